Context: an optimization exercise on an open-source flow, tuned for small area. The choices shown serve that exercise and are no tape-out recipe. The RTL was checked by simulation tests, not by an equivalence proof against the original design. The runs stand in the order in which they began. Some may have run side by side, so a run need not build on the results above it, and the first need not be the original design. Not every run is shown, and edits may drop behaviour that the tests do not exercise. In runs 9 to 15 and 17 to 23 the design's own scripts or RTL, not TritonCTS, make the clock network. The flow treats the clock pin as an ideal source. Dropping or thinning the clock tree relies on that and would not hold on a real chip. Power is estimated from default activity; no workload was simulated.

## design/flow/run.sh

```bash
#!/bin/bash
# synth_recipe.tcl (not shown) runs the flow's synth.tcl, then flattens the netlist and writes it again
# the make line also repeats each setting of config.mk as NAME=value (left out here)
make -C /OpenROAD-flow-scripts/flow DESIGN_CONFIG=/design/flow/config.mk WORK_HOME=/design/flow/orfs CLKGATE_MAP_FILE= SYNTH_SCRIPT=/design/flow/synth_recipe.tcl finish
```

## design/flow/config.mk

```make
export PLATFORM = sky130hd
export DESIGN_NAME = baseline_c5gx
export DESIGN_NICKNAME = baseline_c5gx
export VERILOG_FILES = /design/flow/design.v
export SDC_FILE = /design/flow/constraint.sdc
export NUM_CORES = 4
export LEC_CHECK = 0
export CAP_MARGIN = 20
export CORE_MARGIN = 2
export CORE_UTILIZATION = 40
export SLEW_MARGIN = 20
```

## design/flow/constraint.sdc

```tcl
create_clock -name core_clock -period 20.0 [get_ports {CLOCK_50_B7A}]
set_input_delay 4.0000 -clock core_clock [delete_from_list [all_inputs] [get_ports {CLOCK_50_B7A}]]
set_output_delay 4.0000 -clock core_clock [all_outputs]
set_load 0.01 [all_outputs]
```

## design/flow/design.v

```verilog
module falling_edge_detect (
  input  wire clk,
  input  wire in,
  output wire pulse
);
	reg a; 
	assign pulse = !a&&!in;	
	always @(posedge clk)
	begin
		if(!in)
			a<=1;
		else
			a<=0;
	end
endmodule
module toggle (
  input  wire clk,
  input  wire in,
  input  wire reset,
  output reg enable
);
	always @(posedge clk)
	begin
		if(reset)begin
			enable <= 0;
		end else if(in) begin
			enable <= ~enable;
		end
	end
endmodule
module counter_modulo #(
  parameter N = 10
) (
  input wire clk,
  input wire reset,
  input wire ce,
  input wire enable,
  output reg  [31:0] cnt,
  output reg         tick,
  output wire        wrap
);
	assign wrap = ce && enable && !(N-1>cnt);
	always @(posedge clk, posedge reset) begin
		if(reset) begin
			cnt <= 32'h00000000;
			tick <= 0;		
		end else if (ce) begin
			if (enable && N-1>cnt) begin
				tick <= 0;			
				cnt <= cnt + 1;
			end else if(enable) begin
				cnt <= 0;
				tick <= 1;
			end else
				tick <=0;		
		end
	end
endmodule
module clockDivider #(
	parameter [24:0] RELOAD = 25'b0011111010111100001000000
) (
	input wire clk,
	input wire reset,
	output reg second,
	output wire secondRise
);
	reg [24:0] counter;
	reg [24:0] nextCounter;
	assign secondRise = (counter == 25'h1ffffff) && !second;
	always @(posedge clk, posedge reset)
		begin : clockDivider
			if (reset) begin
				counter <= RELOAD;
				second <= 0;
			end else begin
				nextCounter = counter + 1;
				if (nextCounter == 0) begin
					counter <= RELOAD;
					second <= ~second;
				end	
				else
					counter <= nextCounter;
			end
		end
endmodule
module uiLedBehavior(
	input wire [5:0] sec,  
	input wire [3:0] button,
	input wire [9:0] sw,
	output wire on,  
	output wire set,  
	output wire minOrSec,  
	output wire [1:0] sourceSelect, 
	output wire enableDisplay,
	output wire [1:0] sethms,  
	output wire [1:0] upDown,  
	output wire [9:0] ledr,
	output wire [7:0] ledg
);
	assign ledr = sw;
	assign ledg[7:6] = 0;
	assign ledg[5:0] = sec;
	assign on = sw[8];
	assign enableDisplay = sw[9];
	assign set = sw[2];
	assign minOrSec = sw[7];
	assign sourceSelect[1:0] = sw[4:3];
	assign sethms[1:0] = sw[1:0];
	assign upDown[1:0] = button[1:0];
endmodule
module clock(
	input wire clk,
	input wire reset,
	input wire oneSecTick,
	input wire on,
	input wire set,
	input wire [1:0] sethms,
	input wire [1:0] upDown,
	output reg [4:0] hour,
	output reg [5:0] min,
	output reg [5:0] sec
);
	reg [5:0] nextSec;
	reg [5:0] nextMin;
	reg [4:0] nextHour;
	always @(posedge clk, posedge reset)
		begin : CLOCK
		if (reset) begin
			hour <= 0;
			min <= 0;
			sec <= 0;
		end
		else if (!oneSecTick) begin
		end
		else if(set) 
		begin
 			case (sethms)
				2'b00: begin 
					if(upDown == 2'b01) begin
						if(hour >= 23)
							hour <= 5'b00000;
						else
							hour <= hour + 1;
					end		
					else if(upDown == 2'b10) begin
						if(hour == 0)
							hour <= 5'b10111;
						else
						hour <= hour - 1;
					end
				end 
				2'b01: begin 
					if(upDown == 2'b01) begin 
						if(min >= 59)
							min <= 6'b000000;
						else
							min <= min + 1;
					end		
					else if(upDown == 2'b10) begin
						if(min == 0)
							min <= 6'b111011;
						else
						min <= min - 1;
					end	
				end  
				2'b10: begin 
					if(upDown == 2'b01) 
						sec <= 6'b000000;
					else if(upDown == 2'b10)
						sec <= 6'b000000;
				end
			endcase
		end
		else if (on) begin
				nextSec = sec + 1;
				nextMin = min;
				nextHour = hour;
				if(nextSec == 60) begin
					nextSec = 0;
					nextMin = min + 1;
					if(nextMin == 60) begin
						nextMin = 0;
						nextHour = hour + 1;
						if(nextHour == 24) begin
							nextHour = 0;
						end
					end
				end
				sec <= nextSec;
				min <= nextMin;
				hour <= nextHour;
			end
		end
endmodule
module timeToNumber(
	input wire [4:0] hour,
	input wire [5:0] min,
	input wire [5:0] sec,
	input wire minOrSec,
	output reg [3:0] hhour,
	output reg [3:0] lhour,
	output reg [3:0] hminsec,
	output reg [3:0] lminsec
);
	always @(*)
		begin : CONVERT
			if(minOrSec) begin
				hhour = 0;
				lhour = 0;
				hminsec = sec/10;
				lminsec = sec%10;
			end
			else begin
				hhour = hour/10;
				lhour = hour%10;
				hminsec = min/10;
				lminsec = min%10;
			end
		end
endmodule	
module source_selector(
	input wire clk,
	input wire enable,
	input wire [3:0] stopwatchsech,
	input wire [3:0] stopwatchsecl,
	input wire [3:0] stopwatchmsech,
	input wire [3:0] stopwatchmsecl,
	input wire [3:0] hourh,
	input wire [3:0] hourl,
	input wire [3:0] minh,
	input wire [3:0] minl,
	input wire [3:0] sech,
	input wire [3:0] secl,
	input wire [1:0] select,
	output reg [3:0] hex,
	output reg [3:0] hex3,	
	output reg [3:0] hex2,
	output reg [3:0] hex1,
	output reg [3:0] hex0
);
	always @(posedge clk)
	begin : selector
		if(enable) begin
			case (select)
				2'b00: begin 
					hex <= 4'hf;
					hex3 <= hourh;
					hex2 <= hourl;
					hex1 <= minh;
					hex0 <= minl;
				end 
				2'b01: begin 
					hex <= 4'h3;
					hex3 <= 4'h0;
					hex2 <= 4'h0;
					hex1 <= sech;
					hex0 <= secl;
				end  
				2'b10: begin 
					hex <= 4'hf;
					hex3 <= stopwatchsech;
					hex2 <= stopwatchsecl;
					hex1 <= stopwatchmsech;
					hex0 <= stopwatchmsecl;				
				end
				2'b11: begin
					hex <=4'h0;
					hex3 <= 4'h0;
					hex2 <= 4'h0;
					hex1 <= 4'h0;
					hex0 <= 4'h0;
				end
			endcase
		end else begin
			hex <=4'h0;
		end
	end
endmodule
module sevenSegDisplay(
	input wire enable,
	input wire [3:0] number,
	output reg [6:0] pattern
);
	always @(*)
		begin : DISPLAY
			if (enable) begin
				case(number)
				0: pattern = 	7'b1000000;
				1: pattern = 	7'b1111001;  
				2: pattern = 	7'b0100100;  
				3: pattern = 	7'b0110000;  
				4: pattern = 	7'b0011001;  
				5: pattern = 	7'b0010010;  
				6: pattern = 	7'b0000010;  
				7: pattern = 	7'b1111000;  
				8: pattern = 	7'b0000000;
				9: pattern = 	7'b0010000;  
				10: pattern =	7'b0100000;  
				11: pattern =	7'b0000011;  
				12: pattern =	7'b1000110;  
				13: pattern =	7'b0100001;  
				14: pattern =	7'b0000110;  
				15: pattern =	7'b0001110;  
				default:
					pattern = 7'b1111111;
				endcase
			end
			else begin
				pattern = 7'b1111111;
			end
		end
endmodule
module baseline_c5gx(
      input              CLOCK_50_B7A,
      input              CPU_RESET_n,
      output      [6:0]  HEX0,
      output      [6:0]  HEX1,
      output      [6:0]  HEX2,
      output      [6:0]  HEX3,
      input       [3:0]  KEY,
      output      [7:0]  LEDG,
      output      [9:0]  LEDR,
      input       [9:0]  SW
);
		wire clk; 
		wire on;  
		wire enableDisplay;  
		wire set;  
		wire minOrSec;  
		wire toggleEnable;
		wire pulse_from_key3;
		wire tick10ms;
		wire tick0;
		wire tick1;
		wire tick2;
		wire tick3;
		wire wrap10ms;
		wire wrap0;
		wire wrap1;
		wire wrap2;
		wire wrap3;
		wire [31:0] stopwatch0;  
		wire [31:0] stopwatch1;  
		wire [31:0] stopwatch2;  
		wire [31:0] stopwatch3;  
		wire [1:0] sethms;
		wire [1:0] upDown;
		wire [5:0] sec;
		wire [5:0] min;
		wire [4:0] hour;
		wire [3:0] hhour;
		wire [3:0] lhour;
		wire [3:0] hminsec;
		wire [3:0] lminsec;
		wire [1:0] sourceSelect;
		wire [3:0] toHex;
		wire [3:0] toHex3;  
		wire [3:0] toHex2;  
		wire [3:0] toHex1;  
		wire [3:0] toHex0;  
		wire secondRise;
		falling_edge_detect falling_edge_detect_inst3(
				.clk (CLOCK_50_B7A),
				.in (KEY[3]),
				.pulse (pulse_from_key3)
		);
		toggle toggle_inst(
				.clk (CLOCK_50_B7A),
				.in (pulse_from_key3),
				.reset (!CPU_RESET_n),
				.enable (toggleEnable)				
		);
		counter_modulo #(.N(8)) counter_modulo10ms(
				 .clk (CLOCK_50_B7A),
				 .reset (!CPU_RESET_n),
				 .ce (1'b1),
				 .enable (toggleEnable),
				 .cnt (),
				 .tick (tick10ms),
				 .wrap (wrap10ms)
		);
		counter_modulo counter_modulo0(
				 .clk (CLOCK_50_B7A),
				 .reset (!CPU_RESET_n),
				 .ce (wrap10ms),
				 .enable (toggleEnable),
				 .cnt (stopwatch0),
				 .tick (tick0),
				 .wrap (wrap0)
		);
		counter_modulo counter_modulo1(
				 .clk (CLOCK_50_B7A),
				 .reset (!CPU_RESET_n),
				 .ce (wrap0),
				 .enable (toggleEnable),
				 .cnt (stopwatch1),
				 .tick (tick1),
				 .wrap (wrap1)
		);
		counter_modulo counter_modulo2(
				 .clk (CLOCK_50_B7A),
				 .reset (!CPU_RESET_n),
				 .ce (wrap1),
				 .enable (toggleEnable),
				 .cnt (stopwatch2),
				 .tick (tick2),
				 .wrap (wrap2)
		);
		counter_modulo counter_modulo3(
				 .clk (CLOCK_50_B7A),
				 .reset (!CPU_RESET_n),
				 .ce (wrap2),
				 .enable (toggleEnable),
				 .cnt (stopwatch3),
				 .tick (tick3),
				 .wrap (wrap3)
		);
		clockDivider #(.RELOAD(25'h1fffff8)) clockDivider_inst(
				.clk (CLOCK_50_B7A),
				.reset (!CPU_RESET_n),
				.second (clk),
				.secondRise (secondRise)
		);
		uiLedBehavior uiLedBehavior_instance (
				.sec (sec),  
				.button (KEY),
				.sw (SW),
				.on (on),  
				.enableDisplay (enableDisplay),
				.set (set),  
				.minOrSec (minOrSec),  
				.sourceSelect (sourceSelect),  
				.sethms (sethms),  
				.upDown (upDown),  
				.ledr (LEDR),
				.ledg (LEDG)
		);
		clock clock_inst (
				.clk (CLOCK_50_B7A),
				.reset (!CPU_RESET_n),
				.oneSecTick (secondRise),
				.on (on),
				.set (set),
				.sethms (sethms),
				.upDown (upDown),
				.hour (hour),
				.min (min),
				.sec (sec)
		);
		timeToNumber timeToNumber_instance (
				.hour (hour),
				.min (min),
				.sec (sec),
				.minOrSec (minOrSec),
				.hhour (hhour),
				.lhour (lhour),
				.hminsec (hminsec),
				.lminsec (lminsec)
		);
		source_selector source_selector_insance(
				.clk (CLOCK_50_B7A),
				.enable (enableDisplay),
				.stopwatchsech (stopwatch3[3:0]),
				.stopwatchsecl (stopwatch2[3:0]),
				.stopwatchmsech (stopwatch1[3:0]),
				.stopwatchmsecl (stopwatch0[3:0]),
				.hourh (hhour),
				.hourl (lhour),
				.minh (hminsec),  
				.minl (lminsec),
				.sech (hminsec),
				.secl (lminsec),
				.select (sourceSelect),
				.hex (toHex),
				.hex3 (toHex3),	
				.hex2 (toHex2),
				.hex1 (toHex1),
				.hex0 (toHex0)
		);
		sevenSegDisplay sevenSegDisplay_inst0 (
				.enable (toHex[3]),
				.number (toHex3),
				.pattern (HEX3)
		);
		sevenSegDisplay sevenSegDisplay_inst1 (
				.enable (toHex[2]),
				.number (toHex2),
				.pattern (HEX2)
		);
		sevenSegDisplay sevenSegDisplay_inst2 (
				.enable (toHex[1]),
				.number (toHex1),
				.pattern (HEX1)
		);
		sevenSegDisplay sevenSegDisplay_inst3 (
				.enable (toHex[0]),
				.number (toHex0),
				.pattern (HEX0)
		);
endmodule
```

==> impl_metrics.yaml, run 1 <==
placed_design:
  numPortBuffers: 54
  place_congestion: 0.783
  place_inst: 1785
  pre_cts_slack_ns: 10.43
  hpwl_mm: 17.6
timing:
  fin_crit_ns: 9.57
  fmax_mhz: 104
  hold-worst-slack_ns: 0.463
  fin_crit_sh_pct: 47.9
  setup_viol: 0
  clock_skew_ns: 0.0221
  worst_slack_ns: 10.43
  tightest_slew_ns: 1.01
  tns_ns: 0
  rsz0062_at_grt: "no"
  slew_viol_final: 0
  final-hold-violation-count: 0
  slew-limit-headroom_pct: 32.9
clocking:
  cts_buffer_depth: 3
  cts_resized: 0
  insertion_delay_ns: 0.54
  cts_sinks: 251
  htreeDepth: 1
  cts_tree: "yes"
  clk_pin_slew_ns: 0.06
  ctsHoldBuffers: 0
  cts_root_buf: "clkbuf_16"
  numCtsBuffers: 29
  post-cts-setup-buffer-count: 0
grt:
  antenna_found_initial: 0
  grt_pass1_vias: 9454
  grt_use_total_pct: 15.8
  overflow: 0
  grt_first_pass_wirelength_mm: 45.5
  grt_max_degree: 77
power:
  p_clk_share_pct: 45.0
  leakagePower_nw: 6.80
  ir_drop_v: 0.0000551
  powerDensity_nw_per_um2: 75.2
  intPower_uw: 848
  power_mw: 1.10
  p_sw_uw: 254
  swShare_pct: 23.0
  power.share.combinational_pct: 6.7
  seqPwrFrac_pct: 48.4
worst_setup_path:
  crit_path_top_delay_cell: "clkdlybuf4s50_1"
  cp_cell_sequence: "clkdlybuf4s50_1, clkdlybuf4s50_1"
  worstSetupPathType: "in -> out"
  critPathTopFamily: "buffers and inverters"
  cp-end-kind: "output pin"
  reg2regPathDepth: 15
  cp.required_ns: 16.00
  cp_common_cell: "clkdlybuf4s50_1"
  crit_fanout: 20
  startpoint_type: "input port"
  reg2reg_slack_ns: 16.31
  timing.rr.start: "clock_inst.min[3]$_DFFE_PN0P_"
  arrival_ns: 5.57
  cp_num_buf_inv: 2
  critPathMaxStageDelay_ns: 0.90
synthesis:
  synth_top_area_cell: "dfrtp_1"
  yosysSeqAreaShare_pct: 48.1
  synthFlopType: "dfrtp_1"
  ys_ff_latch: 251
  ys_warn_count: 9
  post-synth-top-count-cell: "nor2_1"
  async_flop_share_pct: 80.9
  synthTopCellsByCount: "206 x nor2_1, 181 x dfrtp_1, 120 x nand2_1"
  syn-instance-count: 1386
  syn_area_per_cell_sq_um: 9.34
  synth_edf_count: 16
  synth.top_cell.area_share_pct: 35.0
  synthTopCellsByArea: "dfrtp_1 35%, nor2_1 6.0%, dfxtp_1 4.9%"
  netlist_area_sq_um: 12900
  ys_types: 78
finish:
  drive_gt1_share_pct: 7.53
  nNetsFinal: 1472
  diodes: 0
  area_growth_pct: 13.2
  fin_cells: 1837
floorplanning:
  fp.dieW_um: 184
  core_area_sq_um: 31700
  io_pins: 62
  row_count: 65
  die_area_sq_um: 33800
  initial_utilization_pct: 40.8
  dieHeight_um: 184
hold_path:
  worstHoldEndpoint: "clockDivider_inst.second$_DFFE_PN0P_"
  worstHoldPathCells: 1
  hold_path.class: "reg -> reg"
  min_from: "clockDivider_inst.second$_DFFE_PN0P_"
outcome:
  status: "timing/DRC/antenna clean"
routing:
  wl_per_cell_um: 14.4
  drt_iter0_drc: 673
  dr.pass1.iters: 5
  routed_wl_mm: 26.4
  antenna_left: 0
  drc: 0
  num_vias: 10061
  avgViaCountPerCell: 5.48
flow_run:
  drv_cap: 0
layer usage:
layer,vias up,wire [um],track usage [%]
met1,4817,13100,22.6
met4,0,509,4.10
met5,-,0,0
li1,5036,-,-
met3,44,944,2.18
met2,164,11800,25.1
how the worst max path moves through the flow:
stage / to / startpoint / cells past startpoint / slack, ns
finish: LEDR[2] / SW[2] / 2 / 10.43
global route: LEDR[2] / SW[2] / 2 / 10.35
CTS: LEDR[2] / SW[2] / 2 / 10.43
detailed placement: LEDR[2] / SW[2] / 2 / 10.43
global placement: LEDR[2] / SW[2] / 2 / 10.42
floorplan: LEDR[0] / SW[0] / 1 / 11.88
metrics by stage:
stage          util (%)  instance area, sq um
2_1_floorplan         -                 13000
3_3_place_gp       43.4                 13800
3_5_place_dp       43.4                 13800
6_report           46.2                 14700
5_1_grt            46.2                 14700
4_1_cts            46.2                 14600
logic make-up (layout without fill, tap and decap cells):
| kind of cell | after synthesis | count (layout) | synth area share, % |
|---|---|---|---|
| AOI/OAI and AO/OA | 298 | 298 | 14.9 |
| buffers and inverters | 98 | 146 | 3.41 |
| xor gates and xnor gates | 37 | 37 | 2.50 |
| muxes | 36 | 36 | 3.12 |
| and+or+nand+nor | 623 | 623 | 23.9 |
| DFF | 251 | 251 | 48.1 |
| other | 1 | 2 | 0.0290 |
| adders and majority gates | 42 | 42 | 4.06 |
power by group through the flow:
| stage | Combinational [mW] | Sequential (mW) | Clock, mW |
|---|---|---|---|
| 2_1_floorplan | 0.0469 | 0.539 | 0 |
| 3_3_place_gp | 0.0729 | 0.542 | 0 |
| 3_5_place_dp | 0.0746 | 0.542 | 0 |
| 4_1_cts | 0.0746 | 0.533 | 0.513 |
| 5_1_grt | 0.0837 | 0.534 | 0.531 |
| 6_report | 0.0734 | 0.533 | 0.495 |
cell usage in the layout, fill, tap and decap left out, types with 29 or more instances in the layout:
cell,count
and3_1,42
o21ai_0,61
nand2b_1,41
inv_1,29
nand3_1,44
dfxtp_1,32
a21oi_1,72
clkbuf_16,29
nor2_1,205
a31oi_1,58
nand2_1,120
clkdlybuf4s50_1,52
nor4_1,40
ha_1,42
dfrtp_1,181
cell type report:
type / instances / area, sq um
Tap cell: 402 / 503
Multi-Input combinational cell: 1038 / 6300
Sequential cell: 251 / 6230
Clock inverter: 9 / 48.8
Timing Repair Buffer: 63 / 607
Clock buffer: 43 / 848
Inverter: 31 / 124
Fill cell: 3040 / 17100
==> inputs of run 2 (changes only) <==
==> design/flow/design.v (replaced) <==
module baseline_c5gx(
      input              CLOCK_50_B7A,
      input              CPU_RESET_n,
      output      [6:0]  HEX0,
      output      [6:0]  HEX1,
      output      [6:0]  HEX2,
      output      [6:0]  HEX3,
      input       [3:0]  KEY,
      output      [7:0]  LEDG,
      output      [9:0]  LEDR,
      input       [9:0]  SW
);
	wire clk = CLOCK_50_B7A;
	wire rst = !CPU_RESET_n;
	localparam [2:0] OP_CLR  = 3'd0,
	                 OP_NONE = 3'd1,
	                 OP_HUP  = 3'd4,
	                 OP_HDN  = 3'd5,
	                 OP_MUP  = 3'd6,
	                 OP_MDN  = 3'd7,
	                 OP_SCLR = 3'd3,
	                 OP_ADV  = 3'd2;
	reg key3_low;
	always @(posedge clk) key3_low <= !KEY[3];
	wire pulse = !key3_low && !KEY[3];
	reg run;
	always @(posedge clk) run <= !rst && (run ^ pulse);
	reg [2:0] step;
	always @(posedge clk, posedge rst)
		if (rst) step <= 3'd0;
		else if (run) step <= step + 3'd1;
	reg [3:0] div;
	always @(posedge clk, posedge rst)
		if (rst) div <= 4'd0;
		else div <= div + 4'd1;
	wire tick = (div == 4'd7);
	reg [2:0] op;
	reg       sw_inc;
	reg [2:0] op_next;
	always @(*) begin
		op_next = OP_NONE;
		if (tick) begin
			if (SW[2]) begin
				case (SW[1:0])
					2'b00: if (KEY[1:0] == 2'b01) op_next = OP_HUP;
					       else if (KEY[1:0] == 2'b10) op_next = OP_HDN;
					2'b01: if (KEY[1:0] == 2'b01) op_next = OP_MUP;
					       else if (KEY[1:0] == 2'b10) op_next = OP_MDN;
					2'b10: if (KEY[1] != KEY[0]) op_next = OP_SCLR;
					default: ;
				endcase
			end else if (SW[8])
				op_next = OP_ADV;
		end
	end
	always @(posedge clk, posedge rst)
		if (rst) op <= OP_CLR;
		else op <= op_next;
	always @(posedge clk) sw_inc <= run && (step == 3'd7);
	wire clr = (op == OP_CLR);
	wire adv = (op == OP_ADV);
	reg [4:0] t_h;
	reg [5:0] t_m;
	reg [5:0] t_s;
	wire s_last = t_s[5] & t_s[4] & t_s[3] & t_s[1] & t_s[0];
	wire m_last = t_m[5] & t_m[4] & t_m[3] & t_m[1] & t_m[0];
	wire h_last = t_h[4] & t_h[2] & t_h[1] & t_h[0];
	wire m_zero = (t_m == 6'd0);
	wire h_zero = (t_h == 5'd0);
	wire s_clr = clr | (op == OP_SCLR);
	wire m_up = (op == OP_MUP) | adv & s_last;
	wire m_dn = (op == OP_MDN);
	wire h_up = (op == OP_HUP) | adv & s_last & m_last;
	wire h_dn = (op == OP_HDN);
	wire [5:0] s_t;
	assign s_t[0] = adv;
	assign s_t[1] = adv & t_s[0];
	assign s_t[2] = adv & t_s[0] & t_s[1] & !s_last;
	assign s_t[3] = adv & (t_s[0] & t_s[1] & t_s[2] | s_last);
	assign s_t[4] = adv & (t_s[0] & t_s[1] & t_s[2] & t_s[3] | s_last);
	assign s_t[5] = adv & (t_s[0] & t_s[1] & t_s[2] & t_s[3] & t_s[4] | s_last);
	wire [5:0] c_s = s_clr ? 6'd0 : t_s ^ s_t;
	wire [5:0] md = t_m ^ {6{m_dn}};
	wire m_en = m_up | m_dn;
	wire m_wrap = m_up & m_last | m_dn & m_zero;
	wire [5:0] m_t;
	assign m_t[0] = m_en;
	assign m_t[1] = m_en & md[0];
	assign m_t[2] = m_en & md[0] & md[1] & !m_wrap;
	assign m_t[3] = m_en & md[0] & md[1] & md[2] | m_up & m_last;
	assign m_t[4] = m_en & md[0] & md[1] & md[2] & md[3] | m_up & m_last;
	assign m_t[5] = m_en & md[0] & md[1] & md[2] & md[3] & md[4] | m_up & m_last;
	wire [5:0] c_m = clr ? 6'd0 : t_m ^ m_t;
	wire [4:0] hd = t_h ^ {5{h_dn}};
	wire h_en = h_up | h_dn;
	wire [4:0] h_t;
	assign h_t[0] = h_en;
	assign h_t[1] = h_en & hd[0];
	assign h_t[2] = h_en & hd[0] & hd[1];
	assign h_t[3] = h_en & hd[0] & hd[1] & hd[2] & !(h_up & h_last | h_dn & h_zero);
	assign h_t[4] = h_en & hd[0] & hd[1] & hd[2] & hd[3] | h_up & h_last;
	wire [4:0] c_h = clr ? 5'd0 : t_h ^ h_t;
	always @(posedge clk) begin
		t_h <= c_h;
		t_m <= c_m;
		t_s <= c_s;
	end
	reg [3:0] d0, d1, d2, d3;
	function [3:0] dnext(input [3:0] d, input inc, input clr);
	begin
		dnext[0] = !clr & (d[0] ^ inc);
		dnext[1] = !clr & (d[1] ^ (inc & d[0] & !d[3]));
		dnext[2] = !clr & (d[2] ^ (inc & d[0] & d[1]));
		dnext[3] = !clr & (d[3] ^ (inc & d[0] & (d[3] | d[1] & d[2])));
	end
	endfunction
	wire i1 = sw_inc & d0[0] & d0[3];
	wire i2 = i1 & d1[0] & d1[3];
	wire i3 = i2 & d2[0] & d2[3];
	always @(posedge clk) begin
		d0 <= dnext(d0, sw_inc, clr);
		d1 <= dnext(d1, i1, clr);
		d2 <= dnext(d2, i2, clr);
		d3 <= dnext(d3, i3, clr);
	end
	reg [1:0] dsp_mode;
	reg       dsp_sec;
	always @(posedge clk) begin
		dsp_mode <= SW[9] ? SW[4:3] : 2'b11;
		dsp_sec  <= SW[7];
	end
	function [6:0] seg(input [3:0] n);
	begin
		seg[0] = (n[0] & !n[1] & !n[2] & !n[3]) | (n[2] & n[3]) | (!n[0] & !n[1] & n[2]);
		seg[1] = !((!n[0] & !n[1]) | (n[0] & n[1] & !n[3]) | (!n[2]));
		seg[2] = (n[1] & n[3]) | (!n[0] & n[1] & !n[2]);
		seg[3] = (!n[0] & !n[1] & n[2]) | (n[0] & !n[1] & !n[2] & !n[3]) | (n[0] & n[1] & n[2]);
		seg[4] = (!n[1] & n[2]) | (n[0]);
		seg[5] = (n[1] & !n[2]) | (n[0] & !n[2] & !n[3]) | (n[0] & n[1]);
		seg[6] = (!n[1] & !n[2] & !n[3]) | (n[0] & n[1] & n[2]);
	end
	endfunction
	function [6:0] bcd60(input [5:0] v);
	begin
		bcd60[0] = (v[0]);
		bcd60[1] = !((v[1] & v[3] & !v[4] & !v[5]) | (v[1] & !v[2] & !v[3] & v[4]) | (!v[1] & !v[2] & v[3] & !v[5]) | (v[2] & v[3] & v[4]) | (!v[1] & !v[2] & !v[4] & !v[5]) | (v[1] & v[4] & v[5]) | (!v[1] & v[3] & !v[4] & v[5]) | (v[1] & !v[3] & v[5]) | (!v[2] & !v[3] & v[4] & v[5]) | (!v[1] & v[2] & !v[3] & !v[5]));
		bcd60[2] = !((v[1] & v[2] & !v[3] & !v[4] & v[5]) | (!v[1] & !v[3] & v[4] & v[5]) | (v[1] & !v[2] & !v[3] & v[4]) | (!v[1] & v[2] & v[3] & !v[5]) | (v[2] & v[4] & !v[5]) | (!v[1] & !v[2] & !v[4]) | (v[1] & !v[2] & v[3] & v[5]) | (!v[2] & !v[4] & !v[5]));
		bcd60[3] = (v[1] & v[2] & !v[3] & !v[4] & v[5]) | (!v[1] & v[2] & v[3] & v[4]) | (v[1] & v[3] & v[4] & v[5]) | (v[1] & !v[2] & !v[3] & v[4] & !v[5]) | (!v[1] & !v[2] & !v[3] & v[4] & v[5]) | (!v[1] & !v[2] & v[3] & !v[4] & !v[5]);
		bcd60[4] = !((!v[1] & v[2] & v[3] & v[4]) | (!v[3] & !v[4] & !v[5]) | (!v[1] & !v[2] & !v[3] & v[4] & v[5]) | (!v[1] & !v[2] & v[3] & !v[4]) | (v[3] & !v[4] & v[5]) | (v[2] & !v[3] & !v[5]) | (!v[2] & v[3] & v[4] & !v[5]));
		bcd60[5] = (v[2] & v[4] & !v[5]) | (!v[3] & !v[4] & v[5]) | (v[3] & v[4] & !v[5]);
		bcd60[6] = !((!v[5]) | (!v[3] & !v[4]));
	end
	endfunction
	function [5:0] bcd24(input [4:0] v);
	begin
		bcd24[0] = (v[0]);
		bcd24[1] = !((v[1] & !v[2] & v[4]) | (v[1] & v[3]) | (!v[1] & v[2] & !v[3]) | (!v[1] & !v[2] & !v[4]));
		bcd24[2] = !((v[2] & v[4]) | (v[1] & !v[2]) | (!v[1] & v[3]) | (!v[2] & !v[4]));
		bcd24[3] = !((!v[1] & !v[3]) | (v[2]) | (v[1] & !v[4]));
		bcd24[4] = (v[1] & v[3]) | (!v[2] & v[4]) | (v[2] & v[3]);
		bcd24[5] = (v[2] & v[4]);
	end
	endfunction
	wire [5:0] x  = dsp_sec ? t_s : t_m;
	wire [6:0] xb = bcd60(x);
	wire [5:0] hb = bcd24(t_h);
	wire [3:0] n3 = dsp_mode == 2'b00 ? (dsp_sec ? 4'd0 : {2'b00, hb[5:4]}) :
	                dsp_mode == 2'b10 ? d3 : 4'hf;
	wire [3:0] n2 = dsp_mode == 2'b00 ? (dsp_sec ? 4'd0 : hb[3:0]) :
	                dsp_mode == 2'b10 ? d2 : 4'hf;
	wire [3:0] n1 = !dsp_mode[1] ? {1'b0, xb[6:4]} : dsp_mode[0] ? 4'hf : d1;
	wire [3:0] n0 = !dsp_mode[1] ? xb[3:0] : dsp_mode[0] ? 4'hf : d0;
	assign HEX3 = seg(n3);
	assign HEX2 = seg(n2);
	assign HEX1 = seg(n1);
	assign HEX0 = seg(n0);
	assign LEDR = SW;
	assign LEDG = {2'b00, c_s};
endmodule
==> impl_metrics.yaml, run 2 <==
synthesis:
  synthMuxAreaShare_pct: 7.08
  yosys.area_share.simple_pct: 24.6
  ys_ff_latch: 49
  post-synth-top-count-cell: "nor2_1"
  synthTopCellsByArea: "dfxtp_1 23%, dfrtp_1 7.3%, nor2_1 5.8%"
  syn-instance-count: 425
  synth_edf_count: 0
  ys_warn_count: 1
  netlist_area_sq_um: 3450
  synth_xor_area_share_pct: 5.59
  synthFlopType: "dfxtp_1"
  synth_top_area_cell: "dfxtp_1"
  async_flop_share_pct: 20.4
  yosysSeqAreaShare_pct: 29.9
  syn_area_per_cell_sq_um: 8.11
  synth.top_cell.area_share_pct: 22.6
  ys_types: 66
  synth_top_family_by_area: "simple AND/OR/NAND/NOR gates"
  synth-compound-area-share_pct: 22.8
  synthTopCellsByCount: "53 x nor2_1, 39 x dfxtp_1, 31 x o21ai_0"
  synthAdderAreaFrac_pct: 3.63
floorplanning:
  dieHeight_um: 96.8
  fp.dieW_um: 96.8
  row_count: 33
  die_area_sq_um: 9380
  initial_utilization_pct: 41.5
  core_area_sq_um: 8300
  io_pins: 62
timing:
  clock_skew_ns: 0.00857
  tns_ns: 0
  rsz0062_at_grt: "no"
  slew-limit-headroom_pct: 33.3
  tightest_slew_ns: 1.00
  fmax_mhz: 110
  fin_crit_sh_pct: 45.5
  slew_viol_final: 0
  final-hold-violation-count: 0
  hold-worst-slack_ns: 0.473
  setup_viol: 0
  fin_crit_ns: 9.11
clocking:
  numCtsBuffers: 5
  cts_root_buf: "clkbuf_8"
  cts_buffer_depth: 2
  post-cts-setup-buffer-count: 0
  cts_sinks: 49
  ctsHoldBuffers: 0
  cts_tree: "yes"
  cts_resized: 0
  htreeDepth: 2
  clk_pin_slew_ns: 0.10
  insertion_delay_ns: 0.31
worst_setup_path:
  cp-end-kind: "output pin"
  cp_cell_sequence: "clkdlybuf4s50_1, clkdlybuf4s50_1"
  critPathMaxStageDelay_ns: 0.57
  crit_cells: 2
  worstSetupPathType: "in -> out"
  cp_num_buf_inv: 2
  arrival_ns: 5.11
  startpoint_type: "input port"
  cp.required_ns: 16.00
  reg2regPathDepth: 6
  crit_fanout: 5
  critPathTopFamily: "buffers and inverters"
  crit_path_top_delay_cell: "clkdlybuf4s50_1"
  cp_common_cell: "clkdlybuf4s50_1"
power:
  ir_drop_v: 0.0000338
  powerDensity_nw_per_um2: 63.1
  leakagePower_nw: 1.56
routing:
  avgViaCountPerCell: 5.53
  antenna_left: 0
  drt_iter0_drc: 161
  routed_wl_mm: 7.46
  num_vias: 3111
  dr.pass1.iters: 4
  wl_per_cell_um: 13.3
  drc: 0
finish:
  nNetsFinal: 483
  drive_gt1_share_pct: 7.86
  fin_util_pct: 48.7
  final_common_cell: "clkdlybuf4s50_1"
  diodes: 0
  area_growth_pct: 17.2
  largestRegisters: "t_m x6, t_s x6, t_h x5"
  mostFrequentLayoutCells: "54 x clkdlybuf4s50_1, 52 x nor2_1, 39 x dfxtp_1"
placed_design:
  place_congestion: 0.840
  hpwl_mm: 5.54
  numPortBuffers: 54
hold_path:
  worstHoldPathCells: 1
  hold_path.class: "reg -> reg"
grt:
  grt_use_total_pct: 15.9
  grt_pass1_vias: 2849
  grt_max_degree: 26
  grt_first_pass_wirelength_mm: 13.0
  overflow: 0
  antenna_found_initial: 0
flow_run:
  drv_cap: 0
outcome:
  status: "timing/DRC/antenna clean"
-- run 2: changes by cell type after synthesis, sizes merged, moves of 39 or more --
cell   change
dfrtp    -171
nor2     -153
a21oi     -57
and3      -40
a31oi     -51
nor4      -39
nand2     -92
-- run 2: per-stage QoR --
step                      total power, mW  cell area, sq um  setup WS, ns  cells
after floorplan                     0.168              3450         11.88    426
after global placement              0.194              3950         10.91    555
after detailed placement            0.196              3950         10.89    555
after CTS                           0.258              4040         10.88    563
after global routing                0.272              4040         10.86    563
final                               0.255              4040         10.89    563
-- run 2: logic make-up after synthesis --
kind of cell               count (synthesis)
AOI/OAI and AO/OA                        113
xor gates and xnor gates                  22
adders and majority gates                 10
buffers and inverters                     40
DFF                                       49
muxes                                     21
other                                      1
and+or+nand+nor                          169
-- run 2: final timing paths --
path                                  endpoint  slack, ns        startpoint
max                                    LEDR[2]      10.89             SW[2]
min                           div[0]$_DFF_PN0_       0.47  div[0]$_DFF_PN0_
max reg2reg                  t_h[3]$_SDFF_PN0_      17.62   op[1]$_DFF_PN0_
min reg2reg                   div[0]$_DFF_PN0_       0.47  div[0]$_DFF_PN0_
max in group asynchronous      op[2]$_DFF_PN0_      15.66       CPU_RESET_n
min in group asynchronous  step[1]$_DFFE_PN0P_       4.01       CPU_RESET_n
-- run 2: layer usage --
layer | global-route usage, % | wire length, um | vias up
li1 | - | - | 1586
met2 | 26.5 | 3440 | 71
met3 | 2.38 | 248 | 6
met5 | 0 | 0 | -
met4 | 4.12 | 67 | 0
met1 | 21.5 | 3710 | 1448
-- run 2: worst reg2reg max path: stages, from the launching register on --
cell and delay [ns]:
dfrtp_1 0.74, nor3b_1 0.45, nand2_1 0.09, nor3_1 0.22, nor2_1 0.18, or4_1 0.49
a21oi_1 0.14
-- run 2: power breakdown --
part	switching (mW)	internal (mW)	leakage (nW)
Sequential	0.0147	0.110	0.446
Combinational	0.0287	0.0395	1.07
Clock	0.0365	0.0256	0.0452
-- run 2: cell type report --
type	count	area [sq um]
Clock inverter	3	25.0
Clock buffer	5	68.8
Fill cell	816	4260
Multi-Input combinational cell	337	2210
Sequential cell	49	1030
Timing Repair Buffer	54	541
Tap cell	105	131
Inverter	10	37.5
==> inputs of run 3 (changes only) <==
==> design/flow/flow/run.sh (new file) <==
#!/bin/bash
# Standard synthesis, then the combinational gates re-optimised with a stronger
# ABC script (flip-flops untouched), then the standard layout from floorplan on.
set -euo pipefail
W=$PWD
F=$W/flow
R=$W/orfs/results/$FLOW_PLATFORM/baseline_c5gx/base
YOSYS=$(command -v yosys || echo /OpenROAD-flow-scripts/tools/install/yosys/bin/yosys)

bash standard.sh synth > $W/std_synth.log 2>&1

cp $R/1_2_yosys.v $W/std_netlist.v
printf 'set_driving_cell sky130_fd_sc_hd__buf_1\nset_load 5\n' > $W/abc.constr
PERIOD_PS=$(python3 -c "print(int(float('$FLOW_PERIOD_NS')*1000))")
RS_LIB=$FLOW_HOME/platforms/$FLOW_PLATFORM/lib/sky130_fd_sc_hd__tt_025C_1v80.lib \
RS_TOP=$FLOW_TOP RS_IN=$W/std_netlist.v RS_OUT=$W/resynth_netlist.v \
RS_SCRIPT=$F/abc.script RS_CONSTR=$W/abc.constr RS_PERIOD_PS=$PERIOD_PS \
  $YOSYS -c $F/resynth.tcl > $W/resynth.log 2>&1

cp $W/resynth_netlist.v $R/1_2_yosys.v
rm -f $R/1_synth.odb $R/1_synth.sdc
bash standard.sh > $W/std_layout.log 2>&1
==> design/flow/flow/abc.script (new file) <==
strash
&get -n
&deepsyn -T 10
&nf -R 1000
&put
topo
stime -c
upsize -c
dnsize -c
==> design/flow/flow/resynth.tcl (new file) <==
# Re-optimises the combinational logic of the standard synthesis netlist with a
# stronger ABC script. Every flip-flop (and tie cell) stays the same instance,
# with the same name and cell type; only the gates between them change.
yosys -import
set lib $::env(RS_LIB)
set top $::env(RS_TOP)
read_liberty -overwrite -ignore_miss_func -ignore_miss_dir $lib
read_verilog -overwrite $::env(RS_IN)
hierarchy -top $top
setattr -mod -set keep_hierarchy 1 {sky130_fd_sc_hd__df*} {sky130_fd_sc_hd__edf*} {sky130_fd_sc_hd__conb*}
flatten
opt_clean -purge
techmap
opt -fast
abc -script $::env(RS_SCRIPT) -liberty $lib -dont_use *lpflow* -dont_use *probe* -constr $::env(RS_CONSTR) -D $::env(RS_PERIOD_PS)
opt_clean -purge
hilomap -singleton -hicell sky130_fd_sc_hd__conb_1 HI -locell sky130_fd_sc_hd__conb_1 LO
splitnets
opt_clean -purge
select -module $top
tee -o $::env(RS_OUT).stat stat -liberty $lib
write_verilog -noattr -nohex -nodec -selected $::env(RS_OUT)
==> design/flow/standard.sh (new file) <==
#!/bin/bash
# synth_recipe.tcl (not shown) runs the flow's synth.tcl, then flattens the netlist and writes it again
# the make line also repeats each setting of config.mk as NAME=value (left out here)
make -C /OpenROAD-flow-scripts/flow DESIGN_CONFIG=/design/flow/config.mk WORK_HOME=/design/flow/orfs CLKGATE_MAP_FILE= SYNTH_SCRIPT=/design/flow/synth_recipe.tcl "${@:-finish}"
removed: design/flow/run.sh
==> impl_metrics.yaml, run 3 <==
outcome:
  status: "timing/DRC/antenna clean"
finish:
  fin_cells: 490
  fin_area_sq_um: 3460
  nNetsFinal: 425
  drive_gt1_share_pct: 5.12
  diodes: 0
  fin_util_pct: 51.8
  final_common_cell: "clkdlybuf4s50_1"
  mostFrequentLayoutCells: "54 x clkdlybuf4s50_1, 41 x nor2_1, 39 x dfxtp_1"
  area_growth_pct: 27.0
  largestRegisters: "t_m x6, t_s x6, t_h x5"
floorplanning:
  io_pins: 62
  row_count: 30
  die_area_sq_um: 7500
  fp.dieW_um: 86.6
  core_area_sq_um: 6680
  initial_utilization_pct: 40.8
  dieHeight_um: 86.6
worst_setup_path:
  cp.required_ns: 16.00
  crit_fanout: 3
  cp_num_buf_inv: 2
  startpoint_type: "input port"
  crit_cells: 2
  critPathLaunch: "SW[1]"
  reg2regPathDepth: 16
  timing.rr.start: "op[0]$_DFF_PN0_"
  cp_cell_sequence: "clkdlybuf4s50_1, clkdlybuf4s50_1"
  arrival_ns: 5.07
  cp_common_cell: "clkdlybuf4s50_1"
  worstSetupPathType: "in -> out"
  cp-end-kind: "output pin"
  crit_path_top_delay_cell: "clkdlybuf4s50_1"
  critPathMaxStageDelay_ns: 0.55
  critPathTopFamily: "buffers and inverters"
placed_design:
  placed_area_sq_um: 3380
  place_inst: 482
  hpwl_mm: 4.59
  numPortBuffers: 54
  place_congestion: 0.803
clocking:
  cts_tree: "yes"
  cts_resized: 0
  clk_pin_slew_ns: 0.08
  cts_buffer_depth: 2
  insertion_delay_ns: 0.30
  ctsHoldBuffers: 0
  cts_root_buf: "clkbuf_8"
  cts_sinks: 49
  htreeDepth: 2
  post-cts-setup-buffer-count: 0
  numCtsBuffers: 5
grt:
  grt_max_degree: 31
  antenna_found_initial: 0
  grt_first_pass_wirelength_mm: 10.4
  grt_use_total_pct: 17.1
  grt_pass1_vias: 2430
  overflow: 0
synthesis:
  syn-instance-count: 346
  syn_area_per_cell_sq_um: 7.88
  ys_warn_count: 1
  netlist_area_sq_um: 2730
power:
  powerDensity_nw_per_um2: 82.3
  leakagePower_nw: 1.35
  ir_drop_v: 0.0000450
timing:
  fmax_mhz: 110
  setup_viol: 0
  slew_viol_final: 0
  fin_crit_sh_pct: 45.3
  slew-limit-headroom_pct: 34.5
  rsz0062_at_grt: "no"
  fin_crit_ns: 9.07
  tightest_slew_ns: 0.982
  tns_ns: 0
  final-hold-violation-count: 0
  clock_skew_ns: 0.00258
hold_path:
  min_from: "div[3]$_DFF_PN0_"
  worstHoldPathCells: 1
  hold_path.class: "reg -> reg"
flow_run:
  drv_cap: 0
routing:
  wl_met2_mm: 2.83
  drt_iter0_drc: 104
  wl_met1_mm: 3.00
  antenna_left: 0
  dr_wl_met3_um: 226
  routed_wl_mm: 6.10
  routed.top_layer: "met4"
  wl_per_cell_um: 12.5
  dr.pass1.iters: 4
  drc: 0
  num_vias: 2709
  avgViaCountPerCell: 5.53
## run 3: per-stage QoR
step | hold WS (ns) | setup slack (ns) | power (mW)
2_1_floorplan | 0.445 | 12.00 | 0.190
3_3_place_gp | 0.461 | 10.93 | 0.230
3_5_place_dp | 0.464 | 10.94 | 0.232
4_1_cts | 0.480 | 10.93 | 0.288
5_1_grt | 0.505 | 10.91 | 0.308
6_report | 0.476 | 10.93 | 0.285
## run 3: worst paths after layout
check / to / slack [ns]
worst min-delay path: div[3]$_DFF_PN0_ / 0.48
worst max-delay path: LEDR[1] / 10.93
min in group asynchronous: step[2]$_DFFE_PN0P_ / 4.03
worst min register to register: div[3]$_DFF_PN0_ / 0.48
max in group asynchronous: op[1]$_DFF_PN0_ / 15.64
worst max register to register: t_h[4]$_SDFF_PN0_ / 16.83
## run 3: cell type report
type                            instances  area, sq um
Clock buffer                            7         76.3
Tap cell                               80          100
Timing Repair Buffer                   55          548
Fill cell                             683         3220
Inverter                               11         41.3
Sequential cell                        49         1030
Clock inverter                          1         7.51
Multi-Input combinational cell        287         1660
## run 3: metal layers
layer	GRT usage, %	vias up
met4	6.82	0
met5	0	-
met3	3.33	4
met1	21.8	1254
met2	28.5	56
li1	-	1395
## run 3: power breakdown
| part | internal (mW) | switching, mW | total, mW |
|---|---|---|---|
| combinational | 0.0472 | 0.0395 | 0.0867 |
| sequential | 0.118 | 0.0250 | 0.143 |
| clock | 0.0248 | 0.0310 | 0.0557 |
| total | 0.190 | 0.0954 | 0.285 |
==> inputs of run 4 (changes only) <==
--- a/design/flow/flow/run.sh
+++ b/design/flow/flow/run.sh
@@ -7,4 +7,6 @@
 R=$W/orfs/results/$FLOW_PLATFORM/baseline_c5gx/base
 YOSYS=$(command -v yosys || echo /OpenROAD-flow-scripts/tools/install/yosys/bin/yosys)
+
+export BUFFER_PORTS_ARGS="-buffer_cell sky130_fd_sc_hd__buf_1"
 
 bash standard.sh synth > $W/std_synth.log 2>&1
==> design/flow/flow/abc.script (replaced) <==
strash
&get -n
&deepsyn -I 4 -J 200
&nf -R 1000 -p -F 10 -A 5 -a
&put
topo
stime -c
upsize -c
dnsize -c
--- a/design/flow/config.mk
+++ b/design/flow/config.mk
@@ -8,4 +8,4 @@
 export CAP_MARGIN = 20
 export CORE_MARGIN = 2
-export CORE_UTILIZATION = 40
+export CORE_UTILIZATION = 70
 export SLEW_MARGIN = 20
==> impl_metrics.yaml, run 4 <==
outcome:
  status: "timing/DRC/antenna clean"
finish:
  drive_gt1_share_pct: 4.57
  fin_cells: 442
  fin_area_sq_um: 3030
  mostFrequentLayoutCells: "54 x buf_1, 39 x dfxtp_1, 36 x a21oi_1"
  fillers: 247
  largestRegisters: "t_m x6, t_s x6, t_h x5"
  nNetsFinal: 409
  area_growth_pct: 13.9
  diodes: 0
  fin_util_pct: 82.7
  final_common_cell: "buf_1"
power:
  powerDensity_nw_per_um2: 89.5
  power_uw: 271
  leakagePower_nw: 1.19
  ir_drop_v: 0.0000599
placed_design:
  hpwl_mm: 4.37
  pre_cts_slack_ns: 11.70
  numPortBuffers: 54
  place_congestion: 0.833
  place_inst: 434
  placed_area_sq_um: 2930
grt:
  grt_pass1_vias: 2417
  overflow: 0
  grt_max_degree: 29
  antenna_found_initial: 0
  grt_use_total_pct: 30.3
  grt_first_pass_wirelength_mm: 10.2
routing:
  routed_wl_mm: 6.01
  num_vias: 2679
  drt_iter0_drc: 170
  wl_per_cell_um: 13.6
  avgViaCountPerCell: 6.06
  antenna_left: 0
  dr.pass1.iters: 4
  drc: 0
timing:
  fin_crit_sh_pct: 41.5
  rsz0062_at_grt: "no"
  slew_viol_final: 0
  clock_skew_ns: 0.0130
  fmax_mhz: 120
  tns_ns: 0
  tightest_slew_ns: 0.949
  hold-worst-slack_ns: 0.477
  slew-limit-headroom_pct: 36.7
  fin_crit_ns: 8.30
  worst_slack_ns: 11.70
  final-hold-violation-count: 0
  setup_viol: 0
clocking:
  htreeDepth: 2
  numCtsBuffers: 5
  cts_resized: 0
  clk_pin_slew_ns: 0.09
  cts_sinks: 49
  post-cts-setup-buffer-count: 0
  cts_tree: "yes"
  ctsHoldBuffers: 0
  cts_buffer_depth: 2
  insertion_delay_ns: 0.31
  cts_root_buf: "clkbuf_8"
floorplanning:
  die_area_sq_um: 4310
  initial_utilization_pct: 72.6
  io_pins: 62
  core_area_sq_um: 3660
  row_count: 22
  dieHeight_um: 65.6
  fp.dieW_um: 65.6
hold_path:
  hold_path.class: "reg -> reg"
synthesis:
  syn-instance-count: 330
  ys_warn_count: 1
  netlist_area_sq_um: 2660
  syn_area_per_cell_sq_um: 8.05
worst_setup_path:
  worstSetupPathType: "in -> out"
  cp_num_buf_inv: 2
  cp.required_ns: 16.00
  cp_cell_sequence: "buf_1, buf_1"
  cp-end-kind: "output pin"
  arrival_ns: 4.30
  critPathTopFamily: "buffers and inverters"
  crit_path_top_delay_cell: "buf_1"
  startpoint_type: "input port"
  cp_common_cell: "buf_1"
  critPathMaxStageDelay_ns: 0.17
  crit_fanout: 3
flow_run:
  drv_cap: 0
-- run 4: metal layers --
layer / GRT usage [%] / wire [um] / vias to the layer above
li1: - / - / 1327
met1: 35.3 / 2610 / 1247
met2: 54.8 / 2960 / 94
met3: 6.34 / 345 / 11
met4: 10.4 / 93 / 0
met5: 0 / 0 / -
-- run 4: report_power, final --
part / internal (mW) / switching [mW]
Clock: 0.0281 / 0.0342
Sequential: 0.117 / 0.0233
Combinational: 0.0297 / 0.0392
-- run 4: area by class of cell --
type	instances	area [sq um]	share of cell area [%]
Timing Repair Buffer	55	210	6.94
Multi-Input combinational cell	270	1590	52.4
Clock inverter	2	13.8	0.455
Sequential cell	49	1030	34.0
Inverter	12	45.0	1.49
Tap cell	48	60.1	1.98
Clock buffer	6	82.6	2.73
-- run 4: path summary, 6_finish.rpt --
path / cells past startpoint / end / startpoint / slack (ns)
worst max-delay path: 2 / LEDR[1] / SW[1] / 11.70
worst min-delay path: 1 / step[2]$_DFFE_PN0P_ / step[2]$_DFFE_PN0P_ / 0.48
worst max register to register: 11 / t_h[4]$_SDFF_PN0_ / op[1]$_DFF_PN0_ / 17.22
worst min register to register: 1 / step[2]$_DFFE_PN0P_ / step[2]$_DFFE_PN0P_ / 0.48
max in group asynchronous: 1 / step[1]$_DFFE_PN0P_ / CPU_RESET_n / 16.00
min in group asynchronous: 1 / step[0]$_DFFE_PN0P_ / CPU_RESET_n / 3.64
==> inputs of run 5 (changes only) <==
==> design/flow/flow/abc.script (replaced) <==
strash
&get -n
&deepsyn -I 4 -J 200
&nf -R 1000 -p -F 10 -A 5 -a
&put
topo
dnsize -c
--- a/design/flow/config.mk
+++ b/design/flow/config.mk
@@ -9,3 +9,6 @@
 export CORE_MARGIN = 2
 export CORE_UTILIZATION = 70
+export CTS_BUF_LIST = sky130_fd_sc_hd__clkbuf_16
+export CTS_CLUSTER_DIAMETER = 200
+export CTS_CLUSTER_SIZE = 64
 export SLEW_MARGIN = 20
==> impl_metrics.yaml, run 5 <==
timing:
  fmax_mhz: 120
  rsz0062_at_grt: "no"
  fin_crit_sh_pct: 41.6
  worst_slack_ns: 11.69
  setup_viol: 0
  slew-limit-headroom_pct: 41.8
  slew_viol_final: 0
  fin_crit_ns: 8.31
  tns_ns: 0
  tightest_slew_ns: 0.872
  clock_skew_ns: 0.00552
  final-hold-violation-count: 0
worst_setup_path:
  cp_num_buf_inv: 2
  arrival_ns: 4.31
  worstSetupPathType: "in -> out"
  critPathTopFamily: "buffers and inverters"
  cp_common_cell: "buf_1"
  cp_cell_sequence: "buf_1, buf_1"
  crit_fanout: 3
  critPathMaxStageDelay_ns: 0.17
  startpoint_type: "input port"
  crit_path_top_delay_cell: "buf_1"
  cp.required_ns: 16.00
  cp-end-kind: "output pin"
  reg2reg_slack_ns: 17.34
hold_path:
  hold_path.class: "reg -> reg"
clocking:
  cts_resized: 0
  cts_tree: "yes"
  cts_root_buf: "clkbuf_16"
  ctsHoldBuffers: 0
  cts_sinks: 49
  cts_buffer_depth: 2
  clk_pin_slew_ns: 0.07
  insertion_delay_ns: 0.30
  post-cts-setup-buffer-count: 0
  htreeDepth: 2
  numCtsBuffers: 5
floorplanning:
  row_count: 22
  initial_utilization_pct: 71.7
  die_area_sq_um: 4230
  dieHeight_um: 65.0
  fp.dieW_um: 65.0
  core_area_sq_um: 3630
  io_pins: 62
finish:
  diodes: 0
  mostFrequentLayoutCells: "54 x buf_1, 39 x dfxtp_1, 37 x a21oi_1"
  area_growth_pct: 16.3
  fin_cells: 442
  final_common_cell: "buf_1"
  drive_gt1_share_pct: 2.28
  largestRegisters: "t_m x6, t_s x6, t_h x5"
  nNetsFinal: 409
  fillers: 224
  fin_area_sq_um: 3030
grt:
  grt_pass1_vias: 2330
  overflow: 0
  grt_max_degree: 29
  grt_first_pass_wirelength_mm: 10.0
  antenna_found_initial: 0
  grt_use_total_pct: 30.0
routing:
  drt_iter0_drc: 206
  antenna_left: 0
  dr.pass1.iters: 4
  drc: 0
  avgViaCountPerCell: 6.04
  wl_per_cell_um: 13.4
  num_vias: 2670
  routed_wl_mm: 5.92
synthesis:
  ys_warn_count: 1
  netlist_area_sq_um: 2610
  syn_area_per_cell_sq_um: 7.90
  syn-instance-count: 330
power:
  power.share.combinational_pct: 22.7
  leakagePower_nw: 1.18
  swShare_pct: 34.3
  ir_drop_v: 0.0000659
  intPower_uw: 193
  powerDensity_nw_per_um2: 96.7
  seqPwrFrac_pct: 47.7
  p_sw_uw: 101
  p_clk_share_pct: 29.6
flow_run:
  drv_cap: 0
placed_design:
  placed_area_sq_um: 2880
  place_congestion: 0.806
  place_inst: 434
  pre_cts_slack_ns: 11.69
  numPortBuffers: 54
  hpwl_mm: 4.08
outcome:
  status: "timing/DRC/antenna clean"
[run 5: metrics by stage]
stage / hold WS [ns] / util (%) / total power [mW]
floorplan: 0.439 / - / 0.184
global placement: 0.454 / 79.3 / 0.203
detailed placement: 0.473 / 79.3 / 0.206
CTS: 0.486 / 83.4 / 0.292
global route: 0.511 / 83.4 / 0.308
finish: 0.478 / 83.4 / 0.293
[run 5: worst paths after layout]
kind	start	endpoint	cells past startpoint
min reg2reg	div[3]$_DFF_PN0_	div[3]$_DFF_PN0_	1
max reg2reg	op[1]$_DFF_PN0_	t_h[4]$_SDFF_PN0_	11
min	div[3]$_DFF_PN0_	div[3]$_DFF_PN0_	1
max	SW[1]	LEDR[1]	2
max in group asynchronous	CPU_RESET_n	step[2]$_DFFE_PN0P_	1
min in group asynchronous	CPU_RESET_n	step[1]$_DFFE_PN0P_	1
[run 5: area by class of cell]
class / instances / area, sq um / area share, %
Inverter: 12 / 45.0 / 1.49
Timing Repair Buffer: 55 / 210 / 6.93
Multi-Input combinational cell: 270 / 1530 / 50.6
Clock inverter: 3 / 26.3 / 0.867
Clock buffer: 5 / 125 / 4.13
Sequential cell: 49 / 1030 / 34.0
Tap cell: 48 / 60.1 / 1.98
[run 5: layer usage]
metal / part of all wire (%) / vias to the layer above / track usage [%]
li1: - / 1330 / -
met1: 44 / 1219 / 36.2
met2: 48 / 106 / 53.7
met3: 6.3 / 15 / 6.25
met4: 2.1 / 0 / 8.59
met5: 0 / - / 0
[run 5: power groups by stage]
| stage | Sequential [mW] | Combinational, mW | Clock (mW) |
|---|---|---|---|
| 6_report | 0.140 | 0.0667 | 0.0867 |
| 5_1_grt | 0.143 | 0.0754 | 0.0896 |
| 4_1_cts | 0.139 | 0.0666 | 0.0865 |
| 3_5_place_dp | 0.140 | 0.0660 | 0 |
| 3_3_place_gp | 0.140 | 0.0634 | 0 |
| 2_1_floorplan | 0.135 | 0.0492 | 0 |
==> inputs of run 6 (changes only) <==
--- a/design/flow/config.mk
+++ b/design/flow/config.mk
@@ -9,6 +9,3 @@
 export CORE_MARGIN = 2
 export CORE_UTILIZATION = 70
-export CTS_BUF_LIST = sky130_fd_sc_hd__clkbuf_16
-export CTS_CLUSTER_DIAMETER = 200
-export CTS_CLUSTER_SIZE = 64
 export SLEW_MARGIN = 20
==> impl_metrics.yaml, run 6 <==
placed_design:
  place_congestion: 0.806
  hpwl_mm: 4.08
  numPortBuffers: 54
  placed_area_sq_um: 2880
clocking:
  cts_buffer_depth: 2
  cts_tree: "yes"
  post-cts-setup-buffer-count: 0
  cts_resized: 0
  cts_root_buf: "clkbuf_8"
  htreeDepth: 2
  cts_sinks: 49
  insertion_delay_ns: 0.31
  clk_pin_slew_ns: 0.10
  numCtsBuffers: 5
  ctsHoldBuffers: 0
synthesis:
  netlist_area_sq_um: 2610
  ys_warn_count: 1
  syn-instance-count: 330
  syn_area_per_cell_sq_um: 7.90
worst_setup_path:
  crit_path_top_delay_cell: "buf_1"
  worstSetupPathType: "in -> out"
  critPathMaxStageDelay_ns: 0.17
  cp_common_cell: "buf_1"
  startpoint_type: "input port"
  cp_num_buf_inv: 2
  crit_fanout: 3
  arrival_ns: 4.34
  cp-end-kind: "output pin"
  critPathTopFamily: "buffers and inverters"
  cp.required_ns: 16.00
  cp_cell_sequence: "buf_1, buf_1"
finish:
  diodes: 0
  fin_area_sq_um: 2980
  fin_util_pct: 81.9
  mostFrequentLayoutCells: "54 x buf_1, 39 x dfxtp_1, 37 x a21oi_1"
  nNetsFinal: 409
  drive_gt1_share_pct: 2.28
  final_common_cell: "buf_1"
  area_growth_pct: 14.2
  largestRegisters: "t_m x6, t_s x6, t_h x5"
grt:
  grt_use_total_pct: 29.3
  met3_usage_pct: 4.86
  grt_busiest_layer: "met2"
  grt_pass1_vias: 2288
  antenna_found_initial: 0
  overflow: 0
  grt_max_degree: 29
  gr-usage-met2_pct: 52.2
  grt_first_pass_wirelength_mm: 9.91
  grtUsageMet1_pct: 36.2
timing:
  setup_viol: 0
  clock_skew_ns: 0.00910
  slew_viol_final: 0
  fin_crit_sh_pct: 41.7
  fin_crit_ns: 8.34
  final-hold-violation-count: 0
  slew-limit-headroom_pct: 41.9
  tightest_slew_ns: 0.871
  fmax_mhz: 120
  rsz0062_at_grt: "no"
  tns_ns: 0
floorplanning:
  fp.dieW_um: 65.0
  core_area_sq_um: 3630
  row_count: 22
  io_pins: 62
  initial_utilization_pct: 71.7
  die_area_sq_um: 4230
  dieHeight_um: 65.0
power:
  ir_drop_v: 0.0000707
  leakagePower_nw: 1.16
  power_uw: 268
  powerDensity_nw_per_um2: 90.1
routing:
  wl_per_cell_um: 13.3
  drt_iter0_drc: 211
  antenna_left: 0
  routed_wl_mm: 5.86
  dr.pass1.iters: 5
  num_vias: 2661
  avgViaCountPerCell: 6.02
  drc: 0
flow_run:
  drv_cap: 0
outcome:
  status: "timing/DRC/antenna clean"
hold_path:
  hold_path.class: "reg -> reg"
## run 6: worst paths after layout
| kind | start | to | slack [ns] | cells past startpoint |
|---|---|---|---|---|
| worst max-delay path | SW[1] | LEDR[1] | 11.66 | 2 |
| worst min-delay path | div[3]$_DFF_PN0_ | div[3]$_DFF_PN0_ | 0.48 | 1 |
| worst max register to register | op[1]$_DFF_PN0_ | t_h[4]$_SDFF_PN0_ | 17.26 | 11 |
| worst min register to register | div[3]$_DFF_PN0_ | div[3]$_DFF_PN0_ | 0.48 | 1 |
| max in group asynchronous | CPU_RESET_n | step[1]$_DFFE_PN0P_ | 16.03 | 1 |
| min in group asynchronous | CPU_RESET_n | div[1]$_DFF_PN0_ | 3.62 | 1 |
## run 6: metal layers
layer	up-vias	part of all wire, %
li1	1332	-
met1	1207	44
met2	108	48
met3	14	6.9
met4	0	1.8
met5	-	0
## run 6: metrics by stage
step	cells	setup WS, ns	hold WS, ns
after global placement	434	11.71	0.454
after CTS	442	11.66	0.490
after floorplan	331	12.00	0.439
after global routing	442	11.64	0.516
final	442	11.66	0.482
after detailed placement	434	11.69	0.473
## run 6: final cells by class
cell class	count	area [sq um]
clock buffer	5	68.8
clock inverter	3	26.3
fill	241	658
inverter	12	45.0
multi-input combinational	270	1530
sequential	49	1030
tap	48	60.1
timing repair buffer	55	210
## run 6: report_power, final
group / switching, mW / internal [mW]
clock: 0.0365 / 0.0255
sequential: 0.0231 / 0.117
combinational: 0.0377 / 0.0287
total: 0.0973 / 0.171
==> inputs of run 7 (changes only) <==
--- a/design/flow/flow/run.sh
+++ b/design/flow/flow/run.sh
@@ -9,4 +9,6 @@
 
 export BUFFER_PORTS_ARGS="-buffer_cell sky130_fd_sc_hd__buf_1"
+export PRE_CTS_TCL=$F/prects.tcl
+export ROOT_CLKBUF=sky130_fd_sc_hd__clkbuf_8
 
 bash standard.sh synth > $W/std_synth.log 2>&1
==> design/flow/flow/prects.tcl (new file) <==
# Clock distribution: one clock buffer, placed at the centre of the
# flip-flops it drives, between the clock port and every clock pin (no skew
# between registers). ORFS's clock_tree_synthesis is then skipped; the rest
# of its CTS step (placement legalisation, timing repair) runs as usual.
set clk_port [get_name [lindex [get_property [lindex [all_clocks] 0] sources] 0]]
set block [ord::get_db_block]
set net [$block findNet $clk_port]
set n 0
set sx 0
set sy 0
foreach it [$net getITerms] {
  set inst [$it getInst]
  set box [$inst getBBox]
  set sx [expr {$sx + ([$box xMin] + [$box xMax]) / 2.0}]
  set sy [expr {$sy + ([$box yMin] + [$box yMax]) / 2.0}]
  incr n
}
set dbu [$block getDbUnitsPerMicron]
set x [expr {$sx / $n / $dbu}]
set y [expr {$sy / $n / $dbu}]
puts "clock root buffer $::env(ROOT_CLKBUF) for $n clock pins at ($x, $y)"
insert_buffer -buffer_cell $::env(ROOT_CLKBUF) -net $clk_port -location [list $x $y] \
  -buffer_name clkroot_buf -net_name clknet_root
foreach name [list $clk_port clknet_root] {
  [$block findNet $name] setSigType CLOCK
}
set_propagated_clock [all_clocks]
rename clock_tree_synthesis __orfs_clock_tree_synthesis
proc clock_tree_synthesis { args } {
  puts "clock_tree_synthesis skipped: the clock has its root buffer"
}
==> impl_metrics.yaml, run 7 <==
outcome:
  status: "stopped before the end"
  firstError: "Error: cts.tcl, 6 invalid command name \"NULL\""
  failed_stage: "4_1_cts"
floorplanning:
  fp.dieW_um: 65.0
  io_pins: 62
  initial_utilization_pct: 71.7
  row_count: 22
  dieHeight_um: 65.0
placed_design:
  place_inst: 434
  numPortBuffers: 54
  place_congestion: 0.806
  hpwl_mm: 4.08
  placed_area_sq_um: 2880
synthesis:
  syn-instance-count: 330
  syn_area_per_cell_sq_um: 7.90
  netlist_area_sq_um: 2610
  ys_warn_count: 1
[run 7: power groups by stage]
stage	registers (mW)	clock network (mW)	logic, mW
after floorplan	0.135	0	0.0492
after global placement	0.140	0	0.0634
after detailed placement	0.140	0	0.0660
[run 7: how the worst max path moves through the flow]
stage	depth (start not counted)	start	slack, ns	end
after floorplan	0	SW[0]	12.00	LEDR[0]
after global placement	2	SW[1]	11.71	LEDR[1]
after detailed placement	2	SW[1]	11.69	LEDR[1]
[run 7: through the flow]
step,hold slack (ns),setup slack [ns],power (mW),utilization [%]
after global placement,0.454,11.71,0.203,79.3
after detailed placement,0.473,11.69,0.206,79.3
after floorplan,0.439,12.00,0.184,-
==> inputs of run 8 (changes only) <==
--- a/design/flow/flow/run.sh
+++ b/design/flow/flow/run.sh
@@ -10,5 +10,5 @@
 export BUFFER_PORTS_ARGS="-buffer_cell sky130_fd_sc_hd__buf_1"
 export PRE_CTS_TCL=$F/prects.tcl
-export ROOT_CLKBUF=sky130_fd_sc_hd__clkbuf_8
+export ROOT_CLKBUF=sky130_fd_sc_hd__clkbuf_16
 
 bash standard.sh synth > $W/std_synth.log 2>&1
==> impl_metrics.yaml, run 8 <==
outcome:
  status: "stopped before the end"
  failed_stage: "4_1_cts"
  firstError: "Error: cts.tcl, 6 invalid command name \"NULL\""
placed_design:
  numPortBuffers: 54
  placed_area_sq_um: 2880
  pre_cts_slack_ns: 11.69
  place_congestion: 0.806
  place_inst: 434
  hpwl_mm: 4.08
floorplanning:
  row_count: 22
  io_pins: 62
  dieHeight_um: 65.0
  fp.dieW_um: 65.0
  initial_utilization_pct: 71.7
synthesis:
  netlist_area_sq_um: 2610
  ys_warn_count: 1
  syn_area_per_cell_sq_um: 7.90
  syn-instance-count: 330
==> run 8: worst max-delay path by stage <==
stage / end / slack, ns / cells past startpoint
after detailed placement: LEDR[1] / 11.69 / 2
after floorplan: LEDR[0] / 12.00 / 0
after global placement: LEDR[1] / 11.71 / 2
==> run 8: power by group through the flow <==
stage / clock network, mW / logic (mW) / registers (mW)
floorplan: 0 / 0.0492 / 0.135
detailed placement: 0 / 0.0660 / 0.140
global placement: 0 / 0.0634 / 0.140
==> inputs of run 9 (changes only) <==
--- a/design/flow/flow/run.sh
+++ b/design/flow/flow/run.sh
@@ -10,5 +10,6 @@
 export BUFFER_PORTS_ARGS="-buffer_cell sky130_fd_sc_hd__buf_1"
 export PRE_CTS_TCL=$F/prects.tcl
-export ROOT_CLKBUF=sky130_fd_sc_hd__clkbuf_16
+export ROOT_CLKBUF=sky130_fd_sc_hd__clkbuf_2
+export LEAF_CLKBUF=sky130_fd_sc_hd__clkbuf_8
 
 bash standard.sh synth > $W/std_synth.log 2>&1
==> design/flow/flow/prects.tcl (replaced) <==
# Clock distribution made here instead of by clock_tree_synthesis: the clock
# pins are split into four groups by position (halves in x, then in y), each
# group is driven by a leaf clock buffer at its centre, and one root buffer
# drives the four leaves, so every register's clock passes the same two
# buffers. ORFS's clock_tree_synthesis is then skipped; the rest of its CTS
# step (placement legalisation, timing repair) runs as usual.
set clk_port [get_name [lindex [get_property [lindex [all_clocks] 0] sources] 0]]
set block [ord::get_db_block]
set dbu [$block getDbUnitsPerMicron]
set net [$block findNet $clk_port]
set sinks {}
foreach it [$net getITerms] {
  set box [[$it getInst] getBBox]
  lappend sinks [list [expr {([$box xMin] + [$box xMax]) / 2.0 / $dbu}] \
                      [expr {([$box yMin] + [$box yMax]) / 2.0 / $dbu}] \
                      "[[$it getInst] getName]/[[$it getMTerm] getName]"]
}
proc halves { items idx } {
  set s [lsort -real -index $idx $items]
  set h [expr {[llength $s] / 2}]
  return [list [lrange $s 0 [expr {$h - 1}]] [lrange $s $h end]]
}
proc centre { items } {
  set sx 0.0
  set sy 0.0
  foreach i $items {
    set sx [expr {$sx + [lindex $i 0]}]
    set sy [expr {$sy + [lindex $i 1]}]
  }
  set n [llength $items]
  return [list [expr {$sx / $n}] [expr {$sy / $n}]]
}
set groups {}
foreach half [halves $sinks 0] {
  foreach q [halves $half 1] { lappend groups $q }
}
set k 0
set leaves {}
foreach g $groups {
  set pins {}
  foreach i $g { lappend pins [get_pins [lindex $i 2]] }
  set c [centre $g]
  puts "clock leaf buffer $k: [llength $g] clock pins at $c"
  insert_buffer -buffer_cell $::env(LEAF_CLKBUF) -net $clk_port -load_pins $pins \
    -location $c -buffer_name clkleaf_$k -net_name clknet_leaf_$k
  lappend leaves [list {*}$c x]
  incr k
}
set c [centre $leaves]
puts "clock root buffer at $c"
insert_buffer -buffer_cell $::env(ROOT_CLKBUF) -net $clk_port -location $c \
  -buffer_name clkroot_buf -net_name clknet_root
foreach n [$block getNets] {
  foreach it [$n getITerms] {
    if { [$it isClocked] } { $n setSigType CLOCK; break }
  }
}
$net setSigType CLOCK
foreach it [$net getITerms] {
  set o [[$it getInst] findITerm X]
  if { $o ne "NULL" && [$o getNet] ne "NULL" } { [$o getNet] setSigType CLOCK }
}
set_propagated_clock [all_clocks]
rename clock_tree_synthesis __orfs_clock_tree_synthesis
proc clock_tree_synthesis { args } {
  puts "clock_tree_synthesis skipped: the clock has its buffers"
}
==> impl_metrics.yaml, run 9 <==
outcome:
  status: "timing/DRC/antenna clean"
timing:
  slew_viol_final: 0
  setup_viol: 0
  hold-worst-slack_ns: 0.480
  fin_crit_ns: 8.31
  final-hold-violation-count: 0
  tightest_slew_ns: 0.866
  tns_ns: 0
  fmax_mhz: 120
  clock_skew_ns: 0.0155
  rsz0062_at_grt: "no"
  slew-limit-headroom_pct: 42.2
  fin_crit_sh_pct: 41.6
grt:
  overflow: 0
  grt_use_total_pct: 27.6
  grt_pass1_vias: 2223
  antenna_found_initial: 0
  grt_max_degree: 29
  grt_first_pass_wirelength_mm: 9.71
worst_setup_path:
  critPathMaxStageDelay_ns: 0.17
  startpoint_type: "input port"
  arrival_ns: 4.31
  crit_cells: 2
  cp_common_cell: "buf_1"
  cp.required_ns: 16.00
  critPathTopFamily: "buffers and inverters"
  crit_path_top_delay_cell: "buf_1"
  cp-end-kind: "output pin"
  crit_fanout: 3
  cp_cell_sequence: "buf_1, buf_1"
  reg2regPathDepth: 11
  cp_num_buf_inv: 2
  worstSetupPathType: "in -> out"
routing:
  avgViaCountPerCell: 5.98
  wl_per_cell_um: 13.0
  drc: 0
  routed_wl_mm: 5.70
  num_vias: 2625
  antenna_left: 0
  drt_iter0_drc: 182
  dr.pass1.iters: 4
synthesis:
  netlist_area_sq_um: 2610
  syn-instance-count: 330
  ys_warn_count: 1
  syn_area_per_cell_sq_um: 7.90
placed_design:
  place_congestion: 0.806
  hpwl_mm: 4.08
  placed_area_sq_um: 2880
  numPortBuffers: 54
power:
  ir_drop_v: 0.0000678
  powerDensity_nw_per_um2: 86.8
  leakagePower_nw: 1.15
finish:
  largestRegisters: "t_m x6, t_s x6, t_h x5"
  final_common_cell: "buf_1"
  diodes: 0
  area_growth_pct: 12.8
  drive_gt1_share_pct: 1.53
  mostFrequentLayoutCells: "54 x buf_1, 39 x dfxtp_1, 37 x a21oi_1"
  fillers: 248
  nNetsFinal: 409
  fin_area_sq_um: 2940
floorplanning:
  core_area_sq_um: 3630
  row_count: 22
  io_pins: 62
  dieHeight_um: 65.0
  fp.dieW_um: 65.0
  die_area_sq_um: 4230
  initial_utilization_pct: 71.7
clocking:
  insertion_delay_ns: 0.39
  ctsHoldBuffers: 0
  cts_resized: 0
  clk_pin_slew_ns: 0.07
  post-cts-setup-buffer-count: 0
hold_path:
  hold_path.class: "reg -> reg"
  worstHoldPathCells: 1
flow_run:
  drv_cap: 0
==> run 9: path summary, 6_finish.rpt <==
| path | start | end | slack [ns] |
|---|---|---|---|
| min in group asynchronous | CPU_RESET_n | op[2]$_DFF_PN0_ | 3.56 |
| min | div[3]$_DFF_PN0_ | div[3]$_DFF_PN0_ | 0.48 |
| max in group asynchronous | CPU_RESET_n | step[2]$_DFFE_PN0P_ | 16.07 |
| max | SW[1] | LEDR[1] | 11.69 |
| min reg2reg | div[3]$_DFF_PN0_ | div[3]$_DFF_PN0_ | 0.48 |
| max reg2reg | op[1]$_DFF_PN0_ | t_h[4]$_SDFF_PN0_ | 17.33 |
==> run 9: metal layers <==
metal	vias up	wire (um)	GRT usage, %
li1	1332	-	-
met1	1192	2560	36.7
met2	95	2730	51.0
met3	6	361	1.91
met4	0	48	2.34
met5	-	0	0
==> run 9: layout make-up, clock buffers not listed <==
| class | instances | area [sq um] | share of cell area, % |
|---|---|---|---|
| Timing Repair Buffer | 55 | 210 | 7.15 |
| Multi-Input combinational cell | 270 | 1530 | 52.2 |
| Tap cell | 48 | 60.1 | 2.04 |
| Sequential cell | 49 | 1030 | 35.1 |
| Inverter | 12 | 45.0 | 1.53 |
==> run 9: metrics by stage <==
step / power [mW] / utilization (%) / setup WS [ns] / instances
3_5_place_dp: 0.206 / 79.3 / 11.69 / 434
3_3_place_gp: 0.203 / 79.3 / 11.71 / 434
4_1_cts: 0.255 / 80.9 / 11.69 / 439
2_1_floorplan: 0.184 / - / 12.00 / 331
6_report: 0.255 / 80.9 / 11.69 / 439
5_1_grt: 0.271 / 80.9 / 11.69 / 439
==> run 9: power breakdown <==
| part | internal (mW) | switching (mW) |
|---|---|---|
| Combinational | 0.0287 | 0.0379 |
| Sequential | 0.117 | 0.0228 |
| Clock | 0.0191 | 0.0302 |
==> inputs of run 10 (changes only) <==
--- a/design/flow/flow/run.sh
+++ b/design/flow/flow/run.sh
@@ -10,5 +10,5 @@
 export BUFFER_PORTS_ARGS="-buffer_cell sky130_fd_sc_hd__buf_1"
 export PRE_CTS_TCL=$F/prects.tcl
-export ROOT_CLKBUF=sky130_fd_sc_hd__clkbuf_2
+export ROOT_CLKBUF=sky130_fd_sc_hd__clkbuf_4
 export LEAF_CLKBUF=sky130_fd_sc_hd__clkbuf_8
 
==> impl_metrics.yaml, run 10 <==
routing:
  routed_wl_mm: 5.69
  dr.pass1.iters: 5
  wl_per_cell_um: 13.0
  num_vias: 2626
  drc: 0
  antenna_left: 0
  drt_iter0_drc: 203
  avgViaCountPerCell: 5.98
worst_setup_path:
  cp_num_buf_inv: 2
  crit_fanout: 3
  startpoint_type: "input port"
  critPathMaxStageDelay_ns: 0.17
  arrival_ns: 4.32
  crit_path_top_delay_cell: "buf_1"
  critPathTopFamily: "buffers and inverters"
  worstSetupPathType: "in -> out"
  cp.required_ns: 16.00
  cp-end-kind: "output pin"
  cp_cell_sequence: "buf_1, buf_1"
  reg2reg_slack_ns: 17.33
  cp_common_cell: "buf_1"
clocking:
  ctsHoldBuffers: 0
  clk_pin_slew_ns: 0.09
  insertion_delay_ns: 0.35
  post-cts-setup-buffer-count: 0
  cts_resized: 0
flow_run:
  drv_cap: 0
grt:
  antenna_found_initial: 0
  grt_pass1_vias: 2224
  grt_max_degree: 29
  overflow: 0
  grt_first_pass_wirelength_mm: 9.71
  grt_use_total_pct: 27.6
synthesis:
  netlist_area_sq_um: 2610
  syn_area_per_cell_sq_um: 7.90
  ys_warn_count: 1
  syn-instance-count: 330
finish:
  fillers: 249
  final_common_cell: "buf_1"
  mostFrequentLayoutCells: "54 x buf_1, 39 x dfxtp_1, 37 x a21oi_1"
  largestRegisters: "t_m x6, t_s x6, t_h x5"
  drive_gt1_share_pct: 1.53
  diodes: 0
  area_growth_pct: 12.9
  nNetsFinal: 409
power:
  leakagePower_nw: 1.15
  ir_drop_v: 0.0000678
  powerDensity_nw_per_um2: 87.2
timing:
  slew_viol_final: 0
  final-hold-violation-count: 0
  fin_crit_sh_pct: 41.6
  worst_slack_ns: 11.68
  setup_viol: 0
  tns_ns: 0
  clock_skew_ns: 0.0156
  tightest_slew_ns: 0.864
  rsz0062_at_grt: "no"
  fin_crit_ns: 8.32
  slew-limit-headroom_pct: 42.3
  fmax_mhz: 120
floorplanning:
  initial_utilization_pct: 71.7
  core_area_sq_um: 3630
  fp.dieW_um: 65.0
  io_pins: 62
  dieHeight_um: 65.0
  die_area_sq_um: 4230
  row_count: 22
placed_design:
  hpwl_mm: 4.08
  place_congestion: 0.806
  pre_cts_slack_ns: 11.69
  numPortBuffers: 54
hold_path:
  hold_path.class: "reg -> reg"
outcome:
  status: "timing/DRC/antenna clean"
## run 10: cell types whose count changed in the layout (fill, tap and decap cells not counted)
cell,before,now
clkbuf_2,1,0
clkbuf_4,0,1
## run 10: cell type report, clock buffers not listed
type	instances	area [sq um]	share of cell area (%)
Timing Repair Buffer	55	210	7.14
Sequential cell	49	1030	35.0
Inverter	12	45.0	1.53
Tap cell	48	60.1	2.04
Multi-Input combinational cell	270	1530	52.1
## run 10: path summary, 6_finish.rpt
kind | startpoint | end | depth (start not counted)
max in group asynchronous | CPU_RESET_n | div[1]$_DFF_PN0_ | 1
min in group asynchronous | CPU_RESET_n | op[2]$_DFF_PN0_ | 1
setup / recovery | SW[1] | LEDR[1] | 2
hold reg to reg | sw_inc$_DFF_P_ | d0[0]$_DFF_P_ | 2
setup reg to reg | op[1]$_DFF_PN0_ | t_h[4]$_SDFF_PN0_ | 11
hold / removal | sw_inc$_DFF_P_ | d0[0]$_DFF_P_ | 2
## run 10: power breakdown
group          internal, mW  leakage [nW]  switching [mW]  total (mW)
registers             0.117         0.446          0.0229       0.139
clock network        0.0203        0.0334          0.0302      0.0506
logic                0.0287         0.669          0.0379      0.0666
total                 0.166          1.15          0.0910       0.257
## run 10: routing by layer
layer	GRT usage, %	wire length, um	vias to the layer above
met5	0	0	-
met4	2.08	47	0
met3	2.08	351	6
met2	51.0	2760	91
met1	36.7	2530	1199
li1	-	-	1330
## run 10: per-stage QoR
step	hold WS [ns]	instance area [sq um]	instances	utilization (%)	total power, mW
CTS	0.481	2940	439	81.0	0.256
detailed placement	0.473	2880	434	79.3	0.206
global placement	0.454	2880	434	79.3	0.203
finish	0.480	2940	439	81.0	0.257
floorplan	0.439	2610	331	-	0.184
global route	0.518	2940	439	81.0	0.272
==> inputs of run 11 (changes only) <==
==> design/flow/flow/run.sh (replaced) <==
#!/bin/bash
# Standard synthesis; then the combinational gates re-optimised by ABC with a
# stronger script (flip-flops untouched), tried with several deepsyn seeds
# and the smallest result kept; then the standard layout from floorplan on,
# with buf_1 port buffers and a two-level clock buffer tree (prects.tcl).
set -euo pipefail
W=$PWD
F=$W/flow
R=$W/orfs/results/$FLOW_PLATFORM/baseline_c5gx/base
YOSYS=$(command -v yosys || echo /OpenROAD-flow-scripts/tools/install/yosys/bin/yosys)

export BUFFER_PORTS_ARGS="-buffer_cell sky130_fd_sc_hd__buf_1"
export PRE_CTS_TCL=$F/prects.tcl
export ROOT_CLKBUF=sky130_fd_sc_hd__clkbuf_2
export LEAF_CLKBUF=sky130_fd_sc_hd__clkbuf_8

bash standard.sh synth > $W/std_synth.log 2>&1

cp $R/1_2_yosys.v $W/std_netlist.v
printf 'set_driving_cell sky130_fd_sc_hd__buf_1\nset_load 5\n' > $W/abc.constr
PERIOD_PS=$(python3 -c "print(int(float('$FLOW_PERIOD_NS')*1000))")
export RS_LIB=$FLOW_HOME/platforms/$FLOW_PLATFORM/lib/sky130_fd_sc_hd__tt_025C_1v80.lib
export RS_TOP=$FLOW_TOP RS_IN=$W/std_netlist.v RS_CONSTR=$W/abc.constr RS_PERIOD_PS=$PERIOD_PS
export YOSYS W F
SEEDS="1 2 3 4 5 6 7 8"
for s in $SEEDS; do
  printf 'strash\n&get -n\n&deepsyn -I 4 -J 200 -S %s\n&nf -R 1000 -p -F 10 -A 5 -a\n&put\ntopo\ndnsize -c\n' $s > $W/abc_seed$s.script
done
echo $SEEDS | tr ' ' '\n' | xargs -P ${NUM_CORES:-4} -I{} bash -c \
  'RS_SCRIPT=$W/abc_seed{}.script RS_OUT=$W/resynth_seed{}.v $YOSYS -c $F/resynth.tcl > $W/resynth_seed{}.log 2>&1 || true'
best=$(python3 - "$W" $SEEDS <<'PY'
import re, sys, os
w = sys.argv[1]; best = None
for s in sys.argv[2:]:
    p = f"{w}/resynth_seed{s}.v.stat"
    if not os.path.exists(p) or not os.path.exists(f"{w}/resynth_seed{s}.v"): continue
    m = re.search(r"Chip area for module .*?: ([\d.]+)", open(p).read())
    if m and (best is None or float(m.group(1)) < best[0]): best = (float(m.group(1)), s)
print(best[1])
PY
)
echo "kept seed $best" > $W/resynth_choice.log
cat $W/resynth_seed*.v.stat | grep "Chip area" >> $W/resynth_choice.log || true

cp $W/resynth_seed$best.v $R/1_2_yosys.v
rm -f $R/1_synth.odb $R/1_synth.sdc
bash standard.sh > $W/std_layout.log 2>&1
removed: design/flow/flow/abc.script
==> impl_metrics.yaml, run 11 <==
clocking:
  insertion_delay_ns: 0.40
  ctsHoldBuffers: 0
  cts_resized: 0
  post-cts-setup-buffer-count: 0
  clk_pin_slew_ns: 0.07
floorplanning:
  row_count: 22
  die_area_sq_um: 4220
  io_pins: 62
  fp.dieW_um: 65.0
  core_area_sq_um: 3610
  initial_utilization_pct: 72.2
  dieHeight_um: 65.0
finish:
  drive_gt1_share_pct: 1.77
  fin_cells: 443
  nNetsFinal: 413
  register_area_sq_um: 1030
  final_common_cell: "buf_1"
  diodes: 0
  mostFrequentLayoutCells: "54 x buf_1, 45 x a21oi_1, 39 x dfxtp_1"
  area_growth_pct: 13.1
  multi_input_area_sq_um: 1520
  fillers: 269
  largestRegisters: "t_m x6, t_s x6, t_h x5"
  fin_util_pct: 81.6
timing:
  tightest_slew_ns: 0.790
  slew_viol_final: 0
  fin_crit_sh_pct: 41.5
  fin_crit_ns: 8.31
  clock_skew_ns: 0.0148
  final-hold-violation-count: 0
  setup_viol: 0
  slew-limit-headroom_pct: 47.3
  fmax_mhz: 120
  rsz0062_at_grt: "no"
  tns_ns: 0
  worst_slack_ns: 11.69
placed_design:
  place_congestion: 0.843
  place_inst: 438
  hpwl_mm: 4.39
  pre_cts_slack_ns: 11.69
  numPortBuffers: 54
worst_setup_path:
  crit_fanout: 3
  arrival_ns: 4.31
  cp_num_buf_inv: 2
  worstSetupPathType: "in -> out"
  crit_path_top_delay_cell: "buf_1"
  cp_common_cell: "buf_1"
  cp_cell_sequence: "buf_1, buf_1"
  cp.required_ns: 16.00
  critPathMaxStageDelay_ns: 0.17
  cp-end-kind: "output pin"
  startpoint_type: "input port"
  critPathTopFamily: "buffers and inverters"
grt:
  grt_pass1_vias: 2371
  grt_use_total_pct: 28.4
  overflow: 0
  grt_max_degree: 31
  grt_first_pass_wirelength_mm: 9.97
  antenna_found_initial: 0
routing:
  dr.pass1.iters: 4
  drt_iter0_drc: 206
  wl_per_cell_um: 13.4
  antenna_left: 0
  num_vias: 2639
  drc: 0
  avgViaCountPerCell: 5.96
  routed_wl_mm: 5.95
outcome:
  status: "timing/DRC/antenna clean"
synthesis:
  ys_warn_count: 1
  syn_area_per_cell_sq_um: 7.82
  syn-instance-count: 333
  netlist_area_sq_um: 2600
power:
  power_uw: 249
  ir_drop_v: 0.0000590
  leakagePower_nw: 1.13
  powerDensity_nw_per_um2: 84.4
hold_path:
  hold_path.class: "reg -> reg"
flow_run:
  drv_cap: 0
[run 11: changes by cell type in the layout (fill, tap and decap cells not counted), sizes merged, moves of 4 or more]
cell	change
a21oi	+8
nor3	-5
and2	-4
nor2	+4
o211ai	+4
[run 11: per-stage QoR]
| step | hold slack (ns) | area (sq um) |
|---|---|---|
| 3_3_place_gp | 0.453 | 2880 |
| 2_1_floorplan | 0.439 | 2610 |
| 3_5_place_dp | 0.467 | 2880 |
| 6_report | 0.477 | 2940 |
| 4_1_cts | 0.478 | 2940 |
| 5_1_grt | 0.511 | 2940 |
[run 11: power breakdown]
part | internal (mW) | total [mW] | switching, mW | leakage, nW
Sequential | 0.115 | 0.135 | 0.0194 | 0.445
Clock | 0.0191 | 0.0489 | 0.0298 | 0.0329
Combinational | 0.0270 | 0.0651 | 0.0381 | 0.652
Total | 0.161 | 0.249 | 0.0873 | 1.13
[run 11: worst paths after layout]
path                                          start                   to  slack, ns  cells past startpoint
worst max-delay path                          SW[1]              LEDR[1]      11.69                      2
worst min-delay path            step[2]$_DFFE_PN0P_  step[2]$_DFFE_PN0P_       0.48                      1
worst max register to register      op[2]$_DFF_PN0_    t_h[3]$_SDFF_PN0_      16.54                     13
worst min register to register  step[2]$_DFFE_PN0P_  step[2]$_DFFE_PN0P_       0.48                      1
max in group asynchronous               CPU_RESET_n  step[1]$_DFFE_PN0P_      16.08                      1
min in group asynchronous               CPU_RESET_n      op[2]$_DFF_PN0_       3.56                      1
[run 11: cell type report, clock buffers not listed]
cell class,instances,share of cell area (%)
inverter,14,1.78
multi-input combinational,271,51.7
sequential,49,35.0
tap,48,2.04
timing repair buffer,56,7.39
[run 11: per-layer routing]
metal | wire length, um | vias up | share of wire [%] | global-route usage [%]
met5 | 0 | - | 0 | 0
met4 | 106 | 0 | 1.8 | 8.78
met2 | 2810 | 105 | 47 | 49.7
met3 | 351 | 12 | 5.9 | 1.91
met1 | 2680 | 1182 | 45 | 37.6
li1 | - | 1340 | - | -
==> inputs of run 12 (changes only) <==
--- a/design/flow/design.v
+++ b/design/flow/design.v
@@ -21,4 +21,6 @@
 	                 OP_SCLR = 3'd3,
 	                 OP_ADV  = 3'd2;
+	reg [2:0] op;
+	wire clr = (op == OP_CLR);
 	reg key3_low;
 	always @(posedge clk) key3_low <= !KEY[3];
@@ -27,13 +29,12 @@
 	always @(posedge clk) run <= !rst && (run ^ pulse);
 	reg [2:0] step;
-	always @(posedge clk, posedge rst)
-		if (rst) step <= 3'd0;
-		else if (run) step <= step + 3'd1;
+	wire [2:0] step_now = clr ? 3'd0 : step;
+	always @(posedge clk)
+		step <= step_now + {2'b00, run};
 	reg [3:0] div;
-	always @(posedge clk, posedge rst)
-		if (rst) div <= 4'd0;
-		else div <= div + 4'd1;
-	wire tick = (div == 4'd7);
-	reg [2:0] op;
+	wire [3:0] div_now = clr ? 4'd0 : div;
+	always @(posedge clk)
+		div <= div_now + 4'd1;
+	wire tick = (div_now == 4'd7);
 	reg       sw_inc;
 	reg [2:0] op_next;
@@ -57,6 +58,5 @@
 		if (rst) op <= OP_CLR;
 		else op <= op_next;
-	always @(posedge clk) sw_inc <= run && (step == 3'd7);
-	wire clr = (op == OP_CLR);
+	always @(posedge clk) sw_inc <= run && (step_now == 3'd7);
 	wire adv = (op == OP_ADV);
 	reg [4:0] t_h;
--- a/design/flow/flow/run.sh
+++ b/design/flow/flow/run.sh
@@ -25,5 +25,5 @@
 SEEDS="1 2 3 4 5 6 7 8"
 for s in $SEEDS; do
-  printf 'strash\n&get -n\n&deepsyn -I 4 -J 200 -S %s\n&nf -R 1000 -p -F 10 -A 5 -a\n&put\ntopo\ndnsize -c\n' $s > $W/abc_seed$s.script
+  printf 'strash\n&get -n\n&deepsyn -I 4 -J 200 -S %s\n&dch -f\n&nf -R 1000 -p -F 10 -A 5 -a\n&put\ntopo\ndnsize -c\n' $s > $W/abc_seed$s.script
 done
 echo $SEEDS | tr ' ' '\n' | xargs -P ${NUM_CORES:-4} -I{} bash -c \
==> impl_metrics.yaml, run 12 <==
routing:
  drt_iter0_drc: 139
  num_vias: 2633
  dr.pass1.iters: 4
  wl_per_cell_um: 13.1
  avgViaCountPerCell: 6.01
  antenna_left: 0
  routed_wl_mm: 5.73
  drc: 0
worst_setup_path:
  worstSetupPathType: "in -> out"
  timing.rr.start: "op[2]$_DFF_PN0_"
  cp_num_buf_inv: 2
  r2r_end: "t_h[4]$_SDFF_PN0_"
  critPathTopFamily: "buffers and inverters"
  crit_fanout: 4
  critPathMaxStageDelay_ns: 0.17
  critPathLaunch: "SW[2]"
  startpoint_type: "input port"
  cp_common_cell: "buf_1"
  crit_cells: 2
  crit_path_top_delay_cell: "buf_1"
  arrival_ns: 4.32
  cp-end-kind: "output pin"
  reg2reg_slack_ns: 16.67
  reg2regPathDepth: 17
  crit_end: "LEDR[2]"
  cp_cell_sequence: "buf_1, buf_1"
  cp.required_ns: 16.00
synthesis:
  syn_area_per_cell_sq_um: 7.66
  netlist_area_sq_um: 2540
  ys_warn_count: 1
  syn-instance-count: 331
finish:
  final_common_cell: "buf_1"
  fillers: 225
  drive_gt1_share_pct: 1.53
  diodes: 0
  mostFrequentLayoutCells: "54 x buf_1, 50 x a21oi_1, 46 x dfxtp_1"
  area_growth_pct: 13.1
  nNetsFinal: 410
  largestRegisters: "t_m x6, t_s x6, t_h x5"
clocking:
  cts_resized: 0
  ctsHoldBuffers: 0
  post-cts-setup-buffer-count: 0
  insertion_delay_ns: 0.41
  clk_pin_slew_ns: 0.08
floorplanning:
  io_pins: 62
  fp.dieW_um: 64.2
  core_area_sq_um: 3420
  dieHeight_um: 64.2
  die_area_sq_um: 4120
  initial_utilization_pct: 74.2
  row_count: 21
power:
  ir_drop_v: 0.0000718
  leakagePower_nw: 1.13
  swShare_pct: 39.3
  p_clk_share_pct: 16.3
  seqPwrFrac_pct: 51.1
  power.share.combinational_pct: 32.6
  p_sw_uw: 119
  intPower_uw: 184
  power_uw: 303
  powerDensity_nw_per_um2: 106
placed_design:
  place_congestion: 0.882
  numPortBuffers: 54
  hpwl_mm: 4.21
grt:
  grt_max_degree: 26
  overflow: 0
  antenna_found_initial: 0
  grt_use_total_pct: 26.9
  grt_first_pass_wirelength_mm: 9.44
  grt_pass1_vias: 2272
timing:
  fin_crit_sh_pct: 41.6
  setup_viol: 0
  fmax_mhz: 120
  clock_skew_ns: 0.00906
  tightest_slew_ns: 0.740
  final-hold-violation-count: 0
  fin_crit_ns: 8.32
  slew_viol_final: 0
  slew-limit-headroom_pct: 50.7
  tns_ns: 0
  rsz0062_at_grt: "no"
hold_path:
  hold_path.class: "reg -> reg"
flow_run:
  drv_cap: 0
outcome:
  status: "timing/DRC/antenna clean"
run 12: power by group through the flow:
stage                     logic [mW]  clock network (mW)  registers, mW
final                         0.0988              0.0494          0.155
after global routing           0.110              0.0529          0.159
after CTS                     0.0986              0.0498          0.154
after detailed placement      0.0982                   0          0.155
after global placement        0.0935                   0          0.154
after floorplan               0.0745                   0          0.148
run 12: worst min path at each step:
stage                   startpoint             end  cells past startpoint
floorplan           div[0]$_DFF_P_  div[0]$_DFF_P_                      1
global placement    div[0]$_DFF_P_  div[0]$_DFF_P_                      1
detailed placement  div[0]$_DFF_P_  div[0]$_DFF_P_                      1
CTS                 div[0]$_DFF_P_  div[0]$_DFF_P_                      1
global route        div[0]$_DFF_P_  div[0]$_DFF_P_                      1
finish              div[0]$_DFF_P_  div[0]$_DFF_P_                      1
run 12: per-layer routing:
layer	vias up	routed length, um	global-route usage, %
met3	11	388	2.64
met4	0	75	5.32
met5	-	0	0
li1	1350	-	-
met1	1179	2550	35.1
met2	93	2720	48.4
run 12: stage by stage:
step                area [sq um]  worst slack (ns)  hold WS (ns)  std cells  util (%)
floorplan                   2540             12.00         0.393        332         -
global placement            2810             11.71         0.408        433      82.2
global route                2870             11.64         0.463        438      84.0
detailed placement          2810             11.68         0.421        433      82.2
CTS                         2870             11.68         0.438        438      84.0
finish                      2870             11.68         0.435        438      84.0
run 12: layout make-up, clock buffers not listed:
cell class / count / area [sq um] / area share, %
well taps: 46 / 57.6 / 2.01
inverters: 9 / 33.8 / 1.18
flip-flops and latches: 49 / 996 / 34.7
multi-input cells: 274 / 1510 / 52.7
repair buffers: 55 / 210 / 7.33
==> inputs of run 13 (changes only) <==
--- a/design/flow/flow/run.sh
+++ b/design/flow/flow/run.sh
@@ -14,4 +14,5 @@
 export ROOT_CLKBUF=sky130_fd_sc_hd__clkbuf_2
 export LEAF_CLKBUF=sky130_fd_sc_hd__clkbuf_8
+export LEAF_GROUPS=3
 
 bash standard.sh synth > $W/std_synth.log 2>&1
--- a/design/flow/flow/prects.tcl
+++ b/design/flow/flow/prects.tcl
@@ -1,6 +1,6 @@
 # Clock distribution made here instead of by clock_tree_synthesis: the clock
-# pins are split into four groups by position (halves in x, then in y), each
+# pins are split into LEAF_GROUPS groups by x position, each
 # group is driven by a leaf clock buffer at its centre, and one root buffer
-# drives the four leaves, so every register's clock passes the same two
+# drives the leaves, so every register's clock passes the same two
 # buffers. ORFS's clock_tree_synthesis is then skipped; the rest of its CTS
 # step (placement legalisation, timing repair) runs as usual.
@@ -32,6 +32,9 @@
 }
 set groups {}
-foreach half [halves $sinks 0] {
-  foreach q [halves $half 1] { lappend groups $q }
+set ng $::env(LEAF_GROUPS)
+set s [lsort -real -index 0 $sinks]
+set n [llength $s]
+for {set g 0} {$g < $ng} {incr g} {
+  lappend groups [lrange $s [expr {$g * $n / $ng}] [expr {($g + 1) * $n / $ng - 1}]]
 }
 set k 0
==> impl_metrics.yaml, run 13 <==
outcome:
  status: "timing/DRC/antenna clean"
worst_setup_path:
  startpoint_type: "input port"
  crit_cells: 2
  critPathLaunch: "SW[2]"
  crit_path_top_delay_cell: "buf_1"
  reg2regPathDepth: 17
  cp-end-kind: "output pin"
  cp_cell_sequence: "buf_1, buf_1"
  worstSetupPathType: "in -> out"
  cp.required_ns: 16.00
  critPathTopFamily: "buffers and inverters"
  r2r_end: "t_h[4]$_SDFF_PN0_"
  crit_end: "LEDR[2]"
  timing.rr.start: "op[2]$_DFF_PN0_"
  arrival_ns: 4.32
  crit_fanout: 4
  cp_num_buf_inv: 2
  cp_common_cell: "buf_1"
  critPathMaxStageDelay_ns: 0.17
  reg2reg_slack_ns: 16.66
power:
  seqPwrFrac_pct: 51.9
  intPower_uw: 180
  power.share.combinational_pct: 33.4
  swShare_pct: 39.7
  power_uw: 298
  powerDensity_nw_per_um2: 104
  leakagePower_nw: 1.13
  ir_drop_v: 0.0000930
  p_clk_share_pct: 14.7
  p_sw_uw: 118
timing:
  rsz0062_at_grt: "no"
  tightest_slew_ns: 0.731
  fin_crit_sh_pct: 41.6
  tns_ns: 0
  fin_crit_ns: 8.32
  clock_skew_ns: 0.0238
  slew_viol_final: 0
  slew-limit-headroom_pct: 51.2
  final-hold-violation-count: 0
  setup_viol: 0
  fmax_mhz: 120
floorplanning:
  core_area_sq_um: 3420
  row_count: 21
  die_area_sq_um: 4120
  io_pins: 62
  dieHeight_um: 64.2
  fp.dieW_um: 64.2
  initial_utilization_pct: 74.2
routing:
  antenna_left: 0
  routed_wl_mm: 5.77
  drc: 0
  dr.pass1.iters: 5
  avgViaCountPerCell: 6.08
  wl_per_cell_um: 13.2
  drt_iter0_drc: 174
  num_vias: 2659
hold_path:
  hold_path.class: "reg -> reg"
finish:
  nNetsFinal: 409
  mostFrequentLayoutCells: "54 x buf_1, 50 x a21oi_1, 46 x dfxtp_1"
  drive_gt1_share_pct: 1.28
  largestRegisters: "t_m x6, t_s x6, t_h x5"
  fin_util_pct: 83.6
  fin_cells: 437
  final_common_cell: "buf_1"
  fin_area_sq_um: 2850
  area_growth_pct: 12.5
  diodes: 0
clocking:
  ctsHoldBuffers: 0
  post-cts-setup-buffer-count: 0
  insertion_delay_ns: 0.37
  cts_resized: 0
  clk_pin_slew_ns: 0.09
grt:
  grt_first_pass_wirelength_mm: 9.45
  grt_use_total_pct: 27.0
  antenna_found_initial: 0
  grt_max_degree: 26
  overflow: 0
  grt_pass1_vias: 2244
synthesis:
  syn-instance-count: 331
  netlist_area_sq_um: 2540
  ys_warn_count: 1
  syn_area_per_cell_sq_um: 7.66
placed_design:
  hpwl_mm: 4.21
  place_inst: 433
  place_congestion: 0.882
  numPortBuffers: 54
  placed_area_sq_um: 2810
flow_run:
  drv_cap: 0
-- run 13: power by group through the flow --
stage | Combinational [mW] | Clock [mW] | Sequential [mW]
6_report | 0.0994 | 0.0437 | 0.155
5_1_grt | 0.110 | 0.0471 | 0.159
4_1_cts | 0.0988 | 0.0438 | 0.153
3_5_place_dp | 0.0982 | 0 | 0.155
3_3_place_gp | 0.0935 | 0 | 0.154
2_1_floorplan | 0.0745 | 0 | 0.148
-- run 13: area by class of cell, clock buffers not listed --
type                            count  area [sq um]
Multi-Input combinational cell    274          1510
Sequential cell                    49           996
Fill cell                         238           562
Timing Repair Buffer               55           210
Tap cell                           46          57.6
Inverter                            9          33.8
-- run 13: worst min path at each step --
stage	from	to	slack (ns)	depth (start not counted)
floorplan	div[0]$_DFF_P_	div[0]$_DFF_P_	0.39	1
detailed placement	div[0]$_DFF_P_	div[0]$_DFF_P_	0.42	1
global route	step[2]$_DFF_P_	step[2]$_DFF_P_	0.46	1
finish	div[0]$_DFF_P_	div[0]$_DFF_P_	0.44	1
CTS	div[0]$_DFF_P_	div[0]$_DFF_P_	0.44	1
global placement	div[0]$_DFF_P_	div[0]$_DFF_P_	0.41	1
-- run 13: per-stage QoR --
stage	worst slack (ns)	hold slack, ns
detailed placement	11.68	0.421
CTS	11.68	0.441
finish	11.68	0.438
floorplan	12.00	0.393
global route	11.64	0.458
global placement	11.71	0.408
-- run 13: routing by layer --
metal / vias up / track usage (%) / wire [um]
met3: 14 / 1.94 / 422
met1: 1181 / 35.7 / 2530
met5: - / 0 / 0
met4: 0 / 4.52 / 82
li1: 1343 / - / -
met2: 121 / 49.1 / 2730
==> inputs of run 14 (changes only) <==
--- a/design/flow/flow/run.sh
+++ b/design/flow/flow/run.sh
@@ -3,5 +3,5 @@
 # stronger script (flip-flops untouched), tried with several deepsyn seeds
 # and the smallest result kept; then the standard layout from floorplan on,
-# with buf_1 port buffers and a two-level clock buffer tree (prects.tcl).
+# with buf_1 port buffers and a one level of clock buffers (prects.tcl).
 set -euo pipefail
 W=$PWD
@@ -12,7 +12,6 @@
 export BUFFER_PORTS_ARGS="-buffer_cell sky130_fd_sc_hd__buf_1"
 export PRE_CTS_TCL=$F/prects.tcl
-export ROOT_CLKBUF=sky130_fd_sc_hd__clkbuf_2
+export ROOT_CLKBUF=
 export LEAF_CLKBUF=sky130_fd_sc_hd__clkbuf_8
-export LEAF_GROUPS=3
 
 bash standard.sh synth > $W/std_synth.log 2>&1
--- a/design/flow/flow/prects.tcl
+++ b/design/flow/flow/prects.tcl
@@ -1,7 +1,7 @@
 # Clock distribution made here instead of by clock_tree_synthesis: the clock
-# pins are split into LEAF_GROUPS groups by x position, each
-# group is driven by a leaf clock buffer at its centre, and one root buffer
-# drives the leaves, so every register's clock passes the same two
-# buffers. ORFS's clock_tree_synthesis is then skipped; the rest of its CTS
+# pins are split into four groups by position (halves in x, then in y), each
+# group is driven by a leaf clock buffer at its centre, and the clock port
+# (or a root buffer, if ROOT_CLKBUF is set) drives the four leaves, so every
+# register's clock passes the same buffers. ORFS's clock_tree_synthesis is then skipped; the rest of its CTS
 # step (placement legalisation, timing repair) runs as usual.
 set clk_port [get_name [lindex [get_property [lindex [all_clocks] 0] sources] 0]]
@@ -32,9 +32,6 @@
 }
 set groups {}
-set ng $::env(LEAF_GROUPS)
-set s [lsort -real -index 0 $sinks]
-set n [llength $s]
-for {set g 0} {$g < $ng} {incr g} {
-  lappend groups [lrange $s [expr {$g * $n / $ng}] [expr {($g + 1) * $n / $ng - 1}]]
+foreach half [halves $sinks 0] {
+  foreach q [halves $half 1] { lappend groups $q }
 }
 set k 0
@@ -50,8 +47,10 @@
   incr k
 }
-set c [centre $leaves]
-puts "clock root buffer at $c"
-insert_buffer -buffer_cell $::env(ROOT_CLKBUF) -net $clk_port -location $c \
-  -buffer_name clkroot_buf -net_name clknet_root
+if { $::env(ROOT_CLKBUF) ne "" } {
+  set c [centre $leaves]
+  puts "clock root buffer at $c"
+  insert_buffer -buffer_cell $::env(ROOT_CLKBUF) -net $clk_port -location $c \
+    -buffer_name clkroot_buf -net_name clknet_root
+}
 foreach n [$block getNets] {
   foreach it [$n getITerms] {
==> impl_metrics.yaml, run 14 <==
flow_run:
  drv_cap: 0
finish:
  fillers: 226
  drive_gt1_share_pct: 1.28
  final_common_cell: "buf_1"
  area_growth_pct: 12.9
  largestRegisters: "t_m x6, t_s x6, t_h x5"
  multi_input_area_sq_um: 1510
  diodes: 0
  mostFrequentLayoutCells: "54 x buf_1, 50 x a21oi_1, 46 x dfxtp_1"
  register_area_sq_um: 996
  nNetsFinal: 409
hold_path:
  worstHoldEndpoint: "div[0]$_DFF_P_"
  worstHoldPathCells: 1
  min_from: "div[0]$_DFF_P_"
  hold_path.class: "reg -> reg"
floorplanning:
  core_area_sq_um: 3420
  dieHeight_um: 64.2
  row_count: 21
  initial_utilization_pct: 74.2
  die_area_sq_um: 4120
  io_pins: 62
  fp.dieW_um: 64.2
routing:
  dr.pass1.iters: 5
  drc: 0
  routed_wl_mm: 5.64
  num_vias: 2626
  drt_iter0_drc: 134
  avgViaCountPerCell: 6.01
  antenna_left: 0
  wl_per_cell_um: 12.9
timing:
  fin_crit_ns: 8.32
  rsz0062_at_grt: "no"
  tns_ns: 0
  setup_viol: 0
  final-hold-violation-count: 0
  tightest_slew_ns: 0.740
  slew_viol_final: 0
  fin_crit_sh_pct: 41.6
  hold-worst-slack_ns: 0.435
  clock_skew_ns: 0.0129
  slew-limit-headroom_pct: 50.7
  fmax_mhz: 120
worst_setup_path:
  cp-end-kind: "output pin"
  startpoint_type: "input port"
  arrival_ns: 4.32
  worstSetupPathType: "in -> out"
  crit_cells: 2
  cp.required_ns: 16.00
  r2r_end: "t_h[4]$_SDFF_PN0_"
  cp_cell_sequence: "buf_1, buf_1"
  reg2regPathDepth: 17
  timing.rr.start: "op[2]$_DFF_PN0_"
  critPathMaxStageDelay_ns: 0.17
  cp_common_cell: "buf_1"
  cp_num_buf_inv: 2
  reg2reg_slack_ns: 16.67
  crit_fanout: 4
  critPathTopFamily: "buffers and inverters"
  crit_path_top_delay_cell: "buf_1"
synthesis:
  ys_warn_count: 1
  syn-instance-count: 331
  netlist_area_sq_um: 2540
  syn_area_per_cell_sq_um: 7.66
grt:
  grt_max_degree: 26
  antenna_found_initial: 0
  overflow: 0
  grt_use_total_pct: 26.4
  grt_first_pass_wirelength_mm: 9.27
  grt_pass1_vias: 2237
power:
  intPower_uw: 183
  swShare_pct: 38.3
  power.share.combinational_pct: 33.3
  leakagePower_nw: 1.13
  ir_drop_v: 0.0000702
  seqPwrFrac_pct: 52.0
  p_clk_share_pct: 14.7
  powerDensity_nw_per_um2: 104
  power_uw: 297
  p_sw_uw: 114
clocking:
  insertion_delay_ns: 0.15
  cts_resized: 0
  ctsHoldBuffers: 0
  clk_pin_slew_ns: 0.08
  post-cts-setup-buffer-count: 0
outcome:
  status: "timing/DRC/antenna clean"
placed_design:
  place_congestion: 0.882
  hpwl_mm: 4.21
  numPortBuffers: 54
[run 14: area by class of cell, clock buffers not listed]
| cell class | count | area share (%) |
|---|---|---|
| inverter | 9 | 1.18 |
| multi-input combinational | 274 | 52.8 |
| timing repair buffer | 55 | 7.34 |
| sequential | 49 | 34.8 |
| tap | 46 | 2.01 |
[run 14: stage by stage]
stage	util, %	instance area, sq um	setup slack (ns)	instances
detailed placement	82.2	2810	11.68	433
global route	83.8	2860	11.64	437
CTS	83.8	2860	11.68	437
floorplan	-	2540	12.00	332
finish	83.8	2860	11.68	437
global placement	82.2	2810	11.71	433
[run 14: metal layers]
layer  track usage (%)  part of all wire, %
met5                 0                    0
met4              4.79                  1.3
met3              1.94                  5.6
met2              47.7                   48
met1              34.8                   45
[run 14: worst max-delay path by stage]
stage	to	slack (ns)	startpoint
floorplan	LEDR[0]	12.00	SW[0]
global placement	LEDR[2]	11.71	SW[2]
detailed placement	LEDR[2]	11.68	SW[2]
CTS	LEDR[2]	11.68	SW[2]
global route	LEDR[2]	11.64	SW[2]
finish	LEDR[2]	11.68	SW[2]
[run 14: power by group through the flow]
stage                     logic (mW)  registers, mW  clock network [mW]
after floorplan               0.0745          0.148                   0
after global placement        0.0935          0.154                   0
after detailed placement      0.0982          0.155                   0
after CTS                     0.0986          0.153              0.0435
after global routing           0.110          0.159              0.0464
final                         0.0988          0.155              0.0436
==> inputs of run 15 (changes only) <==
--- a/design/flow/flow/run.sh
+++ b/design/flow/flow/run.sh
@@ -14,4 +14,5 @@
 export ROOT_CLKBUF=
 export LEAF_CLKBUF=sky130_fd_sc_hd__clkbuf_8
+export LEAF_GROUPS=3
 
 bash standard.sh synth > $W/std_synth.log 2>&1
--- a/design/flow/flow/prects.tcl
+++ b/design/flow/flow/prects.tcl
@@ -1,6 +1,6 @@
 # Clock distribution made here instead of by clock_tree_synthesis: the clock
-# pins are split into four groups by position (halves in x, then in y), each
-# group is driven by a leaf clock buffer at its centre, and the clock port
-# (or a root buffer, if ROOT_CLKBUF is set) drives the four leaves, so every
+# pins are split into LEAF_GROUPS groups by x position, each
+# group is driven by a leaf clock buffer at its centre, and the clock port (or
+# a root buffer, if ROOT_CLKBUF is set) drives the leaves, so every
 # register's clock passes the same buffers. ORFS's clock_tree_synthesis is then skipped; the rest of its CTS
 # step (placement legalisation, timing repair) runs as usual.
@@ -32,6 +32,9 @@
 }
 set groups {}
-foreach half [halves $sinks 0] {
-  foreach q [halves $half 1] { lappend groups $q }
+set ng $::env(LEAF_GROUPS)
+set s [lsort -real -index 0 $sinks]
+set n [llength $s]
+for {set g 0} {$g < $ng} {incr g} {
+  lappend groups [lrange $s [expr {$g * $n / $ng}] [expr {($g + 1) * $n / $ng - 1}]]
 }
 set k 0
==> impl_metrics.yaml, run 15 <==
grt:
  antenna_found_initial: 0
  overflow: 0
  grt_first_pass_wirelength_mm: 9.47
  grt_max_degree: 26
  grt_pass1_vias: 2259
  grt_use_total_pct: 27.0
routing:
  dr.pass1.iters: 5
  routed.top_layer: "met4"
  drc: 0
  wl_met2_mm: 2.78
  routed_wl_mm: 5.74
  drt_iter0_drc: 162
  num_vias: 2643
  avgViaCountPerCell: 6.06
  wl_met1_mm: 2.56
  wl_per_cell_um: 13.2
  antenna_left: 0
  dr_wl_met3_um: 380
worst_setup_path:
  worstSetupPathType: "in -> out"
  critPathMaxStageDelay_ns: 0.17
  crit_fanout: 4
  cp_common_cell: "buf_1"
  startpoint_type: "input port"
  arrival_ns: 4.32
  cp-end-kind: "output pin"
  cp_num_buf_inv: 2
  cp_cell_sequence: "buf_1, buf_1"
  cp.required_ns: 16.00
  crit_path_top_delay_cell: "buf_1"
  critPathTopFamily: "buffers and inverters"
outcome:
  status: "timing/DRC/antenna clean"
timing:
  slew-limit-headroom_pct: 51.8
  tns_ns: 0
  rsz0062_at_grt: "no"
  final-hold-violation-count: 0
  slew_viol_final: 0
  fmax_mhz: 120
  fin_crit_ns: 8.32
  setup_viol: 0
  tightest_slew_ns: 0.703
  fin_crit_sh_pct: 41.6
  clock_skew_ns: 0.0218
finish:
  register_area_sq_um: 996
  mostFrequentLayoutCells: "54 x buf_1, 50 x a21oi_1, 46 x dfxtp_1"
  fillers: 240
  diodes: 0
  largestRegisters: "t_m x6, t_s x6, t_h x5"
  final_common_cell: "buf_1"
  multi_input_area_sq_um: 1510
  drive_gt1_share_pct: 1.03
  fin_util_pct: 83.4
  area_growth_pct: 12.3
  fin_area_sq_um: 2850
  nNetsFinal: 408
clocking:
  clk_pin_slew_ns: 0.09
  insertion_delay_ns: 0.17
  post-cts-setup-buffer-count: 0
  ctsHoldBuffers: 0
  cts_resized: 0
floorplanning:
  fp.dieW_um: 64.2
  dieHeight_um: 64.2
  die_area_sq_um: 4120
  io_pins: 62
  core_area_sq_um: 3420
  row_count: 21
  initial_utilization_pct: 74.2
power:
  powerDensity_nw_per_um2: 103
  ir_drop_v: 0.0000927
  leakagePower_nw: 1.12
  power_uw: 293
flow_run:
  drv_cap: 0
placed_design:
  hpwl_mm: 4.21
  place_congestion: 0.882
  numPortBuffers: 54
  placed_area_sq_um: 2810
hold_path:
  hold_path.class: "reg -> reg"
synthesis:
  syn-instance-count: 331
  netlist_area_sq_um: 2540
  ys_warn_count: 1
  syn_area_per_cell_sq_um: 7.66
## run 15: cell type report, clock buffers not listed
class,instances,area share (%)
multi-input cells,274,53.0
flip-flops and latches,49,35.0
repair buffers,55,7.38
well taps,46,2.02
inverters,9,1.19
## run 15: power by group
group | internal (mW) | switching (mW)
clock network | 0.0139 | 0.0245
registers | 0.124 | 0.0308
logic | 0.0408 | 0.0588
total | 0.179 | 0.114
## run 15: final timing paths
check	startpoint	endpoint	slack, ns	depth (start not counted)
max	SW[2]	LEDR[2]	11.68	2
min	div[0]$_DFF_P_	div[0]$_DFF_P_	0.44	1
max reg2reg	op[2]$_DFF_PN0_	t_h[4]$_SDFF_PN0_	16.66	17
min reg2reg	div[0]$_DFF_P_	div[0]$_DFF_P_	0.44	1
max in group asynchronous	CPU_RESET_n	op[1]$_DFF_PN0_	16.19	1
min in group asynchronous	CPU_RESET_n	op[0]$_DFF_PN0_	3.65	1
## run 15: metrics by stage
stage | hold slack (ns) | cells | setup slack, ns
after floorplan | 0.393 | 332 | 12.00
after global placement | 0.408 | 433 | 11.71
after detailed placement | 0.421 | 433 | 11.68
after CTS | 0.441 | 436 | 11.68
after global routing | 0.458 | 436 | 11.64
final | 0.437 | 436 | 11.68
## run 15: routing by layer
metal	GRT usage, %	vias up
li1	-	1338
met5	0	-
met2	50.3	112
met4	3.99	0
met3	1.41	4
met1	35.1	1189
==> inputs of run 16 (changes only) <==
--- a/design/flow/flow/run.sh
+++ b/design/flow/flow/run.sh
@@ -3,5 +3,5 @@
 # stronger script (flip-flops untouched), tried with several deepsyn seeds
 # and the smallest result kept; then the standard layout from floorplan on,
-# with buf_1 port buffers and a one level of clock buffers (prects.tcl).
+# with buf_1 port buffers and one level of clock buffers (prects.tcl).
 set -euo pipefail
 W=$PWD
@@ -26,5 +26,5 @@
 SEEDS="1 2 3 4 5 6 7 8"
 for s in $SEEDS; do
-  printf 'strash\n&get -n\n&deepsyn -I 4 -J 200 -S %s\n&dch -f\n&nf -R 1000 -p -F 10 -A 5 -a\n&put\ntopo\ndnsize -c\n' $s > $W/abc_seed$s.script
+  printf 'strash\n&get -n\n&deepsyn -I 4 -J 500 -S %s\n&dch -f\n&nf -R 1000 -p -F 10 -A 5 -a\n&put\ntopo\ndnsize -c\n' $s > $W/abc_seed$s.script
 done
 echo $SEEDS | tr ' ' '\n' | xargs -P ${NUM_CORES:-4} -I{} bash -c \
--- a/design/flow/config.mk
+++ b/design/flow/config.mk
@@ -8,4 +8,4 @@
 export CAP_MARGIN = 20
 export CORE_MARGIN = 2
-export CORE_UTILIZATION = 70
+export CORE_UTILIZATION = 80
 export SLEW_MARGIN = 20
==> impl_metrics.yaml, run 16 <==
outcome:
  failed_stage: "3_3_place_gp"
  status: "stopped before the end"
  firstError: "[ERROR GPL-0301] Utilization 104.765 % exceeds 100%."
floorplanning:
  row_count: 20
  fp.dieW_um: 60.3
  dieHeight_um: 60.3
  io_pins: 62
  initial_utilization_pct: 83.8
placed_design:
  numPortBuffers: 54
synthesis:
  netlist_area_sq_um: 2540
  syn_area_per_cell_sq_um: 7.66
  ys_warn_count: 1
  syn-instance-count: 331
==> inputs of run 17 (changes only) <==
--- a/design/flow/config.mk
+++ b/design/flow/config.mk
@@ -8,4 +8,4 @@
 export CAP_MARGIN = 20
 export CORE_MARGIN = 2
-export CORE_UTILIZATION = 80
+export CORE_UTILIZATION = 70
 export SLEW_MARGIN = 20
==> impl_metrics.yaml, run 17 <==
timing:
  clock_skew_ns: 0.0218
  rsz0062_at_grt: "no"
  slew_viol_final: 0
  slew-limit-headroom_pct: 51.8
  fin_crit_sh_pct: 41.6
  final-hold-violation-count: 0
  tns_ns: 0
  fmax_mhz: 120
  fin_crit_ns: 8.32
  tightest_slew_ns: 0.703
  setup_viol: 0
floorplanning:
  dieHeight_um: 64.2
  core_area_sq_um: 3420
  row_count: 21
  fp.dieW_um: 64.2
  die_area_sq_um: 4120
  io_pins: 62
  initial_utilization_pct: 74.2
routing:
  wl_per_cell_um: 13.2
  drt_iter0_drc: 162
  drc: 0
  num_vias: 2643
  antenna_left: 0
  dr.pass1.iters: 5
  routed_wl_mm: 5.74
  avgViaCountPerCell: 6.06
worst_setup_path:
  timing.rr.start: "op[2]$_DFF_PN0_"
  critPathTopFamily: "buffers and inverters"
  startpoint_type: "input port"
  cp_common_cell: "buf_1"
  cp.required_ns: 16.00
  critPathMaxStageDelay_ns: 0.17
  worstSetupPathType: "in -> out"
  crit_path_top_delay_cell: "buf_1"
  reg2reg_slack_ns: 16.66
  cp_num_buf_inv: 2
  critPathLaunch: "SW[2]"
  cp_cell_sequence: "buf_1, buf_1"
  cp-end-kind: "output pin"
  crit_fanout: 4
  arrival_ns: 4.32
grt:
  grt_first_pass_wirelength_mm: 9.47
  grt_max_degree: 26
  grt_use_total_pct: 27.0
  grt_pass1_vias: 2259
  antenna_found_initial: 0
  overflow: 0
outcome:
  status: "timing/DRC/antenna clean"
finish:
  area_growth_pct: 12.3
  multi_input_area_sq_um: 1510
  fillers: 240
  largestRegisters: "t_m x6, t_s x6, t_h x5"
  nNetsFinal: 408
  diodes: 0
  mostFrequentLayoutCells: "54 x buf_1, 50 x a21oi_1, 46 x dfxtp_1"
  drive_gt1_share_pct: 1.03
  register_area_sq_um: 996
  final_common_cell: "buf_1"
power:
  powerDensity_nw_per_um2: 103
  power.share.combinational_pct: 34.0
  p_clk_share_pct: 13.1
  intPower_uw: 179
  p_sw_uw: 114
  swShare_pct: 39.0
  ir_drop_v: 0.0000927
  power_uw: 293
  seqPwrFrac_pct: 52.9
  leakagePower_nw: 1.12
hold_path:
  min_from: "div[0]$_DFF_P_"
  hold_path.class: "reg -> reg"
placed_design:
  numPortBuffers: 54
  place_congestion: 0.882
  hpwl_mm: 4.21
synthesis:
  syn-instance-count: 331
  syn_area_per_cell_sq_um: 7.66
  netlist_area_sq_um: 2540
  ys_warn_count: 1
flow_run:
  drv_cap: 0
clocking:
  insertion_delay_ns: 0.17
  clk_pin_slew_ns: 0.09
  ctsHoldBuffers: 0
  post-cts-setup-buffer-count: 0
  cts_resized: 0
-- run 17: cell type report, clock buffers not listed --
type                            count  share of cell area, %
Multi-Input combinational cell    274                   53.0
Sequential cell                    49                   35.0
Timing Repair Buffer               55                   7.38
Tap cell                           46                   2.02
Inverter                            9                   1.19
-- run 17: worst paths after layout --
check / cells past startpoint / endpoint
hold / removal: 1 / div[0]$_DFF_P_
setup reg to reg: 17 / t_h[4]$_SDFF_PN0_
max in group asynchronous: 1 / op[1]$_DFF_PN0_
min in group asynchronous: 1 / op[0]$_DFF_PN0_
hold reg to reg: 1 / div[0]$_DFF_P_
setup / recovery: 2 / LEDR[2]
-- run 17: metal layers --
layer	up-vias	track usage [%]	wire length, um
met5	-	0	0
met4	0	3.99	27
met3	4	1.41	380
met2	112	50.3	2780
met1	1189	35.1	2560
li1	1338	-	-
-- run 17: metrics by stage --
stage | setup WS [ns] | hold WS, ns | utilization [%] | instance area, sq um | instances
CTS | 11.68 | 0.441 | 83.4 | 2850 | 436
finish | 11.68 | 0.437 | 83.4 | 2850 | 436
global placement | 11.71 | 0.408 | 82.2 | 2810 | 433
detailed placement | 11.68 | 0.421 | 82.2 | 2810 | 433
global route | 11.64 | 0.458 | 83.4 | 2850 | 436
floorplan | 12.00 | 0.393 | - | 2540 | 332
-- run 17: power groups by stage --
| stage | registers [mW] | clock network, mW | logic (mW) |
|---|---|---|---|
| CTS | 0.153 | 0.0392 | 0.0988 |
| floorplan | 0.148 | 0 | 0.0745 |
| detailed placement | 0.155 | 0 | 0.0982 |
| finish | 0.155 | 0.0384 | 0.0995 |
| global placement | 0.154 | 0 | 0.0935 |
| global route | 0.159 | 0.0424 | 0.110 |
==> inputs of run 18 (changes only) <==
==> design/flow/flow/run.sh (replaced) <==
#!/bin/bash
# Standard synthesis; then the combinational gates re-optimised by ABC with a
# stronger script (flip-flops untouched), in rounds of several deepsyn seeds,
# the smallest result kept; then the standard layout from floorplan on,
# with buf_1 port buffers and one level of clock buffers (prects.tcl).
set -euo pipefail
W=$PWD
F=$W/flow
R=$W/orfs/results/$FLOW_PLATFORM/baseline_c5gx/base
YOSYS=$(command -v yosys || echo /OpenROAD-flow-scripts/tools/install/yosys/bin/yosys)

export BUFFER_PORTS_ARGS="-buffer_cell sky130_fd_sc_hd__buf_1"
export PRE_CTS_TCL=$F/prects.tcl
export ROOT_CLKBUF=
export LEAF_CLKBUF=sky130_fd_sc_hd__clkbuf_8
export LEAF_GROUPS=3

bash standard.sh synth > $W/std_synth.log 2>&1

cp $R/1_2_yosys.v $W/std_netlist.v
printf 'set_driving_cell sky130_fd_sc_hd__buf_1\nset_load 5\n' > $W/abc.constr
PERIOD_PS=$(python3 -c "print(int(float('$FLOW_PERIOD_NS')*1000))")
export RS_LIB=$FLOW_HOME/platforms/$FLOW_PLATFORM/lib/sky130_fd_sc_hd__tt_025C_1v80.lib
export RS_TOP=$FLOW_TOP RS_IN=$W/std_netlist.v RS_CONSTR=$W/abc.constr RS_PERIOD_PS=$PERIOD_PS
export YOSYS W F
# Round 1 starts from the standard netlist with seeds 1-8; each later round
# starts from the best netlist so far with seeds 1-4; the smallest is kept.
pick() {
  python3 - "$@" <<'PY'
import re, sys, os
best = None
for v in sys.argv[1:]:
    p = v + ".stat"
    if not (os.path.exists(p) and os.path.exists(v)): continue
    m = re.search(r"Chip area for module .*?: ([\d.]+)", open(p).read())
    if m and (best is None or float(m.group(1)) < best[0]): best = (float(m.group(1)), v)
print(best[1])
PY
}
IN=$W/std_netlist.v
BEST=
: > $W/resynth_choice.log
for round in 1 2 3; do
  if [ $round = 1 ]; then SEEDS="1 2 3 4 5 6 7 8"; else SEEDS="1 2 3 4"; fi
  for s in $SEEDS; do
    printf 'strash\n&get -n\n&deepsyn -I 4 -J 200 -S %s\n&dch -f\n&nf -R 1000 -p -F 10 -A 5 -a\n&put\ntopo\ndnsize -c\n' $s > $W/abc_r${round}_s$s.script
  done
  export IN round
  echo $SEEDS | tr ' ' '\n' | xargs -P ${NUM_CORES:-4} -I{} bash -c \
    'RS_IN=$IN RS_SCRIPT=$W/abc_r${round}_s{}.script RS_OUT=$W/resynth_r${round}_s{}.v $YOSYS -c $F/resynth.tcl > $W/resynth_r${round}_s{}.log 2>&1 || true'
  BEST=$(pick $BEST $W/resynth_r${round}_s*.v)
  IN=$BEST
  echo "round $round: best so far $BEST" >> $W/resynth_choice.log
done
grep -H "Chip area" $W/resynth_r*.v.stat >> $W/resynth_choice.log || true

cp $BEST $R/1_2_yosys.v
rm -f $R/1_synth.odb $R/1_synth.sdc
bash standard.sh > $W/std_layout.log 2>&1
==> impl_metrics.yaml, run 18 <==
hold_path:
  worstHoldEndpoint: "div[0]$_DFF_P_"
  hold_path.class: "reg -> reg"
  min_from: "div[0]$_DFF_P_"
  worstHoldPathCells: 1
power:
  leakagePower_nw: 1.11
  power.share.combinational_pct: 34.6
  intPower_uw: 182
  p_sw_uw: 112
  seqPwrFrac_pct: 52.8
  p_clk_share_pct: 12.6
  swShare_pct: 38.0
  ir_drop_v: 0.0000990
  powerDensity_nw_per_um2: 103
  power_uw: 294
floorplanning:
  row_count: 21
  core_area_sq_um: 3390
  initial_utilization_pct: 74.5
  die_area_sq_um: 4100
  io_pins: 62
  fp.dieW_um: 64.1
  dieHeight_um: 64.1
routing:
  routed_wl_mm: 5.47
  drc: 0
  num_vias: 2534
  dr.pass1.iters: 4
  antenna_left: 0
  avgViaCountPerCell: 5.89
  drt_iter0_drc: 169
  wl_per_cell_um: 12.7
grt:
  grt_use_total_pct: 28.0
  overflow: 0
  grt_max_degree: 22
  grt_pass1_vias: 2336
  antenna_found_initial: 0
  grt_first_pass_wirelength_mm: 9.77
worst_setup_path:
  cp_num_buf_inv: 2
  cp_common_cell: "buf_1"
  cp.required_ns: 16.00
  crit_path_top_delay_cell: "buf_1"
  critPathTopFamily: "buffers and inverters"
  cp-end-kind: "output pin"
  crit_fanout: 3
  arrival_ns: 4.30
  reg2regPathDepth: 15
  reg2reg_slack_ns: 16.55
  r2r_end: "t_h[3]$_SDFF_PN0_"
  worstSetupPathType: "in -> out"
  startpoint_type: "input port"
  timing.rr.start: "op[2]$_DFF_PN0_"
  cp_cell_sequence: "buf_1, buf_1"
  critPathMaxStageDelay_ns: 0.17
finish:
  fin_util_pct: 83.9
  fillers: 225
  diodes: 0
  nNetsFinal: 402
  area_growth_pct: 12.6
  drive_gt1_share_pct: 1.30
  mostFrequentLayoutCells: "54 x buf_1, 46 x dfxtp_1, 44 x a21oi_1"
  final_common_cell: "buf_1"
  largestRegisters: "t_m x6, t_s x6, t_h x5"
flow_run:
  drv_cap: 0
synthesis:
  syn_area_per_cell_sq_um: 7.77
  syn-instance-count: 325
  ys_warn_count: 1
  netlist_area_sq_um: 2520
timing:
  tightest_slew_ns: 0.676
  fin_crit_sh_pct: 41.5
  fmax_mhz: 120
  setup_viol: 0
  clock_skew_ns: 0.0120
  rsz0062_at_grt: "no"
  tns_ns: 0
  slew-limit-headroom_pct: 54.9
  final-hold-violation-count: 0
  slew_viol_final: 0
  fin_crit_ns: 8.30
placed_design:
  numPortBuffers: 54
  hpwl_mm: 4.05
  place_congestion: 0.911
clocking:
  cts_resized: 0
  clk_pin_slew_ns: 0.09
  post-cts-setup-buffer-count: 0
  insertion_delay_ns: 0.16
  ctsHoldBuffers: 0
outcome:
  status: "timing/DRC/antenna clean"
-- run 18: power by group through the flow --
stage               sequential, mW  clock, mW  combinational (mW)
finish                       0.155     0.0370               0.102
CTS                          0.154     0.0376               0.102
detailed placement           0.156          0               0.101
global route                 0.160     0.0405               0.116
floorplan                    0.149          0              0.0769
global placement             0.155          0              0.0971
-- run 18: routing by layer --
| metal | share of wire [%] | vias up | GRT usage [%] |
|---|---|---|---|
| li1 | - | 1305 | - |
| met1 | 44 | 1154 | 35.5 |
| met2 | 49 | 71 | 52.5 |
| met3 | 5.6 | 4 | 2.11 |
| met4 | 0.71 | 0 | 4.08 |
| met5 | 0 | - | 0 |
-- run 18: how the worst max path moves through the flow --
stage | startpoint | endpoint | slack (ns) | cells after the start
floorplan | SW[0] | LEDR[0] | 12.00 | 0
global placement | SW[1] | LEDR[1] | 11.70 | 2
detailed placement | SW[1] | LEDR[1] | 11.70 | 2
CTS | SW[1] | LEDR[1] | 11.70 | 2
global route | SW[1] | LEDR[1] | 11.67 | 2
finish | SW[1] | LEDR[1] | 11.70 | 2
-- run 18: cell type report, clock buffers not listed --
class                      count  area (sq um)  share of cell area [%]
inverter                       5          18.8                   0.660
sequential                    49           996                    35.0
multi-input combinational    272          1520                    53.4
timing repair buffer          55           210                    7.39
tap                           46          57.6                    2.02
-- run 18: metrics by stage --
step	instances	worst slack, ns	hold WS (ns)	instance area, sq um
global placement	427	11.70	0.401	2800
CTS	430	11.70	0.434	2840
global route	430	11.67	0.469	2840
finish	430	11.70	0.433	2840
detailed placement	427	11.70	0.412	2800
floorplan	326	12.00	0.394	2530
==> inputs of run 19 (changes only) <==
--- a/design/flow/design.v
+++ b/design/flow/design.v
@@ -141,28 +141,20 @@
 	end
 	endfunction
-	function [6:0] bcd60(input [5:0] v);
+	wire [5:0] x  = dsp_sec ? t_s : t_m;
+	function [3:0] add3(input [3:0] v);
 	begin
-		bcd60[0] = (v[0]);
-		bcd60[1] = !((v[1] & v[3] & !v[4] & !v[5]) | (v[1] & !v[2] & !v[3] & v[4]) | (!v[1] & !v[2] & v[3] & !v[5]) | (v[2] & v[3] & v[4]) | (!v[1] & !v[2] & !v[4] & !v[5]) | (v[1] & v[4] & v[5]) | (!v[1] & v[3] & !v[4] & v[5]) | (v[1] & !v[3] & v[5]) | (!v[2] & !v[3] & v[4] & v[5]) | (!v[1] & v[2] & !v[3] & !v[5]));
-		bcd60[2] = !((v[1] & v[2] & !v[3] & !v[4] & v[5]) | (!v[1] & !v[3] & v[4] & v[5]) | (v[1] & !v[2] & !v[3] & v[4]) | (!v[1] & v[2] & v[3] & !v[5]) | (v[2] & v[4] & !v[5]) | (!v[1] & !v[2] & !v[4]) | (v[1] & !v[2] & v[3] & v[5]) | (!v[2] & !v[4] & !v[5]));
-		bcd60[3] = (v[1] & v[2] & !v[3] & !v[4] & v[5]) | (!v[1] & v[2] & v[3] & v[4]) | (v[1] & v[3] & v[4] & v[5]) | (v[1] & !v[2] & !v[3] & v[4] & !v[5]) | (!v[1] & !v[2] & !v[3] & v[4] & v[5]) | (!v[1] & !v[2] & v[3] & !v[4] & !v[5]);
-		bcd60[4] = !((!v[1] & v[2] & v[3] & v[4]) | (!v[3] & !v[4] & !v[5]) | (!v[1] & !v[2] & !v[3] & v[4] & v[5]) | (!v[1] & !v[2] & v[3] & !v[4]) | (v[3] & !v[4] & v[5]) | (v[2] & !v[3] & !v[5]) | (!v[2] & v[3] & v[4] & !v[5]));
-		bcd60[5] = (v[2] & v[4] & !v[5]) | (!v[3] & !v[4] & v[5]) | (v[3] & v[4] & !v[5]);
-		bcd60[6] = !((!v[5]) | (!v[3] & !v[4]));
+		add3[0] = (v[0] & !v[2] & !v[3]) | (!v[0] & v[3]) | (!v[0] & v[1] & v[2]);
+		add3[1] = (v[1] & !v[2]) | (!v[0] & v[3]) | (v[0] & v[1]);
+		add3[2] = (!v[0] & !v[1] & v[2]) | (v[0] & v[3]);
+		add3[3] = (v[3]) | (v[0] & v[2]) | (v[1] & v[2]);
 	end
 	endfunction
-	function [5:0] bcd24(input [4:0] v);
-	begin
-		bcd24[0] = (v[0]);
-		bcd24[1] = !((v[1] & !v[2] & v[4]) | (v[1] & v[3]) | (!v[1] & v[2] & !v[3]) | (!v[1] & !v[2] & !v[4]));
-		bcd24[2] = !((v[2] & v[4]) | (v[1] & !v[2]) | (!v[1] & v[3]) | (!v[2] & !v[4]));
-		bcd24[3] = !((!v[1] & !v[3]) | (v[2]) | (v[1] & !v[4]));
-		bcd24[4] = (v[1] & v[3]) | (!v[2] & v[4]) | (v[2] & v[3]);
-		bcd24[5] = (v[2] & v[4]);
-	end
-	endfunction
-	wire [5:0] x  = dsp_sec ? t_s : t_m;
-	wire [6:0] xb = bcd60(x);
-	wire [5:0] hb = bcd24(t_h);
+	wire [3:0] xs1 = add3({1'b0, x[5:3]});
+	wire [3:0] xs2 = add3({xs1[2:0], x[2]});
+	wire [3:0] xs3 = add3({xs2[2:0], x[1]});
+	wire [6:0] xb = {xs1[3], xs2[3], xs3[3], xs3[2:0], x[0]};
+	wire [3:0] hs1 = add3({1'b0, t_h[4:2]});
+	wire [3:0] hs2 = add3({hs1[2:0], t_h[1]});
+	wire [5:0] hb = {hs1[3], hs2[3], hs2[2:0], t_h[0]};
 	wire [3:0] n3 = dsp_mode == 2'b00 ? (dsp_sec ? 4'd0 : {2'b00, hb[5:4]}) :
 	                dsp_mode == 2'b10 ? d3 : 4'hf;
==> impl_metrics.yaml, run 19 <==
outcome:
  status: "timing/DRC/antenna clean"
routing:
  drt_iter0_drc: 129
  num_vias: 2592
  wl_per_cell_um: 13.1
  antenna_left: 0
  routed_wl_mm: 5.66
  wl_met2_mm: 2.75
  routed.top_layer: "met4"
  dr_wl_met3_um: 283
  avgViaCountPerCell: 6.01
  drc: 0
  wl_met1_mm: 2.58
  dr.pass1.iters: 4
floorplanning:
  row_count: 21
  fp.dieW_um: 64.2
  core_area_sq_um: 3420
  initial_utilization_pct: 74.3
  die_area_sq_um: 4120
  dieHeight_um: 64.2
  io_pins: 62
finish:
  final_common_cell: "buf_1"
  mostFrequentLayoutCells: "54 x buf_1, 46 x a21oi_1, 46 x dfxtp_1"
  fin_area_sq_um: 2850
  largestRegisters: "t_m x6, t_s x6, t_h x5"
  area_growth_pct: 12.3
  drive_gt1_share_pct: 1.04
  nNetsFinal: 403
  diodes: 0
worst_setup_path:
  crit_fanout: 4
  worstSetupPathType: "in -> out"
  crit_end: "LEDR[2]"
  critPathMaxStageDelay_ns: 0.17
  reg2regPathDepth: 16
  critPathTopFamily: "buffers and inverters"
  crit_cells: 2
  cp_cell_sequence: "buf_1, buf_1"
  startpoint_type: "input port"
  timing.rr.start: "op[0]$_DFF_PN0_"
  arrival_ns: 4.32
  crit_path_top_delay_cell: "buf_1"
  cp_num_buf_inv: 2
  reg2reg_slack_ns: 16.91
  r2r_end: "t_h[3]$_SDFF_PN0_"
  cp_common_cell: "buf_1"
  cp-end-kind: "output pin"
  critPathLaunch: "SW[2]"
  cp.required_ns: 16.00
timing:
  fmax_mhz: 120
  final-hold-violation-count: 0
  setup_viol: 0
  tightest_slew_ns: 0.701
  clock_skew_ns: 0.00871
  tns_ns: 0
  rsz0062_at_grt: "no"
  slew-limit-headroom_pct: 53.2
  fin_crit_ns: 8.32
  worst_slack_ns: 11.68
  slew_viol_final: 0
  fin_crit_sh_pct: 41.6
placed_design:
  place_congestion: 0.857
  placed_area_sq_um: 2810
  numPortBuffers: 54
  hpwl_mm: 4.32
  pre_cts_slack_ns: 11.69
grt:
  overflow: 0
  grt_use_total_pct: 28.1
  grt_pass1_vias: 2337
  grt_first_pass_wirelength_mm: 9.87
  antenna_found_initial: 0
  grt_max_degree: 24
power:
  leakagePower_nw: 1.10
  power_uw: 303
  ir_drop_v: 0.0000870
  powerDensity_nw_per_um2: 106
synthesis:
  ys_warn_count: 1
  netlist_area_sq_um: 2540
  syn_area_per_cell_sq_um: 7.79
  syn-instance-count: 326
clocking:
  post-cts-setup-buffer-count: 0
  insertion_delay_ns: 0.16
  clk_pin_slew_ns: 0.09
  cts_resized: 0
  ctsHoldBuffers: 0
flow_run:
  drv_cap: 0
hold_path:
  hold_path.class: "reg -> reg"
==> run 19: changes by cell type in the layout (fill, tap and decap cells not counted), sizes merged, moves of 4 or more <==
cell / delta
o21ai: +11
nor2: -9
a211oi: -4
nand2: -4
o21a: +5
==> run 19: cell type report, clock buffers not listed <==
| class | instances | area, sq um |
|---|---|---|
| Multi-Input combinational cell | 270 | 1520 |
| Sequential cell | 49 | 996 |
| Fill cell | 238 | 564 |
| Timing Repair Buffer | 55 | 210 |
| Inverter | 8 | 30.0 |
| Tap cell | 46 | 57.6 |
==> run 19: layer usage <==
metal / track usage (%) / vias to the layer above
li1: - / 1326
met1: 36.6 / 1184
met2: 52.9 / 78
met3: 1.23 / 4
met4: 3.19 / 0
met5: 0 / -
==> run 19: stage by stage <==
stage | instances | hold slack [ns] | utilization [%]
after floorplan | 327 | 0.394 | -
after global placement | 428 | 0.409 | 82.3
after detailed placement | 428 | 0.418 | 82.3
after CTS | 431 | 0.440 | 83.5
after global routing | 431 | 0.460 | 83.5
final | 431 | 0.444 | 83.5
==> run 19: worst min-delay path by stage <==
| stage | to | cells past startpoint | from |
|---|---|---|---|
| 6_report | div[0]$_DFF_P_ | 1 | div[0]$_DFF_P_ |
| 5_1_grt | div[0]$_DFF_P_ | 1 | div[0]$_DFF_P_ |
| 4_1_cts | div[0]$_DFF_P_ | 1 | div[0]$_DFF_P_ |
| 3_5_place_dp | div[0]$_DFF_P_ | 1 | div[0]$_DFF_P_ |
| 3_3_place_gp | div[0]$_DFF_P_ | 1 | div[0]$_DFF_P_ |
| 2_1_floorplan | div[0]$_DFF_P_ | 1 | div[0]$_DFF_P_ |
==> run 19: report_power, final <==
part | switching, mW | internal [mW]
logic | 0.0642 | 0.0466
registers | 0.0294 | 0.125
clock network | 0.0235 | 0.0139
==> inputs of run 20 (changes only) <==
==> design/flow/design.v: back to that of run 12 <==
--- a/design/flow/flow/run.sh
+++ b/design/flow/flow/run.sh
@@ -3,5 +3,6 @@
 # stronger script (flip-flops untouched), in rounds of several deepsyn seeds,
 # the smallest result kept; then the standard layout from floorplan on,
-# with buf_1 port buffers and one level of clock buffers (prects.tcl).
+# with buf_1 port buffers and one level of clock buffers (prects.tcl: four
+# buf_4, each driving the clock pins of a strip of the core).
 set -euo pipefail
 W=$PWD
@@ -13,6 +14,6 @@
 export PRE_CTS_TCL=$F/prects.tcl
 export ROOT_CLKBUF=
-export LEAF_CLKBUF=sky130_fd_sc_hd__clkbuf_8
-export LEAF_GROUPS=3
+export LEAF_CLKBUF=sky130_fd_sc_hd__buf_4
+export LEAF_GROUPS=4
 
 bash standard.sh synth > $W/std_synth.log 2>&1
==> impl_metrics.yaml, run 20 <==
power:
  ir_drop_v: 0.0000705
  powerDensity_nw_per_um2: 103
  leakagePower_nw: 1.11
floorplanning:
  io_pins: 62
  row_count: 21
  fp.dieW_um: 64.1
  core_area_sq_um: 3390
  initial_utilization_pct: 74.5
  die_area_sq_um: 4100
  dieHeight_um: 64.1
placed_design:
  hpwl_mm: 4.05
  numPortBuffers: 54
  place_congestion: 0.911
synthesis:
  ys_warn_count: 1
  syn_area_per_cell_sq_um: 7.77
  syn-instance-count: 325
  netlist_area_sq_um: 2520
timing:
  fin_crit_ns: 8.30
  hold-worst-slack_ns: 0.440
  clock_skew_ns: 0.0191
  final-hold-violation-count: 0
  slew_viol_final: 0
  rsz0062_at_grt: "no"
  fin_crit_sh_pct: 41.5
  fmax_mhz: 120
  tns_ns: 0
  setup_viol: 0
  tightest_slew_ns: 0.686
  slew-limit-headroom_pct: 54.3
finish:
  fillers: 226
  final_common_cell: "buf_1"
  mostFrequentLayoutCells: "54 x buf_1, 46 x dfxtp_1, 44 x a21oi_1"
  drive_gt1_share_pct: 1.56
  diodes: 0
  nNetsFinal: 403
  largestRegisters: "t_m x6, t_s x6, t_h x5"
  area_growth_pct: 12.1
worst_setup_path:
  arrival_ns: 4.30
  crit_fanout: 3
  critPathMaxStageDelay_ns: 0.17
  cp_common_cell: "buf_1"
  critPathTopFamily: "buffers and inverters"
  cp-end-kind: "output pin"
  worstSetupPathType: "in -> out"
  startpoint_type: "input port"
  crit_path_top_delay_cell: "buf_1"
  cp_num_buf_inv: 2
  cp_cell_sequence: "buf_1, buf_1"
  cp.required_ns: 16.00
flow_run:
  drv_cap: 0
clocking:
  insertion_delay_ns: 0.16
  cts_resized: 0
  clk_pin_slew_ns: 0.12
  post-cts-setup-buffer-count: 0
  ctsHoldBuffers: 0
grt:
  grt_pass1_vias: 2337
  grt_max_degree: 22
  grt_first_pass_wirelength_mm: 9.65
  overflow: 0
  grt_use_total_pct: 27.5
  antenna_found_initial: 0
routing:
  wl_per_cell_um: 12.5
  num_vias: 2572
  dr.pass1.iters: 4
  antenna_left: 0
  routed_wl_mm: 5.39
  avgViaCountPerCell: 5.97
  drc: 0
  drt_iter0_drc: 171
outcome:
  status: "timing/DRC/antenna clean"
hold_path:
  hold_path.class: "reg -> reg"
run 20: cell types whose count changed in the layout (fill, tap and decap cells not counted), moves of 4 or more:
cell / delta
nor2_1: +9
buf_4: +4
o21ai_0: -11
nand2_1: +4
o21a_1: -5
a211oi_1: +4
run 20: path summary, 6_finish.rpt:
kind	from	slack [ns]	end	cells after the start
setup / recovery	SW[1]	11.70	LEDR[1]	2
hold / removal	div[0]$_DFF_P_	0.44	div[0]$_DFF_P_	1
setup reg to reg	op[1]$_DFF_PN0_	16.48	t_h[3]$_SDFF_PN0_	15
hold reg to reg	div[0]$_DFF_P_	0.44	div[0]$_DFF_P_	1
max in group asynchronous	CPU_RESET_n	16.17	op[2]$_DFF_PN0_	1
min in group asynchronous	CPU_RESET_n	3.63	op[1]$_DFF_PN0_	1
run 20: per-stage QoR:
| step | power, mW | instances | util [%] | setup slack (ns) | cell area (sq um) |
|---|---|---|---|---|---|
| 4_1_cts | 0.291 | 431 | 83.5 | 11.70 | 2830 |
| 6_report | 0.291 | 431 | 83.5 | 11.70 | 2830 |
| 5_1_grt | 0.314 | 431 | 83.5 | 11.67 | 2830 |
| 2_1_floorplan | 0.225 | 326 | - | 12.00 | 2530 |
| 3_5_place_dp | 0.257 | 427 | 82.7 | 11.70 | 2800 |
| 3_3_place_gp | 0.252 | 427 | 82.7 | 11.70 | 2800 |
run 20: area by class of cell, clock buffers not listed:
class                           count  area, sq um  area share (%)
Tap cell                           46         57.6            2.03
Inverter                            5         18.8           0.663
Multi-Input combinational cell    272         1520            53.6
Timing Repair Buffer               55          210            7.42
Sequential cell                    49          996            35.2
run 20: where the power goes:
| group | total (mW) | leakage [nW] | internal [mW] | switching, mW |
|---|---|---|---|---|
| combinational | 0.101 | 0.676 | 0.0430 | 0.0583 |
| clock | 0.0346 | 0.0192 | 0.0106 | 0.0241 |
| sequential | 0.155 | 0.417 | 0.125 | 0.0298 |
| total | 0.291 | 1.11 | 0.179 | 0.112 |
run 20: layer usage:
metal | share of wire, % | global-route usage, % | vias up
met5 | 0 | 0 | -
met4 | 1.7 | 6.79 | 0
met3 | 5.1 | 1.76 | 9
met2 | 49 | 49.7 | 81
met1 | 44 | 35.6 | 1168
li1 | - | - | 1314
==> inputs of run 21 (changes only) <==
--- a/design/flow/flow/run.sh
+++ b/design/flow/flow/run.sh
@@ -44,6 +44,8 @@
 for round in 1 2 3; do
   if [ $round = 1 ]; then SEEDS="1 2 3 4 5 6 7 8"; else SEEDS="1 2 3 4"; fi
+  # round 3 maps without the extra choice computation, for variety
+  if [ $round = 3 ]; then DCH=; else DCH='&dch -f\n'; fi
   for s in $SEEDS; do
-    printf 'strash\n&get -n\n&deepsyn -I 4 -J 200 -S %s\n&dch -f\n&nf -R 1000 -p -F 10 -A 5 -a\n&put\ntopo\ndnsize -c\n' $s > $W/abc_r${round}_s$s.script
+    printf "strash\n&get -n\n&deepsyn -I 4 -J 200 -S %s\n$DCH&nf -R 1000 -p -F 10 -A 5 -a\n&put\ntopo\ndnsize -c\n" $s > $W/abc_r${round}_s$s.script
   done
   export IN round
==> impl_metrics.yaml, run 21 <==
outcome:
  status: "timing/DRC/antenna clean"
floorplanning:
  io_pins: 62
  fp.dieW_um: 64.1
  dieHeight_um: 64.1
  initial_utilization_pct: 74.5
  core_area_sq_um: 3390
  die_area_sq_um: 4100
  row_count: 21
worst_setup_path:
  worstSetupPathType: "in -> out"
  startpoint_type: "input port"
  critPathLaunch: "SW[1]"
  timing.rr.start: "op[1]$_DFF_PN0_"
  cp-end-kind: "output pin"
  crit_path_top_delay_cell: "buf_1"
  critPathMaxStageDelay_ns: 0.17
  cp_num_buf_inv: 2
  cp_cell_sequence: "buf_1, buf_1"
  crit_fanout: 3
  arrival_ns: 4.30
  critPathTopFamily: "buffers and inverters"
  cp_common_cell: "buf_1"
  cp.required_ns: 16.00
clocking:
  insertion_delay_ns: 0.16
  ctsHoldBuffers: 0
  clk_pin_slew_ns: 0.12
  cts_resized: 0
  post-cts-setup-buffer-count: 0
power:
  power_uw: 291
  ir_drop_v: 0.0000705
  leakagePower_nw: 1.11
  powerDensity_nw_per_um2: 103
finish:
  fin_area_sq_um: 2830
  area_growth_pct: 12.1
  drive_gt1_share_pct: 1.56
  mostFrequentLayoutCells: "54 x buf_1, 46 x dfxtp_1, 44 x a21oi_1"
  fin_cells: 431
  largestRegisters: "t_m x6, t_s x6, t_h x5"
  fillers: 226
  final_common_cell: "buf_1"
  diodes: 0
  nNetsFinal: 403
timing:
  slew_viol_final: 0
  tightest_slew_ns: 0.686
  clock_skew_ns: 0.0191
  slew-limit-headroom_pct: 54.3
  tns_ns: 0
  fin_crit_ns: 8.30
  fmax_mhz: 120
  fin_crit_sh_pct: 41.5
  final-hold-violation-count: 0
  setup_viol: 0
  rsz0062_at_grt: "no"
grt:
  overflow: 0
  grt_pass1_vias: 2337
  antenna_found_initial: 0
  grt_busiest_layer: "met2"
  grt_max_degree: 22
  grt_first_pass_wirelength_mm: 9.65
  gr-usage-met2_pct: 49.7
  grtUsageMet1_pct: 35.6
  grt_use_total_pct: 27.5
  met3_usage_pct: 1.76
flow_run:
  drv_cap: 0
synthesis:
  netlist_area_sq_um: 2520
  ys_warn_count: 1
  syn_area_per_cell_sq_um: 7.77
  syn-instance-count: 325
placed_design:
  place_congestion: 0.911
  numPortBuffers: 54
  hpwl_mm: 4.05
  place_inst: 427
  placed_area_sq_um: 2800
routing:
  drt_iter0_drc: 171
  dr.pass1.iters: 4
  num_vias: 2572
  drc: 0
  avgViaCountPerCell: 5.97
  wl_per_cell_um: 12.5
  antenna_left: 0
  routed_wl_mm: 5.39
hold_path:
  min_from: "div[0]$_DFF_P_"
  hold_path.class: "reg -> reg"
[run 21: cell counts in the layout (fill, tap and decap cells not counted)]
Identical to the previous run, type by type.
[run 21: cell type report, clock buffers not listed]
type | instances | area, sq um | area share (%)
multi-input combinational | 272 | 1520 | 53.6
sequential | 49 | 996 | 35.2
timing repair buffer | 55 | 210 | 7.42
tap | 46 | 57.6 | 2.03
inverter | 5 | 18.8 | 0.663
[run 21: per-layer routing]
metal,up-vias,wire [um]
li1,1314,-
met1,1168,2390
met2,81,2620
met3,9,276
met4,0,92
met5,-,0
[run 21: power breakdown]
group	switching, mW	leakage, nW	internal [mW]
Sequential	0.0298	0.417	0.125
Clock	0.0241	0.0192	0.0106
Combinational	0.0583	0.676	0.0430
[run 21: metrics by stage]
stage / utilization [%] / worst slack, ns / hold slack, ns
after floorplan: - / 12.00 / 0.394
after global placement: 82.7 / 11.70 / 0.401
after detailed placement: 82.7 / 11.70 / 0.412
after CTS: 83.5 / 11.70 / 0.439
after global routing: 83.5 / 11.67 / 0.474
final: 83.5 / 11.70 / 0.440
[run 21: worst paths after layout]
kind / end / slack [ns] / depth (start not counted)
worst max-delay path: LEDR[1] / 11.70 / 2
worst min-delay path: div[0]$_DFF_P_ / 0.44 / 1
worst max register to register: t_h[3]$_SDFF_PN0_ / 16.48 / 15
worst min register to register: div[0]$_DFF_P_ / 0.44 / 1
max in group asynchronous: op[2]$_DFF_PN0_ / 16.17 / 1
min in group asynchronous: op[1]$_DFF_PN0_ / 3.63 / 1
==> inputs of run 22 (changes only) <==
--- a/design/flow/flow/run.sh
+++ b/design/flow/flow/run.sh
@@ -44,8 +44,6 @@
 for round in 1 2 3; do
   if [ $round = 1 ]; then SEEDS="1 2 3 4 5 6 7 8"; else SEEDS="1 2 3 4"; fi
-  # round 3 maps without the extra choice computation, for variety
-  if [ $round = 3 ]; then DCH=; else DCH='&dch -f\n'; fi
   for s in $SEEDS; do
-    printf "strash\n&get -n\n&deepsyn -I 4 -J 200 -S %s\n$DCH&nf -R 1000 -p -F 10 -A 5 -a\n&put\ntopo\ndnsize -c\n" $s > $W/abc_r${round}_s$s.script
+    printf 'strash\n&get -n\n&deepsyn -I 4 -J 200 -S %s\n&dch -f\n&nf -R 1000 -p -F 10 -A 5 -a\n&put\ntopo\ndnsize -c\n' $s > $W/abc_r${round}_s$s.script
   done
   export IN round
--- a/design/flow/config.mk
+++ b/design/flow/config.mk
@@ -6,6 +6,7 @@
 export NUM_CORES = 4
 export LEC_CHECK = 0
-export CAP_MARGIN = 20
+export CAP_MARGIN = 0
 export CORE_MARGIN = 2
 export CORE_UTILIZATION = 70
-export SLEW_MARGIN = 20
+export GPL_TIMING_DRIVEN = 0
+export SLEW_MARGIN = 0
==> impl_metrics.yaml, run 22 <==
outcome:
  status: "timing/DRC/antenna clean"
floorplanning:
  fp.dieW_um: 64.1
  dieHeight_um: 64.1
  die_area_sq_um: 4100
  io_pins: 62
  initial_utilization_pct: 74.5
  core_area_sq_um: 3390
  row_count: 21
finish:
  multi_input_area_sq_um: 1520
  nNetsFinal: 403
  fillers: 244
  fin_util_pct: 83.6
  mostFrequentLayoutCells: "54 x buf_1, 46 x dfxtp_1, 44 x a21oi_1"
  fin_area_sq_um: 2840
  largestRegisters: "t_m x6, t_s x6, t_h x5"
  final_common_cell: "buf_1"
  diodes: 0
  register_area_sq_um: 996
  fin_cells: 431
  area_growth_pct: 12.3
  drive_gt1_share_pct: 1.56
worst_setup_path:
  startpoint_type: "input port"
  critPathMaxStageDelay_ns: 0.17
  arrival_ns: 4.32
  cp_cell_sequence: "buf_1, buf_1"
  cp.required_ns: 16.00
  reg2regPathDepth: 15
  cp-end-kind: "output pin"
  worstSetupPathType: "in -> out"
  crit_fanout: 4
  critPathTopFamily: "buffers and inverters"
  crit_path_top_delay_cell: "buf_1"
  cp_common_cell: "buf_1"
  cp_num_buf_inv: 2
  crit_cells: 2
power:
  ir_drop_v: 0.0000802
  power_uw: 293
  leakagePower_nw: 1.11
  powerDensity_nw_per_um2: 103
synthesis:
  syn_area_per_cell_sq_um: 7.77
  netlist_area_sq_um: 2520
  syn-instance-count: 325
  ys_warn_count: 1
timing:
  tns_ns: 0
  tightest_slew_ns: 0.755
  fmax_mhz: 120
  slew_viol_final: 0
  fin_crit_ns: 8.32
  hold-worst-slack_ns: 0.436
  rsz0062_at_grt: "no"
  clock_skew_ns: 0.0134
  final-hold-violation-count: 0
  slew-limit-headroom_pct: 49.7
  setup_viol: 0
  fin_crit_sh_pct: 41.6
  worst_slack_ns: 11.68
flow_run:
  drv_cap: 0
hold_path:
  hold_path.class: "reg -> reg"
  worstHoldPathCells: 1
grt:
  grt_max_degree: 22
  overflow: 0
  grt_use_total_pct: 28.1
  antenna_found_initial: 0
  grt_pass1_vias: 2333
  grt_first_pass_wirelength_mm: 9.78
routing:
  avgViaCountPerCell: 6.01
  num_vias: 2592
  drc: 0
  dr.pass1.iters: 4
  routed_wl_mm: 5.69
  wl_per_cell_um: 13.2
  antenna_left: 0
  drt_iter0_drc: 187
placed_design:
  place_inst: 427
  hpwl_mm: 4.36
  placed_area_sq_um: 2810
  numPortBuffers: 54
  pre_cts_slack_ns: 11.69
  place_congestion: 0.891
clocking:
  ctsHoldBuffers: 0
  insertion_delay_ns: 0.15
  cts_resized: 0
  clk_pin_slew_ns: 0.10
  post-cts-setup-buffer-count: 0
-- run 22: where the power goes --
part	switching (mW)	internal [mW]
Sequential	0.0300	0.125
Clock	0.0243	0.0106
Combinational	0.0593	0.0431
Total	0.114	0.179
-- run 22: cell type report, clock buffers not listed --
| type | instances | area share (%) |
|---|---|---|
| Tap cell | 46 | 2.03 |
| Sequential cell | 49 | 35.1 |
| Multi-Input combinational cell | 272 | 53.6 |
| Timing Repair Buffer | 55 | 7.55 |
| Inverter | 5 | 0.662 |
-- run 22: worst paths after layout --
path,from,slack [ns],endpoint
setup / recovery,SW[2],11.68,LEDR[2]
hold / removal,div[0]$_DFF_P_,0.44,div[0]$_DFF_P_
setup reg to reg,op[2]$_DFF_PN0_,16.53,t_h[3]$_SDFF_PN0_
hold reg to reg,div[0]$_DFF_P_,0.44,div[0]$_DFF_P_
max in group asynchronous,CPU_RESET_n,16.19,op[0]$_DFF_PN0_
min in group asynchronous,CPU_RESET_n,3.65,op[1]$_DFF_PN0_
-- run 22: worst reg2reg max path, delay by kind of cell (launching register included) --
kind | cells | cell delay (ns)
XOR/XNOR | 1 | 0.14
flip-flops | 1 | 0.46
AO/OA/AOI/OAI | 2 | 0.62
AND/OR/NAND/NOR | 12 | 2.20
-- run 22: per-layer routing --
metal	track usage, %	vias to the layer above	share of wire (%)	wire (um)
li1	-	1307	-	-
met1	36.0	1209	45	2550
met2	52.3	72	50	2860
met3	1.41	4	4.2	240
met4	5.16	0	0.77	44
met5	0	-	0	0
==> inputs of run 23 (changes only) <==
--- a/design/flow/flow/run.sh
+++ b/design/flow/flow/run.sh
@@ -3,6 +3,6 @@
 # stronger script (flip-flops untouched), in rounds of several deepsyn seeds,
 # the smallest result kept; then the standard layout from floorplan on,
-# with buf_1 port buffers and one level of clock buffers (prects.tcl: four
-# buf_4, each driving the clock pins of a strip of the core).
+# with buf_1 port buffers and one level of clock buffers (prects.tcl: three
+# buf_6, each driving the clock pins of a strip of the core).
 set -euo pipefail
 W=$PWD
@@ -14,6 +14,6 @@
 export PRE_CTS_TCL=$F/prects.tcl
 export ROOT_CLKBUF=
-export LEAF_CLKBUF=sky130_fd_sc_hd__buf_4
-export LEAF_GROUPS=4
+export LEAF_CLKBUF=sky130_fd_sc_hd__buf_6
+export LEAF_GROUPS=3
 
 bash standard.sh synth > $W/std_synth.log 2>&1
--- a/design/flow/config.mk
+++ b/design/flow/config.mk
@@ -6,7 +6,6 @@
 export NUM_CORES = 4
 export LEC_CHECK = 0
-export CAP_MARGIN = 0
+export CAP_MARGIN = 20
 export CORE_MARGIN = 2
 export CORE_UTILIZATION = 70
-export GPL_TIMING_DRIVEN = 0
-export SLEW_MARGIN = 0
+export SLEW_MARGIN = 20
==> impl_metrics.yaml, run 23 <==
grt:
  grt_use_total_pct: 28.3
  overflow: 0
  grt_pass1_vias: 2399
  antenna_found_initial: 0
  grt_max_degree: 22
  grt_first_pass_wirelength_mm: 9.88
placed_design:
  numPortBuffers: 54
  place_congestion: 0.911
  hpwl_mm: 4.05
routing:
  wl_per_cell_um: 12.7
  routed_wl_mm: 5.48
  antenna_left: 0
  dr.pass1.iters: 6
  num_vias: 2571
  avgViaCountPerCell: 5.98
  drt_iter0_drc: 157
  drc: 0
floorplanning:
  dieHeight_um: 64.1
  row_count: 21
  io_pins: 62
  die_area_sq_um: 4100
  fp.dieW_um: 64.1
  initial_utilization_pct: 74.5
  core_area_sq_um: 3390
timing:
  tns_ns: 0
  fmax_mhz: 120
  setup_viol: 0
  fin_crit_ns: 8.30
  tightest_slew_ns: 0.716
  slew-limit-headroom_pct: 52.3
  rsz0062_at_grt: "no"
  hold-worst-slack_ns: 0.434
  fin_crit_sh_pct: 41.5
  slew_viol_final: 0
  final-hold-violation-count: 0
  clock_skew_ns: 0.0112
synthesis:
  syn_area_per_cell_sq_um: 7.77
  netlist_area_sq_um: 2520
  ys_warn_count: 1
  syn-instance-count: 325
power:
  powerDensity_nw_per_um2: 103
  ir_drop_v: 0.000101
  leakagePower_nw: 1.11
  power_uw: 292
finish:
  largestRegisters: "t_m x6, t_s x6, t_h x5"
  nNetsFinal: 402
  area_growth_pct: 12.3
  fillers: 228
  multi_input_area_sq_um: 1520
  drive_gt1_share_pct: 1.30
  mostFrequentLayoutCells: "54 x buf_1, 46 x dfxtp_1, 44 x a21oi_1"
  diodes: 0
  final_common_cell: "buf_1"
  register_area_sq_um: 996
worst_setup_path:
  cp.required_ns: 16.00
  cp-end-kind: "output pin"
  cp_common_cell: "buf_1"
  timing.rr.start: "op[2]$_DFF_PN0_"
  critPathTopFamily: "buffers and inverters"
  cp_cell_sequence: "buf_1, buf_1"
  worstSetupPathType: "in -> out"
  reg2reg_slack_ns: 16.51
  cp_num_buf_inv: 2
  crit_path_top_delay_cell: "buf_1"
  r2r_end: "t_h[3]$_SDFF_PN0_"
  crit_fanout: 3
  startpoint_type: "input port"
  critPathMaxStageDelay_ns: 0.17
  arrival_ns: 4.30
  reg2regPathDepth: 15
flow_run:
  drv_cap: 0
hold_path:
  worstHoldPathCells: 1
  worstHoldEndpoint: "div[0]$_DFF_P_"
  min_from: "div[0]$_DFF_P_"
  hold_path.class: "reg -> reg"
clocking:
  post-cts-setup-buffer-count: 0
  insertion_delay_ns: 0.13
  cts_resized: 0
  clk_pin_slew_ns: 0.09
  ctsHoldBuffers: 0
outcome:
  status: "timing/DRC/antenna clean"
==> run 23: cell count changes in the layout (fill, tap and decap cells not counted), sizes merged <==
| cell | before | now |
|---|---|---|
| buf | 59 | 58 |
==> run 23: worst max-delay path by stage <==
stage / from / to / cells after the start
after floorplan: SW[0] / LEDR[0] / 0
after global placement: SW[1] / LEDR[1] / 2
after detailed placement: SW[1] / LEDR[1] / 2
after CTS: SW[1] / LEDR[1] / 2
after global routing: SW[1] / LEDR[1] / 2
final: SW[1] / LEDR[1] / 2
==> run 23: cell type report, clock buffers not listed <==
type | instances | share of cell area (%)
multi-input cells | 272 | 53.6
flip-flops and latches | 49 | 35.1
repair buffers | 55 | 7.41
well taps | 46 | 2.03
inverters | 5 | 0.662
==> run 23: stage by stage <==
step / std cells / area [sq um] / worst slack, ns / util, %
6_report: 430 / 2840 / 11.70 / 83.6
3_3_place_gp: 427 / 2800 / 11.70 / 82.7
2_1_floorplan: 326 / 2530 / 12.00 / -
4_1_cts: 430 / 2840 / 11.70 / 83.6
5_1_grt: 430 / 2840 / 11.67 / 83.6
3_5_place_dp: 427 / 2800 / 11.70 / 82.7
==> run 23: layer usage <==
layer | vias to the layer above | global-route usage [%] | share of wire [%]
met3 | 8 | 2.29 | 5.4
met1 | 1178 | 35.4 | 44
li1 | 1304 | - | -
met5 | - | 0 | 0
met4 | 0 | 5.98 | 1.3
met2 | 81 | 52.7 | 49
==> run 23: where the power goes <==
group          total, mW  switching, mW  leakage [nW]  internal, mW
Combinational      0.102         0.0588         0.676        0.0430
Clock             0.0350         0.0229        0.0182        0.0121
Sequential         0.156         0.0300         0.417         0.126
Total              0.292          0.112          1.11         0.181

==> re-timing with driven ports <==
How much do the figures lean on ideal ports? The routed layouts below were timed once more, with nothing changed but the port constraints. Step 1: set_driving_cell puts a clkbuf_16 on CLOCK_50_B7A and a buf_2 on each other input, an assumption about the parent block. Step 2 adds t to the input delays and takes it off the output delays; t is the mean of the earliest and latest rising clock arrival at the registers after step 1. Input paths then give back, and output paths get back, about the clock's delay inside the block. a / b / c = ideal / step 1 / step 2; a / b = the first two.
| run | shift t [ns] | setup WS [ns] | worst hold slack (ns) | worst setup path at the end | clock arrival spread, ns |
|---|---|---|---|---|---|
| run 1 | 0.585 | 10.429 / 10.408 / 10.408 | 0.463 / 0.463 / 0.463 | input to output | 0.023 / 0.023 |
| run 2 | 0.335 | 10.893 / 10.870 / 10.870 | 0.473 / 0.473 / 0.473 | input to output | 0.010 / 0.011 |
| run 3 | 0.326 | 10.933 / 10.911 / 10.911 | 0.476 / 0.476 / 0.476 | input to output | 0.003 / 0.003 |
| run 4 | 0.325 | 11.700 / 11.676 / 11.676 | 0.477 / 0.477 / 0.477 | input to output | 0.013 / 0.013 |
| run 5 | 0.325 | 11.688 / 11.647 / 11.647 | 0.478 / 0.478 / 0.478 | input to output | 0.007 / 0.007 |
| run 6 | 0.331 | 11.661 / 11.637 / 11.637 | 0.482 / 0.482 / 0.482 | input to output | 0.009 / 0.009 |
| run 9 | 0.406 | 11.689 / 11.665 / 11.665 | 0.480 / 0.480 / 0.480 | input to output | 0.016 / 0.016 |
| run 10 | 0.369 | 11.684 / 11.661 / 11.661 | 0.480 / 0.480 / 0.480 | input to output | 0.015 / 0.015 |
| run 11 | 0.415 | 11.692 / 11.665 / 11.665 | 0.477 / 0.477 / 0.477 | input to output | 0.015 / 0.015 |
| run 12 | 0.424 | 11.678 / 11.656 / 11.656 | 0.435 / 0.435 / 0.435 | input to output | 0.010 / 0.010 |
| run 13 | 0.378 | 11.679 / 11.656 / 11.656 | 0.438 / 0.438 / 0.438 | input to output | 0.024 / 0.024 |
| run 14 | 0.195 | 11.678 / 11.656 / 11.656 | 0.435 / 0.435 / 0.435 | input to output | 0.013 / 0.013 |
| run 15 | 0.194 | 11.680 / 11.657 / 11.657 | 0.437 / 0.437 / 0.437 | input to output | 0.021 / 0.022 |
| run 17 | 0.194 | 11.680 / 11.657 / 11.657 | 0.437 / 0.437 / 0.437 | input to output | 0.021 / 0.022 |
| run 18 | 0.195 | 11.696 / 11.674 / 11.674 | 0.433 / 0.433 / 0.433 | input to output | 0.012 / 0.012 |
| run 19 | 0.195 | 11.684 / 11.662 / 11.662 | 0.444 / 0.444 / 0.444 | input to output | 0.008 / 0.009 |
| run 20 | 0.188 | 11.696 / 11.675 / 11.675 | 0.440 / 0.440 / 0.440 | input to output | 0.020 / 0.019 |
| run 21 | 0.188 | 11.696 / 11.675 / 11.675 | 0.440 / 0.440 / 0.440 | input to output | 0.020 / 0.019 |
| run 22 | 0.190 | 11.682 / 11.661 / 11.661 | 0.436 / 0.436 / 0.436 | input to output | 0.013 / 0.013 |
| run 23 | 0.173 | 11.699 / 11.677 / 11.677 | 0.434 / 0.434 / 0.434 | input to output | 0.011 / 0.011 |
After both steps every run listed still meets setup and hold. For run 5, which loses most, drivers alone change the setup slack by -0.041 ns; drivers and shift together by -0.041 ns.
